This design comes from an exercise in tuning for small area on the open sky130 flow, not from production work. The RTL was checked by simulation tests, not by an equivalence proof against the original design. Runs are listed by start time; runs that overlapped did not see each other's results, and the first one shown may already differ from the original design. The series may have gaps, and a smaller design here may also do less where the tests do not look.

`run.sh`:
```
#!/bin/bash
# synth_recipe.tcl (not shown) runs the flow's synth.tcl, then flattens the netlist and writes it again
# the make line also repeats each setting of config.mk as NAME=value (left out here)
make -C /OpenROAD-flow-scripts/flow DESIGN_CONFIG=/design/flow/config.mk WORK_HOME=/design/flow/orfs CLKGATE_MAP_FILE= SYNTH_SCRIPT=/design/flow/synth_recipe.tcl finish
```
`config.mk`:
```
export PLATFORM = sky130hd
export DESIGN_NAME = tv80s
export DESIGN_NICKNAME = tv80s
export VERILOG_FILES = /design/flow/design.v
export SDC_FILE = /design/flow/constraint.sdc
export NUM_CORES = 4
export LEC_CHECK = 0
export CAP_MARGIN = 20
export CORE_MARGIN = 2
export CORE_UTILIZATION = 40
export SLEW_MARGIN = 20
```
`constraint.sdc`:
```
create_clock -name core_clock -period 12.0 [get_ports {clk}]
set_input_delay 2.4000 -clock core_clock [delete_from_list [all_inputs] [get_ports {clk}]]
set_output_delay 2.4000 -clock core_clock [all_outputs]
set_load 0.01 [all_outputs]
```
`design.v`:
```
module tv80_reg ( 
  DOBH, DOAL, DOCL, DOBL, DOCH, DOAH, 
  AddrC, AddrA, AddrB, DIH, DIL, clk, CEN, WEH, WEL
  );
    input  [2:0] AddrC;
    output [7:0] DOBH;
    input  [2:0] AddrA;
    input  [2:0] AddrB;
    input  [7:0] DIH;
    output [7:0] DOAL;
    output [7:0] DOCL;
    input  [7:0] DIL;
    output [7:0] DOBL;
    output [7:0] DOCH;
    output [7:0] DOAH;
    input  clk, CEN, WEH, WEL;
  reg [7:0] RegsH [0:7];
  reg [7:0] RegsL [0:7];
  always @(posedge clk)
    begin
      if (CEN)
        begin
          if (WEH) RegsH[AddrA] <= DIH;
          if (WEL) RegsL[AddrA] <= DIL;
        end
    end
  assign DOAH = RegsH[AddrA];
  assign DOAL = RegsL[AddrA];
  assign DOBH = RegsH[AddrB];
  assign DOBL = RegsL[AddrB];
  assign DOCH = RegsH[AddrC];
  assign DOCL = RegsL[AddrC];
  wire [7:0] B = RegsH[0];
  wire [7:0] BP = RegsH[4];
  wire [7:0] C = RegsL[0];
  wire [7:0] CP = RegsL[4];
  wire [7:0] D = RegsH[1];
  wire [7:0] DP = RegsH[5];
  wire [7:0] E = RegsL[1];
  wire [7:0] EP = RegsL[5];
  wire [7:0] H = RegsH[2];
  wire [7:0] HP = RegsH[6];
  wire [7:0] L = RegsL[2];
  wire [7:0] LP = RegsL[6];
  wire [15:0] IX = { RegsH[3], RegsL[3] };
  wire [15:0] IY = { RegsH[7], RegsL[7] };
endmodule
module tv80_alu ( 
  Q, F_Out, 
  Arith16, Z16, ALU_Op, IR, ISet, BusA, BusB, F_In
  );
  parameter		Mode   = 0;
  parameter		Flag_C = 0;
  parameter		Flag_N = 1;
  parameter		Flag_P = 2;
  parameter		Flag_X = 3;
  parameter		Flag_H = 4;
  parameter		Flag_Y = 5;
  parameter		Flag_Z = 6;
  parameter		Flag_S = 7;
  input 		Arith16;
  input 		Z16;
  input [3:0]           ALU_Op ;
  input [5:0]           IR;
  input [1:0]           ISet;
  input [7:0]           BusA;
  input [7:0]           BusB;
  input [7:0]           F_In;
  output [7:0]          Q;
  output [7:0]          F_Out;
  reg [7:0]             Q;
  reg [7:0]             F_Out;
  function [4:0] AddSub4;
    input [3:0] A;
    input [3:0] B;
    input Sub;
    input Carry_In;
    begin
      AddSub4 = { 1'b0, A } + { 1'b0, (Sub)?~B:B } + {4'h0,Carry_In};
    end
  endfunction  
  function [3:0] AddSub3;
    input [2:0] A;
    input [2:0] B;
    input Sub;
    input Carry_In;
    begin
      AddSub3 = { 1'b0, A } + { 1'b0, (Sub)?~B:B } + {3'h0,Carry_In};
    end
  endfunction  
  function [1:0] AddSub1;
    input A;
    input B;
    input Sub;
    input Carry_In;
    begin
      AddSub1 = { 1'b0, A } + { 1'b0, (Sub)?~B:B } + {1'h0,Carry_In};
    end
  endfunction  
  reg UseCarry;
  reg Carry7_v;
  reg OverFlow_v;
  reg HalfCarry_v;
  reg Carry_v;
  reg [7:0] Q_v;
  reg [7:0] BitMask;
  reg [1:0] addsub1;
  reg [3:0] addsub3;
  reg [4:0] addsub4;
  always @( ALU_Op or BusA or BusB or F_In or IR)
    begin
      case (IR[5:3])
        3'b000 : BitMask = 8'b00000001;
        3'b001 : BitMask = 8'b00000010;
        3'b010 : BitMask = 8'b00000100; 
        3'b011 : BitMask = 8'b00001000; 
        3'b100 : BitMask = 8'b00010000; 
        3'b101 : BitMask = 8'b00100000; 
        3'b110 : BitMask = 8'b01000000; 
        default: BitMask = 8'b10000000; 
      endcase  
      UseCarry = ~ ALU_Op[2] && ALU_Op[0];
      addsub4 = AddSub4(BusA[3:0], BusB[3:0], ALU_Op[1], ALU_Op[1] ^ (UseCarry && F_In[Flag_C]) );
	  HalfCarry_v = addsub4[4];
	  addsub3 = AddSub3(BusA[6:4], BusB[6:4], ALU_Op[1], HalfCarry_v);
	  Carry7_v = addsub3[3];
	  addsub1 = AddSub1(BusA[7], BusB[7], ALU_Op[1], Carry7_v);
	  Carry_v = addsub1[1];
	  Q_v = { addsub1[0], addsub3[2:0], addsub4[3:0]};
      OverFlow_v = Carry_v ^ Carry7_v;
    end  
  reg [7:0] Q_t;
  reg [8:0] DAA_Q;
  always @ ( ALU_Op or Arith16 or BitMask or BusA or BusB
	    or Carry_v or F_In or HalfCarry_v or IR or ISet
	    or OverFlow_v or Q_v or Z16)
    begin
      Q_t = 8'hxx;
      DAA_Q = {9{1'bx}};
      F_Out = F_In;
      case (ALU_Op)
	4'b0000, 4'b0001,  4'b0010, 4'b0011, 4'b0100, 4'b0101, 4'b0110, 4'b0111 :
          begin
	    F_Out[Flag_N] = 1'b0;
	    F_Out[Flag_C] = 1'b0;
	    case (ALU_Op[2:0])
	      3'b000, 3'b001 :  
                begin
		  Q_t = Q_v;
		  F_Out[Flag_C] = Carry_v;
		  F_Out[Flag_H] = HalfCarry_v;
		  F_Out[Flag_P] = OverFlow_v;
                end
	      3'b010, 3'b011, 3'b111 :  
                begin
		  Q_t = Q_v;
		  F_Out[Flag_N] = 1'b1;
		  F_Out[Flag_C] = ~ Carry_v;
		  F_Out[Flag_H] = ~ HalfCarry_v;
		  F_Out[Flag_P] = OverFlow_v;
                end
	      3'b100 :  
                begin
		  Q_t[7:0] = BusA & BusB;
		  F_Out[Flag_H] = 1'b1;
                end
	      3'b101 :  
                begin
		  Q_t[7:0] = BusA ^ BusB;
		  F_Out[Flag_H] = 1'b0;
                end
	      default :  
                begin
		  Q_t[7:0] = BusA | BusB;
		  F_Out[Flag_H] = 1'b0;
                end
	    endcase  
	    if (ALU_Op[2:0] == 3'b111 ) 
              begin  
		F_Out[Flag_X] = BusB[3];
		F_Out[Flag_Y] = BusB[5];
	      end 
            else 
              begin
		F_Out[Flag_X] = Q_t[3];
		F_Out[Flag_Y] = Q_t[5];
	      end
	    if (Q_t[7:0] == 8'b00000000 ) 
              begin
		F_Out[Flag_Z] = 1'b1;
		if (Z16 == 1'b1 ) 
                  begin
		    F_Out[Flag_Z] = F_In[Flag_Z];	 
		  end
	      end 
            else 
              begin
		F_Out[Flag_Z] = 1'b0;
	      end  
	    F_Out[Flag_S] = Q_t[7];
	    case (ALU_Op[2:0])
	      3'b000, 3'b001, 3'b010, 3'b011, 3'b111 :  
                ;
	      default :
	        F_Out[Flag_P] = ~(^Q_t);                    
	    endcase  
	    if (Arith16 == 1'b1 ) 
              begin
		F_Out[Flag_S] = F_In[Flag_S];
		F_Out[Flag_Z] = F_In[Flag_Z];
		F_Out[Flag_P] = F_In[Flag_P];
	      end
          end  
	4'b1100 :
          begin
	    F_Out[Flag_H] = F_In[Flag_H];
	    F_Out[Flag_C] = F_In[Flag_C];
	    DAA_Q[7:0] = BusA;
	    DAA_Q[8] = 1'b0;
	    if (F_In[Flag_N] == 1'b0 ) 
              begin
		if (DAA_Q[3:0] > 9 || F_In[Flag_H] == 1'b1 ) 
                  begin
		    if ((DAA_Q[3:0] > 9) ) 
                      begin
			F_Out[Flag_H] = 1'b1;
		      end 
                    else 
                      begin
			F_Out[Flag_H] = 1'b0;
		      end
		    DAA_Q = DAA_Q + 6;
		  end  
		if (DAA_Q[8:4] > 9 || F_In[Flag_C] == 1'b1 ) 
                  begin
		    DAA_Q = DAA_Q + 96;  
		  end
	      end 
            else 
              begin
		if (DAA_Q[3:0] > 9 || F_In[Flag_H] == 1'b1 ) 
                  begin
		    if (DAA_Q[3:0] > 5 ) 
                      begin
			F_Out[Flag_H] = 1'b0;
		      end
		    DAA_Q[7:0] = DAA_Q[7:0] - 6;
		  end
		if (BusA > 153 || F_In[Flag_C] == 1'b1 ) 
                  begin
		    DAA_Q = DAA_Q - 352;  
		  end
	      end  
	    F_Out[Flag_X] = DAA_Q[3];
	    F_Out[Flag_Y] = DAA_Q[5];
	    F_Out[Flag_C] = F_In[Flag_C] || DAA_Q[8];
	    Q_t = DAA_Q[7:0];
	    if (DAA_Q[7:0] == 8'b00000000 ) 
              begin
		F_Out[Flag_Z] = 1'b1;
	      end 
            else 
              begin
		F_Out[Flag_Z] = 1'b0;
	      end
	    F_Out[Flag_S] = DAA_Q[7];
	    F_Out[Flag_P] = ~ (^DAA_Q[7:0]);
          end  
	4'b1101, 4'b1110 :
          begin
	    Q_t[7:4] = BusA[7:4];
	    if (ALU_Op[0] == 1'b1 ) 
              begin
		Q_t[3:0] = BusB[7:4];
	      end 
            else 
              begin
		Q_t[3:0] = BusB[3:0];
	      end
	    F_Out[Flag_H] = 1'b0;
	    F_Out[Flag_N] = 1'b0;
	    F_Out[Flag_X] = Q_t[3];
	    F_Out[Flag_Y] = Q_t[5];
	    if (Q_t[7:0] == 8'b00000000 ) 
              begin
		F_Out[Flag_Z] = 1'b1;
	      end 
            else 
              begin
		F_Out[Flag_Z] = 1'b0;
	      end
	    F_Out[Flag_S] = Q_t[7];
            F_Out[Flag_P] = ~(^Q_t);
          end  
	4'b1001 :
          begin
	    Q_t[7:0] = BusB & BitMask;
	    F_Out[Flag_S] = Q_t[7];
	    if (Q_t[7:0] == 8'b00000000 ) 
              begin
		F_Out[Flag_Z] = 1'b1;
		F_Out[Flag_P] = 1'b1;
	      end 
            else 
              begin
		F_Out[Flag_Z] = 1'b0;
		F_Out[Flag_P] = 1'b0;
	      end
	    F_Out[Flag_H] = 1'b1;
	    F_Out[Flag_N] = 1'b0;
	    F_Out[Flag_X] = 1'b0;
	    F_Out[Flag_Y] = 1'b0;
	    if (IR[2:0] != 3'b110 ) 
              begin
		F_Out[Flag_X] = BusB[3];
		F_Out[Flag_Y] = BusB[5];
	      end
          end  
	4'b1010 :
	  Q_t[7:0] = BusB | BitMask;
	4'b1011 :
	  Q_t[7:0] = BusB & ~ BitMask;
	4'b1000 :
          begin
	    case (IR[5:3])
	      3'b000 :  
                begin
		  Q_t[7:1] = BusA[6:0];
		  Q_t[0] = BusA[7];
		  F_Out[Flag_C] = BusA[7];
                end
	      3'b010 :  
                begin
		  Q_t[7:1] = BusA[6:0];
		  Q_t[0] = F_In[Flag_C];
		  F_Out[Flag_C] = BusA[7];
                end
	      3'b001 :  
                begin
		  Q_t[6:0] = BusA[7:1];
		  Q_t[7] = BusA[0];
		  F_Out[Flag_C] = BusA[0];
                end
	      3'b011 :  
                begin                        
		  Q_t[6:0] = BusA[7:1];
		  Q_t[7] = F_In[Flag_C];
		  F_Out[Flag_C] = BusA[0];
                end
	      3'b100 :  
                begin
		  Q_t[7:1] = BusA[6:0];
		  Q_t[0] = 1'b0;
		  F_Out[Flag_C] = BusA[7];
                end
	      3'b110 :  
                begin
		  if (Mode == 3 ) 
                    begin
		      Q_t[7:4] = BusA[3:0];
		      Q_t[3:0] = BusA[7:4];
		      F_Out[Flag_C] = 1'b0;                            
		    end 
                  else 
                    begin
		      Q_t[7:1] = BusA[6:0];
		      Q_t[0] = 1'b1;
		      F_Out[Flag_C] = BusA[7];
		    end  
                end  
	      3'b101 :  
                begin
		  Q_t[6:0] = BusA[7:1];
		  Q_t[7] = BusA[7];
		  F_Out[Flag_C] = BusA[0];
                end
	      default :  
                begin
		  Q_t[6:0] = BusA[7:1];
		  Q_t[7] = 1'b0;
		  F_Out[Flag_C] = BusA[0];
                end
	    endcase  
	    F_Out[Flag_H] = 1'b0;
	    F_Out[Flag_N] = 1'b0;
	    F_Out[Flag_X] = Q_t[3];
	    F_Out[Flag_Y] = Q_t[5];
	    F_Out[Flag_S] = Q_t[7];
	    if (Q_t[7:0] == 8'b00000000 ) 
              begin
		F_Out[Flag_Z] = 1'b1;
	      end 
            else 
              begin
		F_Out[Flag_Z] = 1'b0;
	      end
            F_Out[Flag_P] = ~(^Q_t);
	    if (ISet == 2'b00 ) 
              begin
		F_Out[Flag_P] = F_In[Flag_P];
		F_Out[Flag_S] = F_In[Flag_S];
		F_Out[Flag_Z] = F_In[Flag_Z];
	      end
          end  
	default :
	  ;
      endcase  
      Q = Q_t;
    end  
endmodule  
module tv80_mcode 
  ( 
  MCycles, TStates, Prefix, Inc_PC, Inc_WZ, IncDec_16, Read_To_Reg, 
  Read_To_Acc, Set_BusA_To, Set_BusB_To, ALU_Op, Save_ALU, PreserveC, 
  Arith16, Set_Addr_To, IORQ, Jump, JumpE, JumpXY, Call, RstP, LDZ, 
  LDW, LDSPHL, Special_LD, ExchangeDH, ExchangeRp, ExchangeAF, 
  ExchangeRS, I_DJNZ, I_CPL, I_CCF, I_SCF, I_RETN, I_BT, I_BC, I_BTR, 
  I_RLD, I_RRD, I_INRC, SetDI, SetEI, IMode, Halt, NoRead, Write, 
  IR, ISet, MCycle, F, NMICycle, IntCycle
  );
  parameter             Mode   = 0;
  parameter             Flag_C = 0;
  parameter             Flag_N = 1;
  parameter             Flag_P = 2;
  parameter             Flag_X = 3;
  parameter             Flag_H = 4;
  parameter             Flag_Y = 5;
  parameter             Flag_Z = 6;
  parameter             Flag_S = 7;
  input [7:0]           IR;
  input [1:0]           ISet                    ;
  input [6:0]           MCycle                  ;
  input [7:0]           F                       ;
  input                 NMICycle                ;
  input                 IntCycle                ;
  output [2:0]          MCycles                 ;
  output [2:0]          TStates                 ;
  output [1:0]          Prefix                  ;  
  output                Inc_PC                  ;
  output                Inc_WZ                  ;
  output [3:0]          IncDec_16               ;  
  output                Read_To_Reg             ;
  output                Read_To_Acc             ;
  output [3:0]          Set_BusA_To     ;  
  output [3:0]          Set_BusB_To     ;  
  output [3:0]          ALU_Op                  ;
  output                Save_ALU                ;
  output                PreserveC               ;
  output                Arith16                 ;
  output [2:0]          Set_Addr_To             ;  
  output                IORQ                    ;
  output                Jump                    ;
  output                JumpE                   ;
  output                JumpXY                  ;
  output                Call                    ;
  output                RstP                    ;
  output                LDZ                     ;
  output                LDW                     ;
  output                LDSPHL                  ;
  output [2:0]          Special_LD              ;  
  output                ExchangeDH              ;
  output                ExchangeRp              ;
  output                ExchangeAF              ;
  output                ExchangeRS              ;
  output                I_DJNZ                  ;
  output                I_CPL                   ;
  output                I_CCF                   ;
  output                I_SCF                   ;
  output                I_RETN                  ;
  output                I_BT                    ;
  output                I_BC                    ;
  output                I_BTR                   ;
  output                I_RLD                   ;
  output                I_RRD                   ;
  output                I_INRC                  ;
  output                SetDI                   ;
  output                SetEI                   ;
  output [1:0]          IMode                   ;
  output                Halt                    ;
  output                NoRead                  ;
  output                Write   ;                
  reg [2:0]             MCycles                 ;
  reg [2:0]             TStates                 ;
  reg [1:0]             Prefix                  ;  
  reg                   Inc_PC                  ;
  reg                   Inc_WZ                  ;
  reg [3:0]             IncDec_16               ;  
  reg                   Read_To_Reg             ;
  reg                   Read_To_Acc             ;
  reg [3:0]             Set_BusA_To     ;  
  reg [3:0]             Set_BusB_To     ;  
  reg [3:0]             ALU_Op                  ;
  reg                   Save_ALU                ;
  reg                   PreserveC               ;
  reg                   Arith16                 ;
  reg [2:0]             Set_Addr_To             ;  
  reg                   IORQ                    ;
  reg                   Jump                    ;
  reg                   JumpE                   ;
  reg                   JumpXY                  ;
  reg                   Call                    ;
  reg                   RstP                    ;
  reg                   LDZ                     ;
  reg                   LDW                     ;
  reg                   LDSPHL                  ;
  reg [2:0]             Special_LD              ;  
  reg                   ExchangeDH              ;
  reg                   ExchangeRp              ;
  reg                   ExchangeAF              ;
  reg                   ExchangeRS              ;
  reg                   I_DJNZ                  ;
  reg                   I_CPL                   ;
  reg                   I_CCF                   ;
  reg                   I_SCF                   ;
  reg                   I_RETN                  ;
  reg                   I_BT                    ;
  reg                   I_BC                    ;
  reg                   I_BTR                   ;
  reg                   I_RLD                   ;
  reg                   I_RRD                   ;
  reg                   I_INRC                  ;
  reg                   SetDI                   ;
  reg                   SetEI                   ;
  reg [1:0]             IMode                   ;
  reg                   Halt                    ;
  reg                   NoRead                  ;
  reg                   Write   ;                
  parameter             aNone   = 3'b111;
  parameter             aBC     = 3'b000;
  parameter             aDE     = 3'b001;
  parameter             aXY     = 3'b010;
  parameter             aIOA    = 3'b100;
  parameter             aSP     = 3'b101;
  parameter             aZI     = 3'b110;
  function is_cc_true;
    input [7:0] FF;
    input [2:0] cc;
    begin
      if (Mode == 3 ) 
        begin
          case (cc)
            3'b000  : is_cc_true = FF[7] == 1'b0;  
            3'b001  : is_cc_true = FF[7] == 1'b1;  
            3'b010  : is_cc_true = FF[4] == 1'b0;  
            3'b011  : is_cc_true = FF[4] == 1'b1;  
            3'b100  : is_cc_true = 0;
            3'b101  : is_cc_true = 0;
            3'b110  : is_cc_true = 0;
            3'b111  : is_cc_true = 0;
          endcase
        end 
      else 
        begin
          case (cc)
            3'b000  : is_cc_true = FF[6] == 1'b0;  
            3'b001  : is_cc_true = FF[6] == 1'b1;  
            3'b010  : is_cc_true = FF[0] == 1'b0;  
            3'b011  : is_cc_true = FF[0] == 1'b1;  
            3'b100  : is_cc_true = FF[2] == 1'b0;  
            3'b101  : is_cc_true = FF[2] == 1'b1;  
            3'b110  : is_cc_true = FF[7] == 1'b0;  
            3'b111  : is_cc_true = FF[7] == 1'b1;  
          endcase
        end
    end
  endfunction  
  reg [2:0] DDD;
  reg [2:0] SSS;
  reg [1:0] DPAIR;
  always @ ( F or IR or ISet or IntCycle or MCycle
            or NMICycle)
    begin
      DDD = IR[5:3];
      SSS = IR[2:0];
      DPAIR = IR[5:4];
      MCycles = 3'b001;
      if (MCycle[0] ) 
        begin
          TStates = 3'b100;
        end 
      else 
        begin
          TStates = 3'b011;
        end
      Prefix = 2'b00;
      Inc_PC = 1'b0;
      Inc_WZ = 1'b0;
      IncDec_16 = 4'b0000;
      Read_To_Acc = 1'b0;
      Read_To_Reg = 1'b0;
      Set_BusB_To = 4'b0000;
      Set_BusA_To = 4'b0000;
      ALU_Op = { 1'b0, IR[5:3] };
      Save_ALU = 1'b0;
      PreserveC = 1'b0;
      Arith16 = 1'b0;
      IORQ = 1'b0;
      Set_Addr_To = aNone;
      Jump = 1'b0;
      JumpE = 1'b0;
      JumpXY = 1'b0;
      Call = 1'b0;
      RstP = 1'b0;
      LDZ = 1'b0;
      LDW = 1'b0;
      LDSPHL = 1'b0;
      Special_LD = 3'b000;
      ExchangeDH = 1'b0;
      ExchangeRp = 1'b0;
      ExchangeAF = 1'b0;
      ExchangeRS = 1'b0;
      I_DJNZ = 1'b0;
      I_CPL = 1'b0;
      I_CCF = 1'b0;
      I_SCF = 1'b0;
      I_RETN = 1'b0;
      I_BT = 1'b0;
      I_BC = 1'b0;
      I_BTR = 1'b0;
      I_RLD = 1'b0;
      I_RRD = 1'b0;
      I_INRC = 1'b0;
      SetDI = 1'b0;
      SetEI = 1'b0;
      IMode = 2'b11;
      Halt = 1'b0;
      NoRead = 1'b0;
      Write = 1'b0;
      case (ISet)
        2'b00  :
          begin
            casez (IR)
              8'b01zzzzzz :
                begin
                  if (IR[5:0] == 6'b110110)
                    Halt = 1'b1;
                  else if (IR[2:0] == 3'b110)
                    begin
                      MCycles = 3'b010;
                      if (MCycle[0])
                        Set_Addr_To = aXY;
                      if (MCycle[1])
                        begin
                          Set_BusA_To[2:0] = DDD;
                          Read_To_Reg = 1'b1;
                        end
                    end  
                  else if (IR[5:3] == 3'b110)
                    begin
                      MCycles = 3'b010;
                      if (MCycle[0])
                        begin
                          Set_Addr_To = aXY;
                          Set_BusB_To[2:0] = SSS;
                          Set_BusB_To[3] = 1'b0;
                        end
                      if (MCycle[1])
                        Write = 1'b1;
                    end  
                  else
                    begin
                      Set_BusB_To[2:0] = SSS;
                      ExchangeRp = 1'b1;
                      Set_BusA_To[2:0] = DDD;
                      Read_To_Reg = 1'b1;
                    end  
                end  
              8'b00zzz110 :
                begin
                  if (IR[5:3] == 3'b110)
                    begin
                      MCycles = 3'b011;
                      if (MCycle[1])
                        begin
                          Inc_PC = 1'b1;
                          Set_Addr_To = aXY;
                          Set_BusB_To[2:0] = SSS;
                          Set_BusB_To[3] = 1'b0;
                        end
                      if (MCycle[2])
                        Write = 1'b1;
                    end  
                  else
                    begin
                      MCycles = 3'b010;
                      if (MCycle[1])
                        begin
                          Inc_PC = 1'b1;
                          Set_BusA_To[2:0] = DDD;
                          Read_To_Reg = 1'b1;
                        end
                    end
                end
              8'b00001010  :
                begin
                  MCycles = 3'b010;
                  if (MCycle[0])
                    Set_Addr_To = aBC;
                  if (MCycle[1])
                    Read_To_Acc = 1'b1;
                end  
              8'b00011010  :
                begin
                  MCycles = 3'b010;
                  if (MCycle[0])
                    Set_Addr_To = aDE;
                  if (MCycle[1])
                    Read_To_Acc = 1'b1;
                end  
              8'b00111010  :
                begin
                  if (Mode == 3 ) 
                    begin
                      MCycles = 3'b010;
                      if (MCycle[0])
                        Set_Addr_To = aXY;
                      if (MCycle[1])
                        begin
                          Read_To_Acc = 1'b1;
                          IncDec_16 = 4'b1110;
                        end
                    end 
                  else 
                    begin
                      MCycles = 3'b100;
                      if (MCycle[1])
                        begin
                          Inc_PC = 1'b1;
                          LDZ = 1'b1;
                        end
                      if (MCycle[2])
                        begin
                          Set_Addr_To = aZI;
                          Inc_PC = 1'b1;
                        end
                      if (MCycle[3])
                        begin
                          Read_To_Acc = 1'b1;
                        end
                    end  
                end  
              8'b00000010  :
                begin
                  MCycles = 3'b010;
                  if (MCycle[0])
                    begin
                      Set_Addr_To = aBC;
                      Set_BusB_To = 4'b0111;
                    end
                  if (MCycle[1])
                    begin
                      Write = 1'b1;
                    end
                end  
              8'b00010010  :
                begin
                  MCycles = 3'b010;
                  case (1'b1)  
                    MCycle[0] :
                      begin
                        Set_Addr_To = aDE;
                        Set_BusB_To = 4'b0111;
                      end
                    MCycle[1] :
                      Write = 1'b1;
                    default :;
                  endcase  
                end  
              8'b00110010  :
                begin
                  if (Mode == 3 ) 
                    begin
                      MCycles = 3'b010;
                      case (1'b1)  
                        MCycle[0] :
                          begin
                            Set_Addr_To = aXY;
                            Set_BusB_To = 4'b0111;
                          end
                        MCycle[1] :
                          begin
                            Write = 1'b1;
                            IncDec_16 = 4'b1110;
                          end
                        default :;
                      endcase  
                    end 
                  else 
                    begin
                      MCycles = 3'b100;
                      case (1'b1)  
                        MCycle[1] :
                          begin
                            Inc_PC = 1'b1;
                            LDZ = 1'b1;
                          end
                        MCycle[2] :
                          begin
                            Set_Addr_To = aZI;
                            Inc_PC = 1'b1;
                            Set_BusB_To = 4'b0111;
                          end
                        MCycle[3] :
                          begin
                            Write = 1'b1;
                          end
                        default :;
                      endcase
                    end  
                end  
              8'b00000001,8'b00010001,8'b00100001,8'b00110001  :
                begin
                  MCycles = 3'b011;
                  case (1'b1)  
                    MCycle[1] :
                      begin
                        Inc_PC = 1'b1;
                        Read_To_Reg = 1'b1;
                        if (DPAIR == 2'b11 ) 
                          begin
                            Set_BusA_To[3:0] = 4'b1000;
                          end 
                        else 
                          begin
                            Set_BusA_To[2:1] = DPAIR;
                            Set_BusA_To[0] = 1'b1;
                          end
                      end  
                    MCycle[2] :
                      begin
                        Inc_PC = 1'b1;
                        Read_To_Reg = 1'b1;
                        if (DPAIR == 2'b11 ) 
                          begin
                            Set_BusA_To[3:0] = 4'b1001;
                          end 
                        else 
                          begin
                            Set_BusA_To[2:1] = DPAIR;
                            Set_BusA_To[0] = 1'b0;
                          end
                      end  
                    default :;
                  endcase  
                end  
              8'b00101010  :
                begin
                  if (Mode == 3 ) 
                    begin
                      MCycles = 3'b010;
                      case (1'b1)  
                        MCycle[0] :
                          Set_Addr_To = aXY;
                        MCycle[1] :
                          begin
                            Read_To_Acc = 1'b1;
                            IncDec_16 = 4'b0110;
                          end
                        default :;
                      endcase
                    end 
                  else 
                    begin
                      MCycles = 3'b101;
                      case (1'b1)  
                        MCycle[1] :
                          begin
                            Inc_PC = 1'b1;
                            LDZ = 1'b1;
                          end
                        MCycle[2] :
                          begin
                            Set_Addr_To = aZI;
                            Inc_PC = 1'b1;
                            LDW = 1'b1;
                          end
                        MCycle[3] :
                          begin
                            Set_BusA_To[2:0] = 3'b101;  
                            Read_To_Reg = 1'b1;
                            Inc_WZ = 1'b1;
                            Set_Addr_To = aZI;
                          end
                        MCycle[4] :
                          begin
                            Set_BusA_To[2:0] = 3'b100;  
                            Read_To_Reg = 1'b1;
                          end
                        default :;
                      endcase
                    end  
                end  
              8'b00100010  :
                begin
                  if (Mode == 3 ) 
                    begin
                      MCycles = 3'b010;
                      case (1'b1)  
                        MCycle[0] :
                          begin
                            Set_Addr_To = aXY;
                            Set_BusB_To = 4'b0111;
                          end
                        MCycle[1] :
                          begin
                            Write = 1'b1;
                            IncDec_16 = 4'b0110;
                          end
                        default :;
                      endcase
                    end 
                  else 
                    begin
                      MCycles = 3'b101;
                      case (1'b1)  
                        MCycle[1] :
                          begin
                            Inc_PC = 1'b1;
                            LDZ = 1'b1;
                          end
                        MCycle[2] :
                          begin
                            Set_Addr_To = aZI;
                            Inc_PC = 1'b1;
                            LDW = 1'b1;
                            Set_BusB_To = 4'b0101;  
                          end
                        MCycle[3] :
                          begin
                            Inc_WZ = 1'b1;
                            Set_Addr_To = aZI;
                            Write = 1'b1;
                            Set_BusB_To = 4'b0100;  
                          end
                        MCycle[4] :                          
                          Write = 1'b1;
                        default :;
                      endcase
                    end  
                end  
              8'b11111001  :
                begin
                  TStates = 3'b110;
                  LDSPHL = 1'b1;
                end
              8'b11zz0101 :
                begin
                  MCycles = 3'b011;
                  case (1'b1)  
                    MCycle[0] :
                      begin
                        TStates = 3'b101;
                        IncDec_16 = 4'b1111;
                        Set_Addr_To = aSP;
                        if (DPAIR == 2'b11 ) 
                          begin
                            Set_BusB_To = 4'b0111;
                          end 
                        else
                          begin
                            Set_BusB_To[2:1] = DPAIR;
                            Set_BusB_To[0] = 1'b0;
                            Set_BusB_To[3] = 1'b0;
                          end
                      end  
                    MCycle[1] :
                      begin
                        IncDec_16 = 4'b1111;
                        Set_Addr_To = aSP;
                        if (DPAIR == 2'b11 ) 
                          begin
                            Set_BusB_To = 4'b1011;
                          end 
                        else 
                          begin
                            Set_BusB_To[2:1] = DPAIR;
                            Set_BusB_To[0] = 1'b1;
                            Set_BusB_To[3] = 1'b0;
                          end
                        Write = 1'b1;
                      end  
                    MCycle[2] :
                      Write = 1'b1;
                    default :;
                  endcase  
                end  
              8'b11zz0001 :
                begin
                  MCycles = 3'b011;
                  case (1'b1)  
                    MCycle[0] :
                      Set_Addr_To = aSP;
                    MCycle[1] :
                      begin
                        IncDec_16 = 4'b0111;
                        Set_Addr_To = aSP;
                        Read_To_Reg = 1'b1;
                        if (DPAIR == 2'b11 ) 
                          begin
                            Set_BusA_To[3:0] = 4'b1011;
                          end 
                        else 
                          begin
                            Set_BusA_To[2:1] = DPAIR;
                            Set_BusA_To[0] = 1'b1;
                          end
                      end  
                    MCycle[2] :
                      begin
                        IncDec_16 = 4'b0111;
                        Read_To_Reg = 1'b1;
                        if (DPAIR == 2'b11 ) 
                          begin
                            Set_BusA_To[3:0] = 4'b0111;
                          end 
                        else 
                          begin
                            Set_BusA_To[2:1] = DPAIR;
                            Set_BusA_To[0] = 1'b0;
                          end
                      end  
                    default :;
                  endcase  
                end  
              8'b11101011  :
                begin
                  if (Mode != 3 ) 
                    begin
                      ExchangeDH = 1'b1;
                    end
                end
              8'b00001000  :
                begin
                  if (Mode == 3 ) 
                    begin
                      MCycles = 3'b101;
                      case (1'b1)  
                        MCycle[1] :
                          begin
                            Inc_PC = 1'b1;
                            LDZ = 1'b1;
                          end
                        MCycle[2] :
                          begin
                            Set_Addr_To = aZI;
                            Inc_PC = 1'b1;
                            LDW = 1'b1;
                            Set_BusB_To = 4'b1000;
                          end
                        MCycle[3] :
                          begin
                            Inc_WZ = 1'b1;
                            Set_Addr_To = aZI;
                            Write = 1'b1;
                            Set_BusB_To = 4'b1001;
                          end
                        MCycle[4] :
                          Write = 1'b1;
                        default :;
                      endcase
                    end 
                  else if (Mode < 2 ) 
                    begin
                      ExchangeAF = 1'b1;
                    end
                end  
              8'b11011001  :
                begin
                  if (Mode == 3 ) 
                    begin
                      MCycles = 3'b011;
                      case (1'b1)  
                        MCycle[0] :
                          Set_Addr_To = aSP;
                        MCycle[1] :
                          begin
                            IncDec_16 = 4'b0111;
                            Set_Addr_To = aSP;
                            LDZ = 1'b1;
                          end
                        MCycle[2] :
                          begin
                            Jump = 1'b1;
                            IncDec_16 = 4'b0111;
                            I_RETN = 1'b1;
                            SetEI = 1'b1;
                          end
                        default :;
                      endcase
                    end 
                  else if (Mode < 2 ) 
                    begin
                      ExchangeRS = 1'b1;
                    end
                end  
              8'b11100011  :
                begin
                  if (Mode != 3 ) 
                    begin
                      MCycles = 3'b101;
                      case (1'b1)  
                        MCycle[0] :
                          Set_Addr_To = aSP;
                        MCycle[1] :
                          begin
                            Read_To_Reg = 1'b1;
                            Set_BusA_To = 4'b0101;
                            Set_BusB_To = 4'b0101;
                            Set_Addr_To = aSP;
                          end
                        MCycle[2] :
                          begin
                            IncDec_16 = 4'b0111;
                            Set_Addr_To = aSP;
                            TStates = 3'b100;
                            Write = 1'b1;
                          end
                        MCycle[3] :
                          begin
                            Read_To_Reg = 1'b1;
                            Set_BusA_To = 4'b0100;
                            Set_BusB_To = 4'b0100;
                            Set_Addr_To = aSP;
                          end
                        MCycle[4] :
                          begin
                            IncDec_16 = 4'b1111;
                            TStates = 3'b101;
                            Write = 1'b1;
                          end
                        default :;
                      endcase
                    end  
                end  
              8'b10zzzzzz :
                begin
                  if (IR[2:0] == 3'b110)
                    begin
                      MCycles = 3'b010;
                      case (1'b1)  
                        MCycle[0] :
                          Set_Addr_To = aXY;
                        MCycle[1] :
                          begin
                            Read_To_Reg = 1'b1;
                            Save_ALU = 1'b1;
                            Set_BusB_To[2:0] = SSS;
                            Set_BusA_To[2:0] = 3'b111;
                          end
                        default :;
                      endcase  
                    end  
                  else
                    begin
                      Set_BusB_To[2:0] = SSS;
                      Set_BusA_To[2:0] = 3'b111;
                      Read_To_Reg = 1'b1;
                      Save_ALU = 1'b1;
                    end  
                end  
              8'b11zzz110 :
                begin
                  MCycles = 3'b010;
                  if (MCycle[1] ) 
                    begin
                      Inc_PC = 1'b1;
                      Read_To_Reg = 1'b1;
                      Save_ALU = 1'b1;
                      Set_BusB_To[2:0] = SSS;
                      Set_BusA_To[2:0] = 3'b111;
                    end
                end
              8'b00zzz100 :
                begin
                  if (IR[5:3] == 3'b110)
                    begin
                      MCycles = 3'b011;
                      case (1'b1)  
                        MCycle[0] :
                          Set_Addr_To = aXY;
                        MCycle[1] :
                          begin
                            TStates = 3'b100;
                            Set_Addr_To = aXY;
                            Read_To_Reg = 1'b1;
                            Save_ALU = 1'b1;
                            PreserveC = 1'b1;
                            ALU_Op = 4'b0000;
                            Set_BusB_To = 4'b1010;
                            Set_BusA_To[2:0] = DDD;
                          end  
                        MCycle[2] :
                          Write = 1'b1;
                        default :;
                      endcase  
                    end  
                  else
                    begin
                      Set_BusB_To = 4'b1010;
                      Set_BusA_To[2:0] = DDD;
                      Read_To_Reg = 1'b1;
                      Save_ALU = 1'b1;
                      PreserveC = 1'b1;
                      ALU_Op = 4'b0000;
                    end
                end
              8'b00zzz101 :
                begin               
                  if (IR[5:3] == 3'b110)
                    begin
                      MCycles = 3'b011;
                      case (1'b1)  
                        MCycle[0] :
                          Set_Addr_To = aXY;
                        MCycle[1] :
                          begin
                            TStates = 3'b100;
                            Set_Addr_To = aXY;
                            ALU_Op = 4'b0010;
                            Read_To_Reg = 1'b1;
                            Save_ALU = 1'b1;
                            PreserveC = 1'b1;
                            Set_BusB_To = 4'b1010;
                            Set_BusA_To[2:0] = DDD;
                          end  
                        MCycle[2] :
                          Write = 1'b1;
                        default :;
                      endcase  
                    end
                  else
                    begin
                      Set_BusB_To = 4'b1010;
                      Set_BusA_To[2:0] = DDD;
                      Read_To_Reg = 1'b1;
                      Save_ALU = 1'b1;
                      PreserveC = 1'b1;
                      ALU_Op = 4'b0010;
                    end
                end
              8'b00100111  :
                begin
                  Set_BusA_To[2:0] = 3'b111;
                  Read_To_Reg = 1'b1;
                  ALU_Op = 4'b1100;
                  Save_ALU = 1'b1;
                end
              8'b00101111  :
                I_CPL = 1'b1;
              8'b00111111  :
                I_CCF = 1'b1;
              8'b00110111  :
                I_SCF = 1'b1;
              8'b00000000  :
                begin
                  if (NMICycle == 1'b1 ) 
                    begin
                      MCycles = 3'b011;
                      case (1'b1)  
                        MCycle[0] :
                          begin
                            TStates = 3'b101;
                            IncDec_16 = 4'b1111;
                            Set_Addr_To = aSP;
                            Set_BusB_To = 4'b1101;
                          end
                        MCycle[1] :
                          begin
                            TStates = 3'b100;
                            Write = 1'b1;
                            IncDec_16 = 4'b1111;
                            Set_Addr_To = aSP;
                            Set_BusB_To = 4'b1100;
                          end
                        MCycle[2] :
                          begin
                            TStates = 3'b100;
                            Write = 1'b1;
                          end
                        default :;
                      endcase  
                    end 
                  else if (IntCycle == 1'b1 ) 
                    begin
                      MCycles = 3'b101;
                      case (1'b1)  
                        MCycle[0] :
                          begin
                            LDZ = 1'b1;
                            TStates = 3'b101;
                            IncDec_16 = 4'b1111;
                            Set_Addr_To = aSP;
                            Set_BusB_To = 4'b1101;
                          end
                        MCycle[1] :
                          begin
                            TStates = 3'b100;
                            Write = 1'b1;
                            IncDec_16 = 4'b1111;
                            Set_Addr_To = aSP;
                            Set_BusB_To = 4'b1100;
                          end
                        MCycle[2] :
                          begin
                            TStates = 3'b100;
                            Write = 1'b1;
                          end
                        MCycle[3] :
                          begin
                            Inc_PC = 1'b1;
                            LDZ = 1'b1;
                          end
                        MCycle[4] :
                          Jump = 1'b1;
                        default :;
                      endcase
                    end
                end  
              8'b11110011  :
                SetDI = 1'b1;
              8'b11111011  :
                SetEI = 1'b1;
              8'b00zz1001  :
                begin
                  MCycles = 3'b011;
                  case (1'b1)  
                    MCycle[1] :
                      begin
                        NoRead = 1'b1;
                        ALU_Op = 4'b0000;
                        Read_To_Reg = 1'b1;
                        Save_ALU = 1'b1;
                        Set_BusA_To[2:0] = 3'b101;
                        case (IR[5:4])
                          0,1,2  :
                            begin
                              Set_BusB_To[2:1] = IR[5:4];
                              Set_BusB_To[0] = 1'b1;
                            end
                          default :
                            Set_BusB_To = 4'b1000;
                        endcase  
                        TStates = 3'b100;
                        Arith16 = 1'b1;
                      end  
                    MCycle[2] :
                      begin
                        NoRead = 1'b1;
                        Read_To_Reg = 1'b1;
                        Save_ALU = 1'b1;
                        ALU_Op = 4'b0001;
                        Set_BusA_To[2:0] = 3'b100;
                        case (IR[5:4])
                          0,1,2  :
                            Set_BusB_To[2:1] = IR[5:4];
                          default :
                            Set_BusB_To = 4'b1001;
                        endcase
                        Arith16 = 1'b1;
                      end  
                    default :;
                  endcase  
                end  
              8'b00zz0011 :
                begin
                  TStates = 3'b110;
                  IncDec_16[3:2] = 2'b01;
                  IncDec_16[1:0] = DPAIR;
                end
              8'b00zz1011 :
                begin
                  TStates = 3'b110;
                  IncDec_16[3:2] = 2'b11;
                  IncDec_16[1:0] = DPAIR;
                end
              8'b00000111,
                  8'b00010111,
                  8'b00001111,
                  8'b00011111 :
                    begin
                      Set_BusA_To[2:0] = 3'b111;
                      ALU_Op = 4'b1000;
                      Read_To_Reg = 1'b1;
                      Save_ALU = 1'b1;
                    end  
              8'b11000011  :
                begin
                  MCycles = 3'b011;
                  if (MCycle[1])
                    begin
                      Inc_PC = 1'b1;
                      LDZ = 1'b1;
                    end
                  if (MCycle[2])
                    begin
                      Inc_PC = 1'b1;
                      Jump = 1'b1;
                    end
                end  
              8'b11zzz010  :
                begin
                  if (IR[5] == 1'b1 && Mode == 3 ) 
                    begin
                      case (IR[4:3])
                        2'b00  :
                          begin
                            MCycles = 3'b010;
                            case (1'b1)  
                              MCycle[0] :
                                begin
                                  Set_Addr_To = aBC;
                                  Set_BusB_To   = 4'b0111;
                                end
                              MCycle[1] :
                                begin
                                  Write = 1'b1;
                                  IORQ = 1'b1;
                                end
                              default :;
                            endcase  
                          end  
                        2'b01  :
                          begin
                            MCycles = 3'b100;
                            case (1'b1)  
                              MCycle[1] :
                                begin
                                  Inc_PC = 1'b1;
                                  LDZ = 1'b1;
                                end
                              MCycle[2] :
                                begin
                                  Set_Addr_To = aZI;
                                  Inc_PC = 1'b1;
                                  Set_BusB_To = 4'b0111;
                                end
                              MCycle[3] :
                                Write = 1'b1;
                              default :;
                            endcase  
                          end  
                        2'b10  :
                          begin
                            MCycles = 3'b010;
                            case (1'b1)  
                              MCycle[0] :
                                Set_Addr_To = aBC;
                              MCycle[1] :
                                begin
                                  Read_To_Acc = 1'b1;
                                  IORQ = 1'b1;
                                end
                              default :;
                            endcase  
                          end  
                        2'b11  :
                          begin
                            MCycles = 3'b100;
                            case (1'b1)  
                              MCycle[1] :
                                begin
                                  Inc_PC = 1'b1;
                                  LDZ = 1'b1;
                                end
                              MCycle[2] :
                                begin
                                  Set_Addr_To = aZI;
                                  Inc_PC = 1'b1;
                                end
                              MCycle[3] :
                                Read_To_Acc = 1'b1;
                              default :;
                            endcase  
                          end
                      endcase
                    end 
                  else 
                    begin
                      MCycles = 3'b011;
                      case (1'b1)  
                        MCycle[1] :
                          begin
                            Inc_PC = 1'b1;
                            LDZ = 1'b1;
                          end
                        MCycle[2] :
                          begin
                            Inc_PC = 1'b1;
                            if (is_cc_true(F, IR[5:3]) ) 
                              begin
                                Jump = 1'b1;
                              end
                          end
                        default :;
                      endcase
                    end  
                end  
              8'b00011000  :
                begin
                  if (Mode != 2 ) 
                    begin
                      MCycles = 3'b011;
                      case (1'b1)  
                        MCycle[1] :
                          Inc_PC = 1'b1;
                        MCycle[2] :
                          begin
                            NoRead = 1'b1;
                            JumpE = 1'b1;
                            TStates = 3'b101;
                          end
                        default :;
                      endcase
                    end  
                end  
              8'b001zz000  :
                begin
                  if (Mode != 2 ) 
                    begin
                      MCycles = 3'd3;
                      case (1'b1)  
                        MCycle[1] :
                          begin
                            Inc_PC = 1'b1;
                            case (IR[4:3])
                              0 : MCycles = (F[Flag_Z]) ? 3'd2 : 3'd3;
                              1 : MCycles = (!F[Flag_Z]) ? 3'd2 : 3'd3;
                              2 : MCycles = (F[Flag_C]) ? 3'd2 : 3'd3;
                              3 : MCycles = (!F[Flag_C]) ? 3'd2 : 3'd3;
                            endcase
                          end
                        MCycle[2] :
                          begin
                            NoRead = 1'b1;
                            JumpE = 1'b1;
                            TStates = 3'd5;
                          end
                        default :;
                      endcase
                    end  
                end  
              8'b11101001  :
                JumpXY = 1'b1;
              8'b00010000  :
                begin
                  if (Mode == 3 ) 
                    begin
                      I_DJNZ = 1'b1;
                    end 
                  else if (Mode < 2 ) 
                    begin
                      MCycles = 3'b011;
                      case (1'b1)  
                        MCycle[0] :
                          begin
                            TStates = 3'b101;
                            I_DJNZ = 1'b1;
                            Set_BusB_To = 4'b1010;
                            Set_BusA_To[2:0] = 3'b000;
                            Read_To_Reg = 1'b1;
                            Save_ALU = 1'b1;
                            ALU_Op = 4'b0010;
                          end
                        MCycle[1] :
                          begin
                            I_DJNZ = 1'b1;
                            Inc_PC = 1'b1;
                          end
                        MCycle[2] :
                          begin
                            NoRead = 1'b1;
                            JumpE = 1'b1;
                            TStates = 3'b101;
                          end
                        default :;
                      endcase
                    end  
                end  
              8'b11001101  :
                begin
                  MCycles = 3'b101;
                  case (1'b1)  
                    MCycle[1] :
                      begin
                        Inc_PC = 1'b1;
                        LDZ = 1'b1;
                      end
                    MCycle[2] :
                      begin
                        IncDec_16 = 4'b1111;
                        Inc_PC = 1'b1;
                        TStates = 3'b100;
                        Set_Addr_To = aSP;
                        LDW = 1'b1;
                        Set_BusB_To = 4'b1101;
                      end
                    MCycle[3] :
                      begin
                        Write = 1'b1;
                        IncDec_16 = 4'b1111;
                        Set_Addr_To = aSP;
                        Set_BusB_To = 4'b1100;
                      end
                    MCycle[4] :
                      begin
                        Write = 1'b1;
                        Call = 1'b1;
                      end
                    default :;
                  endcase  
                end  
              8'b11zzz100  :
                begin
                  if (IR[5] == 1'b0 || Mode != 3 ) 
                    begin
                      MCycles = 3'b101;
                      case (1'b1)  
                        MCycle[1] :
                          begin
                            Inc_PC = 1'b1;
                            LDZ = 1'b1;
                          end
                        MCycle[2] :
                          begin
                            Inc_PC = 1'b1;
                            LDW = 1'b1;
                            if (is_cc_true(F, IR[5:3]) ) 
                              begin
                                IncDec_16 = 4'b1111;
                                Set_Addr_To = aSP;
                                TStates = 3'b100;
                                Set_BusB_To = 4'b1101;
                              end 
                            else 
                              begin
                                MCycles = 3'b011;
                              end  
                          end  
                        MCycle[3] :
                          begin
                            Write = 1'b1;
                            IncDec_16 = 4'b1111;
                            Set_Addr_To = aSP;
                            Set_BusB_To = 4'b1100;
                          end
                        MCycle[4] :
                          begin
                            Write = 1'b1;
                            Call = 1'b1;
                          end
                        default :;
                      endcase
                    end  
                end  
              8'b11001001  :
                begin
                  MCycles = 3'b011;
                  case (1'b1)  
                    MCycle[0] :
                      begin
                        Set_Addr_To = aSP;
                      end
                    MCycle[1] :
                      begin
                        IncDec_16 = 4'b0111;
                        Set_Addr_To = aSP;
                        LDZ = 1'b1;
                      end
                    MCycle[2] :
                      begin
                        Jump = 1'b1;
                        IncDec_16 = 4'b0111;
                      end
                    default :;
                  endcase  
                end  
              8'b11000000,8'b11001000,8'b11010000,8'b11011000,8'b11100000,8'b11101000,8'b11110000,8'b11111000  :
                begin                  
                  if (IR[5] == 1'b1 && Mode == 3 ) 
                    begin
                      case (IR[4:3])
                        2'b00  :
                          begin
                            MCycles = 3'b011;
                            case (1'b1)  
                              MCycle[1] :
                                begin
                                  Inc_PC = 1'b1;
                                  Set_Addr_To = aIOA;
                                  Set_BusB_To   = 4'b0111;
                                end
                              MCycle[2] :
                                Write = 1'b1;
                              default :;
                            endcase  
                          end  
                        2'b01  :
                          begin
                            MCycles = 3'b011;
                            case (1'b1)  
                              MCycle[1] :
                                begin
                                  ALU_Op = 4'b0000;
                                  Inc_PC = 1'b1;
                                  Read_To_Reg = 1'b1;
                                  Save_ALU = 1'b1;
                                  Set_BusA_To = 4'b1000;
                                  Set_BusB_To = 4'b0110;
                                end
                              MCycle[2] :
                                begin
                                  NoRead = 1'b1;
                                  Read_To_Reg = 1'b1;
                                  Save_ALU = 1'b1;
                                  ALU_Op = 4'b0001;
                                  Set_BusA_To = 4'b1001;
                                  Set_BusB_To = 4'b1110;         
                                end
                              default :;
                            endcase  
                          end  
                        2'b10  :
                          begin
                            MCycles = 3'b011;
                            case (1'b1)  
                              MCycle[1] :
                                begin
                                  Inc_PC = 1'b1;
                                  Set_Addr_To = aIOA;
                                end
                              MCycle[2] :
                                Read_To_Acc = 1'b1;
                              default :;
                            endcase  
                          end  
                        2'b11  :
                          begin
                            MCycles = 3'b101;
                            case (1'b1)  
                              MCycle[1] :
                                begin
                                  Inc_PC = 1'b1;
                                  LDZ = 1'b1;
                                end
                              MCycle[2] :
                                begin
                                  Set_Addr_To = aZI;
                                  Inc_PC = 1'b1;
                                  LDW = 1'b1;
                                end
                              MCycle[3] :
                                begin
                                  Set_BusA_To[2:0] = 3'b101;  
                                  Read_To_Reg = 1'b1;
                                  Inc_WZ = 1'b1;
                                  Set_Addr_To = aZI;
                                end
                              MCycle[4] :
                                begin
                                  Set_BusA_To[2:0] = 3'b100;  
                                  Read_To_Reg = 1'b1;
                                end
                              default :;
                            endcase  
                          end  
                      endcase  
                    end 
                  else 
                    begin
                      MCycles = 3'b011;
                      case (1'b1)  
                        MCycle[0] :
                          begin
                            if (is_cc_true(F, IR[5:3]) )                              
                              begin
                                Set_Addr_To = aSP;
                              end 
                            else 
                              begin
                                MCycles = 3'b001;
                              end
                            TStates = 3'b101;
                          end  
                        MCycle[1] :
                          begin
                            IncDec_16 = 4'b0111;
                            Set_Addr_To = aSP;
                            LDZ = 1'b1;
                          end
                        MCycle[2] :
                          begin
                            Jump = 1'b1;
                            IncDec_16 = 4'b0111;
                          end
                        default :;
                      endcase
                    end  
                end  
              8'b11000111,8'b11001111,8'b11010111,8'b11011111,8'b11100111,8'b11101111,8'b11110111,8'b11111111  :
                begin
                  MCycles = 3'b011;
                  case (1'b1)  
                    MCycle[0] :
                      begin
                        TStates = 3'b101;
                        IncDec_16 = 4'b1111;
                        Set_Addr_To = aSP;
                        Set_BusB_To = 4'b1101;
                      end
                    MCycle[1] :
                      begin
                        Write = 1'b1;
                        IncDec_16 = 4'b1111;
                        Set_Addr_To = aSP;
                        Set_BusB_To = 4'b1100;
                      end
                    MCycle[2] :
                      begin
                        Write = 1'b1;
                        RstP = 1'b1;
                      end
                    default :;
                  endcase  
                end  
              8'b11011011  :
                begin
                  if (Mode != 3 ) 
                    begin
                      MCycles = 3'b011;
                      case (1'b1)  
                        MCycle[1] :
                          begin
                            Inc_PC = 1'b1;
                            Set_Addr_To = aIOA;
                          end
                        MCycle[2] :
                          begin
                            Read_To_Acc = 1'b1;
                            IORQ = 1'b1;
                          end
                        default :;
                      endcase
                    end  
                end  
              8'b11010011  :
                begin
                  if (Mode != 3 ) 
                    begin
                      MCycles = 3'b011;
                      case (1'b1)  
                        MCycle[1] :
                          begin
                            Inc_PC = 1'b1;
                            Set_Addr_To = aIOA;
                            Set_BusB_To = 4'b0111;
                          end
                        MCycle[2] :
                          begin
                            Write = 1'b1;
                            IORQ = 1'b1;
                          end
                        default :;
                      endcase
                    end  
                end  
              8'b11001011  :
                begin
                  if (Mode != 2 ) 
                    begin
                      Prefix = 2'b01;
                    end
                end              
              8'b11101101  :
                begin
                  if (Mode < 2 ) 
                    begin
                      Prefix = 2'b10;
                    end
                end
              8'b11011101,8'b11111101  :
                begin
                  if (Mode < 2 ) 
                    begin
                      Prefix = 2'b11;
                    end
                end
            endcase  
          end  
        2'b01  :
          begin
            Set_BusA_To[2:0] = IR[2:0];
            Set_BusB_To[2:0] = IR[2:0];
            casez (IR)
              8'b00000000,8'b00000001,8'b00000010,8'b00000011,8'b00000100,8'b00000101,8'b00000111,
              8'b00010000,8'b00010001,8'b00010010,8'b00010011,8'b00010100,8'b00010101,8'b00010111,
              8'b00001000,8'b00001001,8'b00001010,8'b00001011,8'b00001100,8'b00001101,8'b00001111,
              8'b00011000,8'b00011001,8'b00011010,8'b00011011,8'b00011100,8'b00011101,8'b00011111,
              8'b00100000,8'b00100001,8'b00100010,8'b00100011,8'b00100100,8'b00100101,8'b00100111,
              8'b00101000,8'b00101001,8'b00101010,8'b00101011,8'b00101100,8'b00101101,8'b00101111,
              8'b00110000,8'b00110001,8'b00110010,8'b00110011,8'b00110100,8'b00110101,8'b00110111,
              8'b00111000,8'b00111001,8'b00111010,8'b00111011,8'b00111100,8'b00111101,8'b00111111 :
                begin
                  if (MCycle[0] ) begin
                    ALU_Op = 4'b1000;
                    Read_To_Reg = 1'b1;
                    Save_ALU = 1'b1;
                  end
                end  
              8'b00zzz110  :
                begin
                  MCycles = 3'b011;
                  case (1'b1)  
                    MCycle[0], MCycle[6] :
                      Set_Addr_To = aXY;
                    MCycle[1] :
                      begin
                        ALU_Op = 4'b1000;
                        Read_To_Reg = 1'b1;
                        Save_ALU = 1'b1;
                        Set_Addr_To = aXY;
                        TStates = 3'b100;
                      end
                    MCycle[2] :
                      Write = 1'b1;
                    default :;
                  endcase  
                end  
              8'b01000000,8'b01000001,8'b01000010,8'b01000011,8'b01000100,8'b01000101,8'b01000111,
                  8'b01001000,8'b01001001,8'b01001010,8'b01001011,8'b01001100,8'b01001101,8'b01001111,
                  8'b01010000,8'b01010001,8'b01010010,8'b01010011,8'b01010100,8'b01010101,8'b01010111,
                  8'b01011000,8'b01011001,8'b01011010,8'b01011011,8'b01011100,8'b01011101,8'b01011111,
                  8'b01100000,8'b01100001,8'b01100010,8'b01100011,8'b01100100,8'b01100101,8'b01100111,
                  8'b01101000,8'b01101001,8'b01101010,8'b01101011,8'b01101100,8'b01101101,8'b01101111,
                  8'b01110000,8'b01110001,8'b01110010,8'b01110011,8'b01110100,8'b01110101,8'b01110111,
                  8'b01111000,8'b01111001,8'b01111010,8'b01111011,8'b01111100,8'b01111101,8'b01111111 :
                    begin
                      if (MCycle[0] )
                        begin
                          Set_BusB_To[2:0] = IR[2:0];
                          ALU_Op = 4'b1001;
                        end
                    end  
              8'b01000110,8'b01001110,8'b01010110,8'b01011110,8'b01100110,8'b01101110,8'b01110110,8'b01111110  :
                begin
                  MCycles = 3'b010;
                  case (1'b1)  
                    MCycle[0], MCycle[6] :
                      Set_Addr_To = aXY;
                    MCycle[1] :
                      begin
                        ALU_Op = 4'b1001;
                        TStates = 3'b100;
                      end
                    default :;
                  endcase  
                end  
              8'b11000000,8'b11000001,8'b11000010,8'b11000011,8'b11000100,8'b11000101,8'b11000111,
                  8'b11001000,8'b11001001,8'b11001010,8'b11001011,8'b11001100,8'b11001101,8'b11001111,
                  8'b11010000,8'b11010001,8'b11010010,8'b11010011,8'b11010100,8'b11010101,8'b11010111,
                  8'b11011000,8'b11011001,8'b11011010,8'b11011011,8'b11011100,8'b11011101,8'b11011111,
                  8'b11100000,8'b11100001,8'b11100010,8'b11100011,8'b11100100,8'b11100101,8'b11100111,
                  8'b11101000,8'b11101001,8'b11101010,8'b11101011,8'b11101100,8'b11101101,8'b11101111,
                  8'b11110000,8'b11110001,8'b11110010,8'b11110011,8'b11110100,8'b11110101,8'b11110111,
                  8'b11111000,8'b11111001,8'b11111010,8'b11111011,8'b11111100,8'b11111101,8'b11111111 :
                    begin
                      if (MCycle[0] ) 
                        begin
                          ALU_Op = 4'b1010;
                          Read_To_Reg = 1'b1;
                          Save_ALU = 1'b1;
                        end
                    end  
              8'b11000110,8'b11001110,8'b11010110,8'b11011110,8'b11100110,8'b11101110,8'b11110110,8'b11111110  :
                begin
                  MCycles = 3'b011;
                  case (1'b1)  
                    MCycle[0], MCycle[6] :
                      Set_Addr_To = aXY;
                    MCycle[1] :
                      begin
                        ALU_Op = 4'b1010;
                        Read_To_Reg = 1'b1;
                        Save_ALU = 1'b1;
                        Set_Addr_To = aXY;
                        TStates = 3'b100;
                      end
                    MCycle[2] :
                      Write = 1'b1;
                    default :;
                  endcase  
                end  
              8'b10000000,8'b10000001,8'b10000010,8'b10000011,8'b10000100,8'b10000101,8'b10000111,
                  8'b10001000,8'b10001001,8'b10001010,8'b10001011,8'b10001100,8'b10001101,8'b10001111,
                  8'b10010000,8'b10010001,8'b10010010,8'b10010011,8'b10010100,8'b10010101,8'b10010111,
                  8'b10011000,8'b10011001,8'b10011010,8'b10011011,8'b10011100,8'b10011101,8'b10011111,
                  8'b10100000,8'b10100001,8'b10100010,8'b10100011,8'b10100100,8'b10100101,8'b10100111,
                  8'b10101000,8'b10101001,8'b10101010,8'b10101011,8'b10101100,8'b10101101,8'b10101111,
                  8'b10110000,8'b10110001,8'b10110010,8'b10110011,8'b10110100,8'b10110101,8'b10110111,
                  8'b10111000,8'b10111001,8'b10111010,8'b10111011,8'b10111100,8'b10111101,8'b10111111 :
                    begin
                      if (MCycle[0] ) 
                        begin
                          ALU_Op = 4'b1011;
                          Read_To_Reg = 1'b1;
                          Save_ALU = 1'b1;
                        end
                    end  
              8'b10000110,8'b10001110,8'b10010110,8'b10011110,8'b10100110,8'b10101110,8'b10110110,8'b10111110  :
                begin
                  MCycles = 3'b011;
                  case (1'b1)  
                    MCycle[0], MCycle[6] :
                      Set_Addr_To = aXY;
                    MCycle[1] :
                      begin
                        ALU_Op = 4'b1011;
                        Read_To_Reg = 1'b1;
                        Save_ALU = 1'b1;
                        Set_Addr_To = aXY;
                        TStates = 3'b100;
                      end
                    MCycle[2] :
                      Write = 1'b1;
                    default :;
                  endcase  
                end  
            endcase  
          end  
        default :
          begin : default_ed_block
            casez (IR)
              8'b01010111  :
                begin
                  Special_LD = 3'b100;
                  TStates = 3'b101;
                end
              8'b01011111  :
                begin
                  Special_LD = 3'b101;
                  TStates = 3'b101;
                end
              8'b01000111  :
                begin
                  Special_LD = 3'b110;
                  TStates = 3'b101;
                end
              8'b01001111  :
                begin
                  Special_LD = 3'b111;
                  TStates = 3'b101;
                end
              8'b01001011,8'b01011011,8'b01101011,8'b01111011  :
                begin
                  MCycles = 3'b101;
                  case (1'b1)  
                    MCycle[1] :
                      begin
                        Inc_PC = 1'b1;
                        LDZ = 1'b1;
                      end
                    MCycle[2] :
                      begin
                        Set_Addr_To = aZI;
                        Inc_PC = 1'b1;
                        LDW = 1'b1;
                      end
                    MCycle[3] :
                      begin
                        Read_To_Reg = 1'b1;
                        if (IR[5:4] == 2'b11 ) 
                          begin
                            Set_BusA_To = 4'b1000;
                          end 
                        else 
                          begin
                            Set_BusA_To[2:1] = IR[5:4];
                            Set_BusA_To[0] = 1'b1;
                          end
                        Inc_WZ = 1'b1;
                        Set_Addr_To = aZI;
                      end  
                    MCycle[4] :
                      begin
                        Read_To_Reg = 1'b1;
                        if (IR[5:4] == 2'b11 ) 
                          begin
                            Set_BusA_To = 4'b1001;
                          end 
                        else 
                          begin
                            Set_BusA_To[2:1] = IR[5:4];
                            Set_BusA_To[0] = 1'b0;
                          end
                      end  
                    default :;
                  endcase  
                end  
              8'b01000011,8'b01010011,8'b01100011,8'b01110011  :
                begin
                  MCycles = 3'b101;
                  case (1'b1)  
                    MCycle[1] :
                      begin
                        Inc_PC = 1'b1;
                        LDZ = 1'b1;
                      end
                    MCycle[2] :
                      begin
                        Set_Addr_To = aZI;
                        Inc_PC = 1'b1;
                        LDW = 1'b1;
                        if (IR[5:4] == 2'b11 ) 
                          begin
                            Set_BusB_To = 4'b1000;
                          end 
                        else 
                          begin
                            Set_BusB_To[2:1] = IR[5:4];
                            Set_BusB_To[0] = 1'b1;
                            Set_BusB_To[3] = 1'b0;
                          end
                      end  
                    MCycle[3] :
                      begin
                        Inc_WZ = 1'b1;
                        Set_Addr_To = aZI;
                        Write = 1'b1;
                        if (IR[5:4] == 2'b11 ) 
                          begin
                            Set_BusB_To = 4'b1001;
                          end 
                        else 
                          begin
                            Set_BusB_To[2:1] = IR[5:4];
                            Set_BusB_To[0] = 1'b0;
                            Set_BusB_To[3] = 1'b0;
                          end
                      end  
                    MCycle[4] :
                      begin
                        Write = 1'b1;
                      end
                    default :;
                  endcase  
                end  
              8'b10100000 , 8'b10101000 , 8'b10110000 , 8'b10111000  :
                begin
                  MCycles = 3'b100;
                  case (1'b1)  
                    MCycle[0] :
                      begin
                        Set_Addr_To = aXY;
                        IncDec_16 = 4'b1100;  
                      end
                    MCycle[1] :
                      begin
                        Set_BusB_To = 4'b0110;
                        Set_BusA_To[2:0] = 3'b111;
                        ALU_Op = 4'b0000;
                        Set_Addr_To = aDE;
                        if (IR[3] == 1'b0 ) 
                          begin
                            IncDec_16 = 4'b0110;  
                          end 
                        else 
                          begin
                            IncDec_16 = 4'b1110;
                          end
                      end  
                    MCycle[2] :
                      begin
                        I_BT = 1'b1;
                        TStates = 3'b101;
                        Write = 1'b1;
                        if (IR[3] == 1'b0 ) 
                          begin
                            IncDec_16 = 4'b0101;  
                          end 
                        else 
                          begin
                            IncDec_16 = 4'b1101;
                          end
                      end  
                    MCycle[3] :
                      begin
                        NoRead = 1'b1;
                        TStates = 3'b101;
                      end
                    default :;
                  endcase  
                end  
              8'b10100001 , 8'b10101001 , 8'b10110001 , 8'b10111001  :
                begin
                  MCycles = 3'b100;
                  case (1'b1)  
                    MCycle[0] :
                      begin
                        Set_Addr_To = aXY;
                        IncDec_16 = 4'b1100;  
                      end
                    MCycle[1] :
                      begin
                        Set_BusB_To = 4'b0110;
                        Set_BusA_To[2:0] = 3'b111;
                        ALU_Op = 4'b0111;
                        Save_ALU = 1'b1;
                        PreserveC = 1'b1;
                        if (IR[3] == 1'b0 ) 
                          begin
                            IncDec_16 = 4'b0110;
                          end 
                        else 
                          begin
                            IncDec_16 = 4'b1110;
                          end
                      end  
                    MCycle[2] :
                      begin
                        NoRead = 1'b1;
                        I_BC = 1'b1;
                        TStates = 3'b101;
                      end
                    MCycle[3] :
                      begin
                        NoRead = 1'b1;
                        TStates = 3'b101;
                      end
                    default :;
                  endcase  
                end  
              8'b01000100,8'b01001100,8'b01010100,8'b01011100,8'b01100100,8'b01101100,8'b01110100,8'b01111100  :
                begin
                  ALU_Op = 4'b0010;
                  Set_BusB_To = 4'b0111;
                  Set_BusA_To = 4'b1010;
                  Read_To_Acc = 1'b1;
                  Save_ALU = 1'b1;
                end
              8'b01000110,8'b01001110,8'b01100110,8'b01101110  :
                begin
                  IMode = 2'b00;
                end
              8'b01010110,8'b01110110  :
                IMode = 2'b01;
              8'b01011110,8'b01110111  :
                IMode = 2'b10;
              8'b01001010,8'b01011010,8'b01101010,8'b01111010  :
                begin
                  MCycles = 3'b011;
                  case (1'b1)  
                    MCycle[1] :
                      begin
                        NoRead = 1'b1;
                        ALU_Op = 4'b0001;
                        Read_To_Reg = 1'b1;
                        Save_ALU = 1'b1;
                        Set_BusA_To[2:0] = 3'b101;
                        case (IR[5:4])
                          0,1,2  :
                            begin
                              Set_BusB_To[2:1] = IR[5:4];
                              Set_BusB_To[0] = 1'b1;
                            end
                          default :
                            Set_BusB_To = 4'b1000;
                        endcase
                        TStates = 3'b100;
                      end  
                    MCycle[2] :
                      begin
                        NoRead = 1'b1;
                        Read_To_Reg = 1'b1;
                        Save_ALU = 1'b1;
                        ALU_Op = 4'b0001;
                        Set_BusA_To[2:0] = 3'b100;
                        case (IR[5:4])
                          0,1,2  :
                            begin
                              Set_BusB_To[2:1] = IR[5:4];
                              Set_BusB_To[0] = 1'b0;
                            end
                          default :
                            Set_BusB_To = 4'b1001;
                        endcase  
                      end  
                    default :;
                  endcase  
                end  
              8'b01000010,8'b01010010,8'b01100010,8'b01110010  :
                begin
                  MCycles = 3'b011;
                  case (1'b1)  
                    MCycle[1] :
                      begin
                        NoRead = 1'b1;
                        ALU_Op = 4'b0011;
                        Read_To_Reg = 1'b1;
                        Save_ALU = 1'b1;
                        Set_BusA_To[2:0] = 3'b101;
                        case (IR[5:4])
                          0,1,2  :
                            begin
                              Set_BusB_To[2:1] = IR[5:4];
                              Set_BusB_To[0] = 1'b1;
                            end
                          default :
                            Set_BusB_To = 4'b1000;
                        endcase
                        TStates = 3'b100;
                      end  
                    MCycle[2] :
                      begin
                        NoRead = 1'b1;
                        ALU_Op = 4'b0011;
                        Read_To_Reg = 1'b1;
                        Save_ALU = 1'b1;
                        Set_BusA_To[2:0] = 3'b100;
                        case (IR[5:4])
                          0,1,2  :
                            Set_BusB_To[2:1] = IR[5:4];
                          default :
                            Set_BusB_To = 4'b1001;
                        endcase
                      end  
                    default :;
                  endcase  
                end  
              8'b01101111  :
                begin
                  MCycles = 3'b100;
                  case (1'b1)  
                    MCycle[1] :
                      begin
                        NoRead = 1'b1;
                        Set_Addr_To = aXY;
                      end
                    MCycle[2] :
                      begin
                        Read_To_Reg = 1'b1;
                        Set_BusB_To[2:0] = 3'b110;
                        Set_BusA_To[2:0] = 3'b111;
                        ALU_Op = 4'b1101;
                        TStates = 3'b100;
                        Set_Addr_To = aXY;
                        Save_ALU = 1'b1;
                      end
                    MCycle[3] :
                      begin
                        I_RLD = 1'b1;
                        Write = 1'b1;
                      end
                    default :;
                  endcase  
                end  
              8'b01100111  :
                begin
                  MCycles = 3'b100;
                  case (1'b1)  
                    MCycle[1] :
                      Set_Addr_To = aXY;
                    MCycle[2] :
                      begin
                        Read_To_Reg = 1'b1;
                        Set_BusB_To[2:0] = 3'b110;
                        Set_BusA_To[2:0] = 3'b111;
                        ALU_Op = 4'b1110;
                        TStates = 3'b100;
                        Set_Addr_To = aXY;
                        Save_ALU = 1'b1;
                      end
                    MCycle[3] :
                      begin
                        I_RRD = 1'b1;
                        Write = 1'b1;
                      end
                    default :;
                  endcase  
                end  
              8'b01000101,8'b01001101,8'b01010101,8'b01011101,8'b01100101,8'b01101101,8'b01110101,8'b01111101  :
                begin
                  MCycles = 3'b011;
                  case (1'b1)  
                    MCycle[0] :
                      Set_Addr_To = aSP;
                    MCycle[1] :
                      begin
                        IncDec_16 = 4'b0111;
                        Set_Addr_To = aSP;
                        LDZ = 1'b1;
                      end
                    MCycle[2] :
                      begin
                        Jump = 1'b1;
                        IncDec_16 = 4'b0111;
                        I_RETN = 1'b1;
                      end
                    default :;
                  endcase  
                end  
              8'b01000000,8'b01001000,8'b01010000,8'b01011000,8'b01100000,8'b01101000,8'b01110000,8'b01111000  :
                begin
                  MCycles = 3'b010;
                  case (1'b1)  
                    MCycle[0] :
                      Set_Addr_To = aBC;
                    MCycle[1] :
                      begin
                        IORQ = 1'b1;
                        if (IR[5:3] != 3'b110 ) 
                          begin
                            Read_To_Reg = 1'b1;
                            Set_BusA_To[2:0] = IR[5:3];
                          end
                        I_INRC = 1'b1;
                      end
                    default :;
                  endcase  
                end  
              8'b01000001,8'b01001001,8'b01010001,8'b01011001,8'b01100001,8'b01101001,8'b01110001,8'b01111001  :
                begin
                  MCycles = 3'b010;
                  case (1'b1)  
                    MCycle[0] :
                      begin
                        Set_Addr_To = aBC;
                        Set_BusB_To[2:0]        = IR[5:3];
                        if (IR[5:3] == 3'b110 ) 
                          begin
                            Set_BusB_To[3] = 1'b1;
                          end
                      end
                    MCycle[1] :
                      begin
                        Write = 1'b1;
                        IORQ = 1'b1;
                      end
                    default :;
                  endcase  
                end  
              8'b10100010 , 8'b10101010 , 8'b10110010 , 8'b10111010  :
                begin
                  MCycles = 3'b100;
                  case (1'b1)  
                    MCycle[0] :
                      begin
                        Set_Addr_To = aBC;
                        Set_BusB_To = 4'b1010;
                        Set_BusA_To = 4'b0000;
                        Read_To_Reg = 1'b1;
                        Save_ALU = 1'b1;
                        ALU_Op = 4'b0010;
                      end
                    MCycle[1] :
                      begin
                        IORQ = 1'b1;
                        Set_BusB_To = 4'b0110;
                        Set_Addr_To = aXY;
                      end
                    MCycle[2] :
                      begin
                        if (IR[3] == 1'b0 ) 
                          begin
			    IncDec_16 = 4'b0110;
                          end 
                        else 
                          begin
			    IncDec_16 = 4'b1110;
                          end
                        TStates = 3'b100;
                        Write = 1'b1;
                        I_BTR = 1'b1;
                      end  
                    MCycle[3] :
                      begin
                        NoRead = 1'b1;
                        TStates = 3'b101;
                      end
                    default :;
                  endcase  
                end  
              8'b10100011 , 8'b10101011 , 8'b10110011 , 8'b10111011  :
                begin
                  MCycles = 3'b100;
                  case (1'b1)  
                    MCycle[0] :
                      begin
                        TStates = 3'b101;
                        Set_Addr_To = aXY;
                        Set_BusB_To = 4'b1010;
                        Set_BusA_To = 4'b0000;
                        Read_To_Reg = 1'b1;
                        Save_ALU = 1'b1;
                        ALU_Op = 4'b0010;
                      end
                    MCycle[1] :
                      begin
                        Set_BusB_To = 4'b0110;
                        Set_Addr_To = aBC;
                        if (IR[3] == 1'b0 ) 
                          begin
                            IncDec_16 = 4'b0110;
                          end 
                        else 
                          begin
                            IncDec_16 = 4'b1110;
                          end
                      end
                    MCycle[2] :
                      begin
                        if (IR[3] == 1'b0 ) 
                          begin
                            IncDec_16 = 4'b0010;
                          end 
                        else 
                          begin
                            IncDec_16 = 4'b1010;
                          end
                        IORQ = 1'b1;
                        Write = 1'b1;
                        I_BTR = 1'b1;
                      end  
                    MCycle[3] :
                      begin
                        NoRead = 1'b1;
                        TStates = 3'b101;
                      end
                    default :;
                  endcase  
                end  
              default : ;
            endcase  
          end  
      endcase  
      if (Mode == 1 ) 
        begin
          if (MCycle[0] ) 
            begin
            end 
          else 
            begin
              TStates = 3'b011;
            end
        end
      if (Mode == 3 ) 
        begin
          if (MCycle[0] ) 
            begin
            end 
          else 
            begin
              TStates = 3'b100;
            end
        end
      if (Mode < 2 ) 
        begin
          if (MCycle[5] ) 
            begin
              Inc_PC = 1'b1;
              if (Mode == 1 ) 
                begin
                  Set_Addr_To = aXY;
                  TStates = 3'b100;
                  Set_BusB_To[2:0] = SSS;
                  Set_BusB_To[3] = 1'b0;
                end
              if (IR == 8'b00110110 || IR == 8'b11001011 ) 
                begin
                  Set_Addr_To = aNone;
                end
            end
          if (MCycle[6] ) 
            begin
              if (Mode == 0 ) 
                begin
                  TStates = 3'b101;
                end
              if (ISet != 2'b01 ) 
                begin
                  Set_Addr_To = aXY;
                end
              Set_BusB_To[2:0] = SSS;
              Set_BusB_To[3] = 1'b0;
              if (IR == 8'b00110110 || ISet == 2'b01 ) 
                begin
                  Inc_PC = 1'b1;
                end 
              else 
                begin
                  NoRead = 1'b1;
                end
            end
        end  
    end  
endmodule  
module tv80_core ( 
  m1_n, iorq, no_read, write, rfsh_n, halt_n, busak_n, A, dout, mc,
  ts, intcycle_n, IntE, stop,
  reset_n, clk, cen, wait_n, int_n, nmi_n, busrq_n, dinst, di
  );
  parameter Mode = 1;    
  parameter IOWait = 1;  
  parameter Flag_C = 0;
  parameter Flag_N = 1;
  parameter Flag_P = 2;
  parameter Flag_X = 3;
  parameter Flag_H = 4;
  parameter Flag_Y = 5;
  parameter Flag_Z = 6;
  parameter Flag_S = 7;
  input     reset_n;            
  input     clk;                
  input     cen;                
  input     wait_n;             
  input     int_n;              
  input     nmi_n;              
  input     busrq_n;            
  output    m1_n;               
  output    iorq;               
  output    no_read;            
  output    write;              
  output    rfsh_n;             
  output    halt_n;             
  output    busak_n;            
  output [15:0] A; 
  input [7:0]   dinst;  
  input [7:0]   di;     
  output [7:0]  dout;     
  output [6:0]  mc;     
  output [6:0]  ts;     
  output        intcycle_n;     
  output        IntE;           
  output        stop;           
  reg    m1_n;          
  reg    iorq; 
  reg    halt_n;                
  reg    busak_n;               
  reg [15:0] A; 
  reg [7:0]  dout;        
  reg [6:0]  mc;        
  reg [6:0]  ts;        
  reg   intcycle_n;     
  reg   IntE;           
  reg   stop;           
  parameter     aNone    = 3'b111;
  parameter     aBC      = 3'b000;
  parameter     aDE      = 3'b001;
  parameter     aXY      = 3'b010;
  parameter     aIOA     = 3'b100;
  parameter     aSP      = 3'b101;
  parameter     aZI      = 3'b110;
  reg [7:0]     ACC, F;
  reg [7:0]     Ap, Fp;
  reg [7:0]     I;
  reg [15:0]    SP, PC;
  reg [7:0]     RegDIH;
  reg [7:0]     RegDIL;
  wire [15:0]   RegBusA;
  wire [15:0]   RegBusB;
  wire [15:0]   RegBusC;
  reg [2:0]     RegAddrA_r;
  reg [2:0]     RegAddrA;
  reg [2:0]     RegAddrB_r;
  reg [2:0]     RegAddrB;
  reg [2:0]     RegAddrC;
  reg           RegWEH;
  reg           RegWEL;
  reg           Alternate;
  reg [15:0]    TmpAddr;         
  reg [7:0]     IR;              
  reg [1:0]     ISet;            
  reg [15:0]    RegBusA_r;
  reg [15:0]    ID16;
  reg [7:0]     Save_Mux;
  reg [6:0]     tstate;
  reg [6:0]     mcycle;
  reg           last_mcycle, last_tstate;
  reg           IntE_FF1;
  reg           IntE_FF2;
  reg           Halt_FF;
  reg           BusReq_s;
  reg           BusAck;
  reg           ClkEn;
  reg           NMI_s;
  reg           INT_s;
  reg [1:0]     IStatus;
  reg [7:0]     DI_Reg;
  reg           T_Res;
  reg [1:0]     XY_State;
  reg [2:0]     Pre_XY_F_M;
  reg           NextIs_XY_Fetch;
  reg           XY_Ind;
  reg           No_BTR;
  reg           BTR_r;
  reg           Auto_Wait;
  reg           Auto_Wait_t1;
  reg           Auto_Wait_t2;
  reg           IncDecZ;
  reg [7:0]     BusB;
  reg [7:0]     BusA;
  wire [7:0]    ALU_Q;
  wire [7:0]    F_Out;
  wire [7:0]    cpi_xy_n = ALU_Q - {7'b0, F_Out[Flag_H]};
  reg [4:0]     Read_To_Reg_r;
  reg           Arith16_r;
  reg           Z16_r;
  reg [3:0]     ALU_Op_r;
  reg           Save_ALU_r;
  reg           PreserveC_r;
  reg [2:0]     mcycles;
  wire [2:0]    mcycles_d;
  wire [2:0]    tstates;
  reg           IntCycle;
  reg           NMICycle;
  wire          Inc_PC;
  wire          Inc_WZ;
  wire [3:0]    IncDec_16;
  wire [1:0]    Prefix;
  wire          Read_To_Acc;
  wire          Read_To_Reg;
  wire [3:0]     Set_BusB_To;
  wire [3:0]     Set_BusA_To;
  wire [3:0]     ALU_Op;
  wire           Save_ALU;
  wire           PreserveC;
  wire           Arith16;
  wire [2:0]     Set_Addr_To;
  wire           Jump;
  wire           JumpE;
  wire           JumpXY;
  wire           Call;
  wire           RstP;
  wire           LDZ;
  wire           LDW;
  wire           LDSPHL;
  wire           iorq_i;
  wire [2:0]     Special_LD;
  wire           ExchangeDH;
  wire           ExchangeRp;
  wire           ExchangeAF;
  wire           ExchangeRS;
  wire           I_DJNZ;
  wire           I_CPL;
  wire           I_CCF;
  wire           I_SCF;
  wire           I_RETN;
  wire           I_BT;
  wire           I_BC;
  wire           I_BTR;
  wire           I_RLD;
  wire           I_RRD;
  wire           I_INRC;
  wire           SetDI;
  wire           SetEI;
  wire [1:0]     IMode;
  wire           Halt;
  reg [15:0]     PC16;
  reg [15:0]     PC16_B;
  reg [15:0]     SP16, SP16_A, SP16_B;
  reg [15:0]     ID16_B;
  reg            Oldnmi_n;
  tv80_mcode #(Mode, Flag_C, Flag_N, Flag_P, Flag_X, Flag_H, Flag_Y, Flag_Z, Flag_S) i_mcode
    (
     .IR                   (IR),
     .ISet                 (ISet),
     .MCycle               (mcycle),
     .F                    (F),
     .NMICycle             (NMICycle),
     .IntCycle             (IntCycle),
     .MCycles              (mcycles_d),
     .TStates              (tstates),
     .Prefix               (Prefix),
     .Inc_PC               (Inc_PC),
     .Inc_WZ               (Inc_WZ),
     .IncDec_16            (IncDec_16),
     .Read_To_Acc          (Read_To_Acc),
     .Read_To_Reg          (Read_To_Reg),
     .Set_BusB_To          (Set_BusB_To),
     .Set_BusA_To          (Set_BusA_To),
     .ALU_Op               (ALU_Op),
     .Save_ALU             (Save_ALU),
     .PreserveC            (PreserveC),
     .Arith16              (Arith16),
     .Set_Addr_To          (Set_Addr_To),
     .IORQ                 (iorq_i),
     .Jump                 (Jump),
     .JumpE                (JumpE),
     .JumpXY               (JumpXY),
     .Call                 (Call),
     .RstP                 (RstP),
     .LDZ                  (LDZ),
     .LDW                  (LDW),
     .LDSPHL               (LDSPHL),
     .Special_LD           (Special_LD),
     .ExchangeDH           (ExchangeDH),
     .ExchangeRp           (ExchangeRp),
     .ExchangeAF           (ExchangeAF),
     .ExchangeRS           (ExchangeRS),
     .I_DJNZ               (I_DJNZ),
     .I_CPL                (I_CPL),
     .I_CCF                (I_CCF),
     .I_SCF                (I_SCF),
     .I_RETN               (I_RETN),
     .I_BT                 (I_BT),
     .I_BC                 (I_BC),
     .I_BTR                (I_BTR),
     .I_RLD                (I_RLD),
     .I_RRD                (I_RRD),
     .I_INRC               (I_INRC),
     .SetDI                (SetDI),
     .SetEI                (SetEI),
     .IMode                (IMode),
     .Halt                 (Halt),
     .NoRead               (no_read),
     .Write                (write)
     );
  tv80_alu #(Mode, Flag_C, Flag_N, Flag_P, Flag_X, Flag_H, Flag_Y, Flag_Z, Flag_S) i_alu
    (
     .Arith16              (Arith16_r),
     .Z16                  (Z16_r),
     .ALU_Op               (ALU_Op_r),
     .IR                   (IR[5:0]),
     .ISet                 (ISet),
     .BusA                 (BusA),
     .BusB                 (BusB),
     .F_In                 (F),
     .Q                    (ALU_Q),
     .F_Out                (F_Out)
     );
  function [6:0] number_to_bitvec;
    input [2:0] num;
    begin
      case (num)
        1 : number_to_bitvec = 7'b0000001;
        2 : number_to_bitvec = 7'b0000010;
        3 : number_to_bitvec = 7'b0000100;
        4 : number_to_bitvec = 7'b0001000;
        5 : number_to_bitvec = 7'b0010000;
        6 : number_to_bitvec = 7'b0100000;
        7 : number_to_bitvec = 7'b1000000;
        default : number_to_bitvec = 7'bx;
      endcase  
    end
  endfunction  
  function [2:0] mcyc_to_number;
    input [6:0] mcyc;
    begin
      casez (mcyc)
        7'b1zzzzzz : mcyc_to_number = 3'h7;
        7'b01zzzzz : mcyc_to_number = 3'h6;
        7'b001zzzz : mcyc_to_number = 3'h5;
        7'b0001zzz : mcyc_to_number = 3'h4;
        7'b00001zz : mcyc_to_number = 3'h3;
        7'b000001z : mcyc_to_number = 3'h2;
        7'b0000001 : mcyc_to_number = 3'h1;
        default : mcyc_to_number = 3'h1;
      endcase
    end
  endfunction
  always @( mcycle or mcycles or tstate or tstates)
    begin
      case (mcycles)
        1 : last_mcycle = mcycle[0];
        2 : last_mcycle = mcycle[1];
        3 : last_mcycle = mcycle[2];
        4 : last_mcycle = mcycle[3];
        5 : last_mcycle = mcycle[4];
        6 : last_mcycle = mcycle[5];
        7 : last_mcycle = mcycle[6];
        default : last_mcycle = 1'bx;
      endcase  
      case (tstates)
        0 : last_tstate = tstate[0];
        1 : last_tstate = tstate[1];
        2 : last_tstate = tstate[2];
        3 : last_tstate = tstate[3];
        4 : last_tstate = tstate[4];
        5 : last_tstate = tstate[5];
        6 : last_tstate = tstate[6];
        default : last_tstate = 1'bx;
      endcase
    end  
  always @( ALU_Q or BusAck or BusB or DI_Reg
	   or ExchangeRp or IR or Save_ALU_r or Set_Addr_To or XY_Ind
	   or XY_State or cen or last_tstate or mcycle)
    begin
      ClkEn = cen && ~ BusAck;
      if (last_tstate)
        T_Res = 1'b1;
      else T_Res = 1'b0;
      if (XY_State != 2'b00 && XY_Ind == 1'b0 &&
          ((Set_Addr_To == aXY) ||
           (mcycle[0] && IR == 8'b11001011) ||
           (mcycle[0] && IR == 8'b00110110)))
        NextIs_XY_Fetch = 1'b1;
      else 
        NextIs_XY_Fetch = 1'b0;
      if (ExchangeRp)
        Save_Mux = BusB;
      else if (!Save_ALU_r)
        Save_Mux = DI_Reg;
      else
        Save_Mux = ALU_Q;
    end  
  always @ (posedge clk or negedge reset_n)
    begin
      if (reset_n == 1'b0 ) 
        begin
          PC <=  0;   
          A <=  0;
          TmpAddr <=  0;
          IR <=  8'b00000000;
          ISet <=  2'b00;
          XY_State <=  2'b00;
          IStatus <=  2'b00;
          mcycles <=  3'b000;
          dout <=  8'b00000000;
          ACC <=  8'hFF;
          F <=  8'hFF;
          Ap <=  8'hFF;
          Fp <=  8'hFF;
          I <=  0;
          SP <=  16'hFFFF;
          Alternate <=  1'b0;
          Read_To_Reg_r <=  5'b00000;
          Arith16_r <=  1'b0;
          BTR_r <=  1'b0;
          Z16_r <=  1'b0;
          ALU_Op_r <=  4'b0000;
          Save_ALU_r <=  1'b0;
          PreserveC_r <=  1'b0;
          XY_Ind <=  1'b0;
        end 
      else 
        begin
          if (ClkEn == 1'b1 ) 
            begin
              ALU_Op_r <=  4'b0000;
              Save_ALU_r <=  1'b0;
              Read_To_Reg_r <=  5'b00000;
              mcycles <=  mcycles_d;
              if (IMode != 2'b11 ) 
                begin
                  IStatus <=  IMode;
                end
              Arith16_r <=  Arith16;
              PreserveC_r <=  PreserveC;
              if (ISet == 2'b10 && ALU_Op[2] == 1'b0 && ALU_Op[0] == 1'b1 && mcycle[2] ) 
                begin
                  Z16_r <=  1'b1;
                end 
              else 
                begin
                  Z16_r <=  1'b0;
                end
              if (mcycle[0] && (tstate[1] | tstate[2] | tstate[3] )) 
                begin
                  if (tstate[2] && wait_n == 1'b1 ) 
                    begin
                      if (Jump == 1'b0 && Call == 1'b0 && NMICycle == 1'b0 && IntCycle == 1'b0 && ~ (Halt_FF == 1'b1 || Halt == 1'b1) ) 
                        begin
                          PC <=  PC16;
                        end
                      if (IntCycle == 1'b1 && IStatus == 2'b01 ) 
                        begin
                          IR <=  8'b11111111;
                        end 
                      else if (Halt_FF == 1'b1 || (IntCycle == 1'b1 && IStatus == 2'b10) || NMICycle == 1'b1 ) 
                        begin
                          IR <=  8'b00000000;
			  TmpAddr[7:0] <=  dinst;  
                        end 
                      else 
                        begin
                          IR <=  dinst;
                        end
                      ISet <=  2'b00;
                      if (Prefix != 2'b00 ) 
                        begin
                          if (Prefix == 2'b11 ) 
                            begin
                              if (IR[5] == 1'b1 ) 
                                begin
                                  XY_State <=  2'b10;
                                end 
                              else 
                                begin
                                  XY_State <=  2'b01;
                                end
                            end 
                          else 
                            begin
                              if (Prefix == 2'b10 ) 
                                begin
                                  XY_State <=  2'b00;
                                  XY_Ind <=  1'b0;
                                end
                              ISet <=  Prefix;
                            end
                        end 
                      else 
                        begin
                          XY_State <=  2'b00;
                          XY_Ind <=  1'b0;
                        end
                    end  
                end 
              else 
                begin
                  if (mcycle[5] ) 
                    begin
                      XY_Ind <=  1'b1;
                      if (Prefix == 2'b01 ) 
                        begin
                          ISet <=  2'b01;
                        end
                    end
                  if (T_Res == 1'b1 ) 
                    begin
                      BTR_r <=  (I_BT || I_BC || I_BTR) && ~ No_BTR;
                      if (Jump == 1'b1 ) 
                        begin
                          A[15:8] <=  DI_Reg;
                          A[7:0] <=  TmpAddr[7:0];
                          PC[15:8] <=  DI_Reg;
                          PC[7:0] <=  TmpAddr[7:0];
                        end 
                      else if (JumpXY == 1'b1 ) 
                        begin
                          A <=  RegBusC;
                          PC <=  RegBusC;
                        end else if (Call == 1'b1 || RstP == 1'b1 ) 
                          begin
                            A <=  TmpAddr;
                            PC <=  TmpAddr;
                          end 
                        else if (last_mcycle && NMICycle == 1'b1 ) 
                          begin
                            A <=  16'b0000000001100110;
                            PC <=  16'b0000000001100110;
                          end 
                        else if (mcycle[2] && IntCycle == 1'b1 && IStatus == 2'b10 ) 
                          begin
                            A[15:8] <=  I;
                            A[7:0] <=  TmpAddr[7:0];
                            PC[15:8] <=  I;
                            PC[7:0] <=  TmpAddr[7:0];
                          end 
                        else 
                          begin
                            case (Set_Addr_To)
                              aXY :
                                begin
                                  if (XY_State == 2'b00 ) 
                                    begin
                                      A <=  RegBusC;
                                    end 
                                  else 
                                    begin
                                      if (NextIs_XY_Fetch == 1'b1 )
                                        begin
                                          A <=  PC;
                                        end 
                                      else 
                                        begin
                                          A <=  TmpAddr;
                                        end
                                    end  
                                end  
                              aIOA :
                                begin
                                  if (Mode == 3 ) 
                                    begin
                                      A[15:8] <=  8'hFF;
                                    end 
                                  else if (Mode == 2 ) 
                                    begin
                                      A[15:8] <=  DI_Reg;
                                    end 
                                  else 
                                    begin
                                      A[15:8] <=  ACC;
                                    end
                                  A[7:0] <=  DI_Reg;
                                end  
                              aSP :
                                begin
                                  A <=  SP;
                                end
                              aBC :
                                begin
                                  if (Mode == 3 && iorq_i == 1'b1 ) 
                                    begin
                                      A[15:8] <=  8'hFF;
                                      A[7:0] <=  RegBusC[7:0];
                                    end 
                                  else 
                                    begin
                                      A <=  RegBusC;
                                    end
                                end  
                              aDE :
                                begin
                                  A <=  RegBusC;
                                end
                              aZI :
                                begin                                  
                                  if (Inc_WZ == 1'b1 ) 
                                    begin
                                      A <=  TmpAddr + 1;
                                    end 
                                  else 
                                    begin
                                      A[15:8] <=  DI_Reg;
                                      A[7:0] <=  TmpAddr[7:0];
                                    end
                                end  
                              default   :
                                begin                                    
                                  A <=  PC;
                                end
                            endcase  
                          end  
                      Save_ALU_r <=  Save_ALU;
                      ALU_Op_r <=  ALU_Op;
                      if (I_CPL == 1'b1 ) 
                        begin
                          ACC <=  ~ ACC;
                          F[Flag_Y] <=  ~ ACC[5];
                          F[Flag_H] <=  1'b1;
                          F[Flag_X] <=  ~ ACC[3];
                          F[Flag_N] <=  1'b1;
                        end
                      if (I_CCF == 1'b1 ) 
                        begin
                          F[Flag_C] <=  ~ F[Flag_C];
                          F[Flag_Y] <=  ACC[5];
                          F[Flag_H] <=  F[Flag_C];
                          F[Flag_X] <=  ACC[3];
                          F[Flag_N] <=  1'b0;
                        end
                      if (I_SCF == 1'b1 ) 
                        begin
                          F[Flag_C] <=  1'b1;
                          F[Flag_Y] <=  ACC[5];
                          F[Flag_H] <=  1'b0;
                          F[Flag_X] <=  ACC[3];
                          F[Flag_N] <=  1'b0;
                        end
                    end  
                  if (tstate[2] && wait_n == 1'b1 ) 
                    begin
                      if (ISet == 2'b01 && mcycle[6] ) 
                        begin
                          IR <=  dinst;
                        end
                      if (JumpE == 1'b1 ) 
                        begin
                          PC <=  PC16;
                        end 
                      else if (Inc_PC == 1'b1 ) 
                        begin
                          PC <=  PC16;
                        end
                      if (BTR_r == 1'b1 ) 
                        begin
                          PC <=  PC16;
                        end
                      if (RstP == 1'b1 ) 
                        begin
                          TmpAddr <=  { 10'h0, IR[5:3], 3'h0 };
                        end
                    end
                  if (tstate[3] && mcycle[5] ) 
                    begin
                      TmpAddr <=  SP16;
                    end
                  if ((tstate[2] && wait_n == 1'b1) || (tstate[4] && mcycle[0]) ) 
                    begin
                      if (IncDec_16[2:0] == 3'b111 ) 
                        begin
                          SP <=  SP16;
                        end
                    end
                  if (LDSPHL == 1'b1 ) 
                    begin
                      SP <=  RegBusC;
                    end
                  if (ExchangeAF == 1'b1 ) 
                    begin
                      Ap <=  ACC;
                      ACC <=  Ap;
                      Fp <=  F;
                      F <=  Fp;
                    end
                  if (ExchangeRS == 1'b1 ) 
                    begin
                      Alternate <=  ~ Alternate;
                    end
                end  
              if (tstate[3] ) 
                begin
                  if (LDZ == 1'b1 ) 
                    begin
                      TmpAddr[7:0] <=  DI_Reg;
                    end
                  if (LDW == 1'b1 ) 
                    begin
                      TmpAddr[15:8] <=  DI_Reg;
                    end
                  if (Special_LD[2] == 1'b1 ) 
                    begin
                      case (Special_LD[1:0])
                        2'b00 :
                          begin
                            ACC <=  I;
                            F[Flag_P] <=  IntE_FF2;
			    F[Flag_Z] <= (I == 0);
			    F[Flag_S] <= I[7];
			    F[Flag_H] <= 0;
			    F[Flag_N] <= 0; 
                          end
                        2'b01 :
                          begin
                            ACC <=  0;
                            F[Flag_P] <=  IntE_FF2;
			    F[Flag_Z] <= (I == 0);
			    F[Flag_S] <= I[7];
			    F[Flag_H] <= 0;
			    F[Flag_N] <= 0; 
                          end
                        2'b10 :
                          I <=  ACC;
                        default : ;
                      endcase
                    end
                end  
              if ((I_DJNZ == 1'b0 && Save_ALU_r == 1'b1) || ALU_Op_r == 4'b1001 ) 
                begin
                  if (Mode == 3 ) 
                    begin
                      F[6] <=  F_Out[6];
                      F[5] <=  F_Out[5];
                      F[7] <=  F_Out[7];
                      if (PreserveC_r == 1'b0 ) 
                        begin
                          F[4] <=  F_Out[4];
                        end
                    end 
                  else 
                    begin
                      F[7:1] <=  F_Out[7:1];
                      if (PreserveC_r == 1'b0 ) 
                        begin
                          F[Flag_C] <=  F_Out[0];
                        end
                    end
                end  
              if (T_Res == 1'b1 && I_INRC == 1'b1 ) 
                begin
                  F[Flag_H] <=  1'b0;
                  F[Flag_N] <=  1'b0;
                  if (DI_Reg[7:0] == 8'b00000000 ) 
                    begin
                      F[Flag_Z] <=  1'b1;
                    end 
                  else 
                    begin
                      F[Flag_Z] <=  1'b0;
                    end
                  F[Flag_S] <=  DI_Reg[7];
                  F[Flag_P] <=  ~ (^DI_Reg[7:0]);
                end  
              if (tstate[1] && Auto_Wait_t1 == 1'b0 ) 
                begin
                  dout <=  BusB;
                  if (I_RLD == 1'b1 ) 
                    begin
                      dout[3:0] <=  BusA[3:0];
                      dout[7:4] <=  BusB[3:0];
                    end
                  if (I_RRD == 1'b1 ) 
                    begin
                      dout[3:0] <=  BusB[7:4];
                      dout[7:4] <=  BusA[3:0];
                    end
                end
              if (T_Res == 1'b1 ) 
                begin
                  Read_To_Reg_r[3:0] <=  Set_BusA_To;
                  Read_To_Reg_r[4] <=  Read_To_Reg;
                  if (Read_To_Acc == 1'b1 ) 
                    begin
                      Read_To_Reg_r[3:0] <=  4'b0111;
                      Read_To_Reg_r[4] <=  1'b1;
                    end
                end
              if (tstate[1] && I_BT == 1'b1 )
                begin
                  F[Flag_X] <=  ALU_Q[3];
                  F[Flag_Y] <=  ALU_Q[1];
                  F[Flag_H] <=  1'b0;
                  F[Flag_N] <=  1'b0;
                end
              if (tstate[1] && I_BC == 1'b1 )
                begin
                  F[Flag_X] <=  cpi_xy_n[3];
                  F[Flag_Y] <=  cpi_xy_n[1];
                end
              if (I_BC == 1'b1 || I_BT == 1'b1 )
                begin
                  F[Flag_P] <=  IncDecZ;
                end
              if ((tstate[1] && Save_ALU_r == 1'b0 && Auto_Wait_t1 == 1'b0) ||
                  (Save_ALU_r == 1'b1 && ALU_Op_r != 4'b0111) ) 
                begin
                  case (Read_To_Reg_r)
                    5'b10111 :
                      ACC <=  Save_Mux;
                    5'b10110 :
                      dout <=  Save_Mux;
                    5'b11000 :
                      SP[7:0] <=  Save_Mux;
                    5'b11001 :
                      SP[15:8] <=  Save_Mux;
                    5'b11011 :
                      F <=  Save_Mux;
                    default : ;
                  endcase
                end  
            end  
        end  
    end
  always @ (posedge clk)
    begin
      if (ClkEn == 1'b1 ) 
        begin
          RegAddrA_r <=   { Alternate, Set_BusA_To[2:1] };
          if (XY_Ind == 1'b0 && XY_State != 2'b00 && Set_BusA_To[2:1] == 2'b10 ) 
            begin
              RegAddrA_r <=  { XY_State[1],  2'b11 };
            end
          RegAddrB_r <=  { Alternate, Set_BusB_To[2:1] };
          if (XY_Ind == 1'b0 && XY_State != 2'b00 && Set_BusB_To[2:1] == 2'b10 ) 
            begin
              RegAddrB_r <=  { XY_State[1],  2'b11 };
            end
          RegAddrC <=  { Alternate,  Set_Addr_To[1:0] };
          if ((JumpXY == 1'b1 || LDSPHL == 1'b1) ) 
            begin
              RegAddrC <=  { Alternate, 2'b10 };
            end
          if (((JumpXY == 1'b1 || LDSPHL == 1'b1) && XY_State != 2'b00) || (mcycle[5]) ) 
            begin
              RegAddrC <=  { XY_State[1],  2'b11 };
            end
          if (I_DJNZ == 1'b1 && Save_ALU_r == 1'b1 && Mode < 2 ) 
            begin
              IncDecZ <=  F_Out[Flag_Z];
            end
          if ((tstate[2] || (tstate[3] && mcycle[0])) && IncDec_16[2:0] == 3'b100 ) 
            begin
              if (ID16 == 0 ) 
                begin
                  IncDecZ <=  1'b0;
                end 
              else 
                begin
                  IncDecZ <=  1'b1;
                end
            end
          RegBusA_r <=  RegBusA;
        end
    end  
  always @( Alternate or ExchangeDH or IncDec_16
	   or RegAddrA_r or RegAddrB_r or XY_State or mcycle or tstate)
    begin
      if ((tstate[2] || (tstate[3] && mcycle[0] && IncDec_16[2] == 1'b1)) && XY_State == 2'b00)
        RegAddrA = { Alternate, IncDec_16[1:0] };
      else if ((tstate[2] || (tstate[3] && mcycle[0] && IncDec_16[2] == 1'b1)) && IncDec_16[1:0] == 2'b10)
        RegAddrA = { XY_State[1], 2'b11 };
      else if (ExchangeDH == 1'b1 && tstate[3])
        RegAddrA = { Alternate, 2'b10 };
      else if (ExchangeDH == 1'b1 && tstate[4])
        RegAddrA = { Alternate, 2'b01 };
      else
        RegAddrA = RegAddrA_r;
      if (ExchangeDH == 1'b1 && tstate[3])
        RegAddrB = { Alternate, 2'b01 };
      else
        RegAddrB = RegAddrB_r;
    end  
  always @( ALU_Op_r or Auto_Wait_t1 or ExchangeDH
	   or IncDec_16 or Read_To_Reg_r or Save_ALU_r or mcycle
	   or tstate or wait_n)
    begin
      RegWEH = 1'b0;
      RegWEL = 1'b0;
      if ((tstate[1] && ~Save_ALU_r && ~Auto_Wait_t1) ||
          (Save_ALU_r && (ALU_Op_r != 4'b0111)) ) 
        begin
          case (Read_To_Reg_r)
            5'b10000 , 5'b10001 , 5'b10010 , 5'b10011 , 5'b10100 , 5'b10101 :
              begin
                RegWEH = ~ Read_To_Reg_r[0];
                RegWEL = Read_To_Reg_r[0];
              end  
            default : ;
          endcase  
        end  
      if (ExchangeDH && (tstate[3] || tstate[4]) ) 
        begin
          RegWEH = 1'b1;
          RegWEL = 1'b1;
        end
      if (IncDec_16[2] && ((tstate[2] && wait_n && ~mcycle[0]) || (tstate[3] && mcycle[0])) ) 
        begin
          case (IncDec_16[1:0])
            2'b00 , 2'b01 , 2'b10 :
              begin
                RegWEH = 1'b1;
                RegWEL = 1'b1;
              end  
            default : ;
          endcase
        end
    end  
  always @( ExchangeDH or ID16 or IncDec_16 or RegBusA_r
	   or RegBusB or Save_Mux or mcycle or tstate)
    begin
      RegDIH = Save_Mux;
      RegDIL = Save_Mux;
      if (ExchangeDH == 1'b1 && tstate[3] ) 
        begin
          RegDIH = RegBusB[15:8];
          RegDIL = RegBusB[7:0];
        end
      else if (ExchangeDH == 1'b1 && tstate[4] ) 
        begin
          RegDIH = RegBusA_r[15:8];
          RegDIL = RegBusA_r[7:0];
        end
      else if (IncDec_16[2] == 1'b1 && ((tstate[2] && ~mcycle[0]) || (tstate[3] && mcycle[0])) ) 
        begin
          RegDIH = ID16[15:8];
          RegDIL = ID16[7:0];
        end
    end
  tv80_reg i_reg
    (
     .clk                  (clk),
     .CEN                  (ClkEn),
     .WEH                  (RegWEH),
     .WEL                  (RegWEL),
     .AddrA                (RegAddrA),
     .AddrB                (RegAddrB),
     .AddrC                (RegAddrC),
     .DIH                  (RegDIH),
     .DIL                  (RegDIL),
     .DOAH                 (RegBusA[15:8]),
     .DOAL                 (RegBusA[7:0]),
     .DOBH                 (RegBusB[15:8]),
     .DOBL                 (RegBusB[7:0]),
     .DOCH                 (RegBusC[15:8]),
     .DOCL                 (RegBusC[7:0])
     );
  always @ (posedge clk)
    begin
      if (ClkEn == 1'b1 ) 
        begin
          case (Set_BusB_To)
            4'b0111 :
              BusB <=  ACC;
            4'b0000 , 4'b0001 , 4'b0010 , 4'b0011 , 4'b0100 , 4'b0101 :
              begin
                if (Set_BusB_To[0] == 1'b1 ) 
                  begin
                    BusB <=  RegBusB[7:0];
                  end 
                else 
                  begin
                    BusB <=  RegBusB[15:8];
                  end
              end
            4'b0110 :
              BusB <=  DI_Reg;
            4'b1000 :
              BusB <=  SP[7:0];
            4'b1001 :
              BusB <=  SP[15:8];
            4'b1010 :
              BusB <=  8'b00000001;
            4'b1011 :
              BusB <=  F;
            4'b1100 :
              BusB <=  PC[7:0];
            4'b1101 :
              BusB <=  PC[15:8];
            4'b1110 :
              BusB <=  8'b00000000;
            default :
              BusB <=  8'h0;
          endcase
          case (Set_BusA_To)
            4'b0111 :
              BusA <=  ACC;
            4'b0000 , 4'b0001 , 4'b0010 , 4'b0011 , 4'b0100 , 4'b0101 :
              begin
                if (Set_BusA_To[0] == 1'b1 )
                  begin
                    BusA <=  RegBusA[7:0];
                  end 
                else 
                  begin
                    BusA <=  RegBusA[15:8];
                  end
              end
            4'b0110 :
              BusA <=  DI_Reg;
            4'b1000 :
              BusA <=  SP[7:0];
            4'b1001 :
              BusA <=  SP[15:8];
            4'b1010 :
              BusA <=  8'b00000000;
            default :
              BusA <=   8'h0;
          endcase
        end
    end
  assign rfsh_n = 1'b1;
  always @( BusAck or Halt_FF or I_DJNZ or IntCycle
	   or IntE_FF1 or di or iorq_i or mcycle or tstate)
    begin
      mc = mcycle;
      ts = tstate;
      DI_Reg = di;
      halt_n = ~ Halt_FF;
      busak_n = ~ BusAck;
      intcycle_n = ~ IntCycle;
      IntE = IntE_FF1;
      iorq = iorq_i;
      stop = I_DJNZ;
    end
  always @ (posedge clk or negedge reset_n)
    begin : sync_inputs
      if (~reset_n) 
        begin
          BusReq_s <=  1'b0;
          INT_s <=  1'b0;
          NMI_s <=  1'b0;
          Oldnmi_n <=  1'b0;
        end 
      else
        begin
          if (cen == 1'b1 ) 
            begin
              BusReq_s <=  ~ busrq_n;
              INT_s <=  ~ int_n;
              if (NMICycle == 1'b1 ) 
                begin
                  NMI_s <=  1'b0;
                end 
              else if (nmi_n == 1'b0 && Oldnmi_n == 1'b1 ) 
                begin
                  NMI_s <=  1'b1;
                end
              Oldnmi_n <=  nmi_n;
            end
        end
    end
  always @ (posedge clk or negedge reset_n)
    begin
      if (reset_n == 1'b0 ) 
        begin
          mcycle <=  7'b0000001;
          tstate <=  7'b0000001;
          Pre_XY_F_M <=  3'b000;
          Halt_FF <=  1'b0;
          BusAck <=  1'b0;
          NMICycle <=  1'b0;
          IntCycle <=  1'b0;
          IntE_FF1 <=  1'b0;
          IntE_FF2 <=  1'b0;
          No_BTR <=  1'b0;
          Auto_Wait_t1 <=  1'b0;
          Auto_Wait_t2 <=  1'b0;
          m1_n <=  1'b1;
        end 
      else
        begin
          if (cen == 1'b1 ) 
            begin
              if (T_Res == 1'b1 ) 
                begin
                  Auto_Wait_t1 <=  1'b0;
                end 
              else 
                begin
		  Auto_Wait_t1 <=  Auto_Wait || (iorq_i & ~Auto_Wait_t2);
                end
              Auto_Wait_t2 <=  Auto_Wait_t1 & !T_Res;
              No_BTR <=  (I_BT && (~ IR[4] || ~ F[Flag_P])) ||
                        (I_BC && (~ IR[4] || F[Flag_Z] || ~ F[Flag_P])) ||
                        (I_BTR && (~ IR[4] || F[Flag_Z]));
              if (tstate[2] ) 
                begin
                  if (SetEI == 1'b1 ) 
                    begin
                      if (!NMICycle)
                        IntE_FF1 <=  1'b1;
                      IntE_FF2 <=  1'b1;
                    end
                  if (I_RETN == 1'b1 ) 
                    begin
                      IntE_FF1 <=  IntE_FF2;
                    end
                end
              if (tstate[3] ) 
                begin
                  if (SetDI == 1'b1 ) 
                    begin
                      IntE_FF1 <=  1'b0;
                      IntE_FF2 <=  1'b0;
                    end
                end
              if (IntCycle == 1'b1 || NMICycle == 1'b1 ) 
                begin
                  Halt_FF <=  1'b0;
                end
              if (mcycle[0] && tstate[2] && wait_n == 1'b1 ) 
                begin
                  m1_n <=  1'b1;
                end
              if (BusReq_s == 1'b1 && BusAck == 1'b1 ) 
                begin
                end 
              else 
                begin
                  BusAck <=  1'b0;
                  if (tstate[2] && wait_n == 1'b0 ) 
                    begin
                    end 
                  else if (T_Res == 1'b1 ) 
                    begin
                      if (Halt == 1'b1 ) 
                        begin
                          Halt_FF <=  1'b1;
                        end
                      if (BusReq_s == 1'b1 ) 
                        begin
                          BusAck <=  1'b1;
                        end 
                      else 
                        begin
                          tstate <=  7'b0000010;
                          if (NextIs_XY_Fetch == 1'b1 ) 
                            begin
                              mcycle <=  7'b0100000;
                              Pre_XY_F_M <=  mcyc_to_number(mcycle);
                              if (IR == 8'b00110110 && Mode == 0 ) 
                                begin
                                  Pre_XY_F_M <=  3'b010;
                                end
                            end 
                          else if ((mcycle[6]) || (mcycle[5] && Mode == 1 && ISet != 2'b01) ) 
                            begin
                              mcycle <=  number_to_bitvec(Pre_XY_F_M + 1);
                            end 
                          else if ((last_mcycle) ||
                                   No_BTR == 1'b1 ||
                                   (mcycle[1] && I_DJNZ == 1'b1 && IncDecZ == 1'b1) ) 
                            begin
                              m1_n <=  1'b0;
                              mcycle <=  7'b0000001;
                              IntCycle <=  1'b0;
                              NMICycle <=  1'b0;
                              if (NMI_s == 1'b1 && Prefix == 2'b00 ) 
                                begin
                                  NMICycle <=  1'b1;
                                  IntE_FF1 <=  1'b0;
                                end 
                              else if ((IntE_FF1 == 1'b1 && INT_s == 1'b1) && Prefix == 2'b00 && SetEI == 1'b0 ) 
                                begin
                                  IntCycle <=  1'b1;
                                  IntE_FF1 <=  1'b0;
                                  IntE_FF2 <=  1'b0;
                                end
                            end 
                          else 
                            begin
                              mcycle <=  { mcycle[5:0], mcycle[6] };
                            end
                        end
                    end 
                  else 
                    begin    
                      if ( ~(Auto_Wait == 1'b1 && Auto_Wait_t2 == 1'b0) &&
                           ~(IOWait == 1 && iorq_i == 1'b1 && Auto_Wait_t1 == 1'b0) ) 
                        begin
                          tstate <=  { tstate[5:0], tstate[6] };
                        end
                    end
                end
              if (tstate[0]) 
                begin
                  m1_n <=  1'b0;
                end
            end
        end
    end
  always @( BTR_r or DI_Reg or IncDec_16 or JumpE or PC
	   or RegBusA or RegBusC or SP or tstate)
    begin
      if (JumpE == 1'b1 ) 
        begin
          PC16_B = { {8{DI_Reg[7]}}, DI_Reg };
        end 
      else if (BTR_r == 1'b1 ) 
        begin
          PC16_B = -2;
        end
      else
        begin
          PC16_B = 1;
        end
      if (tstate[3])
        begin
          SP16_A = RegBusC;
          SP16_B = { {8{DI_Reg[7]}}, DI_Reg };
        end
      else
        begin
          SP16_A = SP;
          if (IncDec_16[3] == 1'b1)
            SP16_B = -1;
          else
            SP16_B = 1;
        end
      if (IncDec_16[3])  
        ID16_B = -1;
      else
        ID16_B = 1;
      ID16 = RegBusA + ID16_B;
      PC16 = PC + PC16_B;
      SP16 = SP16_A + SP16_B;
    end  
  always @( IntCycle or NMICycle or mcycle)
    begin
      Auto_Wait = 1'b0;
      if (IntCycle == 1'b1 || NMICycle == 1'b1 ) 
        begin
          if (mcycle[0] ) 
            begin
              Auto_Wait = 1'b1;
            end
        end
    end  
endmodule  
module tv80s ( 
  m1_n, mreq_n, iorq_n, rd_n, wr_n, rfsh_n, halt_n, busak_n, A, dout, 
  reset_n, clk, wait_n, int_n, nmi_n, busrq_n, di
  );
  parameter Mode = 0;     
  parameter T2Write = 1;  
  parameter IOWait  = 1;  
  input         reset_n; 
  input         clk; 
  input         wait_n; 
  input         int_n; 
  input         nmi_n; 
  input         busrq_n; 
  output        m1_n; 
  output        mreq_n; 
  output        iorq_n; 
  output        rd_n; 
  output        wr_n; 
  output        rfsh_n; 
  output        halt_n; 
  output        busak_n; 
  output [15:0] A;
  input [7:0]   di;
  output [7:0]  dout;
  reg           mreq_n; 
  reg           iorq_n; 
  reg           rd_n; 
  reg           wr_n; 
  wire          cen;
  wire          intcycle_n;
  wire          no_read;
  wire          write;
  wire          iorq;
  reg [7:0]     di_reg;
  wire [6:0]    mcycle;
  wire [6:0]    tstate;
  assign    cen = 1;
  tv80_core #(Mode, IOWait) i_tv80_core
    (
     .cen (cen),
     .m1_n (m1_n),
     .iorq (iorq),
     .no_read (no_read),
     .write (write),
     .rfsh_n (rfsh_n),
     .halt_n (halt_n),
     .wait_n (wait_n),
     .int_n (int_n),
     .nmi_n (nmi_n),
     .reset_n (reset_n),
     .busrq_n (busrq_n),
     .busak_n (busak_n),
     .clk (clk),
     .IntE (),
     .stop (),
     .A (A),
     .dinst (di),
     .di (di_reg),
     .dout (dout),
     .mc (mcycle),
     .ts (tstate),
     .intcycle_n (intcycle_n)
     );  
  always @(posedge clk or negedge reset_n)
    begin
      if (!reset_n)
        begin
          rd_n   <=  1'b1;
          wr_n   <=  1'b1;
          iorq_n <=  1'b1;
          mreq_n <=  1'b1;
          di_reg <=  0;
        end
      else
        begin
          rd_n <=  1'b1;
          wr_n <=  1'b1;
          iorq_n <=  1'b1;
          mreq_n <=  1'b1;
          if (mcycle[0])
            begin
              if (tstate[1] || (tstate[2] && wait_n == 1'b0))
                begin
                  rd_n <=  ~ intcycle_n;
                  mreq_n <=  ~ intcycle_n;
                  iorq_n <=  intcycle_n;
                end
            end  
          else
            begin
              if ((tstate[1] || (tstate[2] && wait_n == 1'b0)) && no_read == 1'b0 && write == 1'b0)
                begin
                  rd_n <=  1'b0;
                  iorq_n <=  ~ iorq;
                  mreq_n <=  iorq;
                end
              if (T2Write == 0)
                begin                          
                  if (tstate[2] && write == 1'b1)
                    begin
                      wr_n <=  1'b0;
                      iorq_n <=  ~ iorq;
                      mreq_n <=  iorq;
                    end
                end
              else
                begin
                  if ((tstate[1] || (tstate[2] && wait_n == 1'b0)) && write == 1'b1)
                    begin
                      wr_n <=  1'b0;
                      iorq_n <=  ~ iorq;
                      mreq_n <=  iorq;
                  end
                end  
            end  
          if (tstate[2] && wait_n == 1'b1 && !write && !no_read)
            di_reg <=  di;
        end  
    end  
endmodule  
```
==> results of run 1 <==
-- worst min-delay path by stage --
stage                                 start                 to  cells past startpoint
after floorplan           i_tv80_core.Z16_r  i_tv80_core.Z16_r                      2
after global placement     i_tv80_core.A[5]   i_tv80_core.A[5]                      2
after detailed placement   i_tv80_core.A[2]   i_tv80_core.A[2]                      2
after CTS                  i_tv80_core.A[2]   i_tv80_core.A[2]                      2
after global routing       i_tv80_core.A[3]   i_tv80_core.A[3]                      2
final                      i_tv80_core.A[9]   i_tv80_core.A[9]                      2
-- area by class of cell --
cell class / count / area [sq um]
multi-input combinational: 3608 / 23100
fill: 8817 / 48100
clock inverter: 20 / 273
sequential: 358 / 9890
timing repair buffer: 228 / 1840
antenna: 10 / 25.0
inverter: 135 / 510
clock buffer: 61 / 1270
tap: 1155 / 1450
-- stage by stage --
step                worst slack (ns)  hold slack, ns  utilization [%]  cells  area [sq um]
global route                    1.42           0.513             44.4   5566         38400
global placement                2.65           0.463             42.5   5481         36800
finish                          2.02           0.478             44.4   5575         38400
floorplan                       4.70           0.452                -   4456         34800
CTS                             2.43           0.483             44.3   5563         38400
detailed placement              2.44           0.471             42.6   5482         36800
-- worst max-delay path: cells and delay by family, from the launching register on --
kind,cells,cell delay (ns)
and+or+nand+nor,13,4.53
AOI/OAI and AO/OA,13,2.58
buffers and inverters,4,1.21
adders and majority gates,2,0.67
DFF,1,0.53
muxes,1,0.15
-- Yosys cell counts, drive strengths merged (62+ instances only) --
library cell,count
buf,92
a21oi,350
o211ai,62
mux2i,136
edfxtp,170
clkbuf,263
inv,132
nor3,97
o22ai,81
a31oi,81
o21ai,367
ha,104
nand3,146
nand2,579
nor2,446
dfrtp,133
-- cells in the final DEF, fill, tap and decap left out, drive strengths merged, types with 59 or more instances in the layout --
cell type and instances:
o211ai 62, a21oi 350, a31oi 81, buf 184
inv 133, nand2 579, dfrtp 133, nand3 146
nor2 446, mux2 60, ha 104, nor3 97
a22oi 59, o21ai 367, o22ai 81, clkbuf 62
mux2i 136, edfxtp 170
-- cell families after synthesis --
group           after synthesis  synth area share, %
simple gates               1652                 22.5
compound gates             1518                 28.6
buf+inv                     490                 5.75
flops                       358                 28.4
mux                         231                 8.13
fa+ha+maj                   112                 4.20
xor+xnor                     94                 2.43
other cells                   1               0.0108
-- routing by layer --
metal / vias to the layer above / global-route usage (%) / wire length [microns]
met5: - / 0 / 74
met4: 12 / 24.5 / 14000
met3: 691 / 13.6 / 26200
met2: 2990 / 63.5 / 83900
met1: 19400 / 60.9 / 83000
li1: 16600 / - / -
==> impl_metrics.sql, run 1 <==
INSERT INTO impl_metrics (metric_group, metric, value, unit) VALUES
('floorplanning', 'core-area', '86500', 'sq um'),
('floorplanning', 'top_level_ports', '46', ''),
('worst_setup_path', 'startpoint', 'i_tv80_core.IR[6]', ''),
('logic_synthesis', 'synth_warnings', '5', ''),
('sta', 'finalCriticalPeriod', '9.98', 'ns'),
('worst_setup_path', 'critical-path-slowest-cell', 'nor4bb_2', ''),
('place', 'gpl.final_weighted_congestion', '1.09', ''),
('sta', 'tightest_slew', '1.29', 'ns'),
('outcome', 'run_status', 'timing/DRC/antenna clean', ''),
('clock_network', 'cts-resized-gates', '0', ''),
('global_route', 'vias_in_the_first_global_route', '36600', ''),
('floorplanning', 'rows', '108', ''),
('drt', 'drtIter0Drc', '6453', ''),
('sta', 'finalMaxSlewViolations', '0', ''),
('logic_synthesis', 'mappedNetlistNets', '4582', ''),
('worst_setup_path', 'setup.worst_path.end_class', 'register', ''),
('global_route', 'grt_max_degree', '80', ''),
('drt', 'drtPass1Iterations', '7', ''),
('clock_network', 'numCtsBuffers', '44', ''),
('logic_synthesis', 'netlist-cell-type-count', '114', ''),
('logic_synthesis', 'synth_edf_count', '170', ''),
('sta', 'final.setup_skew', '0.0374', 'ns'),
('layout', 'area_added_between_synthesis_and_finish', '10.2', '%'),
('layout', 'layout.nets', '4501', ''),
('sta', 'slew-limit-headroom', '11.9', '%'),
('logic_synthesis', 'netlist.area_leader.share', '14.7', '%'),
('logic_synthesis', 'yosys.area.top_type', 'edfxtp_1', ''),
('hold_path', 'hold_path_class', 'register to register', ''),
('worst_setup_path', 'worst_path_largest_cell_delay', '0.98', 'ns'),
('sta', 'timing.final.crit_share', '83.2', '%'),
('clock_network', 'clock_h_tree_levels', '2', ''),
('sta', 'fmax', '0.100', 'GHz'),
('place', 'dp_hpwl', '159', 'mm'),
('logic_synthesis', 'synth.top_cells.by_area', 'edfxtp_1 15%, dfrtp_1 9.6%, nand2_1 6.2%, a21oi_1 5.0%, o21ai_0 5.0%', ''),
('global_route', 'grt_antenna_before_repair', '15', ''),
('clock_network', 'tritoncts_clock_tree', 'built', ''),
('clock_network', 'cts_root_buf', 'clkbuf_16', ''),
('worst_setup_path', 'timing.reg2reg.worst_path_depth', '33', ''),
('worst_setup_path', 'rrSetupSlack', '2.02', 'ns'),
('worst_setup_path', 'timing.critical_path.to', 'i_tv80_core.IncDecZ', ''),
('worst_setup_path', 'crit_arrival', '10.30', 'ns'),
('drt', 'vias_per_cell', '7.13', ''),
('logic_synthesis', 'synth_seq_cells', '358', ''),
('floorplanning', 'floorplan.die_area', '89500', 'sq um'),
('drt', 'drc_errors', '0', ''),
('logic_synthesis', 'synthesis.instances', '4456', ''),
('global_route', 'grt_first_pass_wirelength', '288', 'mm'),
('clock_network', 'cts_setup_buffers', '0', ''),
('floorplanning', 'die_y', '299', 'microns'),
('place', 'numPortBuffers', '44', ''),
('global_route', 'total_global_routing_track_utilization', '44.9', '%'),
('drt', 'routed_wire_length', '207', 'mm'),
('job', 'maxCapViolations', '0', ''),
('layout', 'largestRegisters', 'i_tv80_core.i_reg.RegsH x64, i_tv80_core.i_reg.RegsL x64', ''),
('logic_synthesis', 'yosysSeqAreaShare', '28.4', '%'),
('logic_synthesis', 'ys_dominant_reg_cell', 'edfxtp_1', ''),
('floorplanning', 'die_w', '299', 'microns'),
('clock_network', 'cts.clk_slew.worst_paths', '0.06', 'ns'),
('clock_network', 'clock_insertion_delay_worst_skew', '0.62', 'ns'),
('clock_network', 'clockBufferDepth', '3', ''),
('logic_synthesis', 'synthesis.area_per_instance', '7.82', 'sq um'),
('sta', 'setup_viol', '0', ''),
('floorplanning', 'initial_utilization', '40.3', '%'),
('worst_setup_path', 'critical_path_startpoint_category', 'register', ''),
('drt', 'routedWlPerCell', '37.2', 'microns'),
('clock_network', 'cts-hold-fix-buffers', '0', ''),
('global_route', 'grt_overflow', '0', ''),
('sta', 'setup_repair_after_global_routing_missed_its_margin', 'no', ''),
('layout', 'final_layout_size_suffix_gt1_share', '11.8', '%'),
('worst_setup_path', 'worstPathRequired', '12.32', 'ns'),
('clock_network', 'cts.sinks', '358', ''),
('sta', 'setup-tns-final', '0', 'ns'),
('worst_setup_path', 'timing.setup.critical_path_class', 'register to register', ''),
('drt', 'detail-route-antenna-nets', '0', ''),
('worst_setup_path', 'worstReg2RegEnd', 'i_tv80_core.IncDecZ', ''),
('drt', 'routed-via-count', '39700', ''),
('worst_setup_path', 'crit_path_max_fanout', '25', ''),
('worst_setup_path', 'rr_startpoint', 'i_tv80_core.IR[6]', ''),
('logic_synthesis', 'async_flop_share', '52.5', '%'),
('logic_synthesis', 'post_synth_instance_area', '34800', 'sq um'),
('sta', 'timing_hold_violations_final', '0', '');
Power of run 1 is not shown: the default activity estimate is doubtful for this run.
==> run 2: changes to the inputs <==
--- a/config.mk
+++ b/config.mk
@@ -8,4 +8,5 @@
 export CAP_MARGIN = 20
 export CORE_MARGIN = 2
-export CORE_UTILIZATION = 40
+export CORE_UTILIZATION = 70
+export CTS_BUF_LIST = sky130_fd_sc_hd__clkbuf_4 sky130_fd_sc_hd__clkbuf_8
 export SLEW_MARGIN = 20
==> run 2 against run 1 <==
Effect of this change:
- the run now fails in global routing
- area after synthesis stayed put
- synthesized cell count stayed put
==> impl_metrics.sql, run 2 <==
INSERT INTO impl_metrics (metric_group, metric, value, unit) VALUES
('floorplanning', 'die_w', '227', 'microns'),
('outcome', 'run_status', 'aborted with a tool error', ''),
('logic_synthesis', 'async_flop_share', '52.5', '%'),
('logic_synthesis', 'yosysSeqAreaShare', '28.4', '%'),
('logic_synthesis', 'synth_warnings', '5', ''),
('outcome', 'error_message', '[ERROR GRT-0116] Global routing finished with congestion. Check the congestion regions in the DRC Viewer.', ''),
('clock_network', 'numCtsBuffers', '56', ''),
('floorplanning', 'top_level_ports', '46', ''),
('clock_network', 'cts-resized-gates', '0', ''),
('logic_synthesis', 'mappedNetlistNets', '4582', ''),
('logic_synthesis', 'synthesis.instances', '4456', ''),
('logic_synthesis', 'synth.cells.most_frequent', '579 x nand2_1, 444 x nor2_1, 350 x a21oi_1', ''),
('logic_synthesis', 'synth_seq_cells', '358', ''),
('logic_synthesis', 'synth.top_cells.by_area', 'edfxtp_1 15%, dfrtp_1 9.6%, nand2_1 6.2%, a21oi_1 5.0%, o21ai_0 5.0%', ''),
('logic_synthesis', 'post-synth-top-count-cell', 'nand2_1', ''),
('outcome', 'flow.stopped_at', 'global routing', ''),
('clock_network', 'clockBufferDepth', '3', ''),
('global_route', 'grt_max_degree', '81', ''),
('clock_network', 'clock_h_tree_levels', '2', ''),
('logic_synthesis', 'post_synth_instance_area', '34800', 'sq um'),
('clock_network', 'cts_root_buf', 'clkbuf_8', ''),
('place', 'numPortBuffers', '44', ''),
('logic_synthesis', 'netlist-cell-type-count', '114', ''),
('floorplanning', 'initial_utilization', '71.0', '%'),
('clock_network', 'cts.sinks', '358', ''),
('logic_synthesis', 'yosys.area.top_type', 'edfxtp_1', ''),
('logic_synthesis', 'synthesis.area_per_instance', '7.82', 'sq um'),
('logic_synthesis', 'ys_dominant_reg_cell', 'edfxtp_1', ''),
('place', 'dp_hpwl', '121', 'mm'),
('floorplanning', 'die_y', '227', 'microns'),
('place', 'gpl.final_weighted_congestion', '1.40', ''),
('logic_synthesis', 'synth_edf_count', '170', ''),
('clock_network', 'cts_setup_buffers', '0', ''),
('floorplanning', 'rows', '81', ''),
('clock_network', 'cts-hold-fix-buffers', '0', ''),
('logic_synthesis', 'netlist.area_leader.share', '14.7', '%');
-- run 2: worst max-delay path by stage --
stage | depth (start not counted) | from | slack [ns] | endpoint
after floorplan | 33 | i_tv80_core.IR[7] | 4.70 | i_tv80_core.IncDecZ
after global placement | 29 | i_tv80_core.IR[2] | 2.81 | i_tv80_core.IncDecZ
after detailed placement | 29 | i_tv80_core.IR[2] | 2.71 | i_tv80_core.IncDecZ
after CTS | 29 | i_tv80_core.IR[2] | 2.51 | i_tv80_core.IncDecZ
-- run 2: cells by family after synthesis --
kind of cell	after synthesis	synth area share, %
buffers and inverters	490	5.75
adder cells (fa/ha/maj)	112	4.20
multiplexers	231	8.13
flip-flops	358	28.4
AND/OR/NAND/NOR	1652	22.5
XOR/XNOR	94	2.43
AO/OA/AOI/OAI	1518	28.6
other	1	0.0108
-- run 2: stage by stage --
stage / hold slack, ns / utilization, % / instance area (sq um) / worst slack, ns / std cells
3_3_place_gp: 0.462 / 72.7 / 35700 / 2.81 / 4930
4_1_cts: 0.483 / 75.3 / 36900 / 2.51 / 5037
3_5_place_dp: 0.469 / 72.7 / 35700 / 2.71 / 4931
2_1_floorplan: 0.452 / - / 34800 / 4.70 / 4456
## Run 3: large edit since run 2, in outline
design.v: 3878 -> 9274 lines; modules unchanged: 0
  tv80s: edited, 120 -> 9274 lines, shown in part
  removed: tv80_reg, tv80_alu, tv80_mcode, tv80_core
==> module tv80s, changes in run 3, first 74 of 9394 lines <==
@@ -1,120 +1,9274 @@
-module tv80s ( 
-  m1_n, mreq_n, iorq_n, rd_n, wr_n, rfsh_n, halt_n, busak_n, A, dout, 
-  reset_n, clk, wait_n, int_n, nmi_n, busrq_n, di
-  );
-  parameter Mode = 0;     
-  parameter T2Write = 1;  
-  parameter IOWait  = 1;  
-  input         reset_n; 
-  input         clk; 
-  input         wait_n; 
-  input         int_n; 
-  input         nmi_n; 
-  input         busrq_n; 
-  output        m1_n; 
-  output        mreq_n; 
-  output        iorq_n; 
-  output        rd_n; 
-  output        wr_n; 
-  output        rfsh_n; 
-  output        halt_n; 
-  output        busak_n; 
+module tv80s(m1_n, mreq_n, iorq_n, rd_n, wr_n, rfsh_n, halt_n, busak_n, A, dout, reset_n, clk, wait_n, int_n, nmi_n, busrq_n, di);
+  output m1_n;
+  reg m1_n;
+  output mreq_n;
+  reg mreq_n;
+  output iorq_n;
+  reg iorq_n;
+  output rd_n;
+  reg rd_n;
+  output wr_n;
+  reg wr_n;
+  output rfsh_n;
+  wire rfsh_n;
+  output halt_n;
+  wire halt_n;
+  output busak_n;
+  wire busak_n;
   output [15:0] A;
-  input [7:0]   di;
-  output [7:0]  dout;
-  reg           mreq_n; 
-  reg           iorq_n; 
-  reg           rd_n; 
-  reg           wr_n; 
-  wire          cen;
-  wire          intcycle_n;
-  wire          no_read;
-  wire          write;
-  wire          iorq;
-  reg [7:0]     di_reg;
-  wire [6:0]    mcycle;
-  wire [6:0]    tstate;
-  assign    cen = 1;
-  tv80_core #(Mode, IOWait) i_tv80_core
-    (
-     .cen (cen),
-     .m1_n (m1_n),
-     .iorq (iorq),
-     .no_read (no_read),
-     .write (write),
-     .rfsh_n (rfsh_n),
-     .halt_n (halt_n),
-     .wait_n (wait_n),
-     .int_n (int_n),
-     .nmi_n (nmi_n),
-     .reset_n (reset_n),
-     .busrq_n (busrq_n),
-     .busak_n (busak_n),
-     .clk (clk),
-     .IntE (),
-     .stop (),
-     .A (A),
--- a/config.mk
+++ b/config.mk
@@ -8,5 +8,5 @@
 export CAP_MARGIN = 20
 export CORE_MARGIN = 2
-export CORE_UTILIZATION = 70
+export CORE_UTILIZATION = 55
 export CTS_BUF_LIST = sky130_fd_sc_hd__clkbuf_4 sky130_fd_sc_hd__clkbuf_8
 export SLEW_MARGIN = 20
==> run 3 against run 2 <==
Effect of this change:
- now clean on timing, DRC and antenna
- area after synthesis shrank 12%
- synthesized cell count shrank 16%
==> impl_metrics.sql, run 3 <==
INSERT INTO impl_metrics (metric_group, metric, value, unit) VALUES
('outcome', 'run_status', 'timing/DRC/antenna clean', ''),
('layout', 'layout.nets', '3759', ''),
('logic_synthesis', 'post_synth_instance_area', '30800', 'sq um'),
('floorplanning', 'rows', '86', ''),
('hold_path', 'hold-path-endpoint', 'dout[2]', ''),
('logic_synthesis', 'async_flop_share', '51.4', '%'),
('logic_synthesis', 'ys_dominant_reg_cell', 'edfxtp_1', ''),
('layout', 'mostFrequentLayoutCells', '519 x nand2_1, 323 x nor2_1, 283 x a21oi_1', ''),
('logic_synthesis', 'synth_warnings', '1', ''),
('drt', 'drtPass1Iterations', '13', ''),
('clock_network', 'clock_h_tree_levels', '2', ''),
('drt', 'routed_wire_length', '154', 'mm'),
('sta', 'setup_viol', '0', ''),
('logic_synthesis', 'synth.cells.most_frequent', '520 x nand2_1, 327 x nor2_1, 283 x a21oi_1', ''),
('logic_synthesis', 'yosysSeqAreaShare', '31.4', '%'),
('place', 'numPortBuffers', '44', ''),
('clock_network', 'cts.clk_slew.worst_paths', '0.06', 'ns'),
('logic_synthesis', 'post-synth-top-count-cell', 'nand2_1', ''),
('logic_synthesis', 'synth.top_cells.by_area', 'edfxtp_1 17%, dfrtp_1 10%, nand2_1 6.3%, dfstp_2 4.6%, a21oi_1 4.6%', ''),
('worst_setup_path', 'worstReg2RegEnd', 'r_i_tv80_core_i_reg_RegsH_5[7]', ''),
('drt', 'routedWlPerCell', '34.8', 'microns'),
('place', 'dp_hpwl', '111', 'mm'),
('hold_path', 'worstHoldPathCells', '2', ''),
('layout', 'layout_commonest_cell', 'nand2_1', ''),
('global_route', 'grt_antenna_before_repair', '9', ''),
('sta', 'slew-limit-headroom', '17.5', '%'),
('sta', 'setup_repair_after_global_routing_missed_its_margin', 'no', ''),
('sta', 'setup-tns-final', '0', 'ns'),
('sta', 'finalMaxSlewViolations', '0', ''),
('clock_network', 'cts-resized-gates', '0', ''),
('sta', 'tightest_slew', '1.20', 'ns'),
('place', 'gpl.final_weighted_congestion', '1.10', ''),
('sta', 'fmax', '0.0978', 'GHz'),
('floorplanning', 'die_y', '241', 'microns'),
('logic_synthesis', 'synthesis.instances', '3726', ''),
('sta', 'finalCriticalPeriod', '10.23', 'ns'),
('worst_setup_path', 'rr_startpoint', 'r_i_tv80_core_i_mcode_MNum[0]', ''),
('layout', 'final_layout_size_suffix_gt1_share', '12.8', '%'),
('worst_setup_path', 'setup.worst_path.end_class', 'register', ''),
('clock_network', 'tritoncts_clock_tree', 'built', ''),
('logic_synthesis', 'yosys.area.top_type', 'edfxtp_1', ''),
('clock_network', 'numCtsBuffers', '60', ''),
('logic_synthesis', 'netlist-cell-type-count', '132', ''),
('floorplanning', 'core-area', '55200', 'sq um'),
('global_route', 'grt_first_pass_wirelength', '223', 'mm'),
('drt', 'drtIter0Drc', '7231', ''),
('worst_setup_path', 'rrSetupSlack', '1.77', 'ns'),
('layout', 'multi_input_comb_area', '19400', 'sq um'),
('logic_synthesis', 'synthMuxAreaShare', '7.83', '%'),
('logic_synthesis', 'synth_seq_cells', '350', ''),
('worst_setup_path', 'critPathTopFamily', 'compound AO/OA/AOI/OAI gates', ''),
('logic_synthesis', 'main_combinational_cell_family_by_area_after_synthesis', 'compound AO/OA/AOI/OAI gates', ''),
('floorplanning', 'initial_utilization', '55.8', '%'),
('logic_synthesis', 'synthesis.area_per_instance', '8.26', 'sq um'),
('clock_network', 'cts.sinks', '350', ''),
('worst_setup_path', 'critical_path.n_buffers_inverters', '7', ''),
('global_route', 'vias_in_the_first_global_route', '32400', ''),
('global_route', 'grt_max_degree', '76', ''),
('clock_network', 'cts_root_buf', 'clkbuf_8', ''),
('job', 'maxCapViolations', '0', ''),
('drt', 'detail-route-antenna-nets', '0', ''),
('logic_synthesis', 'mappedNetlistNets', '3849', ''),
('layout', 'fillers', '4777', ''),
('global_route', 'total_global_routing_track_utilization', '52.9', '%'),
('clock_network', 'clock_insertion_delay_worst_skew', '0.75', 'ns'),
('worst_setup_path', 'worst_path_largest_cell_delay', '0.91', 'ns'),
('sta', 'final.setup_skew', '0.0415', 'ns'),
('clock_network', 'clockBufferDepth', '3', ''),
('logic_synthesis', 'synth_xor_area_share', '1.59', '%'),
('drt', 'vias_per_cell', '7.77', ''),
('logic_synthesis', 'synth-adder-area-share', '5.49', '%'),
('logic_synthesis', 'synth-compound-area-share', '26.8', '%'),
('logic_synthesis', 'netlist.area_leader.share', '16.6', '%'),
('drt', 'drc_errors', '0', ''),
('hold_path', 'hold_path_class', 'register to register', ''),
('worst_setup_path', 'crit_arrival', '10.65', 'ns'),
('global_route', 'grt_overflow', '0', ''),
('worst_setup_path', 'crit_path_max_fanout', '27', ''),
('logic_synthesis', 'synthSimpleGateAreaFrac', '21.0', '%'),
('logic_synthesis', 'synth_edf_count', '170', ''),
('worst_setup_path', 'timing.reg2reg.worst_path_depth', '35', ''),
('floorplanning', 'top_level_ports', '46', ''),
('sta', 'timing.final.crit_share', '85.2', '%'),
('worst_setup_path', 'timing.critical_path.mode_cell', 'inv_1', ''),
('clock_network', 'cts-hold-fix-buffers', '0', ''),
('worst_setup_path', 'critical_path_startpoint_category', 'register', ''),
('worst_setup_path', 'critical-path-slowest-cell', 'dfstp_2', ''),
('worst_setup_path', 'worstPathRequired', '12.42', 'ns'),
('layout', 'area_added_between_synthesis_and_finish', '7.70', '%'),
('floorplanning', 'die_w', '241', 'microns'),
('layout', 'regArea', '9690', 'sq um'),
('sta', 'timing_hold_violations_final', '0', ''),
('floorplanning', 'floorplan.die_area', '57900', 'sq um'),
('clock_network', 'cts_setup_buffers', '0', ''),
('hold_path', 'hold_path.startpoint', 'dout[2]', ''),
('worst_setup_path', 'timing.setup.critical_path_class', 'register to register', ''),
('drt', 'routed-via-count', '34500', '');
==> run 3: cell types whose count changed after synthesis, moves of 21 or more <==
cell	previous run	this run
nor4_1	32	11
mux2i_1	134	106
clkbuf_1	263	221
o21ai_0	345	247
ha_1	104	71
a31oi_1	81	50
fa_1	8	38
and3_1	35	57
a21oi_1	350	283
nor2_1	444	327
inv_1	130	103
nand2_1	579	520
==> run 3: tightest hold or removal path, stage by stage (launching register included) <==
cell and delay (ns):
dfrtp_1 0.34, nand2_1 0.05, o21ai_0 0.06
==> run 3: kinds of logic (layout without fill, tap and decap cells) <==
group | count (synthesis) | in the layout
other | 1 | 6
DFF | 350 | 350
AOI/OAI and AO/OA | 1222 | 1222
and+or+nand+nor | 1370 | 1370
adders and majority gates | 113 | 113
muxes | 194 | 194
xor gates and xnor gates | 56 | 56
buffers and inverters | 420 | 379
==> run 3: worst max-delay path by stage <==
stage	startpoint	endpoint	slack (ns)	cells past startpoint
after CTS	r_i_tv80_core_i_mcode_MNum[0]	r_i_tv80_core_i_reg_RegsH_5[7]	2.04	35
after global placement	r_i_tv80_core_i_mcode_MNum[0]	r_i_tv80_core_i_reg_RegsH_2[7]	2.42	35
after detailed placement	r_i_tv80_core_i_mcode_MNum[0]	r_i_tv80_core_i_reg_RegsH_3[7]	2.08	35
after global routing	r_i_tv80_core_i_mcode_MNum[0]	r_i_tv80_core_i_reg_RegsH_0[7]	1.38	35
final	r_i_tv80_core_i_mcode_MNum[0]	r_i_tv80_core_i_reg_RegsH_5[7]	1.77	35
after floorplan	r_i_tv80_core_i_mcode_MNum[0]	r_i_tv80_core_i_reg_RegsH_0[7]	3.71	41
==> run 3: cell type report <==
type	count	area share [%]
multi-input combinational	2956	58.6
sequential	350	29.2
timing repair buffer	160	3.96
clock buffer	84	3.18
tap	748	2.82
inverter	108	1.23
clock inverter	27	1.00
antenna	5	0.0377
==> run 3: layer usage <==
metal / GRT usage, % / part of all wire, % / up-vias
li1: - / - / 13800
met1: 64.8 / 34 / 16100
met2: 75.1 / 40 / 3516
met3: 18.6 / 16 / 1097
met4: 42.7 / 11 / 12
met5: 1.09 / 0.058 / -
==> run 3: per-stage QoR <==
stage                     worst slack [ns]  cells  util, %  hold slack, ns  cell area [sq um]
after floorplan                       3.71   3726        -           0.434              30800
after global placement                2.42   4322     57.4           0.466              31700
after detailed placement              2.08   4322     57.5           0.470              31700
after CTS                             2.04   4433     60.0           0.484              33100
after global routing                  1.38   4434     60.1           0.504              33200
final                                 1.77   4438     60.1           0.479              33200
Power of run 3 is not shown: the default activity estimate is doubtful for this run.
==> run 4: changes to the inputs <==
--- a/config.mk
+++ b/config.mk
@@ -9,4 +9,3 @@
 export CORE_MARGIN = 2
 export CORE_UTILIZATION = 55
-export CTS_BUF_LIST = sky130_fd_sc_hd__clkbuf_4 sky130_fd_sc_hd__clkbuf_8
 export SLEW_MARGIN = 20
==> run 4 against run 3 <==
Effect of this change:
- area after synthesis unchanged
- fmax is 0.35% lower
- design area barely moved
- worst setup slack got worse by 0.036 ns
- synthesized cell count is the same
- die area unchanged
- register-to-register slack worse by 0.04 ns
- clock skew shrank 0.0087 ns
- critical endpoint is now r_i_tv80_core_i_reg_RegsH_0[7]
- largest cell class unchanged
==> impl_metrics.sql, run 4 <==
INSERT INTO impl_metrics (metric_group, metric, value, unit) VALUES
('outcome', 'run_status', 'timing/DRC/antenna clean', ''),
('worst_setup_path', 'worst_path_largest_cell_delay', '0.89', 'ns'),
('layout', 'mostFrequentLayoutCells', '519 x nand2_1, 323 x nor2_1, 282 x a21oi_1', ''),
('sta', 'fmax', '0.0975', 'GHz'),
('place', 'dp_hpwl', '111', 'mm'),
('clock_network', 'clockBufferDepth', '3', ''),
('hold_path', 'worstHoldPathCells', '2', ''),
('floorplanning', 'floorplan.die_area', '57900', 'sq um'),
('logic_synthesis', 'post_synth_instance_area', '30800', 'sq um'),
('logic_synthesis', 'post-synth-top-count-cell', 'nand2_1', ''),
('layout', 'layout.nets', '3741', ''),
('floorplanning', 'core-area', '55200', 'sq um'),
('worst_setup_path', 'setup.worst_path.end_class', 'register', ''),
('sta', 'tightest_slew', '1.27', 'ns'),
('sta', 'finalMaxSlewViolations', '0', ''),
('worst_setup_path', 'critical-path-slowest-cell', 'dfstp_2', ''),
('floorplanning', 'top_level_ports', '46', ''),
('global_route', 'grt_antenna_before_repair', '10', ''),
('place', 'placement.setup.worst_slack', '2.08', 'ns'),
('logic_synthesis', 'mappedNetlistNets', '3849', ''),
('place', 'dpl.cell_count', '4322', ''),
('sta', 'timing_hold_violations_final', '0', ''),
('hold_path', 'hold_path_class', 'register to register', ''),
('logic_synthesis', 'async_flop_share', '51.4', '%'),
('logic_synthesis', 'synth.top_cells.by_area', 'edfxtp_1 17%, dfrtp_1 10%, nand2_1 6.3%, dfstp_2 4.6%, a21oi_1 4.6%', ''),
('clock_network', 'tritoncts_clock_tree', 'built', ''),
('place', 'gpl.final_weighted_congestion', '1.10', ''),
('sta', 'timing.final.ws_setup', '1.74', 'ns'),
('drt', 'routedWlPerCell', '35.2', 'microns'),
('sta', 'finalCriticalPeriod', '10.26', 'ns'),
('place', 'numPortBuffers', '44', ''),
('global_route', 'grt_max_degree', '76', ''),
('logic_synthesis', 'netlist.area_leader.share', '16.6', '%'),
('logic_synthesis', 'yosysSeqAreaShare', '31.4', '%'),
('global_route', 'total_global_routing_track_utilization', '53.2', '%'),
('sta', 'setup_repair_after_global_routing_missed_its_margin', 'no', ''),
('drt', 'routed-via-count', '34500', ''),
('hold_path', 'hold_path.startpoint', 'dout[2]', ''),
('hold_path', 'hold-path-endpoint', 'dout[2]', ''),
('layout', 'layout_commonest_cell', 'nand2_1', ''),
('worst_setup_path', 'timing.setup.critical_path_class', 'register to register', ''),
('global_route', 'grt_first_pass_wirelength', '225', 'mm'),
('sta', 'setup-tns-final', '0', 'ns'),
('sta', 'slew-limit-headroom', '15.0', '%'),
('drt', 'drtPass1Iterations', '13', ''),
('worst_setup_path', 'worstPathRequired', '12.28', 'ns'),
('drt', 'detail-route-antenna-nets', '0', ''),
('worst_setup_path', 'crit_path_max_fanout', '27', ''),
('global_route', 'grt_overflow', '0', ''),
('floorplanning', 'initial_utilization', '55.8', '%'),
('logic_synthesis', 'synth_warnings', '1', ''),
('layout', 'post_route_insts_no_fill', '4402', ''),
('worst_setup_path', 'worstReg2RegEnd', 'r_i_tv80_core_i_reg_RegsH_0[7]', ''),
('layout', 'final_layout_size_suffix_gt1_share', '11.8', '%'),
('sta', 'setup_viol', '0', ''),
('clock_network', 'cts-hold-fix-buffers', '0', ''),
('logic_synthesis', 'synth.cells.most_frequent', '520 x nand2_1, 327 x nor2_1, 283 x a21oi_1', ''),
('global_route', 'vias_in_the_first_global_route', '32300', ''),
('logic_synthesis', 'synthesis.instances', '3726', ''),
('sta', 'timing.final.crit_share', '85.5', '%'),
('logic_synthesis', 'netlist-cell-type-count', '132', ''),
('clock_network', 'cts_root_buf', 'clkbuf_16', ''),
('clock_network', 'clock_insertion_delay_worst_skew', '0.61', 'ns'),
('layout', 'area_added_between_synthesis_and_finish', '7.74', '%'),
('worst_setup_path', 'rr_startpoint', 'r_i_tv80_core_i_mcode_MNum[0]', ''),
('logic_synthesis', 'synth_edf_count', '170', ''),
('worst_setup_path', 'timing.reg2reg.worst_path_depth', '35', ''),
('clock_network', 'cts_setup_buffers', '0', ''),
('worst_setup_path', 'critical_path_startpoint_category', 'register', ''),
('worst_setup_path', 'rrSetupSlack', '1.74', 'ns'),
('clock_network', 'cts.sinks', '350', ''),
('floorplanning', 'die_y', '241', 'microns'),
('floorplanning', 'rows', '86', ''),
('floorplanning', 'die_w', '241', 'microns'),
('sta', 'final.setup_skew', '0.0328', 'ns'),
('drt', 'drtIter0Drc', '7375', ''),
('clock_network', 'numCtsBuffers', '41', ''),
('clock_network', 'cts.clk_slew.worst_paths', '0.06', 'ns'),
('job', 'maxCapViolations', '0', ''),
('logic_synthesis', 'synthesis.area_per_instance', '8.26', 'sq um'),
('worst_setup_path', 'crit_arrival', '10.55', 'ns'),
('clock_network', 'cts-resized-gates', '0', ''),
('drt', 'vias_per_cell', '7.83', ''),
('logic_synthesis', 'ys_dominant_reg_cell', 'edfxtp_1', ''),
('drt', 'drc_errors', '0', ''),
('logic_synthesis', 'synth_seq_cells', '350', ''),
('worst_setup_path', 'timing.critical_path.mode_cell', 'inv_1', ''),
('drt', 'routed_wire_length', '155', 'mm'),
('clock_network', 'clock_h_tree_levels', '2', ''),
('logic_synthesis', 'yosys.area.top_type', 'edfxtp_1', '');
run 4: cells by family (layout without fill, tap and decap cells):
logic type	Yosys count	count (layout)	share of synthesized area, %
mux	194	194	7.83
fa+ha+maj	113	113	5.49
xor+xnor	56	56	1.59
other cells	1	4	0.0122
buf+inv	420	345	5.90
flops	350	350	31.4
compound gates	1222	1222	26.8
simple gates	1370	1370	21.0
run 4: layout make-up:
cell class	count	area, sq um
fill	4753	22000
multi-input combinational	2956	19400
sequential	350	9690
timing repair buffer	161	1320
clock buffer	50	1090
tap	748	936
inverter	108	407
clock inverter	26	305
antenna	3	7.51
run 4: worst max-delay path, delay by kind of cell, from the launching register on:
family / cells / cell delay [ns]
compound gates: 12 / 3.14
buf+inv: 7 / 0.81
xor+xnor: 2 / 0.36
flops: 1 / 0.89
simple gates: 4 / 1.74
fa+ha+maj: 10 / 2.97
run 4: how the worst max path moves through the flow:
stage | startpoint | endpoint | slack (ns)
2_1_floorplan | r_i_tv80_core_i_mcode_MNum[0] | r_i_tv80_core_i_reg_RegsH_0[7] | 3.71
3_3_place_gp | r_i_tv80_core_i_mcode_MNum[0] | r_i_tv80_core_i_reg_RegsH_2[7] | 2.42
3_5_place_dp | r_i_tv80_core_i_mcode_MNum[0] | r_i_tv80_core_i_reg_RegsH_3[7] | 2.08
4_1_cts | r_i_tv80_core_i_mcode_MNum[0] | r_i_tv80_core_i_reg_RegsH_2[7] | 1.98
5_1_grt | r_i_tv80_core_i_mcode_MNum[0] | r_i_tv80_core_i_reg_RegsH_2[7] | 1.28
6_report | r_i_tv80_core_i_mcode_MNum[0] | r_i_tv80_core_i_reg_RegsH_0[7] | 1.74
run 4: metal layers:
metal / up-vias / wire [microns] / track usage, %
met4: 14 / 16600 / 42.7
met1: 16100 / 52000 / 65.7
met3: 1112 / 23900 / 18.5
met2: 3505 / 62300 / 75.4
li1: 13700 / - / -
met5: - / 147 / 0.337
run 4: metrics by stage:
stage / utilization (%) / cell area (sq um) / hold slack, ns
2_1_floorplan: - / 30800 / 0.434
3_3_place_gp: 57.4 / 31700 / 0.466
3_5_place_dp: 57.5 / 31700 / 0.470
4_1_cts: 60.0 / 33100 / 0.483
5_1_grt: 60.1 / 33200 / 0.504
6_report: 60.1 / 33200 / 0.479
Power of run 4 is not shown: the default activity estimate is doubtful for this run.

[port drivers added, routing unchanged]
The flow's constraints put no driver on any port. The routed layouts listed below were extracted and timed again, unchanged, in two steps. Step 1 (the two cells are an assumption about what drives the block):
set clk [get_ports {clk}]
set_driving_cell -lib_cell sky130_fd_sc_hd__clkbuf_16 $clk
set_driving_cell -lib_cell sky130_fd_sc_hd__buf_2 [delete_from_list [all_inputs] $clk]
Step 2 adds t to the input delays and takes it off the output delays; t is the mean of the earliest and latest rising clock arrival at the registers after step 1. Input paths then give back, and output paths get back, about the clock's delay inside the block. Three values: no drivers, after step 1, after step 2; two values: the first two.
| run | t, ns | setup slack, ns | clock arrival spread, ns | slew at the worst register clock pin (ns) |
|---|---|---|---|---|
| run 1 | 0.678 | 2.016 / 2.016 / 2.016 | 0.038 / 0.037 | 0.07 / 0.07 |
| run 3 | 0.794 | 1.775 / 1.775 / 1.775 | 0.042 / 0.042 | 0.08 / 0.08 |
| run 4 | 0.661 | 1.738 / 1.738 / 1.738 | 0.033 / 0.033 | 0.08 / 0.08 |
After both steps every run listed still meets setup and hold.
